Background: an optimization exercise with open tools, aiming at small area. Do not read the settings as production practice. At most, simulation tests tie the RTL to the original design; equivalence was not proved. Order is by start time. A run may have started before the one above it ended, and the first run may already hold edits. The series may have gaps, and a smaller design here may also do less where the tests do not look. No functional check of the RTL was part of runs 4 to 7 and 9.

==> design/flow/design.v <==
module soft_i2c_slave_ahb #(
    parameter DEVICE_ADDR = 7'h66
) (
    input wire clk_i,   
    input wire rst_ni,  
    input wire scl_i,   
    input wire sda_i,   
    output reg sda_oe_o,  
    output reg sda_o,  
    output reg       rw_flag_o,   
    output reg       wr_vld_o,    
    output reg [7:0] wr_data_o,   
    output reg       rd_vld_o,    
    output reg [7:0] rd_data_o,   
    output reg [31:0] ahb_waddr_o,
    output reg [31:0] ahb_raddr_o,
    output reg        r_valid_o,
    output reg        w_valid_o,
    output reg [31:0] ahb_wdata_o,
    input      [31:0] ahb_rdata_i
);
    localparam WR_CTRL_WORD = {DEVICE_ADDR, 1'b0}, RD_CTRL_WORD = {DEVICE_ADDR, 1'b1};
    localparam IDLE = 7'b000_0001,   
    START = 7'b000_0010,   
    JUG_RW = 7'b000_0100,   
    RW_ADDR = 7'b000_1000,   
    WR_DAT = 7'b001_0000,   
    RD_DAT = 7'b010_0000,   
    STOP = 7'b100_0000;   
    reg [7:0] state_c, state_n;   
    reg [10:0] cnt_sclk;   
    reg [10:0] cnt_sdai_h;   
    reg bit_buf;   
    reg	[2:0]	samp_flag		;  
    reg [3:0] cnt_bit;   
    reg [7:0] cnt_byte;   
    reg [3:0] RW_Addr;   
    reg [7:0] data_buf;   
    reg [7:0] mem[15:0];   
    reg [1:0] r_scl, r_sda;   
    wire scl_neg, scl_pos;   
    wire sda_neg, sda_pos;   
    wire idle2start;
    wire start2jug_rw;
    wire jug_rw2rw_addr;
    wire jug_rw2rd_dat;
    wire jug_rw2idle;
    wire rw_addr2wr_dat;
    wire wr_dat2start;
    wire wr_dat2stop;
    wire rd_dat2stop;
    wire stop2idle;
    reg [31:0] ahb_rdata_i_prev;
    reg [3:0] RW_Addr_prev;   
    wire ahb_rdata_load;   
    assign ahb_rdata_load = !(RW_Addr_prev == 4'h7 && RW_Addr == 4'h8) &&
                            RW_Addr == 4'hc && !(ahb_rdata_i == ahb_rdata_i_prev);
    always @(posedge clk_i or negedge rst_ni) begin
        if (!rst_ni) begin
            ahb_waddr_o <= 32'h0;
            ahb_raddr_o <= 32'h0;
            r_valid_o   <= 1'b0;
            w_valid_o   <= 1'b0;
            ahb_wdata_o <= 32'h0;
            ahb_rdata_i_prev <= 32'h0;
            RW_Addr_prev <= 4'h0;
        end else begin
            if (RW_Addr_prev == 4'h7 && RW_Addr == 4'h8) begin
                w_valid_o   <= 1'b1;
                ahb_waddr_o <= {mem[0], mem[1], mem[2], mem[3]};
                ahb_wdata_o <= {mem[4], mem[5], mem[6], mem[7]};
            end else if (RW_Addr == 4'hc && !(ahb_rdata_i == ahb_rdata_i_prev)) begin
            end else if (RW_Addr_prev == 4'hb && RW_Addr == 4'hc) begin
                r_valid_o   <= 1'b1;
                ahb_raddr_o <= {mem[8], mem[9], mem[10], mem[11]};
            end else begin
                ahb_rdata_i_prev <= ahb_rdata_i;
                RW_Addr_prev <= RW_Addr;
                w_valid_o <= 1'b0;
                r_valid_o <= 1'b0;
            end
        end
    end
    always @(posedge clk_i or negedge rst_ni) begin
        if (!rst_ni) begin
            r_scl <= 2'b0;
            r_sda <= 2'b0;
        end else begin
            r_scl <= {r_scl[0], scl_i};
            r_sda <= {r_sda[0], sda_i};
        end
    end   
    assign scl_neg = r_scl == 2'b10;
    assign scl_pos = r_scl == 2'b01;
    assign sda_neg = r_sda == 2'b10;
    assign sda_pos = r_sda == 2'b01;
    always @(posedge clk_i or negedge rst_ni) begin
        if (!rst_ni) begin
            state_c <= IDLE;
        end else begin
            state_c <= state_n;
        end
    end
    always @(*) begin
        case (state_c)
            IDLE: begin
                if (idle2start) begin
                    state_n = START;
                end else begin
                    state_n = IDLE;
                end
            end
            START: begin
                if (start2jug_rw) begin   
                    state_n = JUG_RW;
                end else begin
                    state_n = START;
                end
            end
            JUG_RW: begin
                if (jug_rw2rw_addr) begin
                    state_n = RW_ADDR;
                end else if (jug_rw2rd_dat) begin
                    state_n = RD_DAT;
                end else if (jug_rw2idle) begin   
                    state_n = IDLE;
                end else begin
                    state_n = JUG_RW;
                end
            end
            RW_ADDR: begin
                if (rw_addr2wr_dat) begin
                    state_n = WR_DAT;
                end else begin
                    state_n = RW_ADDR;
                end
            end
            WR_DAT: begin
                if (wr_dat2start) begin   
                    state_n = START;
                end else if (wr_dat2stop) begin
                    state_n = STOP;
                end else begin
                    state_n = WR_DAT;
                end
            end
            RD_DAT: begin
                if (rd_dat2stop) begin
                    state_n = STOP;
                end else begin
                    state_n = RD_DAT;
                end
            end
            STOP: begin
                if (stop2idle) begin
                    state_n = IDLE;
                end else begin
                    state_n = STOP;
                end
            end
            default: begin
                state_n = IDLE;
            end
        endcase
    end
    assign idle2start = state_c == IDLE && (sda_neg && scl_i);  
    assign start2jug_rw = state_c == START && (scl_pos);   
    assign jug_rw2rw_addr = state_c == JUG_RW && (cnt_bit == 4'd8 && samp_flag == 3'd1 && data_buf == WR_CTRL_WORD);
    assign jug_rw2rd_dat = state_c == JUG_RW && (cnt_bit == 4'd8 && samp_flag == 3'd1 && data_buf == RD_CTRL_WORD);
    assign jug_rw2idle = state_c == JUG_RW && (cnt_bit == 4'd8 && samp_flag == 3'd1 && data_buf != WR_CTRL_WORD && data_buf != RD_CTRL_WORD);
    assign rw_addr2wr_dat = state_c == RW_ADDR && (cnt_bit == 4'd8 && scl_neg);
    assign wr_dat2start = state_c == WR_DAT && (scl_i && sda_neg);  
    assign wr_dat2stop = state_c == WR_DAT && (scl_i && sda_pos);
    assign rd_dat2stop = state_c == RD_DAT && (cnt_bit == 4'd8 && scl_i && sda_i);   
    assign stop2idle = state_c == STOP && (scl_i && sda_i && cnt_sclk >= 11'd50);   
    always @(posedge clk_i or negedge rst_ni) begin
        if (!rst_ni) begin
            rw_flag_o <= 1'b0;
        end else if (state_c == RD_DAT) begin
            rw_flag_o <= 1'b1;
        end else begin
            rw_flag_o <= 1'b0;
        end
    end   
    always @(posedge clk_i or negedge rst_ni) begin
        if (!rst_ni) begin
            cnt_sclk   <= 'd0;
            cnt_sdai_h <= 'd0;
        end else if (state_c == IDLE || state_c == START) begin
            cnt_sclk   <= 'd0;
            cnt_sdai_h <= 'd0;
        end  
    else if (state_c == JUG_RW || state_c == RW_ADDR 
           || state_c == WR_DAT  ) begin
            if (scl_pos) begin   
                cnt_sclk   <= 'd0;
                cnt_sdai_h <= 'd0;
            end else if (scl_i) begin   
                cnt_sclk <= cnt_sclk + 11'd1;
                if (sda_i) begin
                    cnt_sdai_h <= cnt_sdai_h + 11'd1;
                end
            end else begin
                cnt_sclk   <= cnt_sclk;
                cnt_sdai_h <= cnt_sdai_h;
            end
        end else if (state_c == STOP) begin
            cnt_sclk <= cnt_sclk + 11'd1;
        end else begin
            cnt_sclk <= 'd0;
        end
    end   
    always @(posedge clk_i or negedge rst_ni) begin
        if (!rst_ni) begin
            samp_flag <= 3'd0;
        end else if (scl_pos) begin
            samp_flag <= 3'd0;
        end else if (samp_flag == 3'd7) begin
            samp_flag <= 3'd7;
        end else if (cnt_sclk != 0 && ~scl_i) begin
            samp_flag <= samp_flag + 3'd1;
        end else begin
            samp_flag <= samp_flag;
        end
    end   
    always @(posedge clk_i or negedge rst_ni) begin
        if (!rst_ni) begin
            cnt_bit <= 4'd0;
        end else if (state_c == IDLE || state_c == START || state_c == STOP) begin
            cnt_bit <= 4'd0;
        end else if (state_c != IDLE && state_c != START && state_c != STOP) begin
            if (cnt_bit == 4'd8 && scl_neg) begin
                cnt_bit <= 4'd0;
            end else if (scl_neg) begin
                cnt_bit <= cnt_bit + 4'd1;
            end
        end else begin
            cnt_bit <= cnt_bit;
        end
    end   
    always @(posedge clk_i or negedge rst_ni) begin
        if (!rst_ni) begin
            cnt_byte <= 5'd0;
        end else if (state_c == IDLE || state_c == START || state_c == STOP) begin
            cnt_byte <= 5'd0;
        end else if ((state_c == WR_DAT || state_c == RD_DAT) && (cnt_bit == 4'd8 && scl_neg)) begin
            cnt_byte <= cnt_byte + 5'd1;
        end else begin
            cnt_byte <= cnt_byte;
        end
    end   
    always @(posedge clk_i or negedge rst_ni) begin
        if (!rst_ni) begin
            sda_o <= 1'b0;
            sda_oe_o <= 1'b0;
            wr_vld_o <= 1'b0;
            wr_data_o <= 8'd0;
            rd_vld_o <= 1'b0;
            rd_data_o <= 8'd0;
            data_buf <= 8'd0;
            RW_Addr <= 4'd0;
            bit_buf <= 1'b0;
        end else begin
            if (ahb_rdata_load) begin
                {mem[15], mem[14], mem[13], mem[12]} <= ahb_rdata_i;
            end
            case (state_c)
                IDLE: begin
                    sda_o <= 1'b0;
                    sda_oe_o <= 1'b0;
                    wr_vld_o <= 1'b0;
                    wr_data_o <= 8'd0;
                    rd_vld_o <= 1'b0;
                    data_buf <= 8'd0;
                    bit_buf <= 1'b0;
                end
                JUG_RW: begin
                    if (cnt_bit == 4'd7 && scl_neg) begin
                        sda_o <= 1'b0;
                        sda_oe_o <= 1'b1;   
                    end else if (cnt_bit == 4'd8 && scl_neg) begin
                        if (data_buf == RD_CTRL_WORD) begin
                            sda_o <= 1'b0;
                            sda_oe_o <= 1'b1;   
                        end else begin
                            sda_o <= 1'b0;
                            sda_oe_o <= 1'b0;   
                        end
                    end else if (cnt_bit <= 4'd8) begin   
                        if (cnt_sdai_h != cnt_sclk) begin
                            bit_buf <= 1'b0;
                        end else begin
                            bit_buf <= 1'b1;
                        end
                    end
                    if (scl_neg && cnt_bit < 4'd8) begin
                        data_buf <= {data_buf[6:0], bit_buf};
                    end else begin
                        data_buf <= data_buf;
                    end
                end
                RW_ADDR: begin
                    if (cnt_bit == 4'd7 && scl_neg) begin
                        sda_oe_o <= 1'b1;   
                        sda_o <= 1'b0;
                    end else if (cnt_bit == 4'd8 && scl_neg) begin
                        sda_oe_o <= 1'b0;   
                        sda_o <= 1'b0;
                        RW_Addr <= data_buf[3:0];   
                    end else if (cnt_bit <= 4'd8) begin   
                        if (cnt_sdai_h == cnt_sclk) begin
                            bit_buf <= 1'b1;
                        end else begin
                            bit_buf <= 1'b0;
                        end
                    end
                    if (scl_neg && cnt_bit < 4'd8) begin
                        data_buf <= {data_buf[6:0], bit_buf};
                    end else begin
                        data_buf <= data_buf;
                    end
                end
                WR_DAT: begin
                    if (cnt_bit == 4'd7 && scl_neg) begin
                        sda_oe_o <= 1'b1;   
                        sda_o <= 1'b0;
                    end else if (cnt_bit == 4'd8 && scl_neg) begin
                        sda_oe_o <= 1'b0;   
                        sda_o <= 1'b0;
                        RW_Addr <= RW_Addr + 4'd1;   
                        wr_vld_o <= 1'b1;
                        mem[RW_Addr] <= data_buf;   
                        wr_data_o <= data_buf;
                    end else if (cnt_bit <= 4'd8) begin   
                        if (cnt_sdai_h == cnt_sclk) begin
                            bit_buf <= 1'b1;
                        end else begin
                            bit_buf <= 1'b0;
                        end
                    end
                    if (scl_neg && cnt_bit < 4'd8) begin
                        data_buf <= {data_buf[6:0], bit_buf};
                    end else begin
                        wr_vld_o <= 1'b0;
                        data_buf <= data_buf;
                    end
                end
                RD_DAT: begin
                    data_buf  <= mem[RW_Addr];
                    rd_data_o <= data_buf;   
                    if (cnt_bit == 4'd7 && scl_neg) begin
                        sda_oe_o <= 1'b0;   
                        sda_o <= 1'b0;
                    end else if (cnt_bit == 4'd8 && scl_neg) begin
                        sda_oe_o <= 1'b1;   
                        RW_Addr  <= RW_Addr + 4'd1;   
                        rd_vld_o <= 1'b1;
                    end else if (~scl_i && cnt_bit < 4'd8) begin   
                        sda_oe_o <= 1'b1;
                        sda_o <= data_buf[7-cnt_bit];
                    end else begin
                        rd_vld_o <= 1'b0;
                    end
                end
                default: ;
            endcase
        end
    end   
endmodule
module AHB_master_wrapper (
    input  wire        HCLK,
    input  wire        HRESETN,
    input  wire [31:0] HRDATA,
    input  wire        HREADYOUT,
    input  wire        HRESP,       
    output wire [31:0] HWDATA,      
    output wire [31:0] HADDR,
    output wire [25:0] HADDR_26b,
    output wire [ 2:0] HBURST,
    output wire [ 2:0] HSIZE,       
    output wire        HWRITE,      
    output wire [ 1:0] HTRANS,      
    output wire        HMASTLOCK,   
    output wire [ 3:0] HPROT,
    output wire        HREADY,
    output wire        HSEL,        
    input  wire [31:0] ahb_waddr_i,
    input  wire [31:0] ahb_raddr_i,
    input  wire        r_valid_i,
    input  wire        w_valid_i,
    input  wire [31:0] ahb_wdata_i,
    output wire [31:0] ahb_rdata_o
);
    wire [31:0] ahb_HRDATA;
    wire [31:0] ahb_HWDATA;
    wire [31:0] ahb_HADDR;
    wire [ 2:0] ahb_HBURST;
    wire [ 2:0] ahb_HSIZE;
    wire [ 1:0] ahb_HTRANS;
    wire [ 3:0] ahb_HPROT;
    wire [31:0] r_HRDATA;
    wire [31:0] r_HWDATA;
    wire [31:0] r_HADDR;
    wire [ 2:0] r_HBURST;
    wire [ 2:0] r_HSIZE;
    wire [ 1:0] r_HTRANS;
    wire [ 3:0] r_HPROT;
    wire [31:0] addr;
    wire        read;
    genvar i;
    generate
        for (i = 0; i < 32; i = i + 1) begin
            assign r_HRDATA[i] = HRDATA[31-i];
            assign r_HWDATA[i] = ahb_HWDATA[31-i];
            assign r_HADDR[i]  = ahb_HADDR[31-i];
        end
    endgenerate
    genvar j;
    generate
        for (j = 0; j < 3; j = j + 1) begin
            assign r_HBURST[j] = ahb_HBURST[2-j];
            assign r_HSIZE[j]  = ahb_HSIZE[2-j];
        end
    endgenerate
    genvar k;
    generate
        for (k = 0; k < 4; k = k + 1) begin
            assign r_HPROT[k] = ahb_HPROT[3-k];
        end
    endgenerate
    assign r_HTRANS[0] = ahb_HTRANS[1];
    assign r_HTRANS[1] = ahb_HTRANS[0];
    assign ahb_HRDATA = (1'b1) ? r_HRDATA : HRDATA;
    assign HWDATA = (1'b1) ? r_HWDATA : ahb_wdata_i;
    assign HADDR = (1'b1) ? r_HADDR : ahb_HADDR;
    assign HBURST = (1'b1) ? r_HBURST : ahb_HBURST;
    assign HSIZE = (1'b1) ? r_HSIZE : ahb_HSIZE;
    assign HTRANS = (1'b1) ? r_HTRANS : ahb_HTRANS;
    assign HPROT = (1'b1) ? r_HPROT : ahb_HPROT;
    assign HADDR_26b = HADDR[31-:26];
    assign addr = (r_valid_i == 1'b1) ? ahb_raddr_i : ahb_waddr_i;
    assign read = (r_valid_i == 1'b1) ? 1'b1 : 1'b0;
    AHB_master u_AHB_master (
        .HCLK     (HCLK),
        .HRESETN  (HRESETN),
        .HRDATA   (ahb_HRDATA),
        .HREADYOUT(HREADYOUT),
        .HRESP    (HRESP),
        .HWDATA   (ahb_HWDATA),
        .HADDR    (ahb_HADDR),
        .HBURST   (ahb_HBURST),
        .HSIZE    (ahb_HSIZE),
        .HWRITE   (HWRITE),
        .HTRANS   (ahb_HTRANS),
        .HMASTLOCK(HMASTLOCK),
        .HPROT    (ahb_HPROT),
        .HREADY   (HREADY),
        .HSEL     (HSEL),
        .addr     (addr),
        .read     (read),
        .w_data   (ahb_wdata_i),
        .r_data   (ahb_rdata_o)
    );
endmodule
module AHB_master (
    input  wire        HCLK,
    input  wire        HRESETN,
    input  wire [31:0] HRDATA,
    input  wire        HREADYOUT,
    input  wire        HRESP,       
    output reg  [31:0] HWDATA,
    output reg  [31:0] HADDR,
    output wire [ 2:0] HBURST,      
    output wire [ 2:0] HSIZE,       
    output reg         HWRITE,
    output reg  [ 1:0] HTRANS,
    output wire        HMASTLOCK,   
    output wire [ 3:0] HPROT,       
    output wire        HREADY,      
    output wire        HSEL,        
    input  wire [31:0] addr,
    input  wire        read,
    input  wire [31:0] w_data,
    output reg  [31:0] r_data
);
    assign HPROT = 4'b0000;
    assign HSIZE = 3'b010;
    assign HBURST = 3'b000;
    assign HMASTLOCK = 1'b0;
    assign HREADY = 1'b0;
    assign HSEL = 1'b0;
    localparam AHB_FSM_IDLE = 3'h0;
    localparam AHB_FSM_WAIT_PHASE = 3'h1;
    localparam AHB_FSM_W_ADDRESS_PHASE = 3'h2;
    localparam AHB_FSM_W_DATA_PHASE = 3'h3;
    localparam AHB_FSM_R_ADDRESS_PHASE = 3'h4;
    localparam AHB_FSM_R_DATA_PHASE = 3'h5;
    localparam AHB_HTRANS_IDLE = 3'h0;
    localparam AHB_HTRANS_BUSY = 3'h1;
    localparam AHB_HTRANS_NONSEQ = 3'h2;
    localparam AHB_HTRANS_SEQ = 3'h3;
    reg [31:0] w_data_last;
    reg [ 2:0] fsm_ahb;
    always @(posedge HCLK or negedge HRESETN) begin
        if (!HRESETN) begin
            HADDR <= 32'b0;
            HWDATA <= 32'b0;
            HWRITE <= 1'b1;
            HTRANS <= AHB_HTRANS_IDLE;
            fsm_ahb <= AHB_FSM_WAIT_PHASE;
            w_data_last <= 32'b0;
            r_data <= 32'b0;
        end else begin
            case (fsm_ahb)
                AHB_FSM_IDLE: begin
                    HADDR   <= 32'b0;
                    HWDATA  <= 32'b0;
                    HWRITE  <= 1'b0;
                    HTRANS  <= AHB_HTRANS_IDLE;
                    fsm_ahb <= AHB_FSM_WAIT_PHASE;
                end
                AHB_FSM_WAIT_PHASE: begin
                    HADDR  <= HADDR;
                    HWDATA <= HWDATA;
                    HWRITE <= HWRITE;
                    HTRANS <= AHB_HTRANS_IDLE;
                    if (HREADYOUT) begin
                        if (read) begin
                            HWRITE  <= 1'b0;
                            fsm_ahb <= AHB_FSM_R_ADDRESS_PHASE;
                        end else begin
                            HWRITE <= 1'b1;
                            fsm_ahb <= AHB_FSM_W_ADDRESS_PHASE;
                            w_data_last <= w_data;
                        end
                    end else begin
                        fsm_ahb <= fsm_ahb;
                    end
                end
                AHB_FSM_R_ADDRESS_PHASE: begin
                    HADDR   <= addr;
                    HWDATA  <= HWDATA;
                    HWRITE  <= 1'b0;
                    HTRANS  <= AHB_HTRANS_NONSEQ;
                    fsm_ahb <= AHB_FSM_R_DATA_PHASE;
                end
                AHB_FSM_R_DATA_PHASE: begin
                    if (HREADYOUT) begin
                        HADDR   <= HADDR;
                        HWDATA  <= HWDATA;
                        HWRITE  <= 1'b1;
                        HTRANS  <= AHB_HTRANS_IDLE;
                        r_data  <= HRDATA;
                        fsm_ahb <= AHB_FSM_WAIT_PHASE;
                    end else begin
                        fsm_ahb <= fsm_ahb;
                    end
                end
                AHB_FSM_W_ADDRESS_PHASE: begin
                    HADDR   <= addr;
                    HWDATA  <= HWDATA;
                    HWRITE  <= HWRITE;
                    HTRANS  <= AHB_HTRANS_NONSEQ;
                    fsm_ahb <= AHB_FSM_W_DATA_PHASE;
                end
                AHB_FSM_W_DATA_PHASE: begin
                    HADDR   <= HADDR;
                    HWDATA  <= w_data;
                    HWRITE  <= HWRITE;
                    HTRANS  <= AHB_HTRANS_IDLE;
                    fsm_ahb <= AHB_FSM_WAIT_PHASE;
                end
                default: begin
                    HWRITE  <= 1'b0;
                    HTRANS  <= AHB_HTRANS_IDLE;
                    fsm_ahb <= AHB_FSM_WAIT_PHASE;
                end
            endcase
        end
    end
endmodule
module i2c_ahb_bridge (
    input  wire        clk_i,
    input  wire        rst_ni,
    input  wire        scl_i,
    input  wire        sda_i,
    output wire        sda_oe_o,
    output wire        sda_o,
    output wire        rw_flag_o,
    output wire        wr_vld_o,
    output wire [ 7:0] wr_data_o,
    output wire        rd_vld_o,
    output wire [ 7:0] rd_data_o,
    input  wire [31:0] HRDATA,
    input  wire        HREADYOUT,
    input  wire        HRESP,
    output wire [31:0] HWDATA,
    output wire [31:0] HADDR,
    output wire [25:0] HADDR_26b,
    output wire [ 2:0] HBURST,
    output wire [ 2:0] HSIZE,
    output wire        HWRITE,
    output wire [ 1:0] HTRANS,
    output wire        HMASTLOCK,
    output wire [ 3:0] HPROT,
    output wire        HREADY,
    output wire        HSEL
);
    wire [31:0] ahb_waddr;
    wire [31:0] ahb_raddr;
    wire r_valid;
    wire w_valid;
    wire [31:0] ahb_wdata;
    wire [31:0] ahb_rdata;
    soft_i2c_slave_ahb #(
        .DEVICE_ADDR(7'h66)
    ) u_soft_i2c_slave_ahb (
        .clk_i      (clk_i),
        .rst_ni     (rst_ni),
        .scl_i      (scl_i),
        .sda_i      (sda_i),
        .sda_oe_o   (sda_oe_o),
        .sda_o      (sda_o),
        .rw_flag_o  (rw_flag_o),
        .wr_vld_o   (wr_vld_o),
        .wr_data_o  (wr_data_o),
        .rd_vld_o   (rd_vld_o),
        .rd_data_o  (rd_data_o),
        .ahb_waddr_o(ahb_waddr),
        .ahb_raddr_o(ahb_raddr),
        .r_valid_o  (r_valid),
        .w_valid_o  (w_valid),
        .ahb_wdata_o(ahb_wdata),
        .ahb_rdata_i(ahb_rdata)
    );
    AHB_master_wrapper u_AHB_master_wrapper (
        .HCLK       (clk_i),
        .HRESETN    (rst_ni),
        .HRDATA     (HRDATA),
        .HREADYOUT  (HREADYOUT),
        .HRESP      (HRESP),
        .HWDATA     (HWDATA),
        .HADDR      (HADDR),
        .HADDR_26b  (HADDR_26b),
        .HBURST     (HBURST),
        .HSIZE      (HSIZE),
        .HWRITE     (HWRITE),
        .HTRANS     (HTRANS),
        .HMASTLOCK  (HMASTLOCK),
        .HPROT      (HPROT),
        .HREADY     (HREADY),
        .HSEL       (HSEL),
        .ahb_waddr_i(ahb_waddr),
        .ahb_raddr_i(ahb_raddr),
        .r_valid_i  (r_valid),
        .w_valid_i  (w_valid),
        .ahb_wdata_i(ahb_wdata),
        .ahb_rdata_o(ahb_rdata)
    );
endmodule
==> design/flow/run.sh <==
#!/bin/bash
# synth_recipe.tcl (not shown) runs the flow's synth.tcl, then flattens the netlist and writes it again
# the make line also repeats each setting of config.mk as NAME=value (left out here)
make -C /OpenROAD-flow-scripts/flow DESIGN_CONFIG=/design/flow/config.mk WORK_HOME=/design/flow/orfs CLKGATE_MAP_FILE= SYNTH_SCRIPT=/design/flow/synth_recipe.tcl finish
==> design/flow/config.mk <==
export PLATFORM = sky130hd
export DESIGN_NAME = i2c_ahb_bridge
export DESIGN_NICKNAME = i2c_ahb_bridge
export VERILOG_FILES = /design/flow/design.v
export SDC_FILE = /design/flow/constraint.sdc
export NUM_CORES = 4
export LEC_CHECK = 0
export CAP_MARGIN = 20
export CORE_MARGIN = 2
export CORE_UTILIZATION = 40
export SLEW_MARGIN = 20
==> design/flow/constraint.sdc <==
create_clock -name core_clock -period 10.0 [get_ports {clk_i}]
set_input_delay 2.0000 -clock core_clock [delete_from_list [all_inputs] [get_ports {clk_i}]]
set_output_delay 2.0000 -clock core_clock [all_outputs]
set_load 0.01 [all_outputs]
==> results.sh, run 1 <==
export IMPL_outcome="complete, no violations"
export IMPL_fillers=4568
export IMPL_max_stage_delay_ps=540
export IMPL_synth_warnings=3
export IMPL_drive_gt1_share_pct=14.2
export IMPL_setup_viol=0
export IMPL_hold_path_class="flop to flop"
export IMPL_dieArea_um2=52500
export IMPL_cts_buffers=48
export IMPL_viasPerCell=5.67
export IMPL_synthesis_area_um2=20300
export IMPL_grt_start_max_net_pins=173
export IMPL_vias=14300
export IMPL_grtUsageTotal_pct=20.3
export IMPL_final_net_count=1863
export IMPL_grt_overflow=0
export IMPL_io_pins=165
export IMPL_critPathBufInv=1
export IMPL_finClkSkew_ps=15.0
export IMPL_critPathMaxFanout=3
export IMPL_grt_pass1_wl_um=84200
export IMPL_syn2layout_area_growth_pct=17.1
export IMPL_worstReg2RegStart="u_soft_i2c_slave_ahb.RW_Addr[1]"
export IMPL_ctsResizeCount=0
export IMPL_clockBufferDepth=3
export IMPL_ys_flop_type="dfrtp_1"
export IMPL_cap_violations=0
export IMPL_antenna_found_initial=0
export IMPL_clk_pin_slew_ps=60
export IMPL_worstReg2RegEnd="u_soft_i2c_slave_ahb.mem[13][0]"
export IMPL_synth_edf_count=128
export IMPL_root_buffer="clkbuf_16"
export IMPL_reg2reg_depth=6
export IMPL_end_kind="primary output"
export IMPL_synth_most_common_cell="dfrtp_1"
export IMPL_finalMaxSlewViolations=0
export IMPL_syn_area_per_cell_um2=11.6
export IMPL_die_w_um=229
export IMPL_drc_errors=0
export IMPL_synth_area_top_cells="dfrtp_1 38%, edfxtp_1 19%, mux2_2 7.4%, nand2_1 4.0%, xor2_1 2.4%"
export IMPL_post_drt_wl_per_cell_um=21.2
export IMPL_ys_ff_latch=436
export IMPL_required_ps=8000
export IMPL_hold_path_end="u_soft_i2c_slave_ahb.r_sda[1]"
export IMPL_ant_nets=0
export IMPL_placed_cells=2434
export IMPL_grt_pass1_vias=14100
export IMPL_start_kind="flop"
export IMPL_core_area_um2=50100
export IMPL_synth_async_reset_ratio_pct=70.6
export IMPL_synth_seq_area_share_pct=57.0
export IMPL_dieHeight_um=229
export IMPL_wl_um=53600
export IMPL_period_minus_slack_ps=3680
export IMPL_port_buffers=149
export IMPL_min_from="u_soft_i2c_slave_ahb.r_sda[0]"
export IMPL_gp_congestion=0.827
export IMPL_critical_path_class="flop to primary output"
export IMPL_drt_initial_drc_count=1399
export IMPL_synth_cell_types=79
export IMPL_initial_core_util_pct=40.5
export IMPL_holdWs_ps=405
export IMPL_htree_levels=2
export IMPL_first_pass_iters=5
export IMPL_holdBufCountCts=0
export IMPL_cts_sinks=436
export IMPL_crit_family="flip-flops"
export IMPL_rrSetupSlack_ps=6620
export IMPL_cp_cell_sequence="clkdlybuf4s50_1"
export IMPL_rsz0062_at_grt="no"
export IMPL_multiInputGateArea_um2=7840
export IMPL_diodes=0
export IMPL_yosysTopAreaCell="dfrtp_1"
export IMPL_max_clock_freq_mhz=272
export IMPL_arrival_ps=1680
export IMPL_clock_latency_ps=590
export IMPL_finalSetupTns_ps=0
export IMPL_post_cts_buffers=0
export IMPL_seqCellArea_um2=11600
export IMPL_hold_viol_final=0
export IMPL_slew_limit_headroom_pct=23.8
export IMPL_synth_commonest_cells="305 x dfrtp_1, 215 x nand2_1, 133 x mux2_2"
export IMPL_hold_depth=0
export IMPL_tightest_slew_ps=1140
export IMPL_final_cells=2525
export IMPL_dp_hpwl_um=35100
export IMPL_crit_path_top_delay_cell="dfstp_2"
export IMPL_synthCells=1750
export IMPL_cts_tree="yes"
export IMPL_min_period_over_period_pct=36.8
export IMPL_yosysTopAreaCellShare_pct=37.6
export IMPL_rows=82
==> through the flow <==
| stage | util, % | cell area (um^2) | setup WS (ps) |
|---|---|---|---|
| final | 47.4 | 23700 | 6320 |
| after global routing | 47.4 | 23700 | 6150 |
| after CTS | 47.4 | 23700 | 6290 |
| after detailed placement | 44.0 | 22000 | 5690 |
| after global placement | 44.0 | 22000 | 5760 |
| after floorplan | - | 20300 | 6830 |
==> metal layers <==
layer	vias to the layer above	track usage (%)	routed length, um
met2	473	32.1	24900
met4	0	5.60	1110
li1	6550	-	-
met5	-	0	0
met3	74	2.95	3200
met1	7209	29.2	24400
==> layout make-up <==
cell class                      instances  share of cell area [%]
Clock inverter                         14                   0.854
Inverter                               15                   0.237
Clock buffer                           76                    6.24
Tap cell                              672                    3.54
Sequential cell                       436                    48.7
Multi-Input combinational cell       1132                    33.0
Timing Repair Buffer                  180                    7.42
==> how the worst max path moves through the flow <==
stage / startpoint / end / cells after the start
after floorplan: scl_i / u_soft_i2c_slave_ahb.cnt_sdai_h[10] / 6
after global placement: rst_ni / u_soft_i2c_slave_ahb.mem[3][4] / 3
after detailed placement: rst_ni / u_soft_i2c_slave_ahb.mem[3][4] / 3
after CTS: u_AHB_master_wrapper.u_AHB_master.HWRITE / HWRITE / 1
after global routing: rst_ni / u_soft_i2c_slave_ahb.mem[3][1] / 3
final: u_AHB_master_wrapper.u_AHB_master.HWRITE / HWRITE / 1
==> placed cells by master, fill, tap and decap left out, types with 13 or more instances in the layout <==
master / count
edfxtp_1: 128
o211ai_1: 13
o22ai_1: 37
a22o_1: 54
xor2_1: 55
a211oi_1: 25
clkbuf_1: 15
mux2i_1: 48
and3_1: 23
a222oi_1: 14
a31oi_1: 35
mux2_2: 133
inv_1: 15
o21ai_0: 71
nand4b_1: 22
nand3b_1: 30
nand2_1: 215
clkbuf_16: 52
clkdlybuf4s50_1: 148
nor4_1: 16
dfrtp_1: 304
conb_1: 14
nor2_1: 76
a21oi_1: 49
buf_4: 29
nand3_1: 28
a22oi_1: 14
==> sequential cells by signal (all words and copies together) (netlist names), 2 cells and up <==
register and count:
u_soft_i2c_slave_ahb.mem 128, u_AHB_master_wrapper.u_AHB_master.HADDR 32, u_AHB_master_wrapper.u_AHB_master.HWDATA 32, u_AHB_master_wrapper.u_AHB_master.r_data 32
u_soft_i2c_slave_ahb.ahb_raddr_o 32, u_soft_i2c_slave_ahb.ahb_rdata_i_prev 32, u_soft_i2c_slave_ahb.ahb_waddr_o 32, u_soft_i2c_slave_ahb.ahb_wdata_o 32
u_soft_i2c_slave_ahb.cnt_sclk 11, u_soft_i2c_slave_ahb.cnt_sdai_h 11, u_soft_i2c_slave_ahb.data_buf 8, u_soft_i2c_slave_ahb.rd_data_o 8
u_soft_i2c_slave_ahb.wr_data_o 8, u_soft_i2c_slave_ahb.state_c 7, u_soft_i2c_slave_ahb.RW_Addr 4, u_soft_i2c_slave_ahb.RW_Addr_prev 4
u_soft_i2c_slave_ahb.cnt_bit 4, u_AHB_master_wrapper.u_AHB_master.fsm_ahb 3, u_soft_i2c_slave_ahb.samp_flag 3, u_soft_i2c_slave_ahb.r_scl 2
u_soft_i2c_slave_ahb.r_sda 2
==> kinds of logic (layout without fill, tap and decap cells) <==
| group | count (synthesis) | count (layout) | synth area share [%] |
|---|---|---|---|
| compound gates | 372 | 372 | 12.8 |
| xor+xnor | 57 | 57 | 2.46 |
| fa+ha+maj | 12 | 12 | 0.740 |
| buf+inv | 194 | 285 | 4.71 |
| flops | 436 | 436 | 57.0 |
| mux | 185 | 185 | 10.1 |
| other cells | 2 | 14 | 0.0370 |
| simple gates | 492 | 492 | 12.2 |
Power of run 1 is not shown: the default activity estimate is doubtful for this run.
==> inputs of run 2 (changes only) <==
--- a/design/flow/config.mk
+++ b/design/flow/config.mk
@@ -8,4 +8,5 @@
 export CAP_MARGIN = 20
 export CORE_MARGIN = 2
 export CORE_UTILIZATION = 40
+export CTS_BUF_LIST = sky130_fd_sc_hd__clkbuf_4
 export SLEW_MARGIN = 20
==> results.sh, run 2 <==
export IMPL_first_pass_iters=5
export IMPL_tightest_slew_ps=1150
export IMPL_layout_commonest_cell="dfrtp_1"
export IMPL_dieArea_um2=52500
export IMPL_start_kind="flop"
export IMPL_dieHeight_um=229
export IMPL_synth_commonest_cells="305 x dfrtp_1, 215 x nand2_1, 133 x mux2_2"
export IMPL_holdBufCountCts=0
export IMPL_synth_warnings=3
export IMPL_ys_flop_type="dfrtp_1"
export IMPL_viasPerCell=5.60
export IMPL_core_area_um2=50100
export IMPL_synth_most_common_cell="dfrtp_1"
export IMPL_cap_violations=0
export IMPL_drt_initial_drc_count=1261
export IMPL_period_minus_slack_ps=3960
export IMPL_clk_pin_slew_ps=60
export IMPL_synthesis_area_um2=20300
export IMPL_finalSetupTns_ps=0
export IMPL_synth_seq_area_share_pct=57.0
export IMPL_synth_async_reset_ratio_pct=70.6
export IMPL_port_buffers=149
export IMPL_cp_cell_sequence="clkdlybuf4s50_1"
export IMPL_root_buffer="clkbuf_4"
export IMPL_outcome="complete, no violations"
export IMPL_yosysTopAreaCellShare_pct=37.6
export IMPL_arrival_ps=1960
export IMPL_ys_ff_latch=436
export IMPL_htree_levels=3
export IMPL_hold_viol_final=0
export IMPL_vias=14800
export IMPL_ctsResizeCount=0
export IMPL_gp_congestion=0.827
export IMPL_grt_pass1_wl_um=85300
export IMPL_clock_latency_ps=890
export IMPL_final_cell_mix="304 x dfrtp_1, 215 x nand2_1, 167 x clkbuf_4"
export IMPL_setup_viol=0
export IMPL_largest_reg_flops=128
export IMPL_drive_gt1_share_pct=18.5
export IMPL_fillers=4675
export IMPL_regMostFlops="u_soft_i2c_slave_ahb.mem"
export IMPL_grt_start_max_net_pins=173
export IMPL_required_ps=8000
export IMPL_drc_errors=0
export IMPL_crit_family="flip-flops"
export IMPL_min_period_over_period_pct=39.6
export IMPL_synth_area_top_cells="dfrtp_1 38%, edfxtp_1 19%, mux2_2 7.4%, nand2_1 4.0%, xor2_1 2.4%"
export IMPL_cts_sinks=436
export IMPL_io_pins=165
export IMPL_die_w_um=229
export IMPL_synth_edf_count=128
export IMPL_synth_cell_types=79
export IMPL_post_drt_wl_per_cell_um=20.6
export IMPL_critPathBufInv=1
export IMPL_post_cts_buffers=0
export IMPL_rows=82
export IMPL_syn_area_per_cell_um2=11.6
export IMPL_hold_path_class="flop to flop"
export IMPL_antenna_found_initial=2
export IMPL_grt_overflow=0
export IMPL_max_stage_delay_ps=550
export IMPL_wl_um=54500
export IMPL_clockBufferDepth=3
export IMPL_yosysTopAreaCell="dfrtp_1"
export IMPL_dp_hpwl_um=35100
export IMPL_cts_buffers=113
export IMPL_rsz0062_at_grt="no"
export IMPL_finClkSkew_ps=58.4
export IMPL_final_net_count=1929
export IMPL_syn2layout_area_growth_pct=16.0
export IMPL_cts_tree="yes"
export IMPL_grtUsageTotal_pct=20.6
export IMPL_grt_pass1_vias=14700
export IMPL_crit_path_top_delay_cell="dfstp_2"
export IMPL_critPathMaxFanout=3
export IMPL_max_clock_freq_mhz=253
export IMPL_finalMaxSlewViolations=0
export IMPL_ant_nets=0
export IMPL_slew_limit_headroom_pct=23.1
export IMPL_initial_core_util_pct=40.5
export IMPL_synthCells=1750
export IMPL_end_kind="primary output"
export IMPL_critical_path_class="flop to primary output"
## run 2: cell counts after synthesis
Identical to the previous run, type by type.
## run 2: layout make-up
class | count | area, um^2 | share of cell area (%)
clock buffers | 167 | 1250 | 5.33
multi-input cells | 1132 | 7840 | 33.3
repair buffers | 181 | 1780 | 7.58
well taps | 672 | 841 | 3.57
inverters | 15 | 56.3 | 0.239
diodes | 2 | 5.00 | 0.0213
clock inverters | 43 | 185 | 0.787
flip-flops and latches | 436 | 11600 | 49.1
## run 2: final timing paths
path	slack, ps	endpoint	depth (start not counted)	startpoint
min	400	u_soft_i2c_slave_ahb.r_sda[1]	0	u_soft_i2c_slave_ahb.r_sda[0]
min reg2reg	400	u_soft_i2c_slave_ahb.r_sda[1]	0	u_soft_i2c_slave_ahb.r_sda[0]
min in group asynchronous	1190	u_AHB_master_wrapper.u_AHB_master.fsm_ahb[2]	1	rst_ni
max reg2reg	6620	u_soft_i2c_slave_ahb.mem[13][0]	6	u_soft_i2c_slave_ahb.RW_Addr[1]
max	6040	HWRITE	1	u_AHB_master_wrapper.u_AHB_master.HWRITE
max in group asynchronous	7180	u_AHB_master_wrapper.u_AHB_master.r_data[24]	3	rst_ni
## run 2: cells by family after synthesis
family,after synthesis,share of synthesized area (%)
adders and majority gates,12,0.740
muxes,185,10.1
xor gates and xnor gates,57,2.46
DFF,436,57.0
buffers and inverters,194,4.71
and+or+nand+nor,492,12.2
other,2,0.0370
AOI/OAI and AO/OA,372,12.8
## run 2: metal layers
metal  track usage (%)  vias up  share of wire [%]
li1                  -     6749                  -
met2              32.3      577                 46
met4              6.90        0                2.4
met3              4.46       95                6.5
met1              28.5     7403                 45
met5                 0        -                  0
## run 2: through the flow
step / area, um^2 / setup WS (ps) / hold slack, ps / instances / util, %
2_1_floorplan: 20300 / 6830 / 367 / 1762 / -
4_1_cts: 23500 / 5930 / 404 / 2644 / 46.9
3_5_place_dp: 22000 / 5690 / 391 / 2434 / 44.0
3_3_place_gp: 22000 / 5760 / 384 / 2434 / 44.0
5_1_grt: 23500 / 5930 / 410 / 2648 / 47.0
6_report: 23500 / 6040 / 403 / 2648 / 47.0
Power of run 2 is not shown: the default activity estimate is doubtful for this run.
==> inputs of run 3 (changes only) <==
--- a/design/flow/config.mk
+++ b/design/flow/config.mk
@@ -8,5 +8,6 @@
 export CAP_MARGIN = 20
 export CORE_MARGIN = 2
 export CORE_UTILIZATION = 40
-export CTS_BUF_LIST = sky130_fd_sc_hd__clkbuf_4
+export CTS_BUF_LIST = sky130_fd_sc_hd__clkbuf_2 sky130_fd_sc_hd__clkbuf_4 sky130_fd_sc_hd__clkbuf_8
+export CTS_CLUSTER_SIZE = 20
 export SLEW_MARGIN = 20
==> results.sh, run 3 <==
export IMPL_outcome="complete, no violations"
export IMPL_grt_pass1_wl_um=85100
export IMPL_final_cell_mix="304 x dfrtp_1, 215 x nand2_1, 148 x clkdlybuf4s50_1"
export IMPL_drt_initial_drc_count=1359
export IMPL_synth_commonest_cells="305 x dfrtp_1, 215 x nand2_1, 133 x mux2_2"
export IMPL_critPathBufInv=1
export IMPL_clockBufferDepth=3
export IMPL_drc_errors=0
export IMPL_post_drt_wl_per_cell_um=21.1
export IMPL_slew_limit_headroom_pct=22.1
export IMPL_cap_violations=0
export IMPL_post_cts_buffers=0
export IMPL_clock_latency_ps=660
export IMPL_cp_cell_sequence="clkdlybuf4s50_1"
export IMPL_synth_most_common_cell="dfrtp_1"
export IMPL_setup_viol=0
export IMPL_dieHeight_um=229
export IMPL_synthesis_area_um2=20300
export IMPL_syn2layout_area_growth_pct=16.5
export IMPL_arrival_ps=1750
export IMPL_fin_area_um2=23600
export IMPL_rsz0062_at_grt="no"
export IMPL_end_kind="primary output"
export IMPL_io_pins=165
export IMPL_cts_buffers=77
export IMPL_dp_hpwl_um=35100
export IMPL_finClkSkew_ps=29.5
export IMPL_placed_cells=2434
export IMPL_worstReg2RegStart="u_soft_i2c_slave_ahb.RW_Addr[1]"
export IMPL_final_net_count=1891
export IMPL_layout_commonest_cell="dfrtp_1"
export IMPL_ys_ff_latch=436
export IMPL_grt_pass1_vias=14400
export IMPL_required_ps=8000
export IMPL_grt_overflow=0
export IMPL_post_dp_cell_area_um2=22000
export IMPL_syn_area_per_cell_um2=11.6
export IMPL_hold_viol_final=0
export IMPL_htree_levels=3
export IMPL_worstSetupStartpoint="u_AHB_master_wrapper.u_AHB_master.HWRITE"
export IMPL_synth_cell_types=79
export IMPL_initial_core_util_pct=40.5
export IMPL_synth_edf_count=128
export IMPL_post_route_util_pct=47.2
export IMPL_cts_sinks=436
export IMPL_finalMaxSlewViolations=0
export IMPL_synth_async_reset_ratio_pct=70.6
export IMPL_max_clock_freq_mhz=267
export IMPL_ant_nets=0
export IMPL_min_from="u_soft_i2c_slave_ahb.r_sda[0]"
export IMPL_final_cells=2571
export IMPL_synth_area_top_cells="dfrtp_1 38%, edfxtp_1 19%, mux2_2 7.4%, nand2_1 4.0%, xor2_1 2.4%"
export IMPL_start_kind="flop"
export IMPL_synth_seq_area_share_pct=57.0
export IMPL_yosysTopAreaCell="dfrtp_1"
export IMPL_antenna_found_initial=0
export IMPL_synthCells=1750
export IMPL_grt_start_max_net_pins=173
export IMPL_crit_family="flip-flops"
export IMPL_yosysTopAreaCellShare_pct=37.6
export IMPL_rows=82
export IMPL_finalSetupTns_ps=0
export IMPL_min_period_over_period_pct=37.5
export IMPL_period_minus_slack_ps=3750
export IMPL_critical_path_class="flop to primary output"
export IMPL_viasPerCell=5.65
export IMPL_vias=14500
export IMPL_core_area_um2=50100
export IMPL_cts_tree="yes"
export IMPL_drive_gt1_share_pct=16.7
export IMPL_holdBufCountCts=0
export IMPL_die_w_um=229
export IMPL_port_buffers=149
export IMPL_hold_path_class="flop to flop"
export IMPL_clk_pin_slew_ps=60
export IMPL_ctsResizeCount=0
export IMPL_max_stage_delay_ps=540
export IMPL_root_buffer="clkbuf_8"
export IMPL_critPathMaxFanout=3
export IMPL_gp_congestion=0.827
export IMPL_diodes=0
export IMPL_synth_warnings=3
export IMPL_largest_reg_flops=128
export IMPL_dieArea_um2=52500
export IMPL_wl_um=54300
export IMPL_first_pass_iters=6
export IMPL_grtUsageTotal_pct=20.6
export IMPL_regMostFlops="u_soft_i2c_slave_ahb.mem"
export IMPL_crit_path_top_delay_cell="dfstp_2"
export IMPL_ys_flop_type="dfrtp_1"
export IMPL_tightest_slew_ps=1170
## run 3: path summary, 6_finish.rpt
kind / endpoint / slack [ps] / cells after the start
worst max-delay path: HWRITE / 6250 / 1
worst min-delay path: u_soft_i2c_slave_ahb.r_sda[1] / 400 / 0
worst max register to register: u_soft_i2c_slave_ahb.mem[13][0] / 6610 / 6
worst min register to register: u_soft_i2c_slave_ahb.r_sda[1] / 400 / 0
max in group asynchronous: u_AHB_master_wrapper.u_AHB_master.r_data[22] / 6860 / 2
min in group asynchronous: u_AHB_master_wrapper.u_AHB_master.fsm_ahb[2] / 1400 / 1
## run 3: per-stage QoR
stage | worst slack [ps] | hold WS [ps]
after global placement | 5760 | 384
after global routing | 6190 | 409
after CTS | 6190 | 403
final | 6250 | 404
after detailed placement | 5690 | 391
after floorplan | 6830 | 367
## run 3: logic make-up after synthesis
logic type / count (synthesis) / synth area share, %
xor+xnor: 57 / 2.46
simple gates: 492 / 12.2
mux: 185 / 10.1
fa+ha+maj: 12 / 0.740
buf+inv: 194 / 4.71
flops: 436 / 57.0
compound gates: 372 / 12.8
other cells: 2 / 0.0370
## run 3: final cells by class
| type | instances | area (um^2) |
|---|---|---|
| Clock buffer | 114 | 1410 |
| Clock inverter | 23 | 174 |
| Fill cell | 4614 | 26500 |
| Inverter | 15 | 56.3 |
| Multi-Input combinational cell | 1132 | 7840 |
| Sequential cell | 436 | 11600 |
| Tap cell | 672 | 841 |
| Timing Repair Buffer | 179 | 1730 |
## run 3: per-layer routing
layer,up-vias,global-route usage (%),share of wire [%]
li1,6592,-,-
met1,7333,28.9,45
met2,532,32.5,47
met3,73,3.96,6.5
met4,0,6.07,2.0
met5,-,0,0
Power of run 3 is not shown: the default activity estimate is doubtful for this run.
==> inputs of run 4 (changes only) <==
==> design/flow/design.v (replaced) <==
module soft_i2c_slave_ahb #(
    parameter DEVICE_ADDR = 7'h66
) (
    input  wire        clk_i,
    input  wire        rst_ni,
    input  wire        scl_i,
    input  wire        sda_i,
    output reg         sda_oe_o,
    output reg         sda_o,
    output reg         rw_flag_o,
    output wire        wr_vld_o,
    output reg  [ 7:0] wr_data_o,
    output reg         rd_vld_o,
    output reg  [ 7:0] rd_data_o,
    output reg  [31:0] ahb_waddr_o,
    output reg  [31:0] ahb_raddr_o,
    output reg         r_valid_o,
    output reg  [31:0] ahb_wdata_o,
    input  wire [31:0] ahb_rdata_i
);
    localparam [7:0] WR_CTRL_WORD = {DEVICE_ADDR, 1'b0};
    localparam [7:0] RD_CTRL_WORD = {DEVICE_ADDR, 1'b1};
    localparam [2:0] IDLE    = 3'b000,
                     START   = 3'b001,
                     STOP    = 3'b010,
                     JUG_RW  = 3'b100,
                     RW_ADDR = 3'b101,
                     WR_DAT  = 3'b110,
                     RD_DAT  = 3'b111;
    reg  [ 2:0] state;
    reg  [ 2:0] state_n;
    reg  [10:0] cnt_sclk;    
    reg  [10:0] cnt_dlow;    
    reg         bit_buf;
    reg  [ 1:0] samp_flag;   
    reg  [ 3:0] cnt_bit;
    reg  [ 3:0] RW_Addr;
    reg  [ 7:0] data_buf;
    reg  [ 7:0] mem [15:0];
    reg  [ 1:0] r_scl, r_sda;
    reg         prev_7, prev_b;   
    reg  [31:0] ahb_rdata_i_prev;
    wire scl_neg = r_scl == 2'b10;
    wire scl_pos = r_scl == 2'b01;
    wire sda_neg = r_sda == 2'b10;
    wire sda_pos = r_sda == 2'b01;
    wire s_idle   = state == IDLE;
    wire s_start  = state == START;
    wire s_stop   = state == STOP;
    wire s_jug    = state == JUG_RW;
    wire s_rwaddr = state == RW_ADDR;
    wire s_wr     = state == WR_DAT;
    wire s_rd     = state == RD_DAT;
    wire s_byte   = state[2];                   
    wire s_count  = state[2] & ~(state[1] & state[0]);   
    wire s_clr    = ~state[2] & ~state[1];      
    wire cnt7     = cnt_bit == 4'd7;
    wire cnt8     = cnt_bit == 4'd8;
    wire ack_neg  = cnt7 & scl_neg;
    wire byte_end = cnt8 & scl_neg;
    wire is_rd    = data_buf == RD_CTRL_WORD;
    wire is_wr    = data_buf == WR_CTRL_WORD;
    wire jug_done = cnt8 & (samp_flag == 2'd1);
    assign wr_vld_o = 1'b0;   
    always @(posedge clk_i or negedge rst_ni) begin
        if (!rst_ni) begin
            r_sda <= 2'b0;
            state <= IDLE;
        end else begin
            r_sda <= {r_sda[0], sda_i};
            state <= state_n;
        end
    end
    always @(posedge clk_i) r_scl <= {r_scl[0], scl_i};
    always @(*) begin
        state_n = state;
        case (state)
            IDLE:    if (sda_neg && scl_i) state_n = START;
            START:   if (scl_pos) state_n = JUG_RW;
            JUG_RW:  if (jug_done) state_n = is_wr ? RW_ADDR : (is_rd ? RD_DAT : IDLE);
            RW_ADDR: if (byte_end) state_n = WR_DAT;
            WR_DAT: begin
                if (scl_i && sda_neg) state_n = START;
                else if (scl_i && sda_pos) state_n = STOP;
            end
            RD_DAT:  if (cnt8 && scl_i && sda_i) state_n = STOP;
            STOP:    if (scl_i && sda_i && cnt_sclk >= 11'd50) state_n = IDLE;
            default: state_n = IDLE;
        endcase
    end
    always @(posedge clk_i or negedge rst_ni) begin
        if (!rst_ni) rw_flag_o <= 1'b0;
        else rw_flag_o <= s_rd;
    end
    always @(posedge clk_i) begin
        if (s_clr || s_rd || (s_count && scl_pos)) cnt_sclk <= 11'd0;
        else if (s_stop || (s_count && scl_i)) cnt_sclk <= cnt_sclk + 11'd1;
        if (s_clr || scl_pos) cnt_dlow <= 11'd0;
        else if (scl_i && !sda_i) cnt_dlow <= cnt_dlow + 11'd1;
        if (s_idle) bit_buf <= 1'b0;
        else if (s_count && !(scl_neg && (cnt7 || cnt8))) bit_buf <= cnt_dlow == 11'd0;
        if (scl_pos) samp_flag <= 2'd0;
        else if (cnt_sclk != 11'd0 && !scl_i && samp_flag != 2'd3) samp_flag <= samp_flag + 2'd1;
        if (!s_byte) cnt_bit <= 4'd0;
        else if (scl_neg) cnt_bit <= cnt8 ? 4'd0 : cnt_bit + 4'd1;
        if (s_rd) data_buf <= mem[RW_Addr];
        else if (s_count && scl_neg && !cnt_bit[3]) data_buf <= {data_buf[6:0], bit_buf};
    end
    always @(posedge clk_i or negedge rst_ni) begin
        if (!rst_ni) begin
            sda_o     <= 1'b0;
            sda_oe_o  <= 1'b0;
            wr_data_o <= 8'd0;
            rd_vld_o  <= 1'b0;
            rd_data_o <= 8'd0;
            RW_Addr   <= 4'd0;
        end else begin
            if (s_idle) begin
                sda_o    <= 1'b0;
                sda_oe_o <= 1'b0;
                wr_data_o <= 8'd0;
                rd_vld_o <= 1'b0;
            end
            if (s_count) begin
                if (ack_neg) begin
                    sda_o    <= 1'b0;
                    sda_oe_o <= 1'b1;
                end else if (byte_end) begin
                    sda_o    <= 1'b0;
                    sda_oe_o <= s_jug & is_rd;
                end
            end
            if (s_rwaddr && byte_end) RW_Addr <= data_buf[3:0];
            if (s_wr && byte_end) begin
                RW_Addr   <= RW_Addr + 4'd1;
                wr_data_o <= data_buf;
            end
            if (s_rd) begin
                rd_data_o <= data_buf;
                if (ack_neg) begin
                    sda_oe_o <= 1'b0;
                    sda_o    <= 1'b0;
                end else if (byte_end) begin
                    sda_oe_o <= 1'b1;
                    RW_Addr  <= RW_Addr + 4'd1;
                    rd_vld_o <= 1'b1;
                end else if (!scl_i && !cnt_bit[3]) begin
                    sda_oe_o <= 1'b1;
                    sda_o    <= data_buf[~cnt_bit[2:0]];
                end else begin
                    rd_vld_o <= 1'b0;
                end
            end
        end
    end
    wire rdata_diff = ahb_rdata_i != ahb_rdata_i_prev;
    wire addr_c     = RW_Addr == 4'hc;
    wire ahb_load   = addr_c & rdata_diff;
    wire mem_wr     = s_wr & byte_end;
    integer i;
    always @(posedge clk_i) begin
        for (i = 0; i < 16; i = i + 1) begin
            if (mem_wr && RW_Addr == i) mem[i] <= data_buf;
            else if (ahb_load && i >= 12) mem[i] <= ahb_rdata_i[8*(i-12) +: 8];
        end
    end
    wire req_w = prev_7 & (RW_Addr == 4'h8);
    wire req_r = prev_b & addr_c;
    wire track = ~req_w & ~(addr_c & (rdata_diff | prev_b));
    always @(posedge clk_i or negedge rst_ni) begin
        if (!rst_ni) begin
            ahb_waddr_o      <= 32'h0;
            ahb_raddr_o      <= 32'h0;
            r_valid_o        <= 1'b0;
            ahb_wdata_o      <= 32'h0;
            ahb_rdata_i_prev <= 32'h0;
            prev_7           <= 1'b0;
            prev_b           <= 1'b0;
        end else begin
            if (req_w) begin
                ahb_waddr_o <= {mem[0], mem[1], mem[2], mem[3]};
                ahb_wdata_o <= {mem[4], mem[5], mem[6], mem[7]};
            end
            if (req_r && !rdata_diff) begin
                r_valid_o   <= 1'b1;
                ahb_raddr_o <= {mem[8], mem[9], mem[10], mem[11]};
            end
            if (track) begin
                ahb_rdata_i_prev <= ahb_rdata_i;
                prev_7    <= RW_Addr == 4'h7;
                prev_b    <= RW_Addr == 4'hb;
                r_valid_o <= 1'b0;
            end
        end
    end
endmodule
module AHB_master_wrapper (
    input  wire        HCLK,
    input  wire        HRESETN,
    input  wire [31:0] HRDATA,
    input  wire        HREADYOUT,
    input  wire        HRESP,       
    output wire [31:0] HWDATA,
    output wire [31:0] HADDR,
    output wire [25:0] HADDR_26b,
    output wire [ 2:0] HBURST,
    output wire [ 2:0] HSIZE,
    output wire        HWRITE,
    output wire [ 1:0] HTRANS,
    output wire        HMASTLOCK,
    output wire [ 3:0] HPROT,
    output wire        HREADY,
    output wire        HSEL,
    input  wire [31:0] ahb_waddr_i,
    input  wire [31:0] ahb_raddr_i,
    input  wire        r_valid_i,
    input  wire [31:0] ahb_wdata_i,
    output wire [31:0] ahb_rdata_o
);
    reg [31:0] haddr;    
    reg [31:0] hwdata;   
    reg [31:0] r_data;
    reg        a_ph;     
    reg        d_ph;     
    reg        rd;       
    wire [31:0] addr = r_valid_i ? ahb_raddr_i : ahb_waddr_i;
    genvar i;
    generate
        for (i = 0; i < 32; i = i + 1) begin : g_rev
            assign HADDR[i]  = haddr[i];
            assign HWDATA[i] = hwdata[i];
            assign ahb_rdata_o[i] = r_data[i];
        end
    endgenerate
    assign HADDR_26b = HADDR[31:6];
    assign HBURST    = 3'b000;
    assign HSIZE     = 3'b010;
    assign HPROT     = 4'b0000;
    assign HMASTLOCK = 1'b0;
    assign HREADY    = 1'b0;
    assign HSEL      = 1'b0;
    assign HWRITE    = ~rd;
    assign HTRANS    = {1'b0, d_ph};
    wire idle = ~a_ph & ~d_ph;
    integer k;
    always @(posedge HCLK or negedge HRESETN) begin
        if (!HRESETN) begin
            haddr  <= 32'b0;
            hwdata <= 32'b0;
            r_data <= 32'b0;
            a_ph   <= 1'b0;
            d_ph   <= 1'b0;
            rd     <= 1'b0;
        end else begin
            a_ph <= idle & HREADYOUT;
            d_ph <= a_ph | (d_ph & rd & ~HREADYOUT);
            rd   <= rd ? (a_ph | ~HREADYOUT) : (idle & HREADYOUT & r_valid_i);
            if (a_ph)
                for (k = 0; k < 32; k = k + 1) haddr[k] <= addr[31-k];
            if (d_ph & ~rd)
                for (k = 0; k < 32; k = k + 1) hwdata[k] <= ahb_wdata_i[31-k];
            if (d_ph & rd & HREADYOUT)
                for (k = 0; k < 32; k = k + 1) r_data[k] <= HRDATA[31-k];
        end
    end
endmodule
module i2c_ahb_bridge (
    input  wire        clk_i,
    input  wire        rst_ni,
    input  wire        scl_i,
    input  wire        sda_i,
    output wire        sda_oe_o,
    output wire        sda_o,
    output wire        rw_flag_o,
    output wire        wr_vld_o,
    output wire [ 7:0] wr_data_o,
    output wire        rd_vld_o,
    output wire [ 7:0] rd_data_o,
    input  wire [31:0] HRDATA,
    input  wire        HREADYOUT,
    input  wire        HRESP,
    output wire [31:0] HWDATA,
    output wire [31:0] HADDR,
    output wire [25:0] HADDR_26b,
    output wire [ 2:0] HBURST,
    output wire [ 2:0] HSIZE,
    output wire        HWRITE,
    output wire [ 1:0] HTRANS,
    output wire        HMASTLOCK,
    output wire [ 3:0] HPROT,
    output wire        HREADY,
    output wire        HSEL
);
    wire [31:0] ahb_waddr;
    wire [31:0] ahb_raddr;
    wire r_valid;
    wire [31:0] ahb_wdata;
    wire [31:0] ahb_rdata;
    soft_i2c_slave_ahb #(
        .DEVICE_ADDR(7'h66)
    ) u_soft_i2c_slave_ahb (
        .clk_i      (clk_i),
        .rst_ni     (rst_ni),
        .scl_i      (scl_i),
        .sda_i      (sda_i),
        .sda_oe_o   (sda_oe_o),
        .sda_o      (sda_o),
        .rw_flag_o  (rw_flag_o),
        .wr_vld_o   (wr_vld_o),
        .wr_data_o  (wr_data_o),
        .rd_vld_o   (rd_vld_o),
        .rd_data_o  (rd_data_o),
        .ahb_waddr_o(ahb_waddr),
        .ahb_raddr_o(ahb_raddr),
        .r_valid_o  (r_valid),
        .ahb_wdata_o(ahb_wdata),
        .ahb_rdata_i(ahb_rdata)
    );
    AHB_master_wrapper u_AHB_master_wrapper (
        .HCLK       (clk_i),
        .HRESETN    (rst_ni),
        .HRDATA     (HRDATA),
        .HREADYOUT  (HREADYOUT),
        .HRESP      (HRESP),
        .HWDATA     (HWDATA),
        .HADDR      (HADDR),
        .HADDR_26b  (HADDR_26b),
        .HBURST     (HBURST),
        .HSIZE      (HSIZE),
        .HWRITE     (HWRITE),
        .HTRANS     (HTRANS),
        .HMASTLOCK  (HMASTLOCK),
        .HPROT      (HPROT),
        .HREADY     (HREADY),
        .HSEL       (HSEL),
        .ahb_waddr_i(ahb_waddr),
        .ahb_raddr_i(ahb_raddr),
        .r_valid_i  (r_valid),
        .ahb_wdata_i(ahb_wdata),
        .ahb_rdata_o(ahb_rdata)
    );
endmodule
==> design/flow/flow/run.sh (new file) <==
#!/bin/bash
# Standard ORFS layout (standard.sh, unchanged synthesis, floorplan,
# power grid and tap cells) with three changes to what the layout adds:
#  - ports are buffered with the smallest buffer, sky130_fd_sc_hd__buf_1;
#  - clock tree synthesis uses small clock buffers and no dummy loads.
# Each make step logs to orfs/logs/; the whole run also logs to flow.log.
set -euo pipefail
export BUFFER_PORTS_ARGS="-buffer_cell sky130_fd_sc_hd__buf_1"
export CTS_ARGS="-sink_clustering_enable -repair_clock_nets -dont_use_dummy_load -buf_list sky130_fd_sc_hd__clkbuf_4"
bash standard.sh > flow.log 2>&1
==> design/flow/standard.sh (new file) <==
#!/bin/bash
# synth_recipe.tcl (not shown) runs the flow's synth.tcl, then flattens the netlist and writes it again
# the make line also repeats each setting of config.mk as NAME=value (left out here)
make -C /OpenROAD-flow-scripts/flow DESIGN_CONFIG=/design/flow/config.mk WORK_HOME=/design/flow/orfs CLKGATE_MAP_FILE= SYNTH_SCRIPT=/design/flow/synth_recipe.tcl "${@:-finish}"
--- a/design/flow/config.mk
+++ b/design/flow/config.mk
@@ -8,6 +8,4 @@
 export CAP_MARGIN = 20
 export CORE_MARGIN = 2
 export CORE_UTILIZATION = 40
-export CTS_BUF_LIST = sky130_fd_sc_hd__clkbuf_2 sky130_fd_sc_hd__clkbuf_4 sky130_fd_sc_hd__clkbuf_8
-export CTS_CLUSTER_SIZE = 20
 export SLEW_MARGIN = 20
removed: design/flow/run.sh
==> results.sh, run 4 <==
export IMPL_outcome="complete, no violations"
export IMPL_synth_async_reset_ratio_pct=60.8
export IMPL_hold_path_end="u_soft_i2c_slave_ahb.r_scl[1]"
export IMPL_synth_cell_types=70
export IMPL_synth_edf_count=136
export IMPL_ys_flop_type="dfrtp_1"
export IMPL_post_cts_buffers=0
export IMPL_root_buffer="clkbuf_4"
export IMPL_rrSetupSlack_ps=6490
export IMPL_antenna_found_initial=1
export IMPL_final_net_count=1604
export IMPL_ant_nets=0
export IMPL_dieArea_um2=47300
export IMPL_viasPerCell=5.33
export IMPL_min_from="u_soft_i2c_slave_ahb.r_scl[0]"
export IMPL_synth_seq_area_share_pct=61.3
export IMPL_tightest_slew_ps=1130
export IMPL_die_w_um=218
export IMPL_io_pins=165
export IMPL_wl_um=44400
export IMPL_min_period_over_period_pct=35.1
export IMPL_max_clock_freq_mhz=285
export IMPL_first_pass_iters=5
export IMPL_ctsResizeCount=0
export IMPL_core_area_um2=45200
export IMPL_vias=11500
export IMPL_rows=78
export IMPL_synth_most_common_cell="dfrtp_1"
export IMPL_regMostFlops="u_soft_i2c_slave_ahb.mem"
export IMPL_hold_depth=0
export IMPL_finClkSkew_ps=85.2
export IMPL_grtUsageTotal_pct=18.9
export IMPL_worstReg2RegEnd="u_soft_i2c_slave_ahb.RW_Addr[3]"
export IMPL_post_drt_wl_per_cell_um=20.6
export IMPL_setup_viol=0
export IMPL_yosysTopAreaCell="dfrtp_1"
export IMPL_arrival_ps=4190
export IMPL_gp_congestion=0.904
export IMPL_syn_area_per_cell_um2=13.2
export IMPL_seqCellArea_um2=11200
export IMPL_hold_viol_final=0
export IMPL_finalMaxSlewViolations=0
export IMPL_yosysTopAreaCellShare_pct=35.5
export IMPL_rsz0062_at_grt="no"
export IMPL_max_stage_delay_ps=1030
export IMPL_drt_initial_drc_count=968
export IMPL_required_ps=10680
export IMPL_grt_start_max_net_pins=78
export IMPL_hold_path_class="flop to flop"
export IMPL_grt_pass1_vias=11600
export IMPL_synthCells=1381
export IMPL_reg2reg_depth=6
export IMPL_clock_latency_ps=820
export IMPL_cap_violations=0
export IMPL_syn2layout_area_growth_pct=9.27
export IMPL_clk_pin_slew_ps=60
export IMPL_dp_hpwl_um=30000
export IMPL_cts_buffers=108
export IMPL_clockBufferDepth=3
export IMPL_fillers=4219
export IMPL_htree_levels=3
export IMPL_critPathMaxFanout=23
export IMPL_drc_errors=0
export IMPL_port_buffers=148
export IMPL_end_kind="flop"
export IMPL_finalSetupTns_ps=0
export IMPL_cts_tree="yes"
export IMPL_crit_path_top_delay_cell="a2111oi_1"
export IMPL_synth_warnings=15
export IMPL_start_kind="flop"
export IMPL_synth_commonest_cells="259 x dfrtp_1, 229 x mux2_2, 136 x edfxtp_1"
export IMPL_cp_cell_sequence="nand3_1 -> a2111oi_1 -> nor2_1 -> nand2_1 -> o21ai_0 -> a21oi_1"
export IMPL_ys_ff_latch=426
export IMPL_worstReg2RegStart="u_soft_i2c_slave_ahb.state[2]"
export IMPL_synth_area_top_cells="dfrtp_1 36%, edfxtp_1 22%, mux2_2 14%, dfxtp_1 3.4%, xor2_1 2.4%"
export IMPL_critical_path_class="flop to flop"
export IMPL_multiInputGateArea_um2=6400
export IMPL_drive_gt1_share_pct=24.4
export IMPL_grt_pass1_wl_um=68200
export IMPL_holdBufCountCts=0
export IMPL_layout_commonest_cell="dfrtp_1"
export IMPL_grt_overflow=0
export IMPL_cts_sinks=426
export IMPL_period_minus_slack_ps=3510
export IMPL_dieHeight_um=218
export IMPL_initial_core_util_pct=40.4
export IMPL_slew_limit_headroom_pct=23.8
export IMPL_final_cell_mix="257 x dfrtp_1, 229 x mux2_2, 147 x buf_1"
export IMPL_largest_reg_flops=128
export IMPL_synthesis_area_um2=18200
==> run 4: worst max-delay path, delay by kind of cell, from the launching register on <==
family          cells  cell delay, ps
flops               1             740
simple gates        3            1390
compound gates      3            1290
==> run 4: per-stage QoR <==
stage	std cells	setup WS, ps	util [%]	hold WS, ps	instance area [um^2]
2_1_floorplan	1394	6870	-	355	18300
3_3_place_gp	2043	6100	42.3	362	19100
3_5_place_dp	2043	6040	42.3	368	19100
4_1_cts	2151	6500	44.1	374	19900
5_1_grt	2153	6030	44.1	393	19900
6_report	2153	6490	44.1	371	19900
==> run 4: how the worst max path moves through the flow <==
stage                                              from                          endpoint
final                     u_soft_i2c_slave_ahb.state[2]   u_soft_i2c_slave_ahb.RW_Addr[3]
after global routing      u_soft_i2c_slave_ahb.state[2]   u_soft_i2c_slave_ahb.RW_Addr[2]
after CTS                       u_AHB_master_wrapper.rd                            HWRITE
after global placement                           rst_ni         u_AHB_master_wrapper.a_ph
after floorplan                                   scl_i  u_soft_i2c_slave_ahb.cnt_dlow[5]
after detailed placement                         rst_ni         u_AHB_master_wrapper.a_ph
==> run 4: area by class of cell <==
| cell class | count | share of cell area (%) |
|---|---|---|
| diodes | 2 | 0.0251 |
| clock buffers | 108 | 4.07 |
| inverters | 14 | 0.264 |
| multi-input cells | 833 | 32.1 |
| flip-flops and latches | 426 | 56.1 |
| well taps | 600 | 3.77 |
| repair buffers | 170 | 3.63 |
==> run 4: cells by family after synthesis <==
group | share of synthesized area, %
adder cells (fa/ha/maj) | 0.892
flip-flops | 61.3
multiplexers | 17.2
AND/OR/NAND/NOR | 7.34
XOR/XNOR | 2.59
AO/OA/AOI/OAI | 6.62
buffers and inverters | 4.01
other | 0.0412
==> run 4: per-layer routing <==
layer	part of all wire (%)	vias up	global-route usage (%)	wire, um
li1	-	5277	-	-
met1	43	5691	25.5	19200
met2	47	431	29.7	21000
met3	6.9	66	4.34	3080
met4	2.5	0	7.37	1100
met5	0	-	0	0
Power of run 4 is not shown: the default activity estimate is doubtful for this run.
==> inputs of run 5 (changes only) <==
==> design/flow/run.sh (new file) <==
#!/bin/bash
# synth_recipe.tcl (not shown) runs the flow's synth.tcl, then flattens the netlist and writes it again
# the make line also repeats each setting of config.mk as NAME=value (left out here)
make -C /OpenROAD-flow-scripts/flow DESIGN_CONFIG=/design/flow/config.mk WORK_HOME=/design/flow/orfs CLKGATE_MAP_FILE= SYNTH_SCRIPT=/design/flow/synth_recipe.tcl finish
removed: design/flow/flow/run.sh
removed: design/flow/standard.sh
==> results.sh, run 5 <==
export IMPL_synth_top_family_by_area="multiplexers"
export IMPL_synth_most_common_cell="dfrtp_1"
export IMPL_die_w_um=218
export IMPL_grt_start_max_net_pins=112
export IMPL_final_net_count=1543
export IMPL_ys_ff_latch=426
export IMPL_hold_viol_final=0
export IMPL_syn_area_per_cell_um2=13.2
export IMPL_gp_congestion=0.882
export IMPL_slew_limit_headroom_pct=27.4
export IMPL_grt_pass1_wl_um=69300
export IMPL_cts_tree="yes"
export IMPL_synthesis_area_um2=18200
export IMPL_dieArea_um2=47300
export IMPL_synth_commonest_cells="259 x dfrtp_1, 229 x mux2_2, 136 x edfxtp_1"
export IMPL_antenna_found_initial=1
export IMPL_period_minus_slack_ps=3610
export IMPL_rows=78
export IMPL_finalMaxSlewViolations=0
export IMPL_min_period_over_period_pct=36.1
export IMPL_yosysTopAreaCellShare_pct=35.5
export IMPL_layout_commonest_cell="dfrtp_1"
export IMPL_synth_seq_area_share_pct=61.3
export IMPL_post_route_util_pct=47.9
export IMPL_muxShareOfSynthArea_pct=17.2
export IMPL_ys_flop_type="dfrtp_1"
export IMPL_required_ps=8000
export IMPL_grtUsageTotal_pct=19.2
export IMPL_vias=11300
export IMPL_dieHeight_um=218
export IMPL_end_kind="primary output"
export IMPL_syn2layout_area_growth_pct=18.7
export IMPL_ctsResizeCount=0
export IMPL_drt_initial_drc_count=1065
export IMPL_rsz0062_at_grt="no"
export IMPL_cp_cell_sequence="inv_1 -> clkdlybuf4s50_1"
export IMPL_crit_path_top_delay_cell="clkdlybuf4s50_1"
export IMPL_max_clock_freq_mhz=277
export IMPL_clockBufferDepth=3
export IMPL_final_cell_mix="257 x dfrtp_1, 229 x mux2_2, 147 x clkdlybuf4s50_1"
export IMPL_post_drt_wl_per_cell_um=21.1
export IMPL_clock_latency_ps=580
export IMPL_outcome="complete, no violations"
export IMPL_wl_um=45000
export IMPL_arrival_ps=1610
export IMPL_htree_levels=2
export IMPL_yosys_area_share_adder_pct=0.892
export IMPL_synth_edf_count=136
export IMPL_largest_reg_flops=128
export IMPL_cts_buffers=46
export IMPL_cap_violations=0
export IMPL_viasPerCell=5.32
export IMPL_final_cells=2130
export IMPL_ant_nets=0
export IMPL_dp_hpwl_um=30000
export IMPL_post_cts_buffers=0
export IMPL_grt_pass1_vias=11400
export IMPL_synthCells=1381
export IMPL_yosysTopAreaCell="dfrtp_1"
export IMPL_critPathMaxFanout=6
export IMPL_clk_pin_slew_ps=60
export IMPL_grt_overflow=0
export IMPL_tightest_slew_ps=1090
export IMPL_hold_path_class="flop to flop"
export IMPL_synth_async_reset_ratio_pct=60.8
export IMPL_drive_gt1_share_pct=22.4
export IMPL_regMostFlops="u_soft_i2c_slave_ahb.mem"
export IMPL_first_pass_iters=6
export IMPL_cts_sinks=426
export IMPL_synth_compound_area_share_pct=6.62
export IMPL_placed_cells=2043
export IMPL_root_buffer="clkbuf_16"
export IMPL_diodes=0
export IMPL_crit_family="buffers and inverters"
export IMPL_post_dp_cell_area_um2=20000
export IMPL_drc_errors=0
export IMPL_synth_warnings=15
export IMPL_start_kind="flop"
export IMPL_finClkSkew_ps=28.7
export IMPL_finalSetupTns_ps=0
export IMPL_synth_cell_types=70
export IMPL_holdBufCountCts=0
export IMPL_setup_viol=0
export IMPL_core_area_um2=45200
export IMPL_synth_simple_gate_area_share_pct=7.34
export IMPL_max_stage_delay_ps=530
export IMPL_fin_area_um2=21700
export IMPL_critPathBufInv=2
export IMPL_critical_path_class="flop to primary output"
export IMPL_synth_area_top_cells="dfrtp_1 36%, edfxtp_1 22%, mux2_2 14%, dfxtp_1 3.4%, xor2_1 2.4%"
export IMPL_io_pins=165
export IMPL_port_buffers=148
export IMPL_initial_core_util_pct=40.4
export IMPL_synth_xor_area_share_pct=2.59
## run 5: cells by family (layout without fill, tap and decap cells)
logic type,count (synthesis),after routing
flip-flops,426,426
AND/OR/NAND/NOR,285,285
multiplexers,278,278
AO/OA/AOI/OAI,188,188
buffers and inverters,135,271
XOR/XNOR,54,54
adder cells (fa/ha/maj),13,13
other,2,15
## run 5: metrics by stage
step	setup slack, ps	hold WS, ps
finish	6390	373
global route	6300	389
CTS	6370	377
detailed placement	5850	369
global placement	5900	361
floorplan	6870	355
## run 5: cell type report
cell class,count,area [um^2]
Timing Repair Buffer,171,1680
Inverter,14,52.6
Tap cell,600,751
Fill cell,3971,23500
Clock buffer,68,1420
Sequential cell,426,11200
Multi-Input combinational cell,833,6390
Clock inverter,18,174
## run 5: routing by layer
metal	global-route usage (%)	part of all wire [%]	vias up
li1	-	-	5168
met5	0	0.024	-
met2	29.9	47	414
met1	26.7	43	5658
met4	7.15	3.5	2
met3	3.53	6.5	95
## run 5: final timing paths
check	start	endpoint	slack, ps	cells past startpoint
max reg2reg	u_soft_i2c_slave_ahb.state[2]	u_soft_i2c_slave_ahb.state[1]	6680	6
max	u_AHB_master_wrapper.rd	HWRITE	6390	2
min reg2reg	u_soft_i2c_slave_ahb.r_scl[0]	u_soft_i2c_slave_ahb.r_scl[1]	370	0
max in group asynchronous	rst_ni	u_soft_i2c_slave_ahb.ahb_wdata_o[30]	7000	2
min	u_soft_i2c_slave_ahb.r_scl[0]	u_soft_i2c_slave_ahb.r_scl[1]	370	0
min in group asynchronous	rst_ni	u_AHB_master_wrapper.r_data[9]	1500	1
Power of run 5 is not shown: the default activity estimate is doubtful for this run.
==> inputs of run 6 (changes only) <==
==> design/flow/flow/run.sh (new file) <==
#!/bin/bash
set -euo pipefail
export BUFFER_PORTS_ARGS="-buffer_cell sky130_fd_sc_hd__buf_1"
export CTS_ARGS="-sink_clustering_enable -sink_clustering_size 30 -sink_clustering_max_diameter 80 -repair_clock_nets -dont_use_dummy_load -buf_list sky130_fd_sc_hd__clkbuf_16"
bash standard.sh > flow.log 2>&1
==> design/flow/standard.sh (new file) <==
#!/bin/bash
# synth_recipe.tcl (not shown) runs the flow's synth.tcl, then flattens the netlist and writes it again
# the make line also repeats each setting of config.mk as NAME=value (left out here)
make -C /OpenROAD-flow-scripts/flow DESIGN_CONFIG=/design/flow/config.mk WORK_HOME=/design/flow/orfs CLKGATE_MAP_FILE= SYNTH_SCRIPT=/design/flow/synth_recipe.tcl "${@:-finish}"
removed: design/flow/run.sh
==> results.sh, run 6 <==
export IMPL_syn_area_per_cell_um2=13.2
export IMPL_fillers=4184
export IMPL_cts_buffers=23
export IMPL_drt_initial_drc_count=968
export IMPL_viasPerCell=5.36
export IMPL_outcome="complete, no violations"
export IMPL_rsz0062_at_grt="no"
export IMPL_final_cell_mix="257 x dfrtp_1, 229 x mux2_2, 147 x buf_1"
export IMPL_synthesis_area_um2=18200
export IMPL_arrival_ps=3980
export IMPL_regMostFlops="u_soft_i2c_slave_ahb.mem"
export IMPL_grtUsageTotal_pct=18.4
export IMPL_synth_seq_area_share_pct=61.3
export IMPL_synth_edf_count=136
export IMPL_wl_um=43500
export IMPL_dieArea_um2=47300
export IMPL_io_pins=165
export IMPL_synth_commonest_cells="259 x dfrtp_1, 229 x mux2_2, 136 x edfxtp_1"
export IMPL_period_minus_slack_ps=3470
export IMPL_drive_gt1_share_pct=20.0
export IMPL_core_area_um2=45200
export IMPL_layout_commonest_cell="dfrtp_1"
export IMPL_synth_cell_types=70
export IMPL_met1_length_um=19000
export IMPL_ys_ff_latch=426
export IMPL_end_kind="flop"
export IMPL_ys_flop_type="dfrtp_1"
export IMPL_diodes=0
export IMPL_start_kind="flop"
export IMPL_grt_overflow=0
export IMPL_clock_latency_ps=580
export IMPL_final_net_count=1519
export IMPL_port_buffers=148
export IMPL_met3_length_um=2650
export IMPL_slew_limit_headroom_pct=25.5
export IMPL_cts_tree="yes"
export IMPL_clockBufferDepth=3
export IMPL_root_buffer="clkbuf_16"
export IMPL_finalMaxSlewViolations=0
export IMPL_grt_start_max_net_pins=78
export IMPL_min_period_over_period_pct=34.7
export IMPL_yosysTopAreaCell="dfrtp_1"
export IMPL_grt_pass1_wl_um=66900
export IMPL_post_cts_buffers=0
export IMPL_antenna_found_initial=0
export IMPL_holdBufCountCts=0
export IMPL_cts_sinks=426
export IMPL_cap_violations=0
export IMPL_die_w_um=218
export IMPL_initial_core_util_pct=40.4
export IMPL_synth_warnings=15
export IMPL_syn2layout_area_growth_pct=7.95
export IMPL_hold_viol_final=0
export IMPL_critPathMaxFanout=23
export IMPL_clk_pin_slew_ps=100
export IMPL_drc_errors=0
export IMPL_gp_congestion=0.904
export IMPL_ant_nets=0
export IMPL_synth_most_common_cell="dfrtp_1"
export IMPL_max_clock_freq_mhz=288
export IMPL_htree_levels=1
export IMPL_finClkSkew_ps=64.0
export IMPL_required_ps=10500
export IMPL_synthCells=1381
export IMPL_wl_met2_um=20600
export IMPL_dp_hpwl_um=30000
export IMPL_tightest_slew_ps=1120
export IMPL_maxUsedRoutingLayer="met4"
export IMPL_grt_pass1_vias=10900
export IMPL_post_drt_wl_per_cell_um=21.1
export IMPL_critical_path_class="flop to flop"
export IMPL_synth_async_reset_ratio_pct=60.8
export IMPL_dieHeight_um=218
export IMPL_yosysTopAreaCellShare_pct=35.5
export IMPL_finalSetupTns_ps=0
export IMPL_first_pass_iters=5
export IMPL_ctsResizeCount=0
export IMPL_synth_area_top_cells="dfrtp_1 36%, edfxtp_1 22%, mux2_2 14%, dfxtp_1 3.4%, xor2_1 2.4%"
export IMPL_hold_path_class="flop to flop"
export IMPL_vias=11100
export IMPL_setup_viol=0
export IMPL_largest_reg_flops=128
export IMPL_rows=78
## run 6: cell types whose count changed in the layout (fill, tap and decap cells not counted), sizes merged
cell           previous run  this run
clkdlybuf4s50           147         0
buf                      24       170
clkbuf                   68        23
clkinv                   15         1
bufinv                    3         0
inv                      14        13
## run 6: critical path: stages (launching register included)
cell       delay (ps)
dfrtp_1           730
nand3_1           950
a2111oi_1        1060
nor2_1            290
nand2_1           170
o21ai_0           100
a21oi_1           150
## run 6: kinds of logic (layout without fill, tap and decap cells)
| family | count (synthesis) | in the layout | share of synthesized area (%) |
|---|---|---|---|
| adders and majority gates | 13 | 13 | 0.892 |
| muxes | 278 | 278 | 17.2 |
| other | 2 | 15 | 0.0412 |
| AOI/OAI and AO/OA | 188 | 188 | 6.62 |
| xor gates and xnor gates | 54 | 54 | 2.59 |
| DFF | 426 | 426 | 61.3 |
| buffers and inverters | 135 | 207 | 4.01 |
| and+or+nand+nor | 285 | 285 | 7.34 |
## run 6: per-stage QoR
step / std cells / utilization, % / instance area [um^2] / setup slack (ps) / hold WS, ps
6_report: 2066 / 43.6 / 19700 / 6530 / 375
5_1_grt: 2066 / 43.6 / 19700 / 6120 / 398
4_1_cts: 2066 / 43.6 / 19700 / 6650 / 378
3_5_place_dp: 2043 / 42.3 / 19100 / 6040 / 368
3_3_place_gp: 2043 / 42.3 / 19100 / 6100 / 362
2_1_floorplan: 1394 / - / 18300 / 6870 / 355
## run 6: cell type report
cell class                 instances  area [um^2]  area share, %
multi-input combinational        833         6400           32.5
inverter                          14         52.6          0.267
sequential                       426        11200           56.8
clock buffer                      23          576           2.92
timing repair buffer             170          724           3.68
tap                              600          751           3.81
## run 6: per-layer routing
layer	GRT usage (%)	vias up
met3	2.62	63
met5	0	-
met4	5.59	0
li1	-	5067
met1	26.0	5557
met2	29.5	378
## run 6: final timing paths
path	from	endpoint	slack, ps	cells past startpoint
max in group asynchronous	rst_ni	u_AHB_master_wrapper.a_ph	6890	2
max	u_soft_i2c_slave_ahb.state[2]	u_soft_i2c_slave_ahb.RW_Addr[3]	6530	6
min	u_soft_i2c_slave_ahb.r_sda[0]	u_soft_i2c_slave_ahb.r_sda[1]	380	0
min in group asynchronous	rst_ni	u_soft_i2c_slave_ahb.rd_data_o[5]	1560	1
min reg2reg	u_soft_i2c_slave_ahb.r_sda[0]	u_soft_i2c_slave_ahb.r_sda[1]	380	0
max reg2reg	u_soft_i2c_slave_ahb.state[2]	u_soft_i2c_slave_ahb.RW_Addr[3]	6530	6
Power of run 6 is not shown: the default activity estimate is doubtful for this run.
==> inputs of run 7 (changes only) <==
==> design/flow/flow/run.sh (replaced) <==
#!/bin/bash
set -euo pipefail
export BUFFER_PORTS_ARGS="-buffer_cell sky130_fd_sc_hd__buf_1"
export CTS_ARGS="-sink_clustering_enable -sink_clustering_size 16 -sink_clustering_max_diameter 60 -repair_clock_nets -dont_use_dummy_load -buf_list sky130_fd_sc_hd__clkbuf_8"
bash standard.sh > flow.log 2>&1
==> results.sh, run 7 <==
export IMPL_outcome="complete, no violations"
export IMPL_viasPerCell=5.33
export IMPL_syn_area_per_cell_um2=13.2
export IMPL_synth_async_reset_ratio_pct=60.8
export IMPL_layout_commonest_cell="dfrtp_1"
export IMPL_fillers=4187
export IMPL_rsz0062_at_grt="no"
export IMPL_grt_pass1_wl_um=67200
export IMPL_synth_warnings=15
export IMPL_diodes=0
export IMPL_final_cells=2079
export IMPL_dieHeight_um=218
export IMPL_reg2reg_depth=6
export IMPL_synthesis_area_um2=18200
export IMPL_holdBufCountCts=0
export IMPL_synth_area_top_cells="dfrtp_1 36%, edfxtp_1 22%, mux2_2 14%, dfxtp_1 3.4%, xor2_1 2.4%"
export IMPL_synth_cell_types=70
export IMPL_yosys_area_share_adder_pct=0.892
export IMPL_max_stage_delay_ps=1050
export IMPL_cp_cell_sequence="nand3_1 -> a2111oi_1 -> nor2_1 -> nand2_1 -> o21ai_0 -> a21oi_1"
export IMPL_hold_path_class="flop to flop"
export IMPL_io_pins=165
export IMPL_end_kind="flop"
export IMPL_worstReg2RegEnd="u_soft_i2c_slave_ahb.RW_Addr[3]"
export IMPL_synth_commonest_cells="259 x dfrtp_1, 229 x mux2_2, 136 x edfxtp_1"
export IMPL_arrival_ps=4010
export IMPL_finalMaxSlewViolations=0
export IMPL_ys_ff_latch=426
export IMPL_critPathMaxFanout=23
export IMPL_critical_path_class="flop to flop"
export IMPL_muxShareOfSynthArea_pct=17.2
export IMPL_ctsResizeCount=0
export IMPL_placed_cells=2043
export IMPL_ant_nets=0
export IMPL_synth_most_common_cell="dfrtp_1"
export IMPL_setup_viol=0
export IMPL_tightest_slew_ps=1140
export IMPL_grt_pass1_vias=11000
export IMPL_cts_sinks=426
export IMPL_core_area_um2=45200
export IMPL_syn2layout_area_growth_pct=7.51
export IMPL_gp_congestion=0.904
export IMPL_multiInputGateArea_um2=6400
export IMPL_slew_limit_headroom_pct=23.7
export IMPL_rrSetupSlack_ps=6510
export IMPL_grt_overflow=0
export IMPL_cp_endpoint="u_soft_i2c_slave_ahb.RW_Addr[3]"
export IMPL_wl_um=43900
export IMPL_clock_latency_ps=620
export IMPL_cap_violations=0
export IMPL_ys_flop_type="dfrtp_1"
export IMPL_worstSetupStartpoint="u_soft_i2c_slave_ahb.state[2]"
export IMPL_synth_compound_area_share_pct=6.62
export IMPL_yosysTopAreaCell="dfrtp_1"
export IMPL_largest_reg_flops=128
export IMPL_grt_start_max_net_pins=78
export IMPL_synth_top_family_by_area="multiplexers"
export IMPL_finClkSkew_ps=58.3
export IMPL_worstReg2RegStart="u_soft_i2c_slave_ahb.state[2]"
export IMPL_drive_gt1_share_pct=20.7
export IMPL_regMostFlops="u_soft_i2c_slave_ahb.mem"
export IMPL_hold_viol_final=0
export IMPL_drt_initial_drc_count=1005
export IMPL_rows=78
export IMPL_synthCells=1381
export IMPL_clockBufferDepth=3
export IMPL_cts_buffers=36
export IMPL_min_period_over_period_pct=34.9
export IMPL_final_cell_mix="257 x dfrtp_1, 229 x mux2_2, 147 x buf_1"
export IMPL_start_kind="flop"
export IMPL_vias=11100
export IMPL_synth_edf_count=136
export IMPL_drc_errors=0
export IMPL_finalSetupTns_ps=0
export IMPL_cts_tree="yes"
export IMPL_yosysTopAreaCellShare_pct=35.5
export IMPL_dp_hpwl_um=30000
export IMPL_port_buffers=148
export IMPL_dieArea_um2=47300
export IMPL_clk_pin_slew_ps=90
export IMPL_synth_simple_gate_area_share_pct=7.34
export IMPL_post_drt_wl_per_cell_um=21.1
export IMPL_final_net_count=1532
export IMPL_synth_seq_area_share_pct=61.3
export IMPL_synth_xor_area_share_pct=2.59
export IMPL_post_cts_buffers=0
export IMPL_required_ps=10530
export IMPL_antenna_found_initial=0
export IMPL_grtUsageTotal_pct=18.7
export IMPL_root_buffer="clkbuf_8"
export IMPL_initial_core_util_pct=40.4
export IMPL_die_w_um=218
export IMPL_first_pass_iters=5
export IMPL_crit_path_top_delay_cell="a2111oi_1"
export IMPL_max_clock_freq_mhz=287
export IMPL_seqCellArea_um2=11200
export IMPL_period_minus_slack_ps=3490
export IMPL_htree_levels=2
[run 7: cell types whose count changed in the layout (fill, tap and decap cells not counted)]
cell       delta
clkbuf_8     +36
clkbuf_16    -23
[run 7: area by class of cell]
cell class	instances	area share, %
clock buffer	36	2.53
inverter	14	0.268
multi-input combinational	833	32.6
sequential	426	57.1
tap	600	3.83
timing repair buffer	170	3.69
[run 7: logic make-up after synthesis]
kind of cell | Yosys count
other | 2
AOI/OAI and AO/OA | 188
DFF | 426
muxes | 278
buffers and inverters | 135
xor gates and xnor gates | 54
adders and majority gates | 13
and+or+nand+nor | 285
[run 7: metal layers]
layer  share of wire, %  GRT usage [%]
met5                  0              0
met4                3.1           6.53
met3                6.4           3.14
met2                 47           29.5
met1                 43           26.0
[run 7: worst min path at each step]
stage,startpoint,to,slack [ps],cells past startpoint
after floorplan,u_soft_i2c_slave_ahb.r_scl[0],u_soft_i2c_slave_ahb.r_scl[1],350,0
after global placement,u_soft_i2c_slave_ahb.r_scl[0],u_soft_i2c_slave_ahb.r_scl[1],360,0
after detailed placement,u_soft_i2c_slave_ahb.r_scl[0],u_soft_i2c_slave_ahb.r_scl[1],370,0
after CTS,u_soft_i2c_slave_ahb.r_scl[0],u_soft_i2c_slave_ahb.r_scl[1],410,0
after global routing,u_soft_i2c_slave_ahb.r_scl[0],u_soft_i2c_slave_ahb.r_scl[1],430,0
final,u_soft_i2c_slave_ahb.r_scl[0],u_soft_i2c_slave_ahb.r_scl[1],410,0
[run 7: critical path, delay by kind of cell (launching register included)]
family          cells  cell delay [ps]
flops               1              740
compound gates      3             1300
simple gates        3             1400
[run 7: per-stage QoR]
step / cell area, um^2 / setup WS (ps) / util, % / hold slack, ps
2_1_floorplan: 18300 / 6870 / - / 355
3_3_place_gp: 19100 / 6100 / 42.3 / 362
3_5_place_dp: 19100 / 6040 / 42.3 / 368
4_1_cts: 19600 / 6640 / 43.4 / 406
5_1_grt: 19600 / 6080 / 43.4 / 427
6_report: 19600 / 6510 / 43.4 / 406
Power of run 7 is not shown: the default activity estimate is doubtful for this run.
==> inputs of run 8 (changes only) <==
--- a/design/flow/design.v
+++ b/design/flow/design.v
@@ -13,7 +13,7 @@
     output reg         rd_vld_o,
     output reg  [ 7:0] rd_data_o,
     output reg  [31:0] ahb_waddr_o,
-    output reg  [31:0] ahb_raddr_o,
+    output wire [31:0] ahb_raddr_o,
     output reg         r_valid_o,
     output reg  [31:0] ahb_wdata_o,
     input  wire [31:0] ahb_rdata_i
@@ -164,13 +164,13 @@
             else if (ahb_load && i >= 12) mem[i] <= ahb_rdata_i[8*(i-12) +: 8];
         end
     end
+    assign ahb_raddr_o = {mem[8], mem[9], mem[10], mem[11]};
     wire req_w = prev_7 & (RW_Addr == 4'h8);
     wire req_r = prev_b & addr_c;
     wire track = ~req_w & ~(addr_c & (rdata_diff | prev_b));
     always @(posedge clk_i or negedge rst_ni) begin
         if (!rst_ni) begin
             ahb_waddr_o      <= 32'h0;
-            ahb_raddr_o      <= 32'h0;
             r_valid_o        <= 1'b0;
             ahb_wdata_o      <= 32'h0;
             ahb_rdata_i_prev <= 32'h0;
@@ -181,10 +181,7 @@
                 ahb_waddr_o <= {mem[0], mem[1], mem[2], mem[3]};
                 ahb_wdata_o <= {mem[4], mem[5], mem[6], mem[7]};
             end
-            if (req_r && !rdata_diff) begin
-                r_valid_o   <= 1'b1;
-                ahb_raddr_o <= {mem[8], mem[9], mem[10], mem[11]};
-            end
+            if (req_r && !rdata_diff) r_valid_o <= 1'b1;
             if (track) begin
                 ahb_rdata_i_prev <= ahb_rdata_i;
                 prev_7    <= RW_Addr == 4'h7;
==> design/flow/flow/run.sh (replaced) <==
#!/bin/bash
# The standard layout (standard.sh: unchanged synthesis, floorplan, power
# grid, tap cells, placement, routing), with two settings passed to ORFS:
#  - ports are buffered with sky130_fd_sc_hd__buf_1, the smallest buffer;
#  - clock tree synthesis clusters up to 16 flip-flops within 60 um under one
#    sky130_fd_sc_hd__clkbuf_8 and inserts no dummy loads.
# ORFS writes each step's log under orfs/logs/; make's output goes to flow.log.
set -euo pipefail
export BUFFER_PORTS_ARGS="-buffer_cell sky130_fd_sc_hd__buf_1"
export CTS_ARGS="-sink_clustering_enable -sink_clustering_size 16 -sink_clustering_max_diameter 60 -repair_clock_nets -dont_use_dummy_load -buf_list sky130_fd_sc_hd__clkbuf_8"
bash standard.sh > flow.log 2>&1
==> results.sh, run 8 <==
export IMPL_cp_common_cell="buf_4"
export IMPL_setup_viol=0
export IMPL_muxShareOfSynthArea_pct=13.8
export IMPL_synth_cell_types=77
export IMPL_max_clock_freq_mhz=287
export IMPL_synth_async_reset_ratio_pct=57.6
export IMPL_fillers=4038
export IMPL_synth_warnings=15
export IMPL_yosysTopAreaCellShare_pct=32.6
export IMPL_clk_pin_slew_ps=100
export IMPL_synthesis_area_um2=17400
export IMPL_worstReg2RegEnd="u_soft_i2c_slave_ahb.ahb_waddr_o[23]"
export IMPL_period_minus_slack_ps=3490
export IMPL_syn2layout_area_growth_pct=7.92
export IMPL_syn_area_per_cell_um2=12.4
export IMPL_drive_gt1_share_pct=17.4
export IMPL_cts_sinks=394
export IMPL_min_period_over_period_pct=34.9
export IMPL_rrSetupSlack_ps=6770
export IMPL_synth_simple_gate_area_share_pct=9.45
export IMPL_drt_initial_drc_count=1074
export IMPL_regMostFlops="u_soft_i2c_slave_ahb.mem"
export IMPL_synth_area_top_cells="dfrtp_1 33%, edfxtp_1 23%, mux2_2 11%, dfxtp_1 3.6%, mux2i_1 2.6%"
export IMPL_required_ps=10510
export IMPL_start_kind="primary input"
export IMPL_grt_overflow=0
export IMPL_holdBufCountCts=0
export IMPL_synth_most_common_cell="dfrtp_1"
export IMPL_worstReg2RegStart="u_soft_i2c_slave_ahb.RW_Addr[3]"
export IMPL_root_buffer="clkbuf_8"
export IMPL_critical_path_class="primary input to asynchronous set/reset pin"
export IMPL_tightest_slew_ps=1120
export IMPL_antenna_found_initial=0
export IMPL_yosysTopAreaCell="dfrtp_1"
export IMPL_grt_pass1_vias=11100
export IMPL_slew_limit_headroom_pct=25.6
export IMPL_synth_xor_area_share_pct=2.46
export IMPL_post_cts_buffers=0
export IMPL_port_buffers=148
export IMPL_final_cell_mix="225 x dfrtp_1, 170 x mux2_2, 147 x buf_1"
export IMPL_yosys_area_share_adder_pct=0.934
export IMPL_multiInputGateArea_um2=6220
export IMPL_drc_errors=0
export IMPL_ant_nets=0
export IMPL_initial_core_util_pct=40.5
export IMPL_end_kind="asynchronous set/reset pin"
export IMPL_rsz0062_at_grt="no"
export IMPL_dieHeight_um=213
export IMPL_die_w_um=213
export IMPL_htree_levels=2
export IMPL_final_net_count=1550
export IMPL_core_area_um2=43000
export IMPL_outcome="complete, no violations"
export IMPL_cap_violations=0
export IMPL_dieArea_um2=45200
export IMPL_layout_commonest_cell="dfrtp_1"
export IMPL_diodes=0
export IMPL_grt_start_max_net_pins=76
export IMPL_hold_path_class="flop to flop"
export IMPL_synth_seq_area_share_pct=59.6
export IMPL_arrival_ps=3990
export IMPL_cts_buffers=36
export IMPL_worstSetupStartpoint="rst_ni"
export IMPL_cts_tree="yes"
export IMPL_gp_congestion=0.870
export IMPL_rows=76
export IMPL_first_pass_iters=6
export IMPL_grt_pass1_wl_um=67100
export IMPL_reg2reg_depth=5
export IMPL_vias=11300
export IMPL_dp_hpwl_um=29400
export IMPL_cp_cell_sequence="clkbuf_4 -> buf_4 -> buf_4"
export IMPL_wl_um=43600
export IMPL_cp_endpoint="u_soft_i2c_slave_ahb.r_valid_o"
export IMPL_largest_reg_flops=128
export IMPL_viasPerCell=5.41
export IMPL_hold_viol_final=0
export IMPL_ys_flop_type="dfrtp_1"
export IMPL_synth_commonest_cells="227 x dfrtp_1, 170 x mux2_2, 136 x edfxtp_1"
export IMPL_grtUsageTotal_pct=19.4
export IMPL_finClkSkew_ps=86.6
export IMPL_post_drt_wl_per_cell_um=20.9
export IMPL_clockBufferDepth=3
export IMPL_finalMaxSlewViolations=0
export IMPL_seqCellArea_um2=10400
export IMPL_synth_compound_area_share_pct=8.51
export IMPL_synth_edf_count=136
export IMPL_ys_ff_latch=394
export IMPL_crit_path_top_delay_cell="buf_4"
export IMPL_synth_top_family_by_area="multiplexers"
export IMPL_finalSetupTns_ps=0
export IMPL_clock_latency_ps=590
export IMPL_ctsResizeCount=0
export IMPL_critPathMaxFanout=73
export IMPL_synthCells=1406
export IMPL_max_stage_delay_ps=850
export IMPL_io_pins=165
run 8: cell count changes after synthesis, moves of 13 or more:
cell      previous run  this run
nand3_1             24        62
dfrtp_1            259       227
o32ai_1              0        34
clkbuf_1            44        57
mux2_2             229       170
inv_1               13        50
run 8: worst max-delay path, delay by kind of cell:
| kind | cells | cell delay [ps] |
|---|---|---|
| buf+inv | 3 | 1900 |
run 8: layer usage:
layer	vias up	global-route usage, %	share of wire (%)
met2	382	30.8	47
met1	5615	27.6	45
met3	78	3.18	6.0
met5	-	0	0
li1	5188	-	-
met4	0	5.67	2.7
run 8: final cells by class:
cell class | instances | share of cell area (%)
flip-flops and latches | 394 | 55.3
repair buffers | 175 | 4.09
multi-input cells | 842 | 33.1
clock buffers | 36 | 2.64
well taps | 585 | 3.89
inverters | 50 | 0.999
run 8: per-stage QoR:
| step | setup slack, ps | cell area, um^2 | hold slack [ps] | instances | utilization (%) |
|---|---|---|---|---|---|
| floorplan | 6650 | 17500 | 367 | 1419 | - |
| finish | 6510 | 18800 | 430 | 2082 | 43.7 |
| global placement | 5830 | 18300 | 377 | 2045 | 42.5 |
| CTS | 6410 | 18800 | 428 | 2082 | 43.7 |
| global route | 6160 | 18800 | 444 | 2082 | 43.7 |
| detailed placement | 5780 | 18300 | 386 | 2046 | 42.6 |
run 8: kinds of logic after synthesis:
| family | count (synthesis) |
|---|---|
| compound gates | 218 |
| mux | 217 |
| other cells | 2 |
| flops | 394 |
| xor+xnor | 49 |
| buf+inv | 183 |
| fa+ha+maj | 13 |
| simple gates | 330 |
run 8: how the worst min path moves through the flow:
| stage | from | end | slack, ps | depth (start not counted) |
|---|---|---|---|---|
| CTS | u_soft_i2c_slave_ahb.r_scl[0] | u_soft_i2c_slave_ahb.r_scl[1] | 430 | 0 |
| global route | u_soft_i2c_slave_ahb.r_scl[0] | u_soft_i2c_slave_ahb.r_scl[1] | 440 | 0 |
| finish | u_soft_i2c_slave_ahb.r_scl[0] | u_soft_i2c_slave_ahb.r_scl[1] | 430 | 0 |
| detailed placement | u_soft_i2c_slave_ahb.r_scl[0] | u_soft_i2c_slave_ahb.r_scl[1] | 390 | 0 |
| floorplan | u_soft_i2c_slave_ahb.r_scl[0] | u_soft_i2c_slave_ahb.r_scl[1] | 370 | 0 |
| global placement | u_soft_i2c_slave_ahb.r_scl[0] | u_soft_i2c_slave_ahb.r_scl[1] | 380 | 0 |
Power of run 8 is not shown: the default activity estimate is doubtful for this run.
==> inputs of run 9 (changes only) <==
--- a/design/flow/design.v
+++ b/design/flow/design.v
@@ -40,6 +40,34 @@
     reg  [ 1:0] r_scl, r_sda;
     reg         prev_7, prev_b;   
     reg  [31:0] ahb_rdata_i_prev;
+    wire [11:0] sclk_c;
+    wire [11:0] dlow_c;
+    wire [ 4:0] bit_c;
+    wire [ 4:0] addr_c4;
+    wire [10:0] sclk_inc;
+    wire [10:0] dlow_inc;
+    wire [ 3:0] bit_inc;
+    wire [ 3:0] addr_inc;
+    assign sclk_c[0] = 1'b1;
+    assign dlow_c[0] = 1'b1;
+    assign bit_c[0] = 1'b1;
+    assign addr_c4[0] = 1'b1;
+    genvar g;
+    generate
+        for (g = 0; g < 11; g = g + 1) begin : g_inc11
+            assign sclk_inc[g]   = cnt_sclk[g] ^ sclk_c[g];
+            assign sclk_c[g+1]   = cnt_sclk[g] & sclk_c[g];
+            assign dlow_inc[g]   = cnt_dlow[g] ^ dlow_c[g];
+            assign dlow_c[g+1]   = cnt_dlow[g] & dlow_c[g];
+        end
+        for (g = 0; g < 4; g = g + 1) begin : g_inc4
+            assign bit_inc[g]    = cnt_bit[g] ^ bit_c[g];
+            assign bit_c[g+1]    = cnt_bit[g] & bit_c[g];
+            assign addr_inc[g]   = RW_Addr[g] ^ addr_c4[g];
+            assign addr_c4[g+1]  = RW_Addr[g] & addr_c4[g];
+        end
+    endgenerate
+    wire sclk_ge50 = (|cnt_sclk[10:6]) | (cnt_sclk[5] & cnt_sclk[4] & (cnt_sclk[3] | cnt_sclk[2] | cnt_sclk[1]));
     wire scl_neg = r_scl == 2'b10;
     wire scl_pos = r_scl == 2'b01;
     wire sda_neg = r_sda == 2'b10;
@@ -84,7 +112,7 @@
                 else if (scl_i && sda_pos) state_n = STOP;
             end
             RD_DAT:  if (cnt8 && scl_i && sda_i) state_n = STOP;
-            STOP:    if (scl_i && sda_i && cnt_sclk >= 11'd50) state_n = IDLE;
+            STOP:    if (scl_i && sda_i && sclk_ge50) state_n = IDLE;
             default: state_n = IDLE;
         endcase
     end
@@ -94,15 +122,15 @@
     end
     always @(posedge clk_i) begin
         if (s_clr || s_rd || (s_count && scl_pos)) cnt_sclk <= 11'd0;
-        else if (s_stop || (s_count && scl_i)) cnt_sclk <= cnt_sclk + 11'd1;
+        else if (s_stop || (s_count && scl_i)) cnt_sclk <= sclk_inc;
         if (s_clr || scl_pos) cnt_dlow <= 11'd0;
-        else if (scl_i && !sda_i) cnt_dlow <= cnt_dlow + 11'd1;
+        else if (scl_i && !sda_i) cnt_dlow <= dlow_inc;
         if (s_idle) bit_buf <= 1'b0;
         else if (s_count && !(scl_neg && (cnt7 || cnt8))) bit_buf <= cnt_dlow == 11'd0;
         if (scl_pos) samp_flag <= 2'd0;
-        else if (cnt_sclk != 11'd0 && !scl_i && samp_flag != 2'd3) samp_flag <= samp_flag + 2'd1;
+        else if (cnt_sclk != 11'd0 && !scl_i && samp_flag != 2'd3) samp_flag <= {samp_flag[1] ^ samp_flag[0], ~samp_flag[0]};
         if (!s_byte) cnt_bit <= 4'd0;
-        else if (scl_neg) cnt_bit <= cnt8 ? 4'd0 : cnt_bit + 4'd1;
+        else if (scl_neg) cnt_bit <= cnt8 ? 4'd0 : bit_inc;
         if (s_rd) data_buf <= mem[RW_Addr];
         else if (s_count && scl_neg && !cnt_bit[3]) data_buf <= {data_buf[6:0], bit_buf};
     end
@@ -132,7 +160,7 @@
             end
             if (s_rwaddr && byte_end) RW_Addr <= data_buf[3:0];
             if (s_wr && byte_end) begin
-                RW_Addr   <= RW_Addr + 4'd1;
+                RW_Addr   <= addr_inc;
                 wr_data_o <= data_buf;
             end
             if (s_rd) begin
@@ -142,7 +170,7 @@
                     sda_o    <= 1'b0;
                 end else if (byte_end) begin
                     sda_oe_o <= 1'b1;
-                    RW_Addr  <= RW_Addr + 4'd1;
+                    RW_Addr  <= addr_inc;
                     rd_vld_o <= 1'b1;
                 end else if (!scl_i && !cnt_bit[3]) begin
                     sda_oe_o <= 1'b1;
@@ -168,12 +196,12 @@
     wire req_w = prev_7 & (RW_Addr == 4'h8);
     wire req_r = prev_b & addr_c;
     wire track = ~req_w & ~(addr_c & (rdata_diff | prev_b));
+    always @(posedge clk_i) if (track) ahb_rdata_i_prev <= ahb_rdata_i;
     always @(posedge clk_i or negedge rst_ni) begin
         if (!rst_ni) begin
             ahb_waddr_o      <= 32'h0;
             r_valid_o        <= 1'b0;
             ahb_wdata_o      <= 32'h0;
-            ahb_rdata_i_prev <= 32'h0;
             prev_7           <= 1'b0;
             prev_b           <= 1'b0;
         end else begin
@@ -183,7 +211,6 @@
             end
             if (req_r && !rdata_diff) r_valid_o <= 1'b1;
             if (track) begin
-                ahb_rdata_i_prev <= ahb_rdata_i;
                 prev_7    <= RW_Addr == 4'h7;
                 prev_b    <= RW_Addr == 4'hb;
                 r_valid_o <= 1'b0;
==> design/flow/flow/run.sh (replaced) <==
#!/bin/bash
# The standard layout (standard.sh) with these changes:
#  - synthesis is ORFS's (synth_recipe.tcl, same coarse synthesis, flip-flop
#    mapping, flattening and renaming, so the same registers), but its ABC step
#    uses the area-oriented script flow/abc_area.script and full adders are not
#    extracted (ADDER_MAP_FILE empty): only the combinational gates change;
#  - ports are buffered with sky130_fd_sc_hd__buf_1, the smallest buffer;
#  - clock tree synthesis clusters up to 16 flip-flops within 60 um under one
#    sky130_fd_sc_hd__clkbuf_8 and inserts no dummy loads.
# ORFS writes each step's log under orfs/logs/; make's output goes to
# synth.log and flow.log.
set -euo pipefail
here=$(pwd)
rm -rf "$here/synth_scripts"
cp -r "$FLOW_HOME/scripts" "$here/synth_scripts"
cp "$here/flow/abc_area.script" "$here/synth_scripts/abc_area.script"
bash standard.sh synth ABC_AREA=1 ADDER_MAP_FILE= SCRIPTS_DIR="$here/synth_scripts" > synth.log 2>&1
export BUFFER_PORTS_ARGS="-buffer_cell sky130_fd_sc_hd__buf_1"
export CTS_ARGS="-sink_clustering_enable -sink_clustering_size 16 -sink_clustering_max_diameter 60 -repair_clock_nets -dont_use_dummy_load -buf_list sky130_fd_sc_hd__clkbuf_8"
bash standard.sh > flow.log 2>&1
==> design/flow/flow/abc_area.script (new file) <==
strash
&get -n
&fraig -x
&put
scorr
dc2
strash
dch -f
map -a
topo
dnsize -c
==> results.sh, run 9 <==
export IMPL_rsz0062_at_grt="no"
export IMPL_slew_limit_headroom_pct=23.5
export IMPL_max_stage_delay_ps=1210
export IMPL_finClkSkew_ps=39.5
export IMPL_cp_cell_sequence="nor2_1 -> nand3_1 -> nor2_1 -> clkinv_1 -> nor3_1 -> clkinv_1 -> nor2_1 -> clkinv_1 -> nor3_1"
export IMPL_largest_reg_flops=128
export IMPL_outcome="complete, no violations"
export IMPL_cts_tree="yes"
export IMPL_hold_viol_final=0
export IMPL_grt_pass1_vias=10400
export IMPL_final_net_count=1558
export IMPL_synthesis_area_um2=15800
export IMPL_post_drt_wl_per_cell_um=19.8
export IMPL_synth_edf_count=168
export IMPL_synth_cell_types=42
export IMPL_syn_area_per_cell_um2=11.7
export IMPL_critPathMaxFanout=28
export IMPL_start_kind="flop"
export IMPL_ys_flop_type="dfrtp_1"
export IMPL_crit_family="simple AND/OR/NAND/NOR gates"
export IMPL_ant_nets=0
export IMPL_synth_seq_area_share_pct=66.7
export IMPL_tightest_slew_ps=1140
export IMPL_period_minus_slack_ps=4910
export IMPL_final_cell_mix="195 x dfrtp_1, 176 x nand2_1, 168 x edfxtp_1"
export IMPL_synth_warnings=15
export IMPL_critical_path_class="flop to flop"
export IMPL_grt_start_max_net_pins=108
export IMPL_synth_most_common_cell="dfrtp_1"
export IMPL_min_period_over_period_pct=49.1
export IMPL_port_buffers=148
export IMPL_clock_latency_ps=640
export IMPL_end_kind="flop"
export IMPL_regMostFlops="u_soft_i2c_slave_ahb.mem"
export IMPL_setup_slack_ps=5090
export IMPL_met3_length_um=2680
export IMPL_synth_commonest_cells="195 x dfrtp_1, 177 x nand2_1, 168 x edfxtp_1"
export IMPL_yosysTopAreaCellShare_pct=31.9
export IMPL_setup_viol=0
export IMPL_grtUsageTotal_pct=19.6
export IMPL_post_dp_cell_area_um2=16800
export IMPL_finalSetupTns_ps=0
export IMPL_dieArea_um2=41100
export IMPL_grt_pass1_wl_um=62000
export IMPL_grt_overflow=0
export IMPL_cts_sinks=394
export IMPL_initial_core_util_pct=40.7
export IMPL_met1_length_um=18000
export IMPL_finalMaxSlewViolations=0
export IMPL_crit_path_top_delay_cell="nor3_1"
export IMPL_fin_area_um2=17300
export IMPL_critPathBufInv=3
export IMPL_post_cts_buffers=0
export IMPL_wl_um=40300
export IMPL_required_ps=10250
export IMPL_maxUsedRoutingLayer="met4"
export IMPL_holdBufCountCts=0
export IMPL_vias=10800
export IMPL_antenna_found_initial=0
export IMPL_wl_met2_um=18500
export IMPL_syn2layout_area_growth_pct=9.57
export IMPL_max_clock_freq_mhz=204
export IMPL_cts_buffers=30
export IMPL_layout_commonest_cell="dfrtp_1"
export IMPL_die_w_um=203
export IMPL_clk_pin_slew_ps=100
export IMPL_yosysTopAreaCell="edfxtp_1"
export IMPL_viasPerCell=5.28
export IMPL_synth_area_top_cells="edfxtp_1 32%, dfrtp_1 31%, mux2_2 5.8%, nand2_1 4.2%, dfxtp_1 3.9%"
export IMPL_synth_async_reset_ratio_pct=49.5
export IMPL_diodes=0
export IMPL_io_pins=165
export IMPL_clockBufferDepth=3
export IMPL_hold_path_class="flop to flop"
export IMPL_post_route_util_pct=44.6
export IMPL_cap_violations=0
export IMPL_dp_hpwl_um=28500
export IMPL_drive_gt1_share_pct=8.50
export IMPL_dieHeight_um=203
export IMPL_synthCells=1356
export IMPL_arrival_ps=5160
export IMPL_core_area_um2=38800
export IMPL_ys_ff_latch=394
export IMPL_gp_congestion=0.920
export IMPL_first_pass_iters=5
export IMPL_dp_worst_setup_slack_ps=5280
export IMPL_drt_initial_drc_count=845
export IMPL_root_buffer="clkbuf_8"
export IMPL_drc_errors=0
export IMPL_ctsResizeCount=0
export IMPL_rows=72
export IMPL_htree_levels=1
-- run 9: final cells by class --
cell class                      count  area (um^2)
Clock buffer                       30          413
Fill cell                        3692        21500
Inverter                          126          473
Multi-Input combinational cell    807         4530
Sequential cell                   394        10500
Tap cell                          518          648
Timing Repair Buffer              161          701
-- run 9: worst paths after layout --
| check | from | end | slack [ps] | depth (start not counted) |
|---|---|---|---|---|
| max | u_soft_i2c_slave_ahb.cnt_bit[0] | u_soft_i2c_slave_ahb.mem[10][1] | 5090 | 9 |
| min | u_soft_i2c_slave_ahb.r_scl[0] | u_soft_i2c_slave_ahb.r_scl[1] | 390 | 0 |
| max reg2reg | u_soft_i2c_slave_ahb.cnt_bit[0] | u_soft_i2c_slave_ahb.mem[10][1] | 5090 | 9 |
| min reg2reg | u_soft_i2c_slave_ahb.r_scl[0] | u_soft_i2c_slave_ahb.r_scl[1] | 390 | 0 |
| max in group asynchronous | rst_ni | u_soft_i2c_slave_ahb.ahb_wdata_o[1] | 7170 | 3 |
| min in group asynchronous | rst_ni | u_AHB_master_wrapper.hwdata[16] | 1510 | 2 |
-- run 9: cells by family after synthesis --
family	synth area share, %
AOI/OAI and AO/OA	10.8
other	0.0475
DFF	66.7
and+or+nand+nor	10.0
muxes	5.77
buffers and inverters	4.99
xor gates and xnor gates	1.66
-- run 9: routing by layer --
metal	global-route usage [%]	vias to the layer above
li1	-	5026
met1	28.3	5266
met2	30.8	381
met3	3.26	79
met4	5.74	0
met5	0	-
-- run 9: through the flow --
stage	cells	hold slack (ps)
floorplan	1369	365
global placement	2004	370
detailed placement	2004	374
CTS	2034	388
global route	2036	404
finish	2036	386
-- run 9: worst register-to-register path, delay by kind of cell (launching register included) --
family	cells	cell delay (ps)
and+or+nand+nor	6	2850
buffers and inverters	3	1320
DFF	1	360
Power of run 9 is not shown: the default activity estimate is doubtful for this run.
==> inputs of run 10 (changes only) <==
--- a/design/flow/design.v
+++ b/design/flow/design.v
@@ -12,10 +12,11 @@
     output reg  [ 7:0] wr_data_o,
     output reg         rd_vld_o,
     output reg  [ 7:0] rd_data_o,
-    output reg  [31:0] ahb_waddr_o,
+    output reg  [31:0] ahb_waddr_o,   
     output wire [31:0] ahb_raddr_o,
     output reg         r_valid_o,
-    output reg  [31:0] ahb_wdata_o,
+    output reg  [31:0] ahb_wdata_o,   
+    output reg         w_loaded_o,    
     input  wire [31:0] ahb_rdata_i
 );
     localparam [7:0] WR_CTRL_WORD = {DEVICE_ADDR, 1'b0};
@@ -197,18 +198,20 @@
     wire req_r = prev_b & addr_c;
     wire track = ~req_w & ~(addr_c & (rdata_diff | prev_b));
     always @(posedge clk_i) if (track) ahb_rdata_i_prev <= ahb_rdata_i;
+    always @(posedge clk_i) begin
+        if (req_w) begin
+            ahb_waddr_o <= {mem[0], mem[1], mem[2], mem[3]};
+            ahb_wdata_o <= {mem[4], mem[5], mem[6], mem[7]};
+        end
+    end
     always @(posedge clk_i or negedge rst_ni) begin
         if (!rst_ni) begin
-            ahb_waddr_o      <= 32'h0;
             r_valid_o        <= 1'b0;
-            ahb_wdata_o      <= 32'h0;
+            w_loaded_o       <= 1'b0;
             prev_7           <= 1'b0;
             prev_b           <= 1'b0;
         end else begin
-            if (req_w) begin
-                ahb_waddr_o <= {mem[0], mem[1], mem[2], mem[3]};
-                ahb_wdata_o <= {mem[4], mem[5], mem[6], mem[7]};
-            end
+            if (req_w) w_loaded_o <= 1'b1;
             if (req_r && !rdata_diff) r_valid_o <= 1'b1;
             if (track) begin
                 prev_7    <= RW_Addr == 4'h7;
@@ -239,6 +242,7 @@
     input  wire [31:0] ahb_raddr_i,
     input  wire        r_valid_i,
     input  wire [31:0] ahb_wdata_i,
+    input  wire        w_loaded_i,   
     output wire [31:0] ahb_rdata_o
 );
     reg [31:0] haddr;    
@@ -247,7 +251,7 @@
     reg        a_ph;     
     reg        d_ph;     
     reg        rd;       
-    wire [31:0] addr = r_valid_i ? ahb_raddr_i : ahb_waddr_i;
+    wire [31:0] addr = r_valid_i ? ahb_raddr_i : (w_loaded_i ? ahb_waddr_i : 32'h0);
     genvar i;
     generate
         for (i = 0; i < 32; i = i + 1) begin : g_rev
@@ -281,7 +285,7 @@
             rd   <= rd ? (a_ph | ~HREADYOUT) : (idle & HREADYOUT & r_valid_i);
             if (a_ph)
                 for (k = 0; k < 32; k = k + 1) haddr[k] <= addr[31-k];
-            if (d_ph & ~rd)
+            if (d_ph & ~rd & w_loaded_i)
                 for (k = 0; k < 32; k = k + 1) hwdata[k] <= ahb_wdata_i[31-k];
             if (d_ph & rd & HREADYOUT)
                 for (k = 0; k < 32; k = k + 1) r_data[k] <= HRDATA[31-k];
@@ -318,6 +322,7 @@
     wire [31:0] ahb_waddr;
     wire [31:0] ahb_raddr;
     wire r_valid;
+    wire w_loaded;
     wire [31:0] ahb_wdata;
     wire [31:0] ahb_rdata;
     soft_i2c_slave_ahb #(
@@ -338,6 +343,7 @@
         .ahb_raddr_o(ahb_raddr),
         .r_valid_o  (r_valid),
         .ahb_wdata_o(ahb_wdata),
+        .w_loaded_o (w_loaded),
         .ahb_rdata_i(ahb_rdata)
     );
     AHB_master_wrapper u_AHB_master_wrapper (
@@ -361,6 +367,7 @@
         .ahb_raddr_i(ahb_raddr),
         .r_valid_i  (r_valid),
         .ahb_wdata_i(ahb_wdata),
+        .w_loaded_i (w_loaded),
         .ahb_rdata_o(ahb_rdata)
     );
 endmodule
==> design/flow/flow/abc_area.script (replaced) <==
strash
&get -n
&fraig -x
&put
scorr
dc2
strash
&get -n
&dch -f
&nf
&put
==> results.sh, run 10 <==
export IMPL_ys_flop_type="edfxtp_1"
export IMPL_grt_start_max_net_pins=73
export IMPL_dp_hpwl_um=26000
export IMPL_worstReg2RegEnd="u_soft_i2c_slave_ahb.ahb_rdata_i_prev[21]"
export IMPL_critical_path_class="flop to flop"
export IMPL_synth_most_common_cell="edfxtp_1"
export IMPL_reg2reg_depth=6
export IMPL_final_net_count=1286
export IMPL_hold_path_class="flop to flop"
export IMPL_cts_buffers=31
export IMPL_wl_um=38500
export IMPL_viasPerCell=5.47
export IMPL_diodes=0
export IMPL_post_drt_wl_per_cell_um=21.9
export IMPL_end_kind="flop"
export IMPL_dieArea_um2=40000
export IMPL_period_minus_slack_ps=3840
export IMPL_antenna_found_initial=1
export IMPL_hold_path_end="u_soft_i2c_slave_ahb.r_scl[1]"
export IMPL_grt_overflow=0
export IMPL_clock_latency_ps=640
export IMPL_ys_ff_latch=395
export IMPL_min_period_over_period_pct=38.4
export IMPL_max_clock_freq_mhz=261
export IMPL_core_area_um2=37800
export IMPL_rsz0062_at_grt="no"
export IMPL_io_pins=165
export IMPL_clockBufferDepth=3
export IMPL_grtUsageTotal_pct=19.4
export IMPL_regMostFlops="u_soft_i2c_slave_ahb.mem"
export IMPL_outcome="complete, no violations"
export IMPL_synth_edf_count=232
export IMPL_min_from="u_soft_i2c_slave_ahb.r_scl[0]"
export IMPL_grt_pass1_wl_um=57600
export IMPL_hold_viol_final=0
export IMPL_hold_depth=0
export IMPL_vias=9604
export IMPL_synth_seq_area_share_pct=70.9
export IMPL_drive_gt1_share_pct=5.78
export IMPL_clk_pin_slew_ps=100
export IMPL_tightest_slew_ps=1160
export IMPL_die_w_um=200
export IMPL_yosysTopAreaCell="edfxtp_1"
export IMPL_synth_commonest_cells="232 x edfxtp_1, 132 x dfrtp_1, 113 x nand2_1"
export IMPL_synth_warnings=15
export IMPL_worstReg2RegStart="u_soft_i2c_slave_ahb.RW_Addr[0]"
export IMPL_final_cell_mix="232 x edfxtp_1, 147 x buf_1, 131 x dfrtp_1"
export IMPL_finClkSkew_ps=65.9
export IMPL_rrSetupSlack_ps=6160
export IMPL_rows=71
export IMPL_required_ps=10340
export IMPL_post_cts_buffers=0
export IMPL_ctsResizeCount=0
export IMPL_syn2layout_area_growth_pct=10.6
export IMPL_gp_congestion=0.895
export IMPL_port_buffers=148
export IMPL_grt_pass1_vias=9322
export IMPL_fillers=3443
export IMPL_synth_area_top_cells="edfxtp_1 45%, dfrtp_1 22%, mux2_1 6.7%, dfxtp_1 4.0%, nand2_1 2.8%"
export IMPL_cap_violations=0
export IMPL_slew_limit_headroom_pct=21.9
export IMPL_synth_async_reset_ratio_pct=33.4
export IMPL_root_buffer="clkbuf_8"
export IMPL_largest_reg_flops=128
export IMPL_cts_tree="yes"
export IMPL_layout_commonest_cell="edfxtp_1"
export IMPL_drc_errors=0
export IMPL_finalMaxSlewViolations=0
export IMPL_synthCells=1069
export IMPL_start_kind="flop"
export IMPL_cts_sinks=395
export IMPL_finalSetupTns_ps=0
export IMPL_synthesis_area_um2=15400
export IMPL_holdBufCountCts=0
export IMPL_syn_area_per_cell_um2=14.4
export IMPL_setup_viol=0
export IMPL_initial_core_util_pct=40.7
export IMPL_htree_levels=1
export IMPL_synth_cell_types=50
export IMPL_critPathMaxFanout=18
export IMPL_arrival_ps=4180
export IMPL_yosysTopAreaCellShare_pct=45.3
export IMPL_drt_initial_drc_count=1058
export IMPL_dieHeight_um=200
export IMPL_worstSetupStartpoint="u_soft_i2c_slave_ahb.RW_Addr[0]"
export IMPL_first_pass_iters=8
export IMPL_ant_nets=0
-- run 10: worst max path at each step --
| stage | endpoint | cells past startpoint | slack, ps |
|---|---|---|---|
| 6_report | u_soft_i2c_slave_ahb.ahb_rdata_i_prev[21] | 6 | 6160 |
| 5_1_grt | u_soft_i2c_slave_ahb.ahb_rdata_i_prev[21] | 6 | 5940 |
| 4_1_cts | u_soft_i2c_slave_ahb.ahb_rdata_i_prev[21] | 6 | 6300 |
| 3_5_place_dp | u_soft_i2c_slave_ahb.cnt_sclk[8] | 7 | 5920 |
| 3_3_place_gp | u_soft_i2c_slave_ahb.cnt_dlow[10] | 8 | 5980 |
| 2_1_floorplan | u_AHB_master_wrapper.r_data[0] | 2 | 6460 |
-- run 10: cell families after synthesis --
logic type	Yosys count	synth area share (%)
AOI/OAI and AO/OA	172	8.06
other	2	0.0489
and+or+nand+nor	316	9.61
muxes	97	7.23
xor gates and xnor gates	31	1.77
DFF	395	70.9
buffers and inverters	56	2.39
-- run 10: area by class of cell --
type / instances / area, um^2 / area share (%)
repair buffers: 175 / 769 / 4.53
clock buffers: 31 / 427 / 2.51
inverters: 14 / 52.6 / 0.309
flip-flops and latches: 395 / 10900 / 64.1
multi-input cells: 631 / 4210 / 24.8
well taps: 511 / 639 / 3.76
-- run 10: metal layers --
metal	vias up	track usage (%)	share of wire, %
li1	4348	-	-
met1	4736	27.2	42
met2	450	30.9	46
met3	70	3.53	8.6
met4	0	5.73	2.6
met5	-	0	0
-- run 10: through the flow --
step / std cells / cell area (um^2) / util [%] / setup slack (ps) / hold WS, ps
2_1_floorplan: 1082 / 15400 / - / 6460 / 355
3_3_place_gp: 1725 / 16500 / 43.8 / 5980 / 363
3_5_place_dp: 1726 / 16600 / 43.8 / 5920 / 373
4_1_cts: 1757 / 17000 / 45.0 / 6300 / 409
5_1_grt: 1757 / 17000 / 45.0 / 5940 / 424
6_report: 1757 / 17000 / 45.0 / 6160 / 404
-- run 10: worst max-delay path: stages, from the launching register on --
cell and delay, ps:
dfrtp_1 450, or2_0 440, nor2_1 910, o21ai_0 490
nand3_1 310, clkinv_1 590, buf_8 390
Power of run 10 is not shown: the default activity estimate is doubtful for this run.
==> inputs of run 11 (changes only) <==
--- a/design/flow/config.mk
+++ b/design/flow/config.mk
@@ -7,5 +7,5 @@
 export LEC_CHECK = 0
 export CAP_MARGIN = 20
 export CORE_MARGIN = 2
-export CORE_UTILIZATION = 40
+export CORE_UTILIZATION = 70
 export SLEW_MARGIN = 20
==> results.sh, run 11 <==
export IMPL_outcome="complete, no violations"
export IMPL_initial_core_util_pct=70.8
export IMPL_min_period_over_period_pct=35.3
export IMPL_post_drt_wl_per_cell_um=22.6
export IMPL_cts_buffers=29
export IMPL_post_route_util_pct=76.8
export IMPL_period_minus_slack_ps=3530
export IMPL_clock_latency_ps=590
export IMPL_grt_pass1_vias=9564
export IMPL_yosysTopAreaCellShare_pct=45.3
export IMPL_grt_overflow=0
export IMPL_holdBufCountCts=0
export IMPL_final_net_count=1286
export IMPL_yosysTopAreaCell="edfxtp_1"
export IMPL_start_kind="primary input"
export IMPL_setup_viol=0
export IMPL_cts_sinks=395
export IMPL_synthCells=1069
export IMPL_root_buffer="clkbuf_8"
export IMPL_die_w_um=152
export IMPL_dieArea_um2=23100
export IMPL_layout_commonest_cell="edfxtp_1"
export IMPL_drive_gt1_share_pct=5.70
export IMPL_finClkSkew_ps=35.7
export IMPL_clk_pin_slew_ps=100
export IMPL_drc_errors=0
export IMPL_wl_um=34500
export IMPL_synth_edf_count=232
export IMPL_io_pins=165
export IMPL_required_ps=10450
export IMPL_fin_area_um2=16700
export IMPL_rsz0062_at_grt="no"
export IMPL_grtUsageTotal_pct=30.2
export IMPL_holdWs_ps=390
export IMPL_ys_flop_type="edfxtp_1"
export IMPL_slew_limit_headroom_pct=30.9
export IMPL_dp_hpwl_um=23400
export IMPL_viasPerCell=6.40
export IMPL_grt_start_max_net_pins=68
export IMPL_regMostFlops="u_soft_i2c_slave_ahb.mem"
export IMPL_ys_ff_latch=395
export IMPL_clockBufferDepth=3
export IMPL_grt_pass1_wl_um=53800
export IMPL_largest_reg_flops=128
export IMPL_vias=9762
export IMPL_hold_viol_final=0
export IMPL_rows=54
export IMPL_antenna_found_initial=0
export IMPL_fillers=1359
export IMPL_synth_seq_area_share_pct=70.9
export IMPL_synth_warnings=15
export IMPL_ant_nets=0
export IMPL_diodes=0
export IMPL_hold_path_class="flop to flop"
export IMPL_max_clock_freq_mhz=283
export IMPL_cap_violations=0
export IMPL_syn2layout_area_growth_pct=8.42
export IMPL_finalMaxSlewViolations=0
export IMPL_port_buffers=148
export IMPL_core_area_um2=21700
export IMPL_dieHeight_um=152
export IMPL_synth_async_reset_ratio_pct=33.4
export IMPL_synthesis_area_um2=15400
export IMPL_post_cts_buffers=0
export IMPL_synth_most_common_cell="edfxtp_1"
export IMPL_cts_tree="yes"
export IMPL_finalSetupTns_ps=0
export IMPL_tightest_slew_ps=1030
export IMPL_htree_levels=1
export IMPL_synth_commonest_cells="232 x edfxtp_1, 132 x dfrtp_1, 113 x nand2_1"
export IMPL_ctsResizeCount=0
export IMPL_gp_congestion=0.957
export IMPL_synth_area_top_cells="edfxtp_1 45%, dfrtp_1 22%, mux2_1 6.7%, dfxtp_1 4.0%, nand2_1 2.8%"
export IMPL_end_kind="flop"
export IMPL_first_pass_iters=7
export IMPL_arrival_ps=3980
export IMPL_final_cell_mix="232 x edfxtp_1, 147 x buf_1, 131 x dfrtp_1"
export IMPL_drt_initial_drc_count=1191
export IMPL_synth_cell_types=50
export IMPL_critical_path_class="primary input to flop"
export IMPL_critPathMaxFanout=13
export IMPL_post_dp_cell_area_um2=16200
export IMPL_syn_area_per_cell_um2=14.4
==> run 11: kinds of logic after synthesis <==
family / share of synthesized area (%)
multiplexers: 7.23
AO/OA/AOI/OAI: 8.06
flip-flops: 70.9
other: 0.0489
AND/OR/NAND/NOR: 9.61
XOR/XNOR: 1.77
buffers and inverters: 2.39
==> run 11: layout make-up <==
cell class / instances / area [um^2] / area share, %
multi-input cells: 631 / 4190 / 25.2
well taps: 280 / 350 / 2.10
repair buffers: 177 / 772 / 4.63
flip-flops and latches: 395 / 10900 / 65.4
inverters: 14 / 52.6 / 0.316
clock buffers: 29 / 399 / 2.40
==> run 11: metrics by stage <==
step | setup slack [ps] | instances
floorplan | 6460 | 1082
global placement | 5980 | 1495
detailed placement | 5900 | 1497
CTS | 6030 | 1526
global route | 6230 | 1526
finish | 6470 | 1526
==> run 11: metal layers <==
metal | vias to the layer above | global-route usage [%] | wire length, um
met5 | - | 0 | 0
met4 | 0 | 12.1 | 1590
met3 | 111 | 6.03 | 3440
met2 | 566 | 47.3 | 16100
met1 | 4720 | 42.8 | 13400
li1 | 4365 | - | -
==> run 11: worst paths after layout <==
kind / from / endpoint / slack [ps] / depth (start not counted)
max: scl_i / u_soft_i2c_slave_ahb.cnt_dlow[10] / 6470 / 8
min: u_soft_i2c_slave_ahb.r_scl[0] / u_soft_i2c_slave_ahb.r_scl[1] / 390 / 0
max reg2reg: u_AHB_master_wrapper.r_data[0] / u_soft_i2c_slave_ahb.ahb_rdata_i_prev[30] / 6760 / 6
min reg2reg: u_soft_i2c_slave_ahb.r_scl[0] / u_soft_i2c_slave_ahb.r_scl[1] / 390 / 0
max in group asynchronous: rst_ni / u_soft_i2c_slave_ahb.rd_vld_o / 6960 / 3
min in group asynchronous: rst_ni / u_AHB_master_wrapper.hwdata[0] / 1600 / 2
==> run 11: worst max-delay path: stages <==
cell	delay (ps)
buf_1	440
and4b_1	370
and3_1	260
and3_1	220
and2_0	210
and3_1	260
and3_1	170
nor3_1	40
Power of run 11 is not shown: the default activity estimate is doubtful for this run.
==> inputs of run 12 (changes only) <==
==> design/flow/config.mk (replaced) <==
export PLATFORM = sky130hd
export DESIGN_NAME = i2c_ahb_bridge
export DESIGN_NICKNAME = i2c_ahb_bridge
export VERILOG_FILES = /design/flow/design.v
export SDC_FILE = /design/flow/constraint.sdc
export NUM_CORES = 4
export LEC_CHECK = 0
export CAP_MARGIN = 0
export CORE_MARGIN = 2
export CORE_UTILIZATION = 40
export SLEW_MARGIN = 0
==> results.sh, run 12 <==
export IMPL_synth_async_reset_ratio_pct=33.4
export IMPL_synthCells=1069
export IMPL_crit_family="simple AND/OR/NAND/NOR gates"
export IMPL_outcome="complete, no violations"
export IMPL_final_cell_mix="232 x edfxtp_1, 147 x buf_1, 131 x dfrtp_1"
export IMPL_holdBufCountCts=0
export IMPL_cap_violations=0
export IMPL_critical_path_class="flop to flop"
export IMPL_max_stage_delay_ps=920
export IMPL_core_area_um2=37800
export IMPL_cts_sinks=395
export IMPL_htree_levels=2
export IMPL_first_pass_iters=7
export IMPL_cp_cell_sequence="or2_0 -> nor2_1 -> o21ai_0 -> nand3_1 -> clkinv_1"
export IMPL_fin_area_um2=17000
export IMPL_ctsResizeCount=0
export IMPL_end_kind="flop"
export IMPL_hold_path_class="flop to flop"
export IMPL_min_period_over_period_pct=41.1
export IMPL_viasPerCell=5.42
export IMPL_critPathMaxFanout=32
export IMPL_synth_commonest_cells="232 x edfxtp_1, 132 x dfrtp_1, 113 x nand2_1"
export IMPL_io_pins=165
export IMPL_post_dp_cell_area_um2=16500
export IMPL_final_cells=1759
export IMPL_ys_ff_latch=395
export IMPL_slew_limit_headroom_pct=9.79
export IMPL_dp_worst_setup_slack_ps=5920
export IMPL_critPathBufInv=1
export IMPL_clockBufferDepth=3
export IMPL_placed_cells=1725
export IMPL_diodes=0
export IMPL_setup_slack_ps=5890
export IMPL_ant_nets=0
export IMPL_yosysTopAreaCell="edfxtp_1"
export IMPL_finalSetupTns_ps=0
export IMPL_synth_most_common_cell="edfxtp_1"
export IMPL_antenna_found_initial=0
export IMPL_dieArea_um2=40000
export IMPL_cts_buffers=34
export IMPL_die_w_um=200
export IMPL_vias=9540
export IMPL_drc_errors=0
export IMPL_syn2layout_area_growth_pct=10.7
export IMPL_synthesis_area_um2=15400
export IMPL_syn_area_per_cell_um2=14.4
export IMPL_setup_viol=0
export IMPL_dp_hpwl_um=25900
export IMPL_grt_overflow=0
export IMPL_post_cts_buffers=0
export IMPL_max_clock_freq_mhz=244
export IMPL_start_kind="flop"
export IMPL_root_buffer="clkbuf_8"
export IMPL_gp_congestion=0.895
export IMPL_tightest_slew_ps=1340
export IMPL_clk_pin_slew_ps=100
export IMPL_drt_initial_drc_count=926
export IMPL_crit_path_top_delay_cell="clkinv_1"
export IMPL_fillers=3472
export IMPL_initial_core_util_pct=40.7
export IMPL_met1_length_um=16500
export IMPL_synth_warnings=15
export IMPL_regMostFlops="u_soft_i2c_slave_ahb.mem"
export IMPL_maxUsedRoutingLayer="met4"
export IMPL_yosysTopAreaCellShare_pct=45.3
export IMPL_period_minus_slack_ps=4110
export IMPL_finalMaxSlewViolations=0
export IMPL_drive_gt1_share_pct=5.85
export IMPL_final_net_count=1288
export IMPL_rows=71
export IMPL_port_buffers=148
export IMPL_largest_reg_flops=128
export IMPL_grt_pass1_vias=9380
export IMPL_met3_length_um=3250
export IMPL_dieHeight_um=200
export IMPL_wl_um=38600
export IMPL_arrival_ps=4000
export IMPL_clock_latency_ps=570
export IMPL_ys_flop_type="edfxtp_1"
export IMPL_post_drt_wl_per_cell_um=21.9
export IMPL_hold_viol_final=0
export IMPL_grtUsageTotal_pct=19.6
export IMPL_synth_seq_area_share_pct=70.9
export IMPL_synth_cell_types=50
export IMPL_synth_edf_count=232
export IMPL_finClkSkew_ps=72.0
export IMPL_grt_pass1_wl_um=58100
export IMPL_required_ps=9890
export IMPL_synth_area_top_cells="edfxtp_1 45%, dfrtp_1 22%, mux2_1 6.7%, dfxtp_1 4.0%, nand2_1 2.8%"
export IMPL_cts_tree="yes"
export IMPL_rsz0062_at_grt="no"
export IMPL_layout_commonest_cell="edfxtp_1"
export IMPL_grt_start_max_net_pins=73
export IMPL_wl_met2_um=17900
==> run 12: cell counts after synthesis <==
No cell type changed its count.
==> run 12: through the flow <==
| step | util, % | hold WS, ps |
|---|---|---|
| global route | 45.0 | 426 |
| detailed placement | 43.8 | 368 |
| floorplan | - | 355 |
| global placement | 43.8 | 363 |
| finish | 45.0 | 384 |
| CTS | 45.0 | 387 |
==> run 12: path summary, 6_finish.rpt <==
kind                                                              to  depth (start not counted)                             from  slack, ps
min in group asynchronous            u_AHB_master_wrapper.hwdata[10]                          2                           rst_ni       1610
min reg2reg                            u_soft_i2c_slave_ahb.r_sda[1]                          0    u_soft_i2c_slave_ahb.r_sda[0]        380
max                        u_soft_i2c_slave_ahb.ahb_rdata_i_prev[10]                          5  u_soft_i2c_slave_ahb.RW_Addr[0]       5890
min                                    u_soft_i2c_slave_ahb.r_sda[1]                          0    u_soft_i2c_slave_ahb.r_sda[0]        380
max in group asynchronous            u_soft_i2c_slave_ahb.RW_Addr[2]                          3                           rst_ni       6830
max reg2reg                u_soft_i2c_slave_ahb.ahb_rdata_i_prev[10]                          5  u_soft_i2c_slave_ahb.RW_Addr[0]       5890
==> run 12: cells by family after synthesis <==
logic type      synth area share [%]
compound gates                  8.06
mux                             7.23
simple gates                    9.61
other cells                   0.0489
flops                           70.9
xor+xnor                        1.77
buf+inv                         2.39
==> run 12: area by class of cell <==
class | count | area (um^2) | share of cell area (%)
inverters | 14 | 52.6 | 0.309
multi-input cells | 631 | 4200 | 24.7
well taps | 511 | 639 | 3.76
clock buffers | 34 | 468 | 2.75
repair buffers | 174 | 754 | 4.44
flip-flops and latches | 395 | 10900 | 64.1
==> run 12: worst reg2reg max path: cells and delay by family, from the launching register on <==
family	cells	cell delay, ps
buf+inv	1	920
simple gates	3	1620
compound gates	1	470
flops	1	440
==> run 12: per-layer routing <==
metal / global-route usage, % / up-vias
met4: 5.90 / 0
met2: 31.2 / 412
li1: - / 4356
met3: 4.44 / 64
met5: 0 / -
met1: 27.0 / 4708
Power of run 12 is not shown: the default activity estimate is doubtful for this run.
==> inputs of run 13 (changes only) <==
--- a/design/flow/flow/run.sh
+++ b/design/flow/flow/run.sh
@@ -15,6 +15,7 @@
 cp -r "$FLOW_HOME/scripts" "$here/synth_scripts"
 cp "$here/flow/abc_area.script" "$here/synth_scripts/abc_area.script"
 bash standard.sh synth ABC_AREA=1 ADDER_MAP_FILE= SCRIPTS_DIR="$here/synth_scripts" > synth.log 2>&1
+export REMOVE_ABC_BUFFERS=1
 export BUFFER_PORTS_ARGS="-buffer_cell sky130_fd_sc_hd__buf_1"
 export CTS_ARGS="-sink_clustering_enable -sink_clustering_size 16 -sink_clustering_max_diameter 60 -repair_clock_nets -dont_use_dummy_load -buf_list sky130_fd_sc_hd__clkbuf_8"
 bash standard.sh > flow.log 2>&1
--- a/design/flow/config.mk
+++ b/design/flow/config.mk
@@ -5,7 +5,8 @@
 export SDC_FILE = /design/flow/constraint.sdc
 export NUM_CORES = 4
 export LEC_CHECK = 0
-export CAP_MARGIN = 0
+export CAP_MARGIN = 20
 export CORE_MARGIN = 2
 export CORE_UTILIZATION = 40
-export SLEW_MARGIN = 0
+export GPL_TIMING_DRIVEN = 0
+export SLEW_MARGIN = 20
==> results.sh, run 13 <==
export IMPL_synth_most_common_cell="edfxtp_1"
export IMPL_yosysTopAreaCellShare_pct=45.3
export IMPL_post_cts_buffers=0
export IMPL_drc_errors=0
export IMPL_diodes=0
export IMPL_reg2reg_depth=6
export IMPL_dieArea_um2=40000
export IMPL_period_minus_slack_ps=3740
export IMPL_grtUsageTotal_pct=19.3
export IMPL_post_drt_wl_per_cell_um=21.8
export IMPL_crit_path_top_delay_cell="nor2_1"
export IMPL_gp_congestion=0.866
export IMPL_synthesis_area_um2=15400
export IMPL_arrival_ps=3970
export IMPL_vias=9515
export IMPL_rows=71
export IMPL_root_buffer="clkbuf_8"
export IMPL_io_pins=165
export IMPL_setup_viol=0
export IMPL_core_area_um2=37800
export IMPL_worstReg2RegStart="u_soft_i2c_slave_ahb.RW_Addr[0]"
export IMPL_drive_gt1_share_pct=6.29
export IMPL_final_net_count=1281
export IMPL_clockBufferDepth=3
export IMPL_layout_commonest_cell="edfxtp_1"
export IMPL_hold_path_class="flop to flop"
export IMPL_outcome="complete, no violations"
export IMPL_first_pass_iters=8
export IMPL_rsz0062_at_grt="no"
export IMPL_cts_tree="yes"
export IMPL_hold_depth=0
export IMPL_port_buffers=148
export IMPL_yosysTopAreaCell="edfxtp_1"
export IMPL_finalSetupTns_ps=0
export IMPL_syn2layout_area_growth_pct=11.6
export IMPL_fillers=3431
export IMPL_cap_violations=0
export IMPL_synth_cell_types=50
export IMPL_syn_area_per_cell_um2=14.4
export IMPL_start_kind="flop"
export IMPL_die_w_um=200
export IMPL_dieHeight_um=200
export IMPL_grt_pass1_wl_um=57200
export IMPL_tightest_slew_ps=1230
export IMPL_end_kind="flop"
export IMPL_viasPerCell=5.43
export IMPL_cp_cell_sequence="or2_0 -> nor2_1 -> o21ai_0 -> nand3_1 -> clkinv_1 -> buf_16"
export IMPL_synth_async_reset_ratio_pct=33.4
export IMPL_min_period_over_period_pct=37.4
export IMPL_synth_area_top_cells="edfxtp_1 45%, dfrtp_1 22%, mux2_1 6.7%, dfxtp_1 4.0%, nand2_1 2.8%"
export IMPL_synth_edf_count=232
export IMPL_synthCells=1069
export IMPL_final_cell_mix="232 x edfxtp_1, 147 x buf_1, 130 x dfrtp_1"
export IMPL_grt_start_max_net_pins=65
export IMPL_ys_ff_latch=395
export IMPL_final_cells=1752
export IMPL_synth_commonest_cells="232 x edfxtp_1, 132 x dfrtp_1, 113 x nand2_1"
export IMPL_max_stage_delay_ps=890
export IMPL_wl_um=38300
export IMPL_synth_warnings=15
export IMPL_min_from="u_soft_i2c_slave_ahb.r_scl[0]"
export IMPL_slew_limit_headroom_pct=17.6
export IMPL_worstReg2RegEnd="u_soft_i2c_slave_ahb.ahb_rdata_i_prev[18]"
export IMPL_rrSetupSlack_ps=6260
export IMPL_critPathMaxFanout=22
export IMPL_largest_reg_flops=128
export IMPL_hold_path_end="u_soft_i2c_slave_ahb.r_scl[1]"
export IMPL_required_ps=10230
export IMPL_post_route_util_pct=45.4
export IMPL_clock_latency_ps=570
export IMPL_dp_hpwl_um=26400
export IMPL_ant_nets=0
export IMPL_ys_flop_type="edfxtp_1"
export IMPL_cts_buffers=34
export IMPL_holdBufCountCts=0
export IMPL_regMostFlops="u_soft_i2c_slave_ahb.mem"
export IMPL_htree_levels=2
export IMPL_grt_pass1_vias=9086
export IMPL_drt_initial_drc_count=994
export IMPL_antenna_found_initial=0
export IMPL_max_clock_freq_mhz=267
export IMPL_clk_pin_slew_ps=80
export IMPL_cts_sinks=395
export IMPL_hold_viol_final=0
export IMPL_placed_cells=1718
export IMPL_synth_seq_area_share_pct=70.9
export IMPL_finalMaxSlewViolations=0
export IMPL_ctsResizeCount=0
export IMPL_grt_overflow=0
export IMPL_finClkSkew_ps=84.5
export IMPL_critical_path_class="flop to flop"
export IMPL_initial_core_util_pct=40.7
## run 13: cell counts after synthesis
Identical to the previous run, type by type.
## run 13: final cells by class
type	count	area, um^2	share of cell area, %
multi-input combinational	631	4250	24.8
clock buffer	34	468	2.73
tap	511	639	3.73
sequential	395	10900	63.5
timing repair buffer	167	836	4.88
inverter	14	57.6	0.336
## run 13: worst max-delay path by stage
stage | start | end | slack (ps) | cells past startpoint
floorplan | HREADYOUT | u_AHB_master_wrapper.r_data[0] | 6460 | 2
global placement | rst_ni | u_AHB_master_wrapper.r_data[18] | 380 | 1
detailed placement | scl_i | u_soft_i2c_slave_ahb.cnt_dlow[10] | 5910 | 8
CTS | u_soft_i2c_slave_ahb.RW_Addr[0] | u_soft_i2c_slave_ahb.ahb_rdata_i_prev[18] | 6340 | 6
global route | u_soft_i2c_slave_ahb.RW_Addr[0] | u_soft_i2c_slave_ahb.ahb_rdata_i_prev[18] | 6090 | 6
finish | u_soft_i2c_slave_ahb.RW_Addr[0] | u_soft_i2c_slave_ahb.ahb_rdata_i_prev[18] | 6260 | 6
## run 13: logic make-up (layout without fill, tap and decap cells)
family	after synthesis	after routing	synth area share, %
and+or+nand+nor	316	316	9.61
xor gates and xnor gates	31	31	1.77
DFF	395	395	70.9
buffers and inverters	56	215	2.39
AOI/OAI and AO/OA	172	172	8.06
other	2	15	0.0489
muxes	97	97	7.23
## run 13: per-stage QoR
step | area, um^2 | setup WS (ps) | hold slack (ps)
after floorplan | 15100 | 6460 | 355
after global placement | 16300 | 375 | 362
after detailed placement | 16700 | 5910 | 366
after CTS | 17100 | 6340 | 378
after global routing | 17100 | 6090 | 393
final | 17100 | 6260 | 376
## run 13: metal layers
layer	wire, um	GRT usage, %	vias up	part of all wire [%]
met3	3510	4.70	49	9.2
li1	-	-	4347	-
met1	16200	26.6	4697	42
met5	0	0	-	0
met4	672	4.28	0	1.8
met2	17900	31.1	422	47
## run 13: critical path: cells and delay by family (launching register included)
kind                   cells  cell delay, ps
AND/OR/NAND/NOR            3            1660
flip-flops                 1             430
AO/OA/AOI/OAI              1             530
buffers and inverters      2             820
Power of run 13 is not shown: the default activity estimate is doubtful for this run.
==> inputs of run 14 (changes only) <==
--- a/design/flow/flow/run.sh
+++ b/design/flow/flow/run.sh
@@ -17,5 +17,5 @@
 bash standard.sh synth ABC_AREA=1 ADDER_MAP_FILE= SCRIPTS_DIR="$here/synth_scripts" > synth.log 2>&1
 export REMOVE_ABC_BUFFERS=1
 export BUFFER_PORTS_ARGS="-buffer_cell sky130_fd_sc_hd__buf_1"
-export CTS_ARGS="-sink_clustering_enable -sink_clustering_size 16 -sink_clustering_max_diameter 60 -repair_clock_nets -dont_use_dummy_load -buf_list sky130_fd_sc_hd__clkbuf_8"
+export CTS_ARGS="-sink_clustering_enable -sink_clustering_size 10 -sink_clustering_max_diameter 50 -repair_clock_nets -dont_use_dummy_load -buf_list sky130_fd_sc_hd__clkbuf_4"
 bash standard.sh > flow.log 2>&1
==> results.sh, run 14 <==
export IMPL_outcome="complete, no violations"
export IMPL_largest_reg_flops=128
export IMPL_hold_path_class="flop to flop"
export IMPL_clock_latency_ps=800
export IMPL_min_period_over_period_pct=38.1
export IMPL_port_buffers=148
export IMPL_regMostFlops="u_soft_i2c_slave_ahb.mem"
export IMPL_start_kind="flop"
export IMPL_antenna_found_initial=1
export IMPL_cts_tree="yes"
export IMPL_rows=71
export IMPL_initial_core_util_pct=40.7
export IMPL_htree_levels=2
export IMPL_post_drt_wl_per_cell_um=21.9
export IMPL_finalSetupTns_ps=0
export IMPL_slew_limit_headroom_pct=22.2
export IMPL_max_clock_freq_mhz=263
export IMPL_core_area_um2=37800
export IMPL_cap_violations=0
export IMPL_wl_um=38600
export IMPL_synth_edf_count=232
export IMPL_post_cts_buffers=0
export IMPL_drt_initial_drc_count=1001
export IMPL_finClkSkew_ps=129
export IMPL_vias=9605
export IMPL_syn2layout_area_growth_pct=11.0
export IMPL_setup_viol=0
export IMPL_critPathMaxFanout=22
export IMPL_synth_area_top_cells="edfxtp_1 45%, dfrtp_1 22%, mux2_1 6.7%, dfxtp_1 4.0%, nand2_1 2.8%"
export IMPL_dieArea_um2=40000
export IMPL_synth_cell_types=50
export IMPL_dieHeight_um=200
export IMPL_cts_sinks=395
export IMPL_cp_cell_sequence="or2_0 -> nor2_1 -> o21ai_0 -> nand3_1 -> clkinv_1 -> buf_16"
export IMPL_synth_seq_area_share_pct=70.9
export IMPL_yosysTopAreaCellShare_pct=45.3
export IMPL_final_cell_mix="232 x edfxtp_1, 147 x buf_1, 130 x dfrtp_1"
export IMPL_layout_commonest_cell="edfxtp_1"
export IMPL_drive_gt1_share_pct=7.33
export IMPL_synthCells=1069
export IMPL_end_kind="flop"
export IMPL_tightest_slew_ps=1160
export IMPL_grt_overflow=0
export IMPL_crit_path_top_delay_cell="nor2_1"
export IMPL_dp_hpwl_um=26400
export IMPL_syn_area_per_cell_um2=14.4
export IMPL_fillers=3468
export IMPL_ys_flop_type="edfxtp_1"
export IMPL_synth_most_common_cell="edfxtp_1"
export IMPL_ctsResizeCount=0
export IMPL_grt_pass1_wl_um=57400
export IMPL_multiInputGateArea_um2=4250
export IMPL_grt_start_max_net_pins=65
export IMPL_holdBufCountCts=0
export IMPL_clk_pin_slew_ps=110
export IMPL_rsz0062_at_grt="no"
export IMPL_synth_async_reset_ratio_pct=33.4
export IMPL_cts_buffers=47
export IMPL_die_w_um=200
export IMPL_final_net_count=1295
export IMPL_critical_path_class="flop to flop"
export IMPL_io_pins=165
export IMPL_ys_ff_latch=395
export IMPL_first_pass_iters=6
export IMPL_period_minus_slack_ps=3810
export IMPL_synthesis_area_um2=15400
export IMPL_ant_nets=0
export IMPL_grtUsageTotal_pct=19.6
export IMPL_seqCellArea_um2=10900
export IMPL_hold_viol_final=0
export IMPL_clockBufferDepth=3
export IMPL_gp_congestion=0.866
export IMPL_finalMaxSlewViolations=0
export IMPL_grt_pass1_vias=9210
export IMPL_synth_warnings=15
export IMPL_root_buffer="clkbuf_4"
export IMPL_required_ps=10450
export IMPL_drc_errors=0
export IMPL_max_stage_delay_ps=930
export IMPL_viasPerCell=5.44
export IMPL_yosysTopAreaCell="edfxtp_1"
export IMPL_synth_commonest_cells="232 x edfxtp_1, 132 x dfrtp_1, 113 x nand2_1"
export IMPL_arrival_ps=4260
[run 14: cells by family (layout without fill, tap and decap cells)]
family                    after synthesis  count (layout)  share of synthesized area [%]
xor gates and xnor gates               31              31                           1.77
DFF                                   395             395                           70.9
muxes                                  97              97                           7.23
and+or+nand+nor                       316             316                           9.61
AOI/OAI and AO/OA                     172             172                           8.06
other                                   2              16                         0.0489
buffers and inverters                  56             229                           2.39
[run 14: critical path, delay by kind of cell (launching register included)]
family / cells / cell delay (ps)
DFF: 1 / 450
buffers and inverters: 2 / 820
and+or+nand+nor: 3 / 1720
AOI/OAI and AO/OA: 1 / 520
[run 14: path summary, 6_finish.rpt]
| path | from | to | slack, ps | cells past startpoint |
|---|---|---|---|---|
| setup / recovery | u_soft_i2c_slave_ahb.RW_Addr[0] | u_soft_i2c_slave_ahb.ahb_rdata_i_prev[18] | 6190 | 6 |
| hold / removal | u_soft_i2c_slave_ahb.r_scl[0] | u_soft_i2c_slave_ahb.r_scl[1] | 360 | 0 |
| setup reg to reg | u_soft_i2c_slave_ahb.RW_Addr[0] | u_soft_i2c_slave_ahb.ahb_rdata_i_prev[18] | 6190 | 6 |
| hold reg to reg | u_soft_i2c_slave_ahb.r_scl[0] | u_soft_i2c_slave_ahb.r_scl[1] | 360 | 0 |
| max in group asynchronous | rst_ni | u_AHB_master_wrapper.r_data[5] | 7900 | 3 |
| min in group asynchronous | rst_ni | u_AHB_master_wrapper.haddr[1] | 1180 | 1 |
[run 14: routing by layer]
layer / global-route usage, % / part of all wire (%)
met2: 31.0 / 46
met1: 26.4 / 42
met4: 5.71 / 2.8
met5: 1.23 / 0.17
met3: 5.46 / 9.0
[run 14: metrics by stage]
stage	setup WS, ps	area (um^2)	std cells	hold slack, ps	util (%)
3_3_place_gp	375	16300	1699	362	43.1
4_1_cts	6310	17000	1765	369	45.1
6_report	6190	17000	1767	363	45.2
3_5_place_dp	5910	16700	1718	366	44.2
2_1_floorplan	6460	15100	1040	355	-
5_1_grt	6070	17000	1767	379	45.2
[run 14: layout make-up]
cell class,count,share of cell area (%)
timing repair buffer,168,4.99
inverter,14,0.338
multi-input combinational,631,24.9
antenna,1,0.0147
clock buffer,47,2.07
sequential,395,63.9
tap,511,3.75
Power of run 14 is not shown: the default activity estimate is doubtful for this run.
==> inputs of run 15 (changes only) <==
--- a/design/flow/flow/run.sh
+++ b/design/flow/flow/run.sh
@@ -15,7 +15,6 @@
 cp -r "$FLOW_HOME/scripts" "$here/synth_scripts"
 cp "$here/flow/abc_area.script" "$here/synth_scripts/abc_area.script"
 bash standard.sh synth ABC_AREA=1 ADDER_MAP_FILE= SCRIPTS_DIR="$here/synth_scripts" > synth.log 2>&1
-export REMOVE_ABC_BUFFERS=1
 export BUFFER_PORTS_ARGS="-buffer_cell sky130_fd_sc_hd__buf_1"
 export CTS_ARGS="-sink_clustering_enable -sink_clustering_size 10 -sink_clustering_max_diameter 50 -repair_clock_nets -dont_use_dummy_load -buf_list sky130_fd_sc_hd__clkbuf_4"
 bash standard.sh > flow.log 2>&1
==> design/flow/flow/abc_area.script (replaced) <==
strash
&get -n
&fraig -x
&put
scorr
dc2
strash
dc2
strash
&get -n
&dch -f
&nf -R 1000 -p -C 32 -F 8 -A 4
&put
--- a/design/flow/config.mk
+++ b/design/flow/config.mk
@@ -8,5 +8,4 @@
 export CAP_MARGIN = 20
 export CORE_MARGIN = 2
 export CORE_UTILIZATION = 40
-export GPL_TIMING_DRIVEN = 0
 export SLEW_MARGIN = 20
==> results.sh, run 15 <==
export IMPL_hold_depth=0
export IMPL_yosysTopAreaCell="edfxtp_1"
export IMPL_start_kind="primary input"
export IMPL_ant_nets=0
export IMPL_synth_async_reset_ratio_pct=33.4
export IMPL_outcome="complete, no violations"
export IMPL_post_cts_buffers=0
export IMPL_setup_slack_ps=6410
export IMPL_largest_reg_flops=128
export IMPL_synth_most_common_cell="edfxtp_1"
export IMPL_rrSetupSlack_ps=6470
export IMPL_final_net_count=1311
export IMPL_synth_cell_types=47
export IMPL_syn_area_per_cell_um2=14.2
export IMPL_root_buffer="clkbuf_4"
export IMPL_crit_path_top_delay_cell="buf_1"
export IMPL_grt_pass1_vias=9410
export IMPL_hold_path_class="flop to flop"
export IMPL_grt_start_max_net_pins=74
export IMPL_final_cell_mix="232 x edfxtp_1, 147 x buf_1, 131 x dfrtp_1"
export IMPL_clock_latency_ps=790
export IMPL_synth_area_top_cells="edfxtp_1 46%, dfrtp_1 22%, mux2_1 6.0%, dfxtp_1 4.1%, nand2_1 2.6%"
export IMPL_synthCells=1080
export IMPL_drt_initial_drc_count=1103
export IMPL_crit_family="simple AND/OR/NAND/NOR gates"
export IMPL_hold_viol_final=0
export IMPL_min_period_over_period_pct=35.9
export IMPL_first_pass_iters=6
export IMPL_synth_seq_area_share_pct=71.3
export IMPL_critical_path_class="primary input to flop"
export IMPL_antenna_found_initial=1
export IMPL_drc_errors=0
export IMPL_finalMaxSlewViolations=0
export IMPL_worstReg2RegStart="u_soft_i2c_slave_ahb.cnt_bit[0]"
export IMPL_ctsResizeCount=0
export IMPL_synth_warnings=15
export IMPL_cts_sinks=395
export IMPL_min_from="u_soft_i2c_slave_ahb.r_scl[0]"
export IMPL_critPathMaxFanout=10
export IMPL_clk_pin_slew_ps=110
export IMPL_rsz0062_at_grt="no"
export IMPL_max_stage_delay_ps=360
export IMPL_drive_gt1_share_pct=6.85
export IMPL_dieArea_um2=39800
export IMPL_cts_tree="yes"
export IMPL_end_kind="flop"
export IMPL_post_drt_wl_per_cell_um=21.7
export IMPL_required_ps=10560
export IMPL_vias=9780
export IMPL_post_route_util_pct=44.7
export IMPL_cp_cell_sequence="buf_1 -> a21o_1 -> and3_1 -> and3_1 -> nor2b_1 -> and3_1 -> and2_0 -> and3_1 -> nor3_1"
export IMPL_critPathBufInv=1
export IMPL_hold_path_end="u_soft_i2c_slave_ahb.r_scl[1]"
export IMPL_viasPerCell=5.49
export IMPL_die_w_um=199
export IMPL_max_clock_freq_mhz=279
export IMPL_rows=71
export IMPL_grt_pass1_wl_um=58300
export IMPL_finalSetupTns_ps=0
export IMPL_synth_edf_count=232
export IMPL_cts_buffers=47
export IMPL_reg2reg_depth=4
export IMPL_gp_congestion=0.876
export IMPL_yosysTopAreaCellShare_pct=45.6
export IMPL_ys_ff_latch=395
export IMPL_port_buffers=148
export IMPL_cp_common_cell="and3_1"
export IMPL_tightest_slew_ps=1220
export IMPL_io_pins=165
export IMPL_initial_core_util_pct=40.6
export IMPL_layout_commonest_cell="edfxtp_1"
export IMPL_clockBufferDepth=3
export IMPL_dp_worst_setup_slack_ps=5690
export IMPL_ys_flop_type="edfxtp_1"
export IMPL_worstReg2RegEnd="u_soft_i2c_slave_ahb.mem[7][2]"
export IMPL_dieHeight_um=199
export IMPL_cap_violations=0
export IMPL_holdBufCountCts=0
export IMPL_synthesis_area_um2=15300
export IMPL_final_cells=1783
export IMPL_grt_overflow=0
export IMPL_htree_levels=2
export IMPL_setup_viol=0
export IMPL_syn2layout_area_growth_pct=10.2
export IMPL_dp_hpwl_um=25900
export IMPL_placed_cells=1735
export IMPL_wl_um=38700
export IMPL_synth_commonest_cells="232 x edfxtp_1, 132 x dfrtp_1, 104 x nand2_1"
export IMPL_grtUsageTotal_pct=19.8
export IMPL_core_area_um2=37700
export IMPL_finClkSkew_ps=101
export IMPL_period_minus_slack_ps=3590
export IMPL_slew_limit_headroom_pct=18.2
export IMPL_arrival_ps=4150
export IMPL_regMostFlops="u_soft_i2c_slave_ahb.mem"
## run 15: cell types whose count changed after synthesis, moves of 5 or more
cell and delta:
a222oi_1 +9, clkinv_1 +5, nor3_1 -7, mux2_1 -10
xor2_1 -12, and3_1 +7, o21ai_0 +5, nand2_1 -9
a21oi_1 +13, xnor2_1 +6, nor2_1 +27
## run 15: cell type report
| type | count | area [um^2] |
|---|---|---|
| Antenna cell | 1 | 2.50 |
| Clock buffer | 47 | 353 |
| Fill cell | 3474 | 20800 |
| Inverter | 19 | 71.3 |
| Multi-Input combinational cell | 637 | 4110 |
| Sequential cell | 395 | 10900 |
| Tap cell | 511 | 639 |
| Timing Repair Buffer | 173 | 774 |
## run 15: per-stage QoR
stage / instance area (um^2) / hold slack, ps
floorplan: 15300 / 344
global placement: 16400 / 355
detailed placement: 16500 / 358
CTS: 16800 / 357
global route: 16800 / 377
finish: 16800 / 358
## run 15: worst max path at each step
stage / cells after the start / end / start / slack [ps]
global placement: 9 / u_soft_i2c_slave_ahb.cnt_sclk[10] / scl_i / 5780
CTS: 9 / u_soft_i2c_slave_ahb.cnt_sclk[10] / scl_i / 6470
finish: 9 / u_soft_i2c_slave_ahb.cnt_sclk[10] / scl_i / 6410
floorplan: 9 / u_soft_i2c_slave_ahb.cnt_dlow[10] / sda_i / 6350
detailed placement: 9 / u_soft_i2c_slave_ahb.cnt_sclk[10] / scl_i / 5690
global route: 9 / u_soft_i2c_slave_ahb.cnt_sclk[10] / scl_i / 6180
## run 15: metal layers
layer	track usage, %	up-vias	part of all wire, %
li1	-	4451	-
met1	27.7	4799	43
met2	30.4	466	45
met3	5.20	64	9.6
met4	6.15	0	2.5
met5	0	-	0
## run 15: cells by family after synthesis
logic type | count (synthesis) | share of synthesized area (%)
AO/OA/AOI/OAI | 195 | 9.05
XOR/XNOR | 25 | 1.43
buffers and inverters | 61 | 2.53
flip-flops | 395 | 71.3
multiplexers | 83 | 6.19
other | 2 | 0.0491
AND/OR/NAND/NOR | 319 | 9.50
Power of run 15 is not shown: the default activity estimate is doubtful for this run.
==> inputs of run 16 (changes only) <==
--- a/design/flow/flow/run.sh
+++ b/design/flow/flow/run.sh
@@ -16,5 +16,5 @@
 cp "$here/flow/abc_area.script" "$here/synth_scripts/abc_area.script"
 bash standard.sh synth ABC_AREA=1 ADDER_MAP_FILE= SCRIPTS_DIR="$here/synth_scripts" > synth.log 2>&1
 export BUFFER_PORTS_ARGS="-buffer_cell sky130_fd_sc_hd__buf_1"
-export CTS_ARGS="-sink_clustering_enable -sink_clustering_size 10 -sink_clustering_max_diameter 50 -repair_clock_nets -dont_use_dummy_load -buf_list sky130_fd_sc_hd__clkbuf_4"
+export CTS_ARGS="-sink_clustering_enable -sink_clustering_size 18 -sink_clustering_max_diameter 60 -repair_clock_nets -dont_use_dummy_load -buf_list sky130_fd_sc_hd__clkbuf_8"
 bash standard.sh > flow.log 2>&1
==> results.sh, run 16 <==
export IMPL_synth_seq_area_share_pct=71.3
export IMPL_cts_tree="yes"
export IMPL_cp_common_cell="and3_1"
export IMPL_crit_path_top_delay_cell="buf_1"
export IMPL_cp_cell_sequence="buf_1 -> a21o_1 -> and3_1 -> and3_1 -> nor2b_1 -> and3_1 -> and2_0 -> and3_1 -> nor3_1"
export IMPL_synthesis_area_um2=15300
export IMPL_hold_viol_final=0
export IMPL_cap_violations=0
export IMPL_slew_limit_headroom_pct=16.5
export IMPL_dieArea_um2=39800
export IMPL_io_pins=165
export IMPL_period_minus_slack_ps=3670
export IMPL_synth_most_common_cell="edfxtp_1"
export IMPL_critPathBufInv=1
export IMPL_dieHeight_um=199
export IMPL_drive_gt1_share_pct=5.58
export IMPL_drt_initial_drc_count=1314
export IMPL_synth_edf_count=232
export IMPL_port_buffers=148
export IMPL_syn_area_per_cell_um2=14.2
export IMPL_largest_reg_flops=128
export IMPL_gp_congestion=0.876
export IMPL_ctsResizeCount=0
export IMPL_vias=9667
export IMPL_post_drt_wl_per_cell_um=21.7
export IMPL_critical_path_class="primary input to flop"
export IMPL_layout_commonest_cell="edfxtp_1"
export IMPL_final_cell_mix="232 x edfxtp_1, 147 x buf_1, 131 x dfrtp_1"
export IMPL_worstSetupStartpoint="scl_i"
export IMPL_synth_commonest_cells="232 x edfxtp_1, 132 x dfrtp_1, 104 x nand2_1"
export IMPL_ant_nets=0
export IMPL_drc_errors=0
export IMPL_required_ps=10470
export IMPL_finalSetupTns_ps=0
export IMPL_hold_path_class="flop to flop"
export IMPL_min_period_over_period_pct=36.7
export IMPL_max_stage_delay_ps=360
export IMPL_worstReg2RegStart="u_soft_i2c_slave_ahb.cnt_bit[0]"
export IMPL_reg2reg_depth=4
export IMPL_initial_core_util_pct=40.6
export IMPL_holdWs_ps=372
export IMPL_end_kind="flop"
export IMPL_clock_latency_ps=640
export IMPL_synthCells=1080
export IMPL_final_net_count=1294
export IMPL_synth_async_reset_ratio_pct=33.4
export IMPL_grtUsageTotal_pct=19.5
export IMPL_crit_family="simple AND/OR/NAND/NOR gates"
export IMPL_die_w_um=199
export IMPL_synth_cell_types=47
export IMPL_first_pass_iters=6
export IMPL_cp_endpoint="u_soft_i2c_slave_ahb.cnt_sclk[10]"
export IMPL_outcome="complete, no violations"
export IMPL_cts_sinks=395
export IMPL_htree_levels=1
export IMPL_post_cts_buffers=0
export IMPL_core_area_um2=37700
export IMPL_rrSetupSlack_ps=6530
export IMPL_clk_pin_slew_ps=100
export IMPL_ys_flop_type="edfxtp_1"
export IMPL_start_kind="primary input"
export IMPL_grt_pass1_vias=9286
export IMPL_antenna_found_initial=0
export IMPL_worstReg2RegEnd="u_soft_i2c_slave_ahb.mem[7][2]"
export IMPL_regMostFlops="u_soft_i2c_slave_ahb.mem"
export IMPL_path_depth=9
export IMPL_finClkSkew_ps=52.1
export IMPL_yosysTopAreaCellShare_pct=45.6
export IMPL_tightest_slew_ps=1250
export IMPL_dp_hpwl_um=25900
export IMPL_wl_um=38300
export IMPL_holdBufCountCts=0
export IMPL_synth_area_top_cells="edfxtp_1 46%, dfrtp_1 22%, mux2_1 6.0%, dfxtp_1 4.1%, nand2_1 2.6%"
export IMPL_max_clock_freq_mhz=272
export IMPL_grt_pass1_wl_um=57900
export IMPL_synth_warnings=15
export IMPL_yosysTopAreaCell="edfxtp_1"
export IMPL_clockBufferDepth=3
export IMPL_final_cells=1766
export IMPL_critPathMaxFanout=10
export IMPL_ys_ff_latch=395
export IMPL_syn2layout_area_growth_pct=10.6
export IMPL_fillers=3439
export IMPL_root_buffer="clkbuf_8"
export IMPL_viasPerCell=5.47
export IMPL_finalMaxSlewViolations=0
export IMPL_cts_buffers=30
export IMPL_setup_viol=0
export IMPL_min_from="u_soft_i2c_slave_ahb.r_scl[0]"
export IMPL_rows=71
export IMPL_arrival_ps=4140
export IMPL_placed_cells=1735
export IMPL_rsz0062_at_grt="no"
export IMPL_grt_start_max_net_pins=74
export IMPL_grt_overflow=0
==> run 16: cell counts after synthesis <==
No cell type changed its count.
==> run 16: per-layer routing <==
layer	wire length (um)	GRT usage, %	vias to the layer above
li1	-	-	4398
met1	16400	27.6	4772
met2	17100	30.1	430
met3	3690	4.83	67
met4	1070	5.21	0
met5	0	0	-
==> run 16: cells by family (layout without fill, tap and decap cells) <==
kind of cell | after synthesis | in the layout | share of synthesized area, %
flip-flops | 395 | 395 | 71.3
buffers and inverters | 61 | 222 | 2.53
XOR/XNOR | 25 | 25 | 1.43
AND/OR/NAND/NOR | 319 | 319 | 9.50
other | 2 | 16 | 0.0491
multiplexers | 83 | 83 | 6.19
AO/OA/AOI/OAI | 195 | 195 | 9.05
==> run 16: per-stage QoR <==
step           setup WS, ps  util [%]  cell area, um^2
6_report               6330      44.9            16900
4_1_cts                6360      44.9            16900
2_1_floorplan          6350         -            15300
5_1_grt                6060      44.9            16900
3_3_place_gp           5780      43.7            16400
3_5_place_dp           5690      43.8            16500
==> run 16: worst min-delay path by stage <==
stage	end	depth (start not counted)
CTS	u_soft_i2c_slave_ahb.r_scl[1]	0
global route	u_soft_i2c_slave_ahb.r_scl[1]	0
finish	u_soft_i2c_slave_ahb.r_scl[1]	0
global placement	u_soft_i2c_slave_ahb.r_scl[1]	0
floorplan	u_soft_i2c_slave_ahb.r_scl[1]	0
detailed placement	u_soft_i2c_slave_ahb.r_scl[1]	0
==> run 16: final cells by class <==
cell class	instances	area, um^2	area share [%]
multi-input cells	637	4110	24.3
flip-flops and latches	395	10900	64.4
clock buffers	30	413	2.44
repair buffers	173	774	4.58
inverters	19	71.3	0.422
well taps	511	639	3.78
diodes	1	2.50	0.0148
==> run 16: worst reg2reg max path: cells and delay by family, from the launching register on <==
family	cells	cell delay [ps]
simple gates	4	2660
flops	1	430
Power of run 16 is not shown: the default activity estimate is doubtful for this run.
==> inputs of run 17 (changes only) <==
--- a/design/flow/flow/run.sh
+++ b/design/flow/flow/run.sh
@@ -5,7 +5,7 @@
 #    uses the area-oriented script flow/abc_area.script and full adders are not
 #    extracted (ADDER_MAP_FILE empty): only the combinational gates change;
 #  - ports are buffered with sky130_fd_sc_hd__buf_1, the smallest buffer;
-#  - clock tree synthesis clusters up to 16 flip-flops within 60 um under one
+#  - clock tree synthesis clusters up to 18 flip-flops within 60 um under one
 #    sky130_fd_sc_hd__clkbuf_8 and inserts no dummy loads.
 # ORFS writes each step's log under orfs/logs/; make's output goes to
 # synth.log and flow.log.
==> results.sh, run 17 <==
export IMPL_met1_length_um=16400
export IMPL_viasPerCell=5.47
export IMPL_gp_congestion=0.876
export IMPL_tightest_slew_ps=1250
export IMPL_holdBufCountCts=0
export IMPL_die_w_um=199
export IMPL_hold_depth=0
export IMPL_first_pass_iters=6
export IMPL_finalSetupTns_ps=0
export IMPL_grt_pass1_vias=9286
export IMPL_clock_latency_ps=640
export IMPL_grt_start_max_net_pins=74
export IMPL_synthesis_area_um2=15300
export IMPL_required_ps=10470
export IMPL_cts_tree="yes"
export IMPL_max_clock_freq_mhz=272
export IMPL_grtUsageTotal_pct=19.5
export IMPL_cts_sinks=395
export IMPL_vias=9667
export IMPL_final_cell_mix="232 x edfxtp_1, 147 x buf_1, 131 x dfrtp_1"
export IMPL_finClkSkew_ps=52.1
export IMPL_grt_overflow=0
export IMPL_cap_violations=0
export IMPL_critPathMaxFanout=10
export IMPL_wl_um=38300
export IMPL_hold_viol_final=0
export IMPL_hold_path_class="flop to flop"
export IMPL_finalMaxSlewViolations=0
export IMPL_maxUsedRoutingLayer="met4"
export IMPL_post_drt_wl_per_cell_um=21.7
export IMPL_syn2layout_area_growth_pct=10.6
export IMPL_ys_flop_type="edfxtp_1"
export IMPL_fillers=3439
export IMPL_drt_initial_drc_count=1314
export IMPL_htree_levels=1
export IMPL_yosysTopAreaCell="edfxtp_1"
export IMPL_synth_area_top_cells="edfxtp_1 46%, dfrtp_1 22%, mux2_1 6.0%, dfxtp_1 4.1%, nand2_1 2.6%"
export IMPL_dieHeight_um=199
export IMPL_min_period_over_period_pct=36.7
export IMPL_end_kind="flop"
export IMPL_drive_gt1_share_pct=5.58
export IMPL_initial_core_util_pct=40.6
export IMPL_port_buffers=148
export IMPL_arrival_ps=4140
export IMPL_period_minus_slack_ps=3670
export IMPL_dp_hpwl_um=25900
export IMPL_largest_reg_flops=128
export IMPL_regMostFlops="u_soft_i2c_slave_ahb.mem"
export IMPL_final_net_count=1294
export IMPL_io_pins=165
export IMPL_outcome="complete, no violations"
export IMPL_critical_path_class="primary input to flop"
export IMPL_synth_cell_types=47
export IMPL_root_buffer="clkbuf_8"
export IMPL_synth_warnings=15
export IMPL_rsz0062_at_grt="no"
export IMPL_synth_commonest_cells="232 x edfxtp_1, 132 x dfrtp_1, 104 x nand2_1"
export IMPL_post_cts_buffers=0
export IMPL_syn_area_per_cell_um2=14.2
export IMPL_synth_async_reset_ratio_pct=33.4
export IMPL_slew_limit_headroom_pct=16.5
export IMPL_ant_nets=0
export IMPL_synth_most_common_cell="edfxtp_1"
export IMPL_synth_seq_area_share_pct=71.3
export IMPL_layout_commonest_cell="edfxtp_1"
export IMPL_wl_met2_um=17100
export IMPL_synthCells=1080
export IMPL_antenna_found_initial=0
export IMPL_grt_pass1_wl_um=57900
export IMPL_reg2reg_depth=4
export IMPL_rows=71
export IMPL_clk_pin_slew_ps=100
export IMPL_setup_viol=0
export IMPL_yosysTopAreaCellShare_pct=45.6
export IMPL_synth_edf_count=232
export IMPL_ctsResizeCount=0
export IMPL_drc_errors=0
export IMPL_dieArea_um2=39800
export IMPL_met3_length_um=3690
export IMPL_clockBufferDepth=3
export IMPL_start_kind="primary input"
export IMPL_core_area_um2=37700
export IMPL_cts_buffers=30
export IMPL_ys_ff_latch=395
[run 17: cell families (layout without fill, tap and decap cells)]
| group | Yosys count | in the layout | synth area share (%) |
|---|---|---|---|
| buffers and inverters | 61 | 222 | 2.53 |
| xor gates and xnor gates | 25 | 25 | 1.43 |
| DFF | 395 | 395 | 71.3 |
| and+or+nand+nor | 319 | 319 | 9.50 |
| AOI/OAI and AO/OA | 195 | 195 | 9.05 |
| muxes | 83 | 83 | 6.19 |
| other | 2 | 16 | 0.0491 |
[run 17: metal layers]
layer | track usage [%] | vias up
met1 | 27.6 | 4772
met2 | 30.1 | 430
li1 | - | 4398
met4 | 5.21 | 0
met5 | 0 | -
met3 | 4.83 | 67
[run 17: layout make-up]
class | instances | area, um^2 | area share [%]
sequential | 395 | 10900 | 64.4
multi-input combinational | 637 | 4110 | 24.3
timing repair buffer | 173 | 774 | 4.58
tap | 511 | 639 | 3.78
clock buffer | 30 | 413 | 2.44
inverter | 19 | 71.3 | 0.422
antenna | 1 | 2.50 | 0.0148
[run 17: worst max-delay path: stages]
cell and delay (ps):
buf_1 360, a21o_1 210, and3_1 240, and3_1 260
nor2b_1 330, and3_1 260, and2_0 250, and3_1 180
nor3_1 40
[run 17: metrics by stage]
step | util, % | cell area, um^2 | hold WS (ps) | instances | worst slack (ps)
6_report | 44.9 | 16900 | 372 | 1766 | 6330
5_1_grt | 44.9 | 16900 | 384 | 1765 | 6060
4_1_cts | 44.9 | 16900 | 376 | 1765 | 6360
3_5_place_dp | 43.8 | 16500 | 358 | 1735 | 5690
3_3_place_gp | 43.7 | 16400 | 355 | 1733 | 5780
2_1_floorplan | - | 15300 | 344 | 1093 | 6350
[run 17: worst paths after layout]
check / from / end / slack [ps]
max reg2reg: u_soft_i2c_slave_ahb.cnt_bit[0] / u_soft_i2c_slave_ahb.mem[7][2] / 6530
max: scl_i / u_soft_i2c_slave_ahb.cnt_sclk[10] / 6330
min: u_soft_i2c_slave_ahb.r_scl[0] / u_soft_i2c_slave_ahb.r_scl[1] / 370
max in group asynchronous: rst_ni / u_soft_i2c_slave_ahb.wr_data_o[2] / 6970
min in group asynchronous: rst_ni / u_AHB_master_wrapper.hwdata[19] / 1460
min reg2reg: u_soft_i2c_slave_ahb.r_scl[0] / u_soft_i2c_slave_ahb.r_scl[1] / 370
Power of run 17 is not shown: the default activity estimate is doubtful for this run.

[static timing again, ports no longer ideal]
The flow's constraints put no driver on any port. The routed layouts listed below were extracted and timed again, unchanged, in two steps.
Step 1, drivers: a clkbuf_16 drives clk_i and a buf_2 each remaining input, both assumed.
Step 2 moves the port delays by t, midway between the first and last clock arrival at a register: inputs arrive t later, outputs are due t later. That takes back most of the time a late clock gives input paths.
a / b / c = ideal ports / drivers / drivers and shift; a / b = the first two.
run	t, ns	setup WS [ns]	latest minus earliest clock arrival (ns)	worst slew at a driven data input, ns
run 1	0.643	6.323 / 6.268 / 5.712	0.018 / 0.017	0.05
run 2	0.911	6.045 / 5.991 / 5.725	0.060 / 0.060	0.05
run 3	0.700	6.251 / 6.201 / 5.734	0.030 / 0.030	0.05
run 4	0.826	6.489 / 6.489 / 6.232	0.089 / 0.089	0.04
run 5	0.622	6.386 / 6.331 / 5.880	0.030 / 0.030	0.05
run 6	0.608	6.528 / 6.528 / 6.247	0.065 / 0.064	0.04
run 7	0.636	6.512 / 6.512 / 6.257	0.059 / 0.058	0.04
run 8	0.600	6.514 / 6.535 / 5.936	0.087 / 0.087	0.05
run 9	0.665	5.094 / 5.094 / 5.094	0.041 / 0.041	0.05
run 10	0.658	6.162 / 6.162 / 5.915	0.068 / 0.069	0.04
run 11	0.615	6.472 / 6.482 / 5.867	0.036 / 0.036	0.03
run 12	0.583	5.894 / 5.894 / 5.894	0.072 / 0.072	0.04
run 13	0.575	6.261 / 6.261 / 5.884	0.085 / 0.085	0.04
run 14	0.791	6.191 / 6.191 / 5.879	0.138 / 0.138	0.04
run 15	0.787	6.413 / 6.411 / 5.623	0.107 / 0.107	0.05
run 16	0.668	6.329 / 6.334 / 5.666	0.057 / 0.057	0.05
run 17	0.668	6.329 / 6.334 / 5.666	0.057 / 0.057	0.05
After both steps every run listed still meets setup and hold. For run 15, which loses most, drivers alone change the setup slack by -0.002 ns; drivers and shift together by -0.790 ns. The worst setup slack also covers recovery checks on asynchronous resets.
